This is an optimization exercise on Yosys and OpenROAD, whose aim is small area, not a production implementation.
Where RTL was checked, it was by simulation tests only, not by an equivalence proof against the original.
The runs stand in the order in which they began. Some may have run side by side, so a run need not build on the results above it, and the first need not be the original design.
Not every run is shown, and edits may drop behaviour that the tests do not exercise.
For runs 5 to 8, only the layout was checked, not whether the RTL still works.
No driver is modelled on the clock port, so clocking that relies on it looks cheaper here than on a real chip.

[design/flow/run.sh]
#!/bin/bash
# synth_recipe.tcl (not shown) runs the flow's synth.tcl, then flattens the netlist and writes it again
# the make line also repeats each setting of config.mk as NAME=value (left out here)
make -C /OpenROAD-flow-scripts/flow DESIGN_CONFIG=/design/flow/config.mk WORK_HOME=/design/flow/orfs CLKGATE_MAP_FILE= SYNTH_SCRIPT=/design/flow/synth_recipe.tcl finish
[design/flow/config.mk]
export PLATFORM = sky130hd
export DESIGN_NAME = RhythmGame_Top
export DESIGN_NICKNAME = RhythmGame_Top
export VERILOG_FILES = /design/flow/design.v
export SDC_FILE = /design/flow/constraint.sdc
export NUM_CORES = 4
export LEC_CHECK = 0
export CAP_MARGIN = 20
export CORE_MARGIN = 2
export CORE_UTILIZATION = 40
export SLEW_MARGIN = 20
[design/flow/constraint.sdc]
create_clock -name core_clock -period 25.0 [get_ports {CLOCK_50}]
set_input_delay 5.0000 -clock core_clock [delete_from_list [all_inputs] [get_ports {CLOCK_50}]]
set_output_delay 5.0000 -clock core_clock [all_outputs]
set_load 0.01 [all_outputs]
[design/flow/design.v]
module LFSR(i_Clk, i_Rst, o_Rand);
    input  wire       i_Clk;   
    input  wire       i_Rst;    
    output wire [7:0] o_Rand; 
    reg  [15:0] r_LFSR;      
    wire        w_Feedback;
    assign w_Feedback = r_LFSR[15] ^ r_LFSR[13] ^ r_LFSR[12] ^ r_LFSR[10];
    always@(posedge i_Clk, negedge i_Rst)
    begin
        if (!i_Rst) begin
            r_LFSR <= 16'h1234; 
        end
        else begin
            r_LFSR <= {r_LFSR[14:0], w_Feedback};
        end
    end
    assign o_Rand = r_LFSR[7:0];
endmodule
module OnePushControl(
    input  wire i_Clk,
    input  wire i_Rst,       
    input  wire i_Push,      
    output reg  o_fPush      
);
    wire w_PushActiveHigh = ~i_Push; 
    parameter DEBOUNCE_MAX = 30;  
    reg r_PushSync0;
    reg r_PushSync1;
    always @(posedge i_Clk or negedge i_Rst) begin
        if (!i_Rst) begin
            r_PushSync0 <= 1'b0;
            r_PushSync1 <= 1'b0;
        end else begin
            r_PushSync0 <= w_PushActiveHigh;  
            r_PushSync1 <= r_PushSync0;
        end
    end
    wire w_Push = r_PushSync1;  
    localparam S_IDLE  = 2'd0;
    localparam S_PULSE = 2'd1;
    localparam S_WAIT  = 2'd2;
    reg [1:0]  r_State, r_NextState;
    reg [18:0] r_Cnt;  
    always @(posedge i_Clk or negedge i_Rst) begin
        if (!i_Rst) begin
            r_State <= S_IDLE;
            r_Cnt   <= 19'd0;
        end else begin
            r_State <= r_NextState;
            if (r_State == S_WAIT) begin
                if (r_Cnt < DEBOUNCE_MAX)
                    r_Cnt <= r_Cnt + 1'b1;
            end else begin
                r_Cnt <= 19'd0;  
            end
        end
    end
    always @(*) begin
        r_NextState = r_State;
        o_fPush     = 1'b0;
        case (r_State)
            S_IDLE: begin
                if (w_Push == 1'b1) 
                    r_NextState = S_PULSE;
            end
            S_PULSE: begin
                o_fPush     = 1'b1;
                r_NextState = S_WAIT;
            end
            S_WAIT: begin
                if (r_Cnt >= DEBOUNCE_MAX) begin
                    if (w_Push == 1'b0)
                        r_NextState = S_IDLE;
                end
            end
            default: r_NextState = S_IDLE;
        endcase
    end
endmodule
module PushControl (
    input  wire       i_Clk,
    input  wire       i_Rst,
    input  wire [3:0] i_Push,     
    output wire [3:0] o_fPush     
);
    OnePushControl u_Btn0 (
        .i_Clk(i_Clk), .i_Rst(i_Rst),
        .i_Push(i_Push[0]), .o_fPush(o_fPush[0])
    );
    OnePushControl u_Btn1 (
        .i_Clk(i_Clk), .i_Rst(i_Rst),
        .i_Push(i_Push[1]), .o_fPush(o_fPush[1])
    );
    OnePushControl u_Btn2 (
        .i_Clk(i_Clk), .i_Rst(i_Rst),
        .i_Push(i_Push[2]), .o_fPush(o_fPush[2])
    );
    OnePushControl u_Btn3 (
        .i_Clk(i_Clk), .i_Rst(i_Rst),
        .i_Push(i_Push[3]), .o_fPush(o_fPush[3])
    );
endmodule
module GameLogic (
    input  wire        i_Clk,         
    input  wire        i_Rst,         
    input  wire [3:0]  i_Pulse,       
    input  wire [7:0]  i_Rand_Val,    
    input  wire [1:0]  i_Speed_Opt,   
    input  wire        i_View_Mode,   
    input  wire        i_Start_Btn,   
    output reg  [63:0] o_Map_Data,    
    output reg  [15:0] o_Score,
    output reg  [7:0]  o_Combo,
    output reg  [9:0]  o_HP,
    output reg  [1:0]  o_Sound_Cmd    
);
    localparam S_IDLE     = 2'd0;
    localparam S_PLAY     = 2'd1;
    localparam S_GAMEOVER = 2'd2;
    localparam SPEED_BASE_1X = 32'd1000;   
    localparam SPEED_LIMIT   = 32'd200;    
    localparam SPEED_STEP    = 32'd2;      
    reg [1:0]  r_State;
    reg [31:0] r_Wait_Cnt;
    reg [15:0] r_Score, r_HighScore; 
    reg [7:0]  r_Combo, r_HighCombo;
    reg [9:0]  r_HP;
    reg [63:0] r_Map;        
    reg [31:0] r_Speed_Cnt;
    reg [31:0] r_Speed_Max;
    reg [63:0] v_Map_Temp; 
    reg [7:0]  v_New_Row;
    always @(posedge i_Clk or negedge i_Rst) begin
        if (!i_Rst) begin
            r_State     <= S_IDLE;
            r_Score     <= 0;
            r_Combo     <= 0;
            r_HP        <= 10'b11_1111_1111;  
            r_Map       <= 64'd0;
            r_Speed_Cnt <= 0;
            r_Speed_Max <= SPEED_BASE_1X;
            o_Sound_Cmd <= 2'd0;
            r_HighScore <= 0;   
            r_HighCombo <= 0;
        end
        else begin
            o_Sound_Cmd <= 2'd0; 
            case (r_State)
                S_IDLE: begin
                    case (i_Speed_Opt)
                        2'b00: r_Speed_Max <= SPEED_BASE_1X;
                        2'b01: r_Speed_Max <= SPEED_BASE_1X >> 1;  
                        2'b10: r_Speed_Max <= SPEED_BASE_1X >> 2;  
                        default: r_Speed_Max <= SPEED_BASE_1X;
                    endcase
                    if (i_Start_Btn) begin
                        r_Score <= 0;
                        r_Combo <= 0;
                        r_HP    <= 10'b11_1111_1111;
                        r_Map   <= 64'd0;
                        r_State <= S_PLAY;
                    end
                end
                S_PLAY: begin
                    v_Map_Temp = r_Map;
                    if (r_HP == 10'd0) begin
                        r_State    <= S_GAMEOVER;
                        r_Wait_Cnt <= 0;
                        if (r_Score > r_HighScore) r_HighScore <= r_Score;
                    end
                    else begin
                        if (i_Pulse[3]) begin
                            if (v_Map_Temp[1:0] != 2'b00) begin  
                                if (r_Speed_Cnt > (r_Speed_Max >> 3) && r_Speed_Cnt < (r_Speed_Max >> 1)) begin
                                    r_Score <= r_Score + 10; o_Sound_Cmd <= 2'd1;  
                                end else begin
                                    r_Score <= r_Score + 5;  o_Sound_Cmd <= 2'd2;  
                                end
                                if (r_Combo < 8'd99) begin
                                    r_Combo <= r_Combo + 1;
                                end
                                v_Map_Temp[1:0] = 2'b00;  
                                if (r_Speed_Max > SPEED_LIMIT) r_Speed_Max <= r_Speed_Max - SPEED_STEP;
                            end else begin
                                r_HP <= {r_HP[8:0], 1'b0}; r_Combo <= 0; o_Sound_Cmd <= 2'd3;
                            end
                        end
                        if (i_Pulse[2]) begin
                            if (v_Map_Temp[3:2] != 2'b00) begin
                                if (r_Speed_Cnt > (r_Speed_Max >> 3) && r_Speed_Cnt < (r_Speed_Max >> 1)) begin
                                    r_Score <= r_Score + 10; o_Sound_Cmd <= 2'd1;
                                end else begin
                                    r_Score <= r_Score + 5;  o_Sound_Cmd <= 2'd2;
                                end
                                if (r_Combo < 8'd99) begin
                                    r_Combo <= r_Combo + 1;
                                end
                                v_Map_Temp[3:2] = 2'b00;
                                if (r_Speed_Max > SPEED_LIMIT) r_Speed_Max <= r_Speed_Max - SPEED_STEP;
                            end else begin
                                r_HP <= {r_HP[8:0], 1'b0}; r_Combo <= 0; o_Sound_Cmd <= 2'd3;
                            end
                        end
                        if (i_Pulse[1]) begin
                            if (v_Map_Temp[5:4] != 2'b00) begin
                                if (r_Speed_Cnt > (r_Speed_Max >> 3) && r_Speed_Cnt < (r_Speed_Max >> 1)) begin
                                    r_Score <= r_Score + 10; o_Sound_Cmd <= 2'd1;
                                end else begin
                                    r_Score <= r_Score + 5;  o_Sound_Cmd <= 2'd2;
                                end
                                if (r_Combo < 8'd99) begin
                                    r_Combo <= r_Combo + 1;
                                end
                                v_Map_Temp[5:4] = 2'b00;
                                if (r_Speed_Max > SPEED_LIMIT) r_Speed_Max <= r_Speed_Max - SPEED_STEP;
                            end else begin
                                r_HP <= {r_HP[8:0], 1'b0}; r_Combo <= 0; o_Sound_Cmd <= 2'd3;
                            end
                        end
                        if (i_Pulse[0]) begin
                            if (v_Map_Temp[7:6] != 2'b00) begin
                                if (r_Speed_Cnt > (r_Speed_Max >> 3) && r_Speed_Cnt < (r_Speed_Max >> 1)) begin
                                    r_Score <= r_Score + 10; o_Sound_Cmd <= 2'd1;
                                end else begin
                                    r_Score <= r_Score + 5;  o_Sound_Cmd <= 2'd2;
                                end
                                if (r_Combo < 8'd99) begin
                                    r_Combo <= r_Combo + 1;
                                end
                                v_Map_Temp[7:6] = 2'b00;
                                if (r_Speed_Max > SPEED_LIMIT) r_Speed_Max <= r_Speed_Max - SPEED_STEP;
                            end else begin
                                r_HP <= {r_HP[8:0], 1'b0}; r_Combo <= 0; o_Sound_Cmd <= 2'd3;
                            end
                        end
                        if (r_Speed_Cnt < r_Speed_Max) begin
                            r_Speed_Cnt <= r_Speed_Cnt + 1;
                            r_Map       <= v_Map_Temp;  
                        end
                        else begin
                            r_Speed_Cnt <= 0;
                            if (v_Map_Temp[7:0] != 8'd0) begin
                                r_HP    <= {r_HP[8:0], 1'b0}; 
                                r_Combo <= 0;
                                o_Sound_Cmd <= 2'd3;
                            end
                            v_New_Row = 8'd0;  
                            if (i_Rand_Val[3:0] > 4'd7) begin  
                                v_New_Row[7:6] = i_Rand_Val[7] ? 2'b11 : 2'b00;
                                v_New_Row[5:4] = i_Rand_Val[6] ? 2'b11 : 2'b00;
                                v_New_Row[3:2] = i_Rand_Val[5] ? 2'b11 : 2'b00;
                                v_New_Row[1:0] = i_Rand_Val[4] ? 2'b11 : 2'b00;
                            end
                            r_Map <= {v_New_Row, v_Map_Temp[63:8]};
                        end
                    end
                    if (r_Combo > r_HighCombo) begin
                        r_HighCombo <= r_Combo;
                    end
                end
                S_GAMEOVER: begin
                    if (r_Wait_Cnt < 32'd1500)  
                        r_Wait_Cnt <= r_Wait_Cnt + 1;
                    else 
                        r_State <= S_IDLE;
                end
            endcase
        end
    end
    always @(*) begin
        o_Map_Data = r_Map;
        o_HP       = r_HP;
        if (i_View_Mode) begin
            o_Score = r_HighScore;   
            o_Combo = r_HighCombo;   
        end else begin
            o_Score = r_Score;       
            o_Combo = r_Combo;       
        end
    end
endmodule
module DotMatrix(i_Clk, i_Rst, i_Data, o_DM_Col, o_DM_Row, o_fDone);
 input i_Clk;
 input i_Rst;
 input [63:0] i_Data;
 output wire [7:0] o_DM_Col, o_DM_Row;
 output wire o_fDone;
 reg [7:0] c_Row, n_Row;
 reg [16:0] c_Cnt, n_Cnt;
 wire f2ms;
 assign o_fDone = c_Row[7] && f2ms;
 assign o_DM_Row = ~c_Row;
wire [7:0] w_Col_Data;
assign w_Col_Data =
    (c_Row[7] ? i_Data[8*7+:8] : 0) |
    (c_Row[6] ? i_Data[8*6+:8] : 0) |
    (c_Row[5] ? i_Data[8*5+:8] : 0) |
    (c_Row[4] ? i_Data[8*4+:8] : 0) |
    (c_Row[3] ? i_Data[8*3+:8] : 0) |
    (c_Row[2] ? i_Data[8*2+:8] : 0) |
    (c_Row[1] ? i_Data[8*1+:8] : 0) |
    (c_Row[0] ? i_Data[8*0+:8] : 0);
assign o_DM_Col = w_Col_Data; 
 assign f2ms = c_Cnt== 12 -1;  
 always@(posedge i_Clk, negedge i_Rst)
 if(!i_Rst) begin
    c_Row <= 1;
    c_Cnt <= 0;
    end
    else begin
        c_Row <= n_Row;
        c_Cnt <= n_Cnt;
    end
 always@*
    begin
        n_Cnt = f2ms ? 0 : c_Cnt+ 1;
        n_Row = f2ms ? {c_Row[6:0], c_Row[7]} : c_Row;
    end
 endmodule
module FND(sel, o_FND);
input wire [3:0] sel;
output reg [6:0] o_FND;
always@*
    case(sel)
        4'h0 : o_FND = 7'b1000000;
        4'h1 : o_FND = 7'b1111001;
        4'h2 : o_FND = 7'b0100100;
        4'h3 : o_FND = 7'b0110000;
        4'h4 : o_FND = 7'b0011001;
        4'h5 : o_FND = 7'b0010010;
        4'h6 : o_FND = 7'b0000010;
        4'h7 : o_FND = 7'b1011000;
        4'h8 : o_FND = 7'b0000000;
        4'h9 : o_FND = 7'b0011000;
        4'hA : o_FND = 7'b0001000;
        4'hB : o_FND = 7'b0000011;
        4'hC : o_FND = 7'b0100110;
        4'hD : o_FND = 7'b0010001;
        4'hE : o_FND = 7'b0000110;
        4'hF : o_FND = 7'b0001110;
    endcase
endmodule
module Sound (
    input  wire       i_Clk,         
    input  wire       i_Rst_n,
    input  wire [1:0] i_Sound_Cmd,   
    output reg        o_Piezo
);
    localparam [17:0] TONE_DIV_PERF_1 = 18'd24;    
    localparam [17:0] TONE_DIV_PERF_2 = 18'd16;    
    localparam [17:0] TONE_DIV_GOOD   = 18'd48;    
    localparam [17:0] TONE_DIV_MISS   = 18'd62;    
    localparam [23:0] DUR_PERF = 24'd150;   
    localparam [23:0] DUR_GOOD = 24'd112;   
    localparam [23:0] DUR_MISS = 24'd200;   
    reg        r_active;        
    reg [1:0]  r_current_cmd;   
    reg [17:0] r_tone_max;     
    reg [17:0] r_tone_cnt;
    reg [23:0] r_dur_max;
    reg [23:0] r_dur_cnt;
    always @(posedge i_Clk or negedge i_Rst_n) begin
        if (!i_Rst_n) begin
            r_active      <= 1'b0;
            r_current_cmd <= 2'd0;
            r_tone_max    <= 18'd0;
            r_tone_cnt    <= 18'd0;
            r_dur_max     <= 24'd0;
            r_dur_cnt     <= 24'd0;
            o_Piezo       <= 1'b0;
        end else begin
            if (i_Sound_Cmd != 2'd0) begin
                r_active      <= 1'b1;
                r_current_cmd <= i_Sound_Cmd;  
                r_tone_cnt    <= 18'd0;
                r_dur_cnt     <= 24'd0;
                o_Piezo       <= 1'b0;
                case (i_Sound_Cmd)
                    2'd1: r_dur_max <= DUR_PERF;  
                    2'd2: r_dur_max <= DUR_GOOD;  
                    2'd3: r_dur_max <= DUR_MISS;  
                    default: r_dur_max <= 24'd0;
                endcase
            end 
            else if (r_active) begin
                if (r_dur_cnt >= r_dur_max) begin
                    r_active <= 1'b0;
                    o_Piezo  <= 1'b0;
                end else begin
                    r_dur_cnt <= r_dur_cnt + 1'b1;
                    if (r_current_cmd == 2'd1) begin
                        if (r_dur_cnt < (DUR_PERF / 2)) 
                            r_tone_max <= TONE_DIV_PERF_1;  
                        else 
                            r_tone_max <= TONE_DIV_PERF_2;  
                    end
                    else if (r_current_cmd == 2'd2) begin
                        r_tone_max <= TONE_DIV_GOOD;
                    end
                    else if (r_current_cmd == 2'd3) begin
                        r_tone_max <= TONE_DIV_MISS;
                    end
                    if (r_tone_max != 18'd0) begin
                        if (r_tone_cnt >= r_tone_max) begin
                            r_tone_cnt <= 18'd0;
                            o_Piezo    <= ~o_Piezo;  
                        end else begin
                            r_tone_cnt <= r_tone_cnt + 1'b1;
                        end
                    end
                end
            end 
            else begin
                o_Piezo <= 1'b0;
            end
        end
    end
endmodule
module UI (
    input  wire        i_Clk,
    input  wire        i_Rst_n,
    input  wire [15:0] i_Score,       
    input  wire [7:0]  i_Combo,       
    input  wire [1:0]  i_Sound_Cmd,   
    output wire [6:0]  o_HEX0, o_HEX1, o_HEX2, o_HEX3,  
    output wire [6:0]  o_HEX4, o_HEX5,                  
    output wire        o_Piezo                          
);
    wire [3:0] score_1    = i_Score % 10;
    wire [3:0] score_10   = (i_Score / 10) % 10;
    wire [3:0] score_100  = (i_Score / 100) % 10;
    wire [3:0] score_1000 = (i_Score / 1000) % 10;
    wire [3:0] combo_1    = i_Combo % 10;
    wire [3:0] combo_10   = (i_Combo / 10) % 10;
    FND u_Score_0 (.sel(score_1),    .o_FND(o_HEX0));
    FND u_Score_1 (.sel(score_10),   .o_FND(o_HEX1));
    FND u_Score_2 (.sel(score_100),  .o_FND(o_HEX2));
    FND u_Score_3 (.sel(score_1000), .o_FND(o_HEX3));
    FND u_Combo_0 (.sel(combo_1),    .o_FND(o_HEX4));
    FND u_Combo_1 (.sel(combo_10),   .o_FND(o_HEX5));
    Sound u_Sound (
        .i_Clk      (i_Clk),
        .i_Rst_n    (i_Rst_n),
        .i_Sound_Cmd(i_Sound_Cmd),
        .o_Piezo    (o_Piezo)
    );
endmodule
module RhythmGame_Top (
    input  wire        CLOCK_50,     
    input  wire [3:0]  KEY,          
    input  wire [9:0]  SW,           
    output wire [6:0]  HEX0, HEX1, HEX2, HEX3, HEX4, HEX5,  
    output wire [9:0]  LEDR,         
    output wire [7:0]  o_DM_Row, 
    output wire [7:0]  o_DM_Col,
    output wire        o_Piezo       
);
    wire        w_Rst_n;       
    wire [3:0]  w_Push_Pulse;  
    wire [7:0]  w_Rand_Val;    
    wire [63:0] w_Map_Data;    
    wire [15:0] w_Score;
    wire [7:0]  w_Combo;
    wire [1:0]  w_Sound_Cmd;
    wire [9:0]  w_HP;
    assign w_Rst_n = SW[9];
    LFSR u_LFSR (
        .i_Clk   (CLOCK_50),
        .i_Rst   (w_Rst_n),
        .o_Rand  (w_Rand_Val)
    );
    PushControl u_Input (
        .i_Clk   (CLOCK_50),
        .i_Rst   (w_Rst_n),
        .i_Push  (KEY),          
        .o_fPush (w_Push_Pulse)
    );
    GameLogic u_GameCore (
        .i_Clk       (CLOCK_50),
        .i_Rst       (w_Rst_n),
        .i_Pulse     (w_Push_Pulse),
        .i_Rand_Val  (w_Rand_Val),
        .i_Speed_Opt (SW[1:0]),      
        .i_View_Mode (SW[2]),        
        .i_Start_Btn (SW[8]),        
        .o_Map_Data  (w_Map_Data),
        .o_Score     (w_Score),
        .o_Combo     (w_Combo),
        .o_HP        (w_HP),
        .o_Sound_Cmd (w_Sound_Cmd)
    );
    DotMatrix u_Display (
        .i_Clk      (CLOCK_50),
        .i_Rst      (w_Rst_n),
        .i_Data     (w_Map_Data),
        .o_DM_Col   (o_DM_Col),      
        .o_DM_Row   (o_DM_Row),      
        .o_fDone    ()               
    );
    UI u_UI (
        .i_Clk       (CLOCK_50),
        .i_Rst_n     (w_Rst_n),
        .i_Score     (w_Score),
        .i_Combo     (w_Combo),
        .i_Sound_Cmd (w_Sound_Cmd),
        .o_HEX0(HEX0), .o_HEX1(HEX1), .o_HEX2(HEX2), .o_HEX3(HEX3),
        .o_HEX4(HEX4), .o_HEX5(HEX5),
        .o_Piezo(o_Piezo)
    );
    assign LEDR = w_HP;
endmodule
==> run notes, run 1 <==
status: timing/DRC/antenna clean
Design Area, Final: 36500 sq um
largest net degree at the start of global routing: 164
IO Pins: 84
vias: 30305
drt pass-1 iters: 6
post-CTS resize count: 0
instance count on the critical path: 41
Worst setup EP type: output pin
Crit path arrival time: 18.75 ns
Netlist cell types: 130
Max Clock Skew: 0.0656 ns
slowest stage cell, crit path: nor4b_4
syn_nets: 4296
initial antenna violation count: 1
crit-path leading delay family: simple AND/OR/NAND/NOR gates
WS Path Type: in2out
initial core utilization: 40.4%
most frequent cells in the layout: 381 x nor2_1, 368 x nand2_1, 328 x dfrtp_1, 269 x o21ai_0, 255 x a21oi_1
total congestion overflow: 0
global-route wire length before repair: 146000 um
layout cells sized above 1: 7.56%
Clock Tree Buf Depth: 3
internal reg-to-reg setup slack: 19.47 ns
post-layout min period: 23.75 ns
sequential element share of the synthesized area: 29.3%
Worst-Margin Slew: 1.13 ns
CP Launch Type: input port
Die ar.: 85400 sq um
cell area after synthesis: 33200 sq um
die height: 292 um
Final #Nets: 4285
Worst Path Buf+Inv: 6
critical path endpoint: HEX1[3]
Post-CTS Setup Repair Bufs: 0
critical path required time: 20.00 ns
filler cell count: 8200
Final ANT Viol Nets: 0
CP Launch Point: SW[2]
Worst-path clk slew: 0.06 ns
Clock Sinks: 382
vias in the first global route: 28576
DR top layer: met4
max_slew headroom: 24.4%
Avg Synthesized Cell Area: 8.18 sq um
most common cell after layout, fill and taps aside: nor2_1
HP Class: reg2reg
clk latency of the worst-skew pair: 0.59 ns
Starting DRT DRC Count: 2063
CTS Buf Count: 44
Syn Inst Count: 4063
fmax: 42.1 MHz
DP Wirelength: 62900 um
Synth async-reset ratio: 91.6%
final setup vio count: 0
Setup TNS: 0 ns
Root Driver: clkbuf_16
DRC viols: 0
htree depth: 2
gpl congestion: 0.903
worst reg2reg startpoint: u_GameCore.r_Speed_Max[3]
WHS: 0.344 ns
Routed WL per cell: 16.8 um
M1 wire length: 42400 um
DIE WIDTH: 292 um
met2 wire length: 39300 um
RSZ-0062 raised after global routing: false
Post-synth EDFFs: 32
RR Endpoint: u_GameCore.r_Score[14]
Tcrit/Tclk final: 95.0%
warnings from Yosys: 6
area post-placement: 35000 sq um
GR Util All Layers: 19.9%
met3 WL post-DR: 3750 um
Post-Route WL: 86900 um
Max Cap Viol: 0
Via density: 5.88
CTS tree: done
CP peak stage delay: 0.69 ns
final hold violation count: 0
area added between synthesis and finish: 9.83%
hold_buf cts: 0
Ant. Diodes: 0
site row count: 105
I/O Buffers: 78
critical path peak fanout: 25
Synth Register Bits: 382
cell count of the worst reg-to-reg path: 33
Main synth FF type: dfrtp_1
Max Slew Vio Count: 0
area of the core: 82200 sq um
-- layer usage --
metal / track usage [%] / up-vias
li1: - / 15044
met1: 28.7 / 14460
met2: 32.3 / 710
met3: 1.95 / 91
met4: 4.53 / 0
met5: 0 / -
-- registers in the layout (all words and copies together) (netlist names), 4 cells and up --
name,count
u_Display.c_Cnt,17
u_Display.c_Row,8
u_GameCore.r_Combo,8
u_GameCore.r_HP,10
u_GameCore.r_HighCombo,8
u_GameCore.r_HighScore,16
u_GameCore.r_Map,36
u_GameCore.r_Score,16
u_GameCore.r_Speed_Cnt,32
u_GameCore.r_Speed_Max,31
u_GameCore.r_Wait_Cnt,32
u_Input.u_Btn0.r_Cnt,19
u_Input.u_Btn1.r_Cnt,19
u_Input.u_Btn2.r_Cnt,19
u_Input.u_Btn3.r_Cnt,19
u_LFSR.r_LFSR,16
u_UI.u_Sound.r_dur_cnt,24
u_UI.u_Sound.r_dur_max,6
u_UI.u_Sound.r_tone_cnt,18
u_UI.u_Sound.r_tone_max,4
-- worst min-delay path by stage --
stage                                           from                         end  slack (ns)  cells past startpoint
after floorplan           u_Input.u_Btn0.r_PushSync0  u_Input.u_Btn0.r_PushSync1        0.33                      0
after global placement              u_LFSR.r_LFSR[0]            u_LFSR.r_LFSR[1]        0.33                      0
after detailed placement  u_Input.u_Btn2.r_PushSync0  u_Input.u_Btn2.r_PushSync1        0.33                      0
after CTS                 u_Input.u_Btn3.r_PushSync0  u_Input.u_Btn3.r_PushSync1        0.35                      0
after global routing               u_LFSR.r_LFSR[14]           u_LFSR.r_LFSR[15]        0.36                      0
final                     u_Input.u_Btn3.r_PushSync0  u_Input.u_Btn3.r_PushSync1        0.34                      0
-- cell usage after synthesis, drive strengths merged (15+ instances only) --
| library cell | count | area share (%) |
|---|---|---|
| a211o | 15 | 0.40 |
| a211oi | 56 | 1.3 |
| a21o | 50 | 1.1 |
| a21oi | 259 | 4.0 |
| a22o | 45 | 1.2 |
| a22oi | 31 | 0.72 |
| a311oi | 19 | 0.52 |
| a31oi | 44 | 0.87 |
| and2 | 115 | 2.2 |
| and3 | 44 | 0.83 |
| and4 | 19 | 0.50 |
| buf | 51 | 0.88 |
| clkbuf | 139 | 1.6 |
| dfrtp | 328 | 25 |
| dfstp | 22 | 1.7 |
| edfxtp | 32 | 2.9 |
| ha | 218 | 8.2 |
| inv | 181 | 2.0 |
| mux2 | 40 | 1.4 |
| mux2i | 75 | 2.3 |
| nand2 | 369 | 4.2 |
| nand2b | 65 | 1.2 |
| nand3 | 130 | 2.0 |
| nand4 | 92 | 1.8 |
| nor2 | 385 | 4.4 |
| nor2b | 60 | 1.1 |
| nor3 | 99 | 1.5 |
| nor4 | 61 | 1.3 |
| o211ai | 46 | 1.1 |
| o21a | 22 | 0.50 |
| o21ai | 296 | 4.5 |
| o22ai | 35 | 0.68 |
| o31ai | 36 | 0.85 |
| or2 | 30 | 0.56 |
| or3 | 29 | 0.55 |
| or4 | 16 | 0.36 |
| xnor2 | 131 | 3.5 |
| xor2 | 84 | 2.2 |
-- per-stage QoR --
stage	util, %	setup WS (ns)	cells
floorplan	-	3.99	4063
global placement	42.6	1.46	5074
detailed placement	42.6	1.31	5074
CTS	44.4	1.33	5155
global route	44.4	0.0248	5157
finish	44.4	1.25	5157
-- cells by family after synthesis --
group / Yosys count / synth area share, %
buffers and inverters: 372 / 4.52
multiplexers: 115 / 3.72
AO/OA/AOI/OAI: 1193 / 24.4
adder cells (fa/ha/maj): 230 / 8.57
flip-flops: 382 / 29.3
XOR/XNOR: 215 / 5.76
AND/OR/NAND/NOR: 1556 / 23.7
-- area by class of cell --
type | count | area, sq um | area share [%]
multi-input combinational | 3309 | 22000 | 60.4
timing repair buffer | 133 | 1210 | 3.30
clock inverter | 22 | 254 | 0.696
tap | 1070 | 1340 | 3.67
sequential | 382 | 9750 | 26.7
clock buffer | 59 | 1230 | 3.37
inverter | 182 | 683 | 1.87
Power of run 1 is not shown: the default activity estimate is doubtful for this run.
==> run 2: changes to the inputs <==
==> design/flow/design.v (replaced) <==
module LFSR(i_Clk, i_Rst, o_Rand);
    input  wire       i_Clk;   
    input  wire       i_Rst;    
    output wire [7:0] o_Rand; 
    reg  [15:0] r_LFSR;      
    wire        w_Feedback;
    assign w_Feedback = r_LFSR[15] ^ r_LFSR[13] ^ r_LFSR[12] ^ r_LFSR[10];
    always@(posedge i_Clk, negedge i_Rst)
    begin
        if (!i_Rst) begin
            r_LFSR <= 16'h1234; 
        end
        else begin
            r_LFSR <= {r_LFSR[14:0], w_Feedback};
        end
    end
    assign o_Rand = r_LFSR[7:0];
endmodule
module OnePushControl(
    input  wire i_Clk,
    input  wire i_Rst,
    input  wire i_Push,
    output wire o_fPush
);
    reg       r_PushSync0, r_PushSync1;
    reg       r_Wait;
    reg [4:0] r_Cnt;
    wire w_Fb = (r_Cnt[4] ^ r_Cnt[2]) & (|r_Cnt[3:0]);
    always @(posedge i_Clk or negedge i_Rst) begin
        if (!i_Rst) begin
            r_PushSync0 <= 1'b0;
            r_PushSync1 <= 1'b0;
            r_Wait      <= 1'b0;
            r_Cnt       <= 5'd0;
        end else begin
            r_PushSync0 <= ~i_Push;
            r_PushSync1 <= r_PushSync0;
            r_Wait      <= r_PushSync1 | (r_Wait & (|r_Cnt));
            r_Cnt       <= {r_Cnt[3:0], w_Fb | (~r_Wait & r_PushSync1)};
        end
    end
    assign o_fPush = (r_Cnt == 5'b00001);
endmodule
module PushControl (
    input  wire       i_Clk,
    input  wire       i_Rst,
    input  wire [3:0] i_Push,
    output wire [3:0] o_fPush
);
    OnePushControl u_Btn0 (.i_Clk(i_Clk), .i_Rst(i_Rst), .i_Push(i_Push[0]), .o_fPush(o_fPush[0]));
    OnePushControl u_Btn1 (.i_Clk(i_Clk), .i_Rst(i_Rst), .i_Push(i_Push[1]), .o_fPush(o_fPush[1]));
    OnePushControl u_Btn2 (.i_Clk(i_Clk), .i_Rst(i_Rst), .i_Push(i_Push[2]), .o_fPush(o_fPush[2]));
    OnePushControl u_Btn3 (.i_Clk(i_Clk), .i_Rst(i_Rst), .i_Push(i_Push[3]), .o_fPush(o_fPush[3]));
endmodule
module GameLogic (
    input  wire        i_Clk,
    input  wire        i_Rst,
    input  wire [3:0]  i_Pulse,
    input  wire [7:0]  i_Rand_Val,
    input  wire [1:0]  i_Speed_Opt,
    input  wire        i_View_Mode,
    input  wire        i_Start_Btn,
    output wire [31:0] o_Map,
    output wire        o_Map_Valid,
    output wire [15:0] o_Score,       
    output wire [7:0]  o_Combo,       
    output wire [9:0]  o_HP,
    output reg  [1:0]  o_Sound_Cmd
);
    reg [1:0]  r_State;
    reg [10:0] r_Half;
    reg [9:0]  r_Speed_Cnt;
    reg [18:0] r_Score, r_HighScore;    
    reg [7:0]  r_Combo, r_HighCombo;
    reg [3:0]  r_Miss;
    reg [31:0] r_Map;
    wire w_Idle = ~(r_State[1] ^ r_State[0]);
    wire w_Play = ~r_State[1] & r_State[0];
    wire w_Over = r_State[1] & ~r_State[0];
    wire w_Hp0  = r_Miss[3] & r_Miss[1];             
    wire w_Act  = w_Play & ~w_Hp0;
    wire [3:0] w_P    = {i_Pulse[0], i_Pulse[1], i_Pulse[2], i_Pulse[3]};
    wire [3:0] w_Row0 = r_Map[3:0];
    wire [3:0] w_Hit  = w_P & w_Row0;
    wire [3:0] w_Mis  = w_P & ~w_Row0;
    wire w_AnyHit  = |w_Hit;
    wire w_AnyMis  = |w_Mis;
    wire w_AnyP    = |w_P;
    wire w_LastHit = w_P[3] ? w_Row0[3] : w_P[2] ? w_Row0[2] : w_P[1] ? w_Row0[1] : w_Row0[0];
    wire [8:0] w_H = r_Half[8:0];
    wire w_Tick    = (r_Speed_Cnt[9:1] >= w_H);      
    wire w_Perfect = (r_Speed_Cnt > {3'b0, w_H[8:2]}) && (r_Speed_Cnt < {1'b0, w_H});
    wire w_BotMiss = w_Tick & (|(w_Row0 & ~w_Hit));
    wire w_Lose    = w_AnyMis | w_BotMiss;
    wire w_ComboUp = ~w_BotMiss & w_AnyP & w_LastHit;
    wire w_ComboClr = w_BotMiss | (w_AnyP & ~w_LastHit);
    wire [2:0] s4 = r_Score[18:16];
    wire [3:0] s3 = r_Score[15:12], s2 = r_Score[11:8], s1 = r_Score[7:4], s0 = r_Score[3:0];
    wire w_Add10 = w_AnyHit & w_Perfect;
    wire       c1   = w_Add10 | (s0 >= 4'd5);
    wire [3:0] n0   = w_Add10 ? s0 : ((s0 >= 4'd5) ? s0 - 4'd5 : s0 + 4'd5);
    wire       c2   = c1 & (s1 == 4'd9);
    wire [3:0] n1   = c1 ? ((s1 == 4'd9) ? 4'd0 : s1 + 4'd1) : s1;
    wire       c3   = c2 & (s2 == 4'd9);
    wire [3:0] n2   = c2 ? ((s2 == 4'd9) ? 4'd0 : s2 + 4'd1) : s2;
    wire       c4   = c3 & (s3 == 4'd9);
    wire [3:0] n3   = c3 ? ((s3 == 4'd9) ? 4'd0 : s3 + 4'd1) : s3;
    wire [2:0] n4   = c4 ? s4 + 3'd1 : s4;
    wire w_Top  = (s4 == 3'd6) & (s3 == 4'd5) & (s2 == 4'd5);
    wire w_Wrap = w_Top & (w_Add10 ? ((s1 == 4'd3) | ((s1 == 4'd2) & (s0 >= 4'd6)))
                                   : ((s1 == 4'd3) & (s0 != 4'd0)));
    wire [3:0] w_WrapOnes = w_Add10 ? ((s1 == 4'd3) ? s0 + 4'd4 : s0 - 4'd6) : s0 - 4'd1;
    wire [18:0] w_ScoreAdd = w_Wrap ? {15'd0, w_WrapOnes} : {n4, n3, n2, n1, n0};
    wire [3:0] k1 = r_Combo[7:4], k0 = r_Combo[3:0];
    wire w_C99 = (k1 == 4'd9) & (k0 == 4'd9);
    wire [7:0] w_ComboInc = w_C99 ? r_Combo :
                            (k0 == 4'd9) ? {k1 + 4'd1, 4'd0} : {k1, k0 + 4'd1};
    reg [8:0] w_OptHalf;
    always @(*) begin
        case (i_Speed_Opt)
            2'b01:   w_OptHalf = 9'd250;
            2'b10:   w_OptHalf = 9'd125;
            default: w_OptHalf = 9'd500;
        endcase
    end
    always @(posedge i_Clk or negedge i_Rst) begin
        if (!i_Rst) begin
            r_State     <= 2'b00;
            r_Score     <= 19'd0;
            r_Combo     <= 8'd0;
            r_Miss      <= 4'd0;
            r_Speed_Cnt <= 10'd0;
            o_Sound_Cmd <= 2'd0;
            r_HighScore <= 19'd0;
            r_HighCombo <= 8'd0;
        end else begin
            o_Sound_Cmd <= 2'd0;
            if (w_Idle) begin
                if (i_Start_Btn) begin
                    r_Score <= 19'd0;
                    r_Combo <= 8'd0;
                    r_Miss  <= 4'd0;
                    r_State <= 2'b01;
                end
            end
            if (w_Play) begin
                if (w_Hp0) begin
                    r_State <= 2'b10;
                    if (r_Score > r_HighScore) r_HighScore <= r_Score;
                end else begin
                    if (w_AnyHit) r_Score <= w_ScoreAdd;
                    if (w_ComboClr) r_Combo <= 8'd0;
                    else if (w_ComboUp) r_Combo <= w_ComboInc;
                    if (w_Lose) r_Miss <= r_Miss + 4'd1;
                    r_Speed_Cnt <= w_Tick ? 10'd0 : r_Speed_Cnt + 10'd1;
                    if (w_BotMiss | (w_AnyP & ~w_LastHit)) o_Sound_Cmd <= 2'd3;
                    else if (w_AnyP) o_Sound_Cmd <= w_Perfect ? 2'd1 : 2'd2;
                end
                if (r_Combo > r_HighCombo) r_HighCombo <= r_Combo;
            end
            if (w_Over && r_Half == 11'd0) r_State <= 2'b11;
        end
    end
    always @(posedge i_Clk) begin
        if (w_Idle)
            r_Half <= {2'b00, w_OptHalf};
        else if (w_Play & w_Hp0)
            r_Half <= 11'd1500;
        else if (w_Over | (w_Act & w_AnyHit & (w_H != 9'd100)))
            r_Half <= r_Half - 11'd1;
        if (w_Idle & i_Start_Btn)
            r_Map <= 32'd0;
        else if (w_Act) begin
            if (w_Tick)
                r_Map <= {i_Rand_Val[7:4] & {4{i_Rand_Val[3]}}, r_Map[31:4]};
            else
                r_Map[3:0] <= w_Row0 & ~w_Hit;
        end
    end
    assign o_Map       = r_Map;
    assign o_Map_Valid = r_State[1] | r_State[0];
    assign o_HP        = 10'h3ff << r_Miss;
    assign o_Score     = i_View_Mode ? r_HighScore[15:0] : r_Score[15:0];
    assign o_Combo     = i_View_Mode ? r_HighCombo : r_Combo;
endmodule
module DotMatrix(
    input  wire        i_Clk,
    input  wire        i_Rst,
    input  wire [31:0] i_Map,
    input  wire        i_Valid,
    output wire [7:0]  o_DM_Col,
    output wire [7:0]  o_DM_Row
);
    reg [3:0] r_Cnt;
    reg [2:0] r_Row;
    wire w_Wrap = r_Cnt[3] & r_Cnt[1] & r_Cnt[0];    
    always @(posedge i_Clk or negedge i_Rst) begin
        if (!i_Rst) begin
            r_Cnt <= 4'd0;
            r_Row <= 3'd0;
        end else begin
            r_Cnt <= w_Wrap ? 4'd0 : r_Cnt + 4'd1;
            if (w_Wrap) r_Row <= r_Row + 3'd1;
        end
    end
    genvar i;
    generate
        for (i = 0; i < 8; i = i + 1) begin : g_row
            assign o_DM_Row[i] = ~(r_Row == i);
        end
        for (i = 0; i < 4; i = i + 1) begin : g_col
            wire w_Bit = i_Valid & i_Map[{r_Row, 2'b00} + i];
            assign o_DM_Col[2*i]   = w_Bit;
            assign o_DM_Col[2*i+1] = w_Bit;
        end
    endgenerate
endmodule
module FND(sel, o_FND);
input  wire [3:0] sel;
output wire [6:0] o_FND;
wire [3:0] s = sel;
assign o_FND[0] = ~(s[3] | s[1] | ~(s[2] ^ s[0]));
assign o_FND[1] = ~(~s[2] | ~(s[1] ^ s[0]));
assign o_FND[2] = ~s[2] & s[1] & ~s[0];
assign o_FND[3] = (~s[2] & ~s[1] & s[0]) | (s[2] & ~s[1] & ~s[0]) | (s[2] & s[1] & s[0]);
assign o_FND[4] = (s[2] & ~s[1]) | s[0];
assign o_FND[5] = ~s[3] & ~s[2] & (s[1] | s[0]);
assign o_FND[6] = (~s[3] & ~s[2] & ~s[1]) | (s[2] & s[1] & s[0]);
endmodule
module Sound (
    input  wire       i_Clk,
    input  wire       i_Rst_n,
    input  wire [1:0] i_Sound_Cmd,
    output reg        o_Piezo
);
    reg [1:0] r_Cur;
    reg       r_Played;
    reg [7:0] r_Dur;
    reg [5:0] r_Tone;
    wire w_End = (r_Cur == 2'd1 & r_Dur[7] & r_Dur[4] & r_Dur[2] & r_Dur[1])    
               | (r_Cur == 2'd2 & r_Dur[6] & r_Dur[5] & r_Dur[4])               
               | (r_Cur == 2'd3 & r_Dur[7] & r_Dur[6] & r_Dur[3]);              
    wire w_Top = (r_Cur == 2'd1) ? ((r_Dur < 8'd76) ? (r_Tone[4] & r_Tone[3])      
                                                    : (r_Tone[5] | r_Tone[4]))     
               : (r_Cur == 2'd2) ? (r_Tone[5] & r_Tone[4])                         
               :                   (&r_Tone[5:1]);                                 
    always @(posedge i_Clk or negedge i_Rst_n) begin
        if (!i_Rst_n) begin
            r_Cur    <= 2'd0;
            r_Played <= 1'b0;
            o_Piezo  <= 1'b0;
        end else if (i_Sound_Cmd != 2'd0) begin
            r_Cur   <= i_Sound_Cmd;
            o_Piezo <= 1'b0;
        end else if (r_Cur != 2'd0) begin
            if (w_End) begin
                r_Cur   <= 2'd0;
                o_Piezo <= 1'b0;
            end else begin
                r_Played <= 1'b1;
                if (r_Played & w_Top) o_Piezo <= ~o_Piezo;
            end
        end
    end
    always @(posedge i_Clk) begin
        if (i_Sound_Cmd != 2'd0) begin
            r_Dur  <= 8'd0;
            r_Tone <= 6'd0;
        end else if (r_Cur != 2'd0 && !w_End) begin
            r_Dur <= r_Dur + 8'd1;
            if (r_Played) r_Tone <= w_Top ? 6'd0 : r_Tone + 6'd1;
        end
    end
endmodule
module UI (
    input  wire        i_Clk,
    input  wire        i_Rst_n,
    input  wire [15:0] i_Score,       
    input  wire [7:0]  i_Combo,       
    input  wire [1:0]  i_Sound_Cmd,
    output wire [6:0]  o_HEX0, o_HEX1, o_HEX2, o_HEX3,
    output wire [6:0]  o_HEX4, o_HEX5,
    output wire        o_Piezo
);
    FND u_Score_0 (.sel(i_Score[3:0]),   .o_FND(o_HEX0));
    FND u_Score_1 (.sel(i_Score[7:4]),   .o_FND(o_HEX1));
    FND u_Score_2 (.sel(i_Score[11:8]),  .o_FND(o_HEX2));
    FND u_Score_3 (.sel(i_Score[15:12]), .o_FND(o_HEX3));
    FND u_Combo_0 (.sel(i_Combo[3:0]),   .o_FND(o_HEX4));
    FND u_Combo_1 (.sel(i_Combo[7:4]),   .o_FND(o_HEX5));
    Sound u_Sound (
        .i_Clk      (i_Clk),
        .i_Rst_n    (i_Rst_n),
        .i_Sound_Cmd(i_Sound_Cmd),
        .o_Piezo    (o_Piezo)
    );
endmodule
module RhythmGame_Top (
    input  wire        CLOCK_50,
    input  wire [3:0]  KEY,
    input  wire [9:0]  SW,
    output wire [6:0]  HEX0, HEX1, HEX2, HEX3, HEX4, HEX5,
    output wire [9:0]  LEDR,
    output wire [7:0]  o_DM_Row,
    output wire [7:0]  o_DM_Col,
    output wire        o_Piezo
);
    wire        w_Rst_n = SW[9];
    wire [3:0]  w_Push_Pulse;
    wire [7:0]  w_Rand_Val;
    wire [31:0] w_Map;
    wire        w_Map_Valid;
    wire [15:0] w_Score;
    wire [7:0]  w_Combo;
    wire [1:0]  w_Sound_Cmd;
    wire [9:0]  w_HP;
    LFSR u_LFSR (
        .i_Clk   (CLOCK_50),
        .i_Rst   (w_Rst_n),
        .o_Rand  (w_Rand_Val)
    );
    PushControl u_Input (
        .i_Clk   (CLOCK_50),
        .i_Rst   (w_Rst_n),
        .i_Push  (KEY),
        .o_fPush (w_Push_Pulse)
    );
    GameLogic u_GameCore (
        .i_Clk       (CLOCK_50),
        .i_Rst       (w_Rst_n),
        .i_Pulse     (w_Push_Pulse),
        .i_Rand_Val  (w_Rand_Val),
        .i_Speed_Opt (SW[1:0]),
        .i_View_Mode (SW[2]),
        .i_Start_Btn (SW[8]),
        .o_Map       (w_Map),
        .o_Map_Valid (w_Map_Valid),
        .o_Score     (w_Score),
        .o_Combo     (w_Combo),
        .o_HP        (w_HP),
        .o_Sound_Cmd (w_Sound_Cmd)
    );
    DotMatrix u_Display (
        .i_Clk    (CLOCK_50),
        .i_Rst    (w_Rst_n),
        .i_Map    (w_Map),
        .i_Valid  (w_Map_Valid),
        .o_DM_Col (o_DM_Col),
        .o_DM_Row (o_DM_Row)
    );
    UI u_UI (
        .i_Clk       (CLOCK_50),
        .i_Rst_n     (w_Rst_n),
        .i_Score     (w_Score),
        .i_Combo     (w_Combo),
        .i_Sound_Cmd (w_Sound_Cmd),
        .o_HEX0(HEX0), .o_HEX1(HEX1), .o_HEX2(HEX2), .o_HEX3(HEX3),
        .o_HEX4(HEX4), .o_HEX5(HEX5),
        .o_Piezo(o_Piezo)
    );
    assign LEDR = w_HP;
endmodule
==> run 2 against run 1 <==
Still clean. Non-clock buffer count decreased by 49. Via count decreased by 72%. Area after synthesis decreased by 67%. Utilization increased by 2.5 points. Worst setup slack improved by 11 ns. Maximum frequency increased by 91%. Clock-buffer cell count decreased by 42. Cell area decreased by 65%. Clock skew decreased by 0.056 ns. Critical endpoint is now HEX2[1].
==> run notes, run 2 <==
Worst setup EP type: output pin
area of the core: 27000 sq um (-67%)
DRC viols: 0 (unchanged)
global-route wire length before repair: 40300 um (-72%)
area added between synthesis and finish: 14.9%
slowest stage cell, crit path: mux2i_1
largest net degree at the start of global routing: 85 (-48%)
sequential element share of the synthesized area: 41.0% (+12 points)
Starting DRT DRC Count: 501 (-76%)
Worst-path clk slew: 0.08 ns (+0.02 ns)
Reg with most FFs: u_GameCore.r_Map
Netlist cell types: 75 (-42%)
cell area after synthesis: 11000 sq um (-67%)
worst reg2reg startpoint: u_GameCore.r_Score[4]
CP most frequent cell: clkdlybuf4s50_1
WS Path Type: in2out
Synth area leaders: dfrtp_1 29%, ha_1 11%, dfxtp_1 8.7%
Max Cap Viol: 0 (unchanged)
RR Endpoint: u_GameCore.r_HighScore[18]
DP Wirelength: 16600 um (-74%)
fin util: 46.9% (+2.5 points)
Ant. Diodes: 0 (unchanged)
HP Class: reg2reg
hold depth: 0 (unchanged)
syn_nets: 1309 (-70%)
cell count of the worst reg-to-reg path: 10 (-70%)
most frequent cells after synthesis: 160 x nand2_1, 126 x dfrtp_1, 99 x ha_1
critical path required time: 20.00 ns (about the same)
CTS tree: done
HP Start: u_Input.u_Btn3.r_PushSync0
Die ar.: 28900 sq um (-66%)
initial antenna violation count: 0 (-1)
warnings from Yosys: 5 (-1)
largest registers: u_GameCore.r_Map: 32 flops, u_GameCore.r_HighScore: 19 flops, u_GameCore.r_Score: 19 flops
drt pass-1 iters: 5 (-1)
vias in the first global route: 8064 (-72%)
gpl congestion: 0.806 (-11%)
final setup vio count: 0 (unchanged)
Crit path arrival time: 7.41 ns (-11.34 ns)
Tcrit/Tclk final: 49.6% (-45 points)
Root Driver: clkbuf_16
die height: 170 um (-42%)
total congestion overflow: 0 (unchanged)
post-CTS resize count: 0 (unchanged)
site row count: 60 (-43%)
Final #Nets: 1368 (-68%)
CP peak stage delay: 0.58 ns (-0.11 ns)
post-layout min period: 12.41 ns (-11.34 ns)
layout cells sized above 1: 6.55% (-1.0 points)
internal reg-to-reg setup slack: 21.66 ns (+2.19 ns)
Via density: 5.28 (-10%)
most frequent cells in the layout: 160 x nand2_1, 126 x dfrtp_1, 99 x ha_1, 87 x inv_1, 87 x a21oi_1
Synth Register Bits: 188 (-51%)
Synth area leader: dfrtp_1
Max Clock Skew: 0.0101 ns (-0.0555 ns)
Post-Route WL: 23400 um (-73%)
Post-synth EDFFs: 9 (-72%)
max_slew headroom: 29.4% (+5.0 points)
IO Pins: 84 (unchanged)
initial core utilization: 40.8% (+0.36 points)
Hold Path Sink: u_Input.u_Btn3.r_PushSync1
critical-path cell list: clkdlybuf4s50_1, buf_4, mux2i_1, ha_1, nor2b_1, clkdlybuf4s50_1
Max Slew Vio Count: 0 (unchanged)
I/O Buffers: 78 (unchanged)
hold_buf cts: 0 (unchanged)
Clock Sinks: 188 (-51%)
count leader, synth: nand2_1
DIE WIDTH: 170 um (-42%)
Synth async-reset ratio: 69.7% (-22 points)
Synth top area share: 28.6% (+3.9 points)
Main synth FF type: dfrtp_1
area post-placement: 12100 sq um (-66%)
htree depth: 4 (+2)
Routed WL per cell: 14.6 um (-14%)
Syn Inst Count: 1195 (-71%)
GR Util All Layers: 17.0% (-2.9 points)
Worst-Margin Slew: 1.06 ns (-0.0750 ns)
Avg Synthesized Cell Area: 9.22 sq um (+13%)
status: timing/DRC/antenna clean
critical path peak fanout: 26 (+4.0%)
Setup TNS: 0 ns (unchanged)
Design Area, Final: 12700 sq um (-65%)
RSZ-0062 raised after global routing: false
CP Launch Type: input port
clk latency of the worst-skew pair: 0.44 ns (-0.15 ns)
fmax: 80.6 MHz (+91%)
vias: 8493 (-72%)
final hold violation count: 0 (unchanged)
Final ANT Viol Nets: 0 (unchanged)
max reg flops: 32 (-11%)
Clock Tree Buf Depth: 2 (-1)
most common cell after layout, fill and taps aside: nand2_1
CTS Buf Count: 17 (-61%)
Post-CTS Setup Repair Bufs: 0 (unchanged)
## run 2: cell types whose count changed after synthesis, moves of 69 or more
| cell | previous run | this run |
|---|---|---|
| nand3_1 | 128 | 52 |
| nand2_1 | 368 | 160 |
| a21oi_1 | 255 | 87 |
| o21ai_0 | 269 | 60 |
| nor3_1 | 98 | 17 |
| xnor2_1 | 128 | 19 |
| nand4_1 | 90 | 21 |
| clkbuf_1 | 137 | 26 |
| inv_1 | 176 | 87 |
| ha_1 | 218 | 99 |
| dfrtp_1 | 328 | 126 |
| nor2_1 | 381 | 82 |
| and2_1 | 114 | 7 |
## run 2: worst max path at each step
stage	start	endpoint	slack (ns)	cells past startpoint
final	SW[2]	HEX2[1]	12.59	6
after global routing	SW[2]	HEX1[3]	12.46	7
after CTS	SW[2]	HEX2[1]	12.57	6
after detailed placement	SW[2]	HEX2[1]	12.57	6
after global placement	SW[2]	HEX2[1]	12.60	6
after floorplan	SW[2]	HEX0[1]	13.37	5
## run 2: metal layers
layer	wire length, um	GRT usage [%]	share of wire [%]
met1	11200	23.1	48
met2	11000	28.4	47
met3	973	2.98	4.2
met4	242	4.09	1.0
met5	0	0	0
## run 2: critical path, delay by kind of cell
family                   cells  cell delay [ns]
adder cells (fa/ha/maj)      1             0.34
buffers and inverters        3             1.35
multiplexers                 1             0.58
AND/OR/NAND/NOR              1             0.13
## run 2: kinds of logic after synthesis
kind of cell    share of synthesized area [%]
xor+xnor                                 2.94
simple gates                             18.1
buf+inv                                  5.06
compound gates                           14.2
fa+ha+maj                                11.3
mux                                      7.41
flops                                    41.0
## run 2: cell type report
type / instances / area (sq um)
Inverter: 90 / 338
Clock buffer: 17 / 425
Tap cell: 341 / 427
Fill cell: 2623 / 14400
Clock inverter: 15 / 174
Sequential cell: 188 / 4520
Multi-Input combinational cell: 873 / 5950
Timing Repair Buffer: 84 / 831
## run 2: per-stage QoR
step / setup WS, ns / hold slack [ns] / std cells
2_1_floorplan: 13.37 / 0.331 / 1195
3_3_place_gp: 12.60 / 0.336 / 1576
3_5_place_dp: 12.57 / 0.337 / 1576
4_1_cts: 12.57 / 0.349 / 1608
5_1_grt: 12.46 / 0.366 / 1608
6_report: 12.59 / 0.347 / 1608
Power of run 2 is not shown: the default activity estimate is doubtful for this run.
==> run 3: changes to the inputs <==
==> design/flow/flow/run.sh (new file) <==
#!/bin/bash
# Standard synthesis, then the combinational logic is re-mapped for area with
# ABC (flip-flops untouched), then the standard layout steps. Ports are
# buffered with the smallest buffer.
set -euo pipefail
HERE=$(pwd)
RES=$HERE/orfs/results/$FLOW_PLATFORM/RhythmGame_Top/base
bash standard.sh $RES/1_2_yosys.v > synth.log 2>&1
cp $RES/1_2_yosys.v $HERE/1_2_yosys_standard.v
export REOPT_LIB=$FLOW_HOME/platforms/$FLOW_PLATFORM/lib/sky130_fd_sc_hd__tt_025C_1v80.lib
export REOPT_IN=$HERE/1_2_yosys_standard.v
export REOPT_OUT=$RES/1_2_yosys.v
export REOPT_ABC=$HERE/flow/reopt.abc
export REOPT_DONT_USE="$(make -s -C $FLOW_HOME DESIGN_CONFIG=$FLOW_CONFIG print-DONT_USE_CELLS 2>/dev/null | sed "s/^DONT_USE_CELLS: //")"
echo "dont use: $REOPT_DONT_USE" > reopt.log
yosys -c flow/reopt.tcl >> reopt.log 2>&1
touch $RES/1_2_yosys.v
bash standard.sh "BUFFER_PORTS_ARGS=-buffer_cell sky130_fd_sc_hd__buf_1" finish > layout.log 2>&1
==> design/flow/flow/reopt.abc (new file) <==
strash; &get -n; &deepsyn -T 30; &put; dch -f; amap
==> design/flow/flow/reopt.tcl (new file) <==
# Re-optimise the combinational logic of the standard synthesis netlist.
# Flip-flops and tie cells stay as they are (same instances, names and types);
# every other cell is read as its liberty function, flattened and re-mapped.
yosys -import
set lib $::env(REOPT_LIB)
set in  $::env(REOPT_IN)
set out $::env(REOPT_OUT)
read_liberty -ignore_miss_func $lib
read_verilog $in
hierarchy -top $::env(FLOW_TOP)
blackbox sky130_fd_sc_hd__df* sky130_fd_sc_hd__edf* sky130_fd_sc_hd__sdf* sky130_fd_sc_hd__conb_1
flatten
hierarchy -top $::env(FLOW_TOP)
opt -purge
set du {}
foreach c $::env(REOPT_DONT_USE) { lappend du -dont_use $c }
abc -liberty $lib {*}$du -script $::env(REOPT_ABC)
opt_clean -purge
hierarchy -top $::env(FLOW_TOP)
stat -liberty $lib
write_verilog -noattr -nohex -nodec $out
==> design/flow/standard.sh (new file) <==
#!/bin/bash
# synth_recipe.tcl (not shown) runs the flow's synth.tcl, then flattens the netlist and writes it again
# the make line also repeats each setting of config.mk as NAME=value (left out here)
make -C /OpenROAD-flow-scripts/flow DESIGN_CONFIG=/design/flow/config.mk WORK_HOME=/design/flow/orfs CLKGATE_MAP_FILE= SYNTH_SCRIPT=/design/flow/synth_recipe.tcl "${@:-finish}"
--- a/design/flow/config.mk
+++ b/design/flow/config.mk
@@ -8,4 +8,5 @@
 export CAP_MARGIN = 20
 export CORE_MARGIN = 2
-export CORE_UTILIZATION = 40
+export CORE_UTILIZATION = 65
+export CTS_BUF_LIST = sky130_fd_sc_hd__clkbuf_8
 export SLEW_MARGIN = 20
removed: design/flow/run.sh
==> run 3 against run 2 <==
Still clean. Sequential share of layout area rose by 12 points. Register-to-register slack got worse by 1.6 ns. Non-clock buffer count down 3. Cell area down 25%. First-iteration DRC count did not move. Clock skew up 0.0064 ns. Final cell count shrank 19%. Critical path depth increased by 3. Die area shrank 51%. Area after synthesis fell by 22%.
==> run notes, run 3 <==
status: timing/DRC/antenna clean
htree depth: 4 (unchanged)
post-CTS resize count: 0 (unchanged)
HP Class: reg2reg
die height: 119 um (-30%)
RSZ-0062 raised after global routing: false
largest net degree at the start of global routing: 81 (-4.7%)
initial antenna violation count: 0 (unchanged)
drt pass-1 iters: 5 (unchanged)
Max Clock Skew: 0.0166 ns (+0.00644 ns)
area added between synthesis and finish: 11.4%
max reg flops: 32 (unchanged)
cell area after synthesis: 8570 sq um (-22%)
largest registers: u_GameCore.r_Map: 32 flops, u_GameCore.r_HighScore: 19 flops, u_GameCore.r_Score: 19 flops
most frequent cells in the layout: 195 x nor2_1, 163 x clkinv_1, 126 x dfrtp_1, 81 x nand2_1, 77 x buf_1
final setup vio count: 0 (unchanged)
gpl congestion: 0.879 (+9.1%)
Starting DRT DRC Count: 501 (unchanged)
Worst-path clk slew: 0.10 ns (+0.02 ns)
Routed WL per cell: 13.9 um (-4.6%)
Ant. Diodes: 0 (unchanged)
Final ANT Viol Nets: 0 (unchanged)
Max Cap Viol: 0 (unchanged)
Via density: 5.79 (+9.6%)
Post-CTS Setup Repair Bufs: 0 (unchanged)
CP peak stage delay: 0.68 ns (+0.10 ns)
WS Path Type: in2out
Crit path arrival time: 7.48 ns (+0.07 ns)
hold_buf cts: 0 (unchanged)
Worst setup EP type: output pin
Worst-Margin Slew: 0.986 ns (-0.0725 ns)
syn_nets: 1031 (-21%)
Root Driver: clkbuf_8
Post-Route WL: 18100 um (-23%)
vias in the first global route: 6765 (-16%)
fin util: 74.8% (+28 points)
max_slew headroom: 34.1% (+4.7 points)
initial core utilization: 67.1% (+26 points)
CTS tree: done
most common cell after layout, fill and taps aside: nor2_1
I/O Buffers: 78 (unchanged)
critical path required time: 20.00 ns (about the same)
clk latency of the worst-skew pair: 0.49 ns (+0.05 ns)
site row count: 41 (-32%)
Setup TNS: 0 ns (unchanged)
Max Slew Vio Count: 0 (unchanged)
Final #Nets: 1131 (-17%)
critical path peak fanout: 26 (unchanged)
Reg with most FFs: u_GameCore.r_Map
final hold violation count: 0 (unchanged)
layout cells sized above 1: 3.72% (-2.8 points)
DRC viols: 0 (unchanged)
WHS: 0.355 ns (+0.00792 ns)
warnings from Yosys: 5 (unchanged)
CP Launch Type: input port
Clock Sinks: 188 (unchanged)
crit-path leading delay family: buffers and inverters
area of the core: 12800 sq um (-53%)
Clock Tree Buf Depth: 2 (unchanged)
IO Pins: 84 (unchanged)
post-layout min period: 12.48 ns (+0.0736 ns)
DIE WIDTH: 119 um (-30%)
Syn Inst Count: 1016 (-15%)
Worst Path Buf+Inv: 5 (+2)
vias: 7533 (-11%)
slowest stage cell, crit path: clkinv_1
CTS Buf Count: 17 (unchanged)
total congestion overflow: 0 (unchanged)
fmax: 80.1 MHz (-0.59%)
Avg Synthesized Cell Area: 8.44 sq um (-8.5%)
global-route wire length before repair: 30900 um (-23%)
Tcrit/Tclk final: 49.9% (+0.29 points)
critical-path cell list: buf_1, buf_4, clkinv_1, o22ai_1, clkinv_1, o21ai_0, nand2_1, nor2_1, buf_1
DP Wirelength: 12800 um (-23%)
Die ar.: 14100 sq um (-51%)
GR Util All Layers: 26.8% (+9.8 points)
run 3: worst paths after layout:
check	start	end	slack (ns)	cells past startpoint
max in group asynchronous	SW[9]	u_LFSR.r_LFSR[10]	19.26	2
min in group asynchronous	SW[9]	u_UI.u_Sound.r_Played	4.56	1
worst max register to register	u_GameCore.r_Speed_Cnt[2]	u_GameCore.r_Map[3]	20.05	14
worst max-delay path	SW[2]	HEX0[1]	12.52	9
worst min register to register	u_LFSR.r_LFSR[14]	u_LFSR.r_LFSR[15]	0.35	0
worst min-delay path	u_LFSR.r_LFSR[14]	u_LFSR.r_LFSR[15]	0.35	0
run 3: metal layers:
layer | part of all wire, % | GRT usage (%) | vias to the layer above
met5 | 0 | 0 | -
met4 | 1.1 | 6.70 | 0
met3 | 4.6 | 6.70 | 22
met2 | 47 | 42.5 | 179
met1 | 47 | 37.3 | 3521
li1 | - | - | 3811
run 3: per-stage QoR:
stage,setup slack (ns),area [sq um],cells
final,12.52,9550,1301
after global routing,12.25,9550,1301
after CTS,12.54,9550,1301
after detailed placement,12.55,9120,1269
after global placement,12.53,9120,1269
after floorplan,13.51,8570,1016
run 3: area by class of cell:
type	count	area [sq um]
tap	172	215
fill	954	3220
timing repair buffer	81	323
multi-input combinational	665	3460
sequential	188	4520
inverter	163	612
clock inverter	15	191
clock buffer	17	234
Power of run 3 is not shown: the default activity estimate is doubtful for this run.
==> run 4: changes to the inputs <==
--- a/design/flow/flow/run.sh
+++ b/design/flow/flow/run.sh
@@ -2,5 +2,5 @@
 # Standard synthesis, then the combinational logic is re-mapped for area with
 # ABC (flip-flops untouched), then the standard layout steps. Ports are
-# buffered with the smallest buffer.
+# buffered with the smallest buffer; CTS takes the arguments in cts_args.txt.
 set -euo pipefail
 HERE=$(pwd)
@@ -16,3 +16,4 @@
 yosys -c flow/reopt.tcl >> reopt.log 2>&1
 touch $RES/1_2_yosys.v
-bash standard.sh "BUFFER_PORTS_ARGS=-buffer_cell sky130_fd_sc_hd__buf_1" finish > layout.log 2>&1
+bash standard.sh "BUFFER_PORTS_ARGS=-buffer_cell sky130_fd_sc_hd__buf_1" \
+  "CTS_ARGS=$(cat flow/cts_args.txt)" finish > layout.log 2>&1
==> design/flow/flow/cts_args.txt (new file) <==
-sink_clustering_enable -repair_clock_nets -buf_list sky130_fd_sc_hd__clkbuf_8 -dont_use_dummy_load
--- a/design/flow/config.mk
+++ b/design/flow/config.mk
@@ -9,4 +9,3 @@
 export CORE_MARGIN = 2
 export CORE_UTILIZATION = 65
-export CTS_BUF_LIST = sky130_fd_sc_hd__clkbuf_8
 export SLEW_MARGIN = 20
==> run 4 against run 3 <==
Routed wire length fell by 0.64%. Clock skew rose by 0.024 ns. Final cell count fell by 1.2%. Critical path type unchanged.
==> run notes, run 4 <==
status: timing/DRC/antenna clean
CP Launch Type: input port
final worst slack: 12.50 ns (-0.0158 ns)
fmax: 80.0 MHz (-0.13%)
drt pass-1 iters: 5 (unchanged)
worst reg2reg startpoint: u_GameCore.r_Speed_Cnt[2]
area of the core: 12800 sq um (unchanged)
Post-CTS Setup Repair Bufs: 0 (unchanged)
Ant. Diodes: 0 (unchanged)
initial antenna violation count: 0 (unchanged)
RR Endpoint: u_GameCore.r_Map[3]
hold depth: 0 (unchanged)
htree depth: 4 (unchanged)
die height: 119 um (unchanged)
Final ANT Viol Nets: 0 (unchanged)
HP Start: u_Input.u_Btn0.r_PushSync0
area added between synthesis and finish: 9.15%
internal reg-to-reg setup slack: 20.12 ns (+0.07 ns)
total congestion overflow: 0 (unchanged)
global-route wire length before repair: 30500 um (-1.5%)
Placed Instances: 1269 (unchanged)
post-CTS resize count: 0 (unchanged)
Die ar.: 14100 sq um (unchanged)
DRC viols: 0 (unchanged)
CTS Buf Count: 17 (unchanged)
most common cell after layout, fill and taps aside: nor2_1
largest net degree at the start of global routing: 81 (unchanged)
Worst-path clk slew: 0.08 ns (-0.02 ns)
Starting DRT DRC Count: 513 (+2.4%)
Routed WL per cell: 14.0 um (+0.52%)
Max Cap Viol: 0 (unchanged)
warnings from Yosys: 5 (unchanged)
HP Class: reg2reg
DP Wirelength: 12800 um (unchanged)
critical path peak fanout: 26 (unchanged)
post-layout min period: 12.50 ns (+0.0158 ns)
I/O Buffers: 78 (unchanged)
cell area after synthesis: 8570 sq um (unchanged)
Avg Synthesized Cell Area: 8.44 sq um (unchanged)
RSZ-0062 raised after global routing: false
final hold violation count: 0 (unchanged)
Post-Route WL: 18000 um (-0.64%)
layout cells sized above 1: 2.42% (-1.3 points)
critical-path cell list: buf_1, buf_4, clkinv_1, o22ai_1, clkinv_1, o21ai_0, nand2_1, nor2_1, buf_1
Final #Nets: 1131 (unchanged)
syn_nets: 1031 (unchanged)
filler cell count: 990 (+3.8%)
critical path required time: 20.00 ns (about the same)
Max Clock Skew: 0.0407 ns (+0.0242 ns)
Syn Inst Count: 1016 (unchanged)
Root Driver: clkbuf_8
vias in the first global route: 6701 (-0.95%)
site row count: 41 (unchanged)
Worst setup EP type: output pin
vias: 7520 (-0.17%)
largest registers: u_GameCore.r_Map: 32 flops, u_GameCore.r_HighScore: 19 flops, u_GameCore.r_Score: 19 flops
Crit path arrival time: 7.50 ns (+0.02 ns)
most frequent cells in the layout: 195 x nor2_1, 163 x clkinv_1, 126 x dfrtp_1, 81 x nand2_1, 77 x buf_1
WS Path Type: in2out
Max Slew Vio Count: 0 (unchanged)
GR Util All Layers: 26.3% (-0.52 points)
Hold Path Sink: u_Input.u_Btn0.r_PushSync1
IO Pins: 84 (unchanged)
DIE WIDTH: 119 um (unchanged)
Setup TNS: 0 ns (unchanged)
gpl congestion: 0.879 (unchanged)
initial core utilization: 67.1% (unchanged)
CTS tree: done
final setup vio count: 0 (unchanged)
Via density: 5.85 (+0.99%)
Clock Tree Buf Depth: 2 (unchanged)
hold_buf cts: 0 (unchanged)
slowest stage cell, crit path: clkinv_1
max reg flops: 32 (unchanged)
clk latency of the worst-skew pair: 0.48 ns (about the same)
Setup WS pre-CTS: 12.55 ns (unchanged)
Tcrit/Tclk final: 50.0% (+0.063 points)
Clock Sinks: 188 (unchanged)
Reg with most FFs: u_GameCore.r_Map
max_slew headroom: 35.7% (+1.6 points)
cell count of the worst reg-to-reg path: 14 (unchanged)
CP peak stage delay: 0.70 ns (+0.02 ns)
Worst-Margin Slew: 0.962 ns (-0.0243 ns)
Layout Cells excl Fill: 1286 (-1.2%)
[run 4: worst max path at each step]
stage	from	end	depth (start not counted)
finish	SW[2]	HEX0[1]	9
global route	SW[2]	HEX2[1]	9
CTS	SW[2]	HEX0[1]	9
detailed placement	SW[2]	HEX0[1]	9
global placement	SW[2]	HEX0[1]	9
floorplan	SW[2]	HEX0[1]	6
[run 4: worst max-delay path: cells and delay by family]
family | cells | cell delay, ns
AO/OA/AOI/OAI | 2 | 0.87
buffers and inverters | 5 | 1.40
AND/OR/NAND/NOR | 2 | 0.21
[run 4: final cells by class]
type	count	area [sq um]	area share [%]
well taps	172	215	2.30
clock buffers	17	234	2.50
repair buffers	81	323	3.45
inverters	163	612	6.54
multi-input cells	665	3460	37.0
flip-flops and latches	188	4520	48.3
[run 4: stage by stage]
step           hold slack, ns  util [%]  area (sq um)
6_report                0.352      73.3          9360
5_1_grt                 0.364      73.3          9360
4_1_cts                 0.353      73.2          9350
3_5_place_dp            0.336      71.4          9120
3_3_place_gp            0.332      71.4          9120
2_1_floorplan           0.331         -          8570
[run 4: layer usage]
metal	global-route usage, %	share of wire (%)	vias up	wire, um
li1	-	-	3778	-
met1	37.0	47	3536	8430
met2	41.6	47	186	8430
met3	5.27	4.8	20	868
met4	7.74	1.3	0	235
met5	0	0	-	0
Power of run 4 is not shown: the default activity estimate is doubtful for this run.
==> run 5: changes to the inputs <==
--- a/design/flow/design.v
+++ b/design/flow/design.v
@@ -71,5 +71,5 @@
     reg [10:0] r_Half;
     reg [9:0]  r_Speed_Cnt;
-    reg [18:0] r_Score, r_HighScore;    
+    reg [18:0] r_Score, r_HighScore;
     reg [7:0]  r_Combo, r_HighCombo;
     reg [3:0]  r_Miss;
@@ -96,24 +96,37 @@
     wire w_ComboClr = w_BotMiss | (w_AnyP & ~w_LastHit);
     wire [2:0] s4 = r_Score[18:16];
-    wire [3:0] s3 = r_Score[15:12], s2 = r_Score[11:8], s1 = r_Score[7:4], s0 = r_Score[3:0];
-    wire w_Add10 = w_AnyHit & w_Perfect;
-    wire       c1   = w_Add10 | (s0 >= 4'd5);
-    wire [3:0] n0   = w_Add10 ? s0 : ((s0 >= 4'd5) ? s0 - 4'd5 : s0 + 4'd5);
-    wire       c2   = c1 & (s1 == 4'd9);
-    wire [3:0] n1   = c1 ? ((s1 == 4'd9) ? 4'd0 : s1 + 4'd1) : s1;
-    wire       c3   = c2 & (s2 == 4'd9);
-    wire [3:0] n2   = c2 ? ((s2 == 4'd9) ? 4'd0 : s2 + 4'd1) : s2;
-    wire       c4   = c3 & (s3 == 4'd9);
-    wire [3:0] n3   = c3 ? ((s3 == 4'd9) ? 4'd0 : s3 + 4'd1) : s3;
-    wire [2:0] n4   = c4 ? s4 + 3'd1 : s4;
-    wire w_Top  = (s4 == 3'd6) & (s3 == 4'd5) & (s2 == 4'd5);
-    wire w_Wrap = w_Top & (w_Add10 ? ((s1 == 4'd3) | ((s1 == 4'd2) & (s0 >= 4'd6)))
-                                   : ((s1 == 4'd3) & (s0 != 4'd0)));
-    wire [3:0] w_WrapOnes = w_Add10 ? ((s1 == 4'd3) ? s0 + 4'd4 : s0 - 4'd6) : s0 - 4'd1;
-    wire [18:0] w_ScoreAdd = w_Wrap ? {15'd0, w_WrapOnes} : {n4, n3, n2, n1, n0};
+    wire [3:0] s3 = r_Score[15:12], s2 = r_Score[11:8], s1 = r_Score[7:4];
+    wire       sb = r_Score[3];
+    wire [2:0] sa = r_Score[2:0];
+    wire w_Add10 = w_Perfect;                          
+    wire       c1 = w_Add10 | sb;
+    wire       c2 = c1 & s1[3] & s1[0];                
+    wire       c3 = c2 & s2[3] & s2[0];
+    wire       c4 = c3 & s3[3] & s3[0];
+    wire [3:0] n1 = c1 ? bcd_inc(s1) : s1;
+    wire [3:0] n2 = c2 ? bcd_inc(s2) : s2;
+    wire [3:0] n3 = c3 ? bcd_inc(s3) : s3;
+    wire [2:0] n4 = c4 ? s4 + 3'd1 : s4;
+    wire w_Top   = s4[2] & s4[1] & s3[2] & s3[0] & s2[2] & s2[0] & s1[1];
+    wire w_ANz   = |sa;
+    wire w_Wrap  = w_Top & (w_Add10 ? (s1[0] | (sb & w_ANz)) : (s1[0] & (sb | w_ANz)));
+    wire       w_WrapB = w_Add10 & s1[0] & (sb | w_ANz);
+    wire [2:0] w_WrapA = {~w_ANz, sa[2] | (sa[1] & sa[0]), sa[2] | (sa[1] & ~sa[0])};   
+    wire [18:0] w_ScoreAdd = w_Wrap ? {15'd0, w_WrapB, w_WrapA}
+                                    : {n4, n3, n2, n1, sb ^ ~w_Add10, sa};
     wire [3:0] k1 = r_Combo[7:4], k0 = r_Combo[3:0];
-    wire w_C99 = (k1 == 4'd9) & (k0 == 4'd9);
+    wire w_K0Nine = k0[3] & k0[0];
+    wire w_C99 = w_K0Nine & k1[3] & k1[0];
     wire [7:0] w_ComboInc = w_C99 ? r_Combo :
-                            (k0 == 4'd9) ? {k1 + 4'd1, 4'd0} : {k1, k0 + 4'd1};
+                            w_K0Nine ? {bcd_inc(k1), 4'd0} : {k1, bcd_inc(k0)};
+    function [3:0] bcd_inc;      
+        input [3:0] d;
+        begin
+            bcd_inc[0] = ~d[0];
+            bcd_inc[1] = (~d[3] & ~d[1] & d[0]) | (d[1] & ~d[0]);
+            bcd_inc[2] = d[2] ^ (d[1] & d[0]);
+            bcd_inc[3] = (d[3] & ~d[0]) | (d[2] & d[1] & d[0]);
+        end
+    endfunction
     reg [8:0] w_OptHalf;
     always @(*) begin
@@ -228,4 +241,16 @@
 assign o_FND[6] = (~s[3] & ~s[2] & ~s[1]) | (s[2] & s[1] & s[0]);
 endmodule
+module FND5(sel, o_FND);
+input  wire [3:0] sel;
+output wire [6:0] o_FND;
+wire [3:0] s = sel;
+assign o_FND[0] = (~s[3] & s[2]) | (~s[3] & ~s[1] & s[0]);
+assign o_FND[1] = s[3] & ~s[2] & ~s[1];
+assign o_FND[2] = ~s[3] & s[1] & ~s[0];
+assign o_FND[3] = (~s[3] & ~s[1] & s[0]) | (s[3] & s[1] & ~s[0]) | s[2];
+assign o_FND[4] = ~((~s[3] & ~s[2] & ~s[0]) | (s[3] & s[0]));
+assign o_FND[5] = ~(s[3] | (~s[1] & ~s[0]));
+assign o_FND[6] = (~s[3] & ~s[2] & ~s[1]) | (s[3] & s[1] & ~s[0]);
+endmodule
 module Sound (
     input  wire       i_Clk,
@@ -283,5 +308,5 @@
     output wire        o_Piezo
 );
-    FND u_Score_0 (.sel(i_Score[3:0]),   .o_FND(o_HEX0));
+    FND5 u_Score_0 (.sel(i_Score[3:0]),   .o_FND(o_HEX0));
     FND u_Score_1 (.sel(i_Score[7:4]),   .o_FND(o_HEX1));
     FND u_Score_2 (.sel(i_Score[11:8]),  .o_FND(o_HEX2));
==> design/flow/flow/cts_args.txt (replaced) <==
-sink_clustering_enable -repair_clock_nets -buf_list sky130_fd_sc_hd__clkbuf_2 sky130_fd_sc_hd__clkbuf_4 sky130_fd_sc_hd__clkbuf_8 -dont_use_dummy_load -balance_levels
==> run 5 against run 4 <==
The flow now stops in clock tree synthesis. Area after synthesis is 1.6% lower. Synthesized cell count down 3.9%.
==> run notes, run 5 <==
site row count: 41 (unchanged)
I/O Buffers: 78 (unchanged)
die height: 118 um (-0.77%)
initial core utilization: 66.6% (-0.53 points)
failing step: clock tree synthesis
syn_nets: 991 (-3.9%)
DP Wirelength: 12100 um (-5.5%)
DIE WIDTH: 118 um (-0.77%)
Syn Inst Count: 976 (-3.9%)
warnings from Yosys: 5 (unchanged)
Avg Synthesized Cell Area: 8.64 sq um (+2.4%)
status: did not finish
gpl congestion: 0.880 (about the same)
cell area after synthesis: 8440 sq um (-1.6%)
IO Pins: 84 (unchanged)
error msg: [ERROR STA-0564] clock_tree_synthesis positional arguments not supported.
Setup WS pre-CTS: 13.07 ns (+0.516 ns)
-- run 5: worst max-delay path by stage --
stage / to / slack, ns
after detailed placement: HEX4[1] / 13.07
after global placement: HEX4[1] / 13.10
after floorplan: HEX0[0] / 13.44
-- run 5: metrics by stage --
step / cells / cell area (sq um) / hold WS [ns]
3_5_place_dp: 1231 / 8990 / 0.338
3_3_place_gp: 1231 / 8990 / 0.332
2_1_floorplan: 976 / 8440 / 0.331
==> run 6: changes to the inputs <==
==> design/flow/flow/cts_args.txt (replaced) <==
-sink_clustering_enable -repair_clock_nets -buf_list sky130_fd_sc_hd__clkbuf_4 sky130_fd_sc_hd__clkbuf_8 -dont_use_dummy_load
==> run 6 against run 5 <==
The flow again stops in clock tree synthesis. Area after synthesis stayed put. Synthesized cell count stayed put.
==> run notes, run 6 <==
status: did not finish
failing step: clock tree synthesis
error msg: [ERROR STA-0564] clock_tree_synthesis positional arguments not supported.
initial core utilization: 66.6% (unchanged)
Setup WS pre-CTS: 13.07 ns (unchanged)
cell area after synthesis: 8440 sq um (unchanged)
die height: 118 um (unchanged)
Avg Synthesized Cell Area: 8.64 sq um (unchanged)
IO Pins: 84 (unchanged)
I/O Buffers: 78 (unchanged)
site row count: 41 (unchanged)
Syn Inst Count: 976 (unchanged)
Placed Instances: 1231 (unchanged)
syn_nets: 991 (unchanged)
DIE WIDTH: 118 um (unchanged)
warnings from Yosys: 5 (unchanged)
DP Wirelength: 12100 um (unchanged)
gpl congestion: 0.880 (unchanged)
## run 6: worst min path at each step
stage	depth (start not counted)	end	start	slack [ns]
2_1_floorplan	0	u_Input.u_Btn0.r_PushSync1	u_Input.u_Btn0.r_PushSync0	0.33
3_3_place_gp	0	u_Input.u_Btn3.r_PushSync1	u_Input.u_Btn3.r_PushSync0	0.33
3_5_place_dp	0	u_LFSR.r_LFSR[1]	u_LFSR.r_LFSR[0]	0.34
## run 6: through the flow
step                hold WS [ns]  instance area (sq um)
detailed placement         0.338                   8990
global placement           0.332                   8990
floorplan                  0.331                   8440
==> run 7: changes to the inputs <==
==> design/flow/flow/cts_args.txt (replaced) <==
-sink_clustering_enable -repair_clock_nets -buf_list {sky130_fd_sc_hd__clkbuf_2 sky130_fd_sc_hd__clkbuf_4 sky130_fd_sc_hd__clkbuf_8} -dont_use_dummy_load -balance_levels
==> run 7 against run 6 <==
The run now finishes clean. Area after synthesis is the same. Synthesized cell count unchanged.
==> run notes, run 7 <==
cell count of the worst reg-to-reg path: 15
fmax: 83.7 MHz
final hold violation count: 0
Worst-Margin Slew: 1.03 ns
post-layout min period: 11.95 ns
IO Pins: 84 (unchanged)
Tcrit/Tclk final: 47.8%
Clock Tree Buf Depth: 2
gpl congestion: 0.880 (unchanged)
Final ANT Viol Nets: 0
Die ar.: 13900 sq um
DP Wirelength: 12100 um (unchanged)
initial antenna violation count: 0
Reg with most FFs: u_GameCore.r_Map
post-CTS resize count: 0
hold_buf cts: 0
max_slew headroom: 31.4%
filler cell count: 1011
Storage cell area: 4520 sq um
max reg flops: 32
vias in the first global route: 6543
most common cell after layout, fill and taps aside: clkinv_1
Multi-input gate area: 3280 sq um
CP peak stage delay: 0.39 ns
Syn Inst Count: 976 (unchanged)
status: timing/DRC/antenna clean
critical path peak fanout: 25
syn_nets: 991 (unchanged)
Max Cap Viol: 0
largest registers: u_GameCore.r_Map: 32 flops, u_GameCore.r_HighScore: 19 flops, u_GameCore.r_Score: 19 flops
Via density: 5.75
site row count: 41 (unchanged)
DIE WIDTH: 118 um (unchanged)
Worst setup EP type: output pin
HP Class: reg2reg
warnings from Yosys: 5 (unchanged)
layout cells sized above 1: 2.60%
final setup vio count: 0
critical path required time: 20.00 ns
Crit path arrival time: 6.95 ns
Clock Sinks: 188
Setup TNS: 0 ns
I/O Buffers: 78 (unchanged)
area added between synthesis and finish: 9.28%
Max Clock Skew: 0.0355 ns
Ant. Diodes: 0
CTS tree: done
Post-Route WL: 17200 um
Root Driver: clkbuf_8
htree depth: 4
drt pass-1 iters: 5
CTS Buf Count: 17
largest net degree at the start of global routing: 69
Placed Instances: 1231 (unchanged)
Avg Synthesized Cell Area: 8.64 sq um (unchanged)
WS Path Type: in2out
Max Slew Vio Count: 0
total congestion overflow: 0
Routed WL per cell: 13.8 um
clk latency of the worst-skew pair: 0.46 ns
area of the core: 12700 sq um
Worst-path clk slew: 0.10 ns
RSZ-0062 raised after global routing: false
GR Util All Layers: 25.5%
initial core utilization: 66.6% (unchanged)
CP Launch Type: input port
most frequent cells in the layout: 171 x clkinv_1, 164 x nor2_1, 126 x dfrtp_1, 95 x o22ai_1, 77 x buf_1
Starting DRT DRC Count: 470
hold depth: 0
global-route wire length before repair: 29500 um
critical-path cell list: buf_1, buf_4, clkinv_1, buf_4, o22ai_1, clkinv_1, nor2_1, nor2_1, o21ai_0, nand2_1, nor2_1, buf_1
CP most frequent cell: nor2_1
die height: 118 um (unchanged)
DRC viols: 0
vias: 7174
Post-CTS Setup Repair Bufs: 0
Final #Nets: 1093
cell area after synthesis: 8440 sq um (unchanged)
Layout Cells excl Fill: 1248
slowest stage cell, crit path: o22ai_1
run 7: metal layers:
layer	up-vias	track usage, %	wire length [um]
met5	-	0	0
met4	0	6.25	162
met3	16	4.75	587
met2	125	42.5	8260
met1	3401	35.0	8240
li1	3632	-	-
run 7: worst max-delay path, delay by kind of cell:
| family | cells | cell delay (ns) |
|---|---|---|
| buffers and inverters | 6 | 1.00 |
| AND/OR/NAND/NOR | 4 | 0.40 |
| AO/OA/AOI/OAI | 2 | 0.52 |
run 7: metrics by stage:
stage / hold WS, ns / utilization [%] / setup WS (ns) / instance area, sq um
after floorplan: 0.331 / - / 13.44 / 8440
after global placement: 0.332 / 70.9 / 13.10 / 8990
after detailed placement: 0.338 / 70.9 / 13.07 / 8990
after CTS: 0.362 / 72.8 / 13.05 / 9220
after global routing: 0.365 / 72.8 / 12.77 / 9220
final: 0.358 / 72.8 / 13.05 / 9220
run 7: cell type report:
| type | count | share of cell area (%) |
|---|---|---|
| Clock buffer | 17 | 2.54 |
| Sequential cell | 188 | 49.0 |
| Timing Repair Buffer | 83 | 3.62 |
| Inverter | 171 | 6.96 |
| Tap cell | 172 | 2.33 |
| Multi-Input combinational cell | 617 | 35.6 |
run 7: worst paths after layout:
check / from / end / slack [ns]
worst max register to register: u_GameCore.r_Speed_Cnt[2] / u_GameCore.r_Map[2] / 19.80
max in group asynchronous: SW[9] / u_GameCore.r_HighCombo[5] / 18.95
min in group asynchronous: SW[9] / u_Input.u_Btn1.r_Cnt[3] / 4.69
worst min-delay path: u_LFSR.r_LFSR[0] / u_LFSR.r_LFSR[1] / 0.36
worst min register to register: u_LFSR.r_LFSR[0] / u_LFSR.r_LFSR[1] / 0.36
worst max-delay path: SW[2] / HEX4[1] / 13.05
Power of run 7 is not shown: the default activity estimate is doubtful for this run.
==> run 8: changes to the inputs <==
==> design/flow/flow/cts_args.txt (replaced) <==
-sink_clustering_enable -repair_clock_nets -buf_list {sky130_fd_sc_hd__clkbuf_4 sky130_fd_sc_hd__clkbuf_8} -dont_use_dummy_load
==> run 8 against run 7 <==
Cell area stayed put. Worst hold slack stayed put. Non-clock buffer count stayed put. Critical path type unchanged. Maximum frequency stayed put. Via count stayed put. Clock-buffer cell count stayed put. Die area stayed put. Area after synthesis stayed put. Synthesized cell count stayed put. Global-route usage stayed put. Critical path depth stayed put. Clock skew stayed put. Highest routed layer unchanged.
==> run notes, run 8 <==
critical path required time: 20.00 ns (about the same)
Worst-path clk slew: 0.10 ns (about the same)
total congestion overflow: 0 (unchanged)
WS Path Type: in2out
CTS tree: done
largest registers: u_GameCore.r_Map: 32 flops, u_GameCore.r_HighScore: 19 flops, u_GameCore.r_Score: 19 flops
Avg Synthesized Cell Area: 8.64 sq um (unchanged)
Starting DRT DRC Count: 470 (unchanged)
CP peak stage delay: 0.39 ns (about the same)
fmax: 83.7 MHz (unchanged)
CP most frequent cell: nor2_1
CTS Buf Count: 17 (unchanged)
GR Util All Layers: 25.5% (unchanged)
vias in the first global route: 6543 (unchanged)
initial core utilization: 66.6% (unchanged)
post-CTS resize count: 0 (unchanged)
drt pass-1 iters: 5 (unchanged)
IO Pins: 84 (unchanged)
critical path peak fanout: 25 (unchanged)
Reg with most FFs: u_GameCore.r_Map
final setup vio count: 0 (unchanged)
Post-Route WL: 17200 um (unchanged)
site row count: 41 (unchanged)
htree depth: 4 (unchanged)
hold_buf cts: 0 (unchanged)
critical-path cell list: buf_1, buf_4, clkinv_1, buf_4, o22ai_1, clkinv_1, nor2_1, nor2_1, o21ai_0, nand2_1, nor2_1, buf_1
Ant. Diodes: 0 (unchanged)
area of the core: 12700 sq um (unchanged)
Final ANT Viol Nets: 0 (unchanged)
Crit path arrival time: 6.95 ns (about the same)
Worst Path Buf+Inv: 6 (unchanged)
Final #Nets: 1093 (unchanged)
Post-CTS Setup Repair Bufs: 0 (unchanged)
largest net degree at the start of global routing: 69 (unchanged)
Setup TNS: 0 ns (unchanged)
fin util: 72.8% (unchanged)
DIE WIDTH: 118 um (unchanged)
final hold violation count: 0 (unchanged)
clk latency of the worst-skew pair: 0.46 ns (about the same)
Clock Tree Buf Depth: 2 (unchanged)
Worst-Margin Slew: 1.03 ns (unchanged)
max reg flops: 32 (unchanged)
cell area after synthesis: 8440 sq um (unchanged)
Tcrit/Tclk final: 47.8% (unchanged)
DP Wirelength: 12100 um (unchanged)
CP Launch Type: input port
syn_nets: 991 (unchanged)
Worst setup EP type: output pin
status: timing/DRC/antenna clean
max_slew headroom: 31.4% (unchanged)
Root Driver: clkbuf_8
warnings from Yosys: 5 (unchanged)
initial antenna violation count: 0 (unchanged)
DRC viols: 0 (unchanged)
Routed WL per cell: 13.8 um (unchanged)
post-layout min period: 11.95 ns (unchanged)
most common cell after layout, fill and taps aside: clkinv_1
Max Clock Skew: 0.0355 ns (unchanged)
RSZ-0062 raised after global routing: false
I/O Buffers: 78 (unchanged)
crit-path leading delay family: buffers and inverters
vias: 7174 (unchanged)
die height: 118 um (unchanged)
layout cells sized above 1: 2.60% (unchanged)
Via density: 5.75 (unchanged)
Clock Sinks: 188 (unchanged)
HP Class: reg2reg
slowest stage cell, crit path: o22ai_1
Max Cap Viol: 0 (unchanged)
gpl congestion: 0.880 (unchanged)
Die ar.: 13900 sq um (unchanged)
global-route wire length before repair: 29500 um (unchanged)
Max Slew Vio Count: 0 (unchanged)
most frequent cells in the layout: 171 x clkinv_1, 164 x nor2_1, 126 x dfrtp_1, 95 x o22ai_1, 77 x buf_1
Syn Inst Count: 976 (unchanged)
area added between synthesis and finish: 9.28% (unchanged)
[run 8: cell type report]
cell class | instances | area [sq um]
clock buffer | 17 | 234
sequential | 188 | 4520
tap | 172 | 215
fill | 1011 | 3450
multi-input combinational | 617 | 3280
inverter | 171 | 642
timing repair buffer | 83 | 334
[run 8: worst register-to-register path, cell delays in order, from the launching register on]
cell      delay [ns]
dfrtp_1         0.38
clkinv_1        0.19
a22oi_1         0.20
nor2_1          0.08
a221oi_1        0.22
a21oi_1         0.08
a222oi_1        0.26
a221oi_1        0.09
o22ai_1         0.19
o221a_1         0.21
a21oi_1         0.06
nor2_1          0.77
clkinv_1        0.94
nand2_1         1.08
o32a_1          0.25
o21ai_0         0.07
[run 8: stage by stage]
stage	area, sq um	std cells	setup slack [ns]	hold slack, ns
floorplan	8440	976	13.44	0.331
global placement	8990	1231	13.10	0.332
detailed placement	8990	1231	13.07	0.338
CTS	9220	1248	13.05	0.362
global route	9220	1248	12.77	0.365
finish	9220	1248	13.05	0.358
[run 8: path summary, 6_finish.rpt]
path | from | endpoint | slack, ns | cells past startpoint
max | SW[2] | HEX4[1] | 13.05 | 12
max in group asynchronous | SW[9] | u_GameCore.r_HighCombo[5] | 18.95 | 2
min in group asynchronous | SW[9] | u_Input.u_Btn1.r_Cnt[3] | 4.69 | 1
min reg2reg | u_LFSR.r_LFSR[0] | u_LFSR.r_LFSR[1] | 0.36 | 0
min | u_LFSR.r_LFSR[0] | u_LFSR.r_LFSR[1] | 0.36 | 0
max reg2reg | u_GameCore.r_Speed_Cnt[2] | u_GameCore.r_Map[2] | 19.80 | 15
[run 8: metal layers]
| layer | wire [um] | track usage, % | vias to the layer above | part of all wire [%] |
|---|---|---|---|---|
| met1 | 8240 | 35.0 | 3401 | 48 |
| met3 | 587 | 4.75 | 16 | 3.4 |
| met5 | 0 | 0 | - | 0 |
| li1 | - | - | 3632 | - |
| met2 | 8260 | 42.5 | 125 | 48 |
| met4 | 162 | 6.25 | 0 | 0.94 |
Power of run 8 is not shown: the default activity estimate is doubtful for this run.
==> run 9: changes to the inputs <==
--- a/design/flow/design.v
+++ b/design/flow/design.v
@@ -270,4 +270,6 @@
                : (r_Cur == 2'd2) ? (r_Tone[5] & r_Tone[4])                         
                :                   (&r_Tone[5:1]);                                 
+    wire w_Start = (i_Sound_Cmd != 2'd0);
+    wire w_Act   = (r_Cur != 2'd0);
     always @(posedge i_Clk or negedge i_Rst_n) begin
         if (!i_Rst_n) begin
@@ -275,25 +277,22 @@
             r_Played <= 1'b0;
             o_Piezo  <= 1'b0;
-        end else if (i_Sound_Cmd != 2'd0) begin
-            r_Cur   <= i_Sound_Cmd;
-            o_Piezo <= 1'b0;
-        end else if (r_Cur != 2'd0) begin
-            if (w_End) begin
-                r_Cur   <= 2'd0;
+        end else begin
+            if (w_Act & ~w_Start) r_Played <= 1'b1;
+            if (w_Start) begin
+                r_Cur   <= i_Sound_Cmd;
                 o_Piezo <= 1'b0;
-            end else begin
-                r_Played <= 1'b1;
-                if (r_Played & w_Top) o_Piezo <= ~o_Piezo;
+            end else if (w_Act) begin
+                if (w_End) begin
+                    r_Cur   <= 2'd0;
+                    o_Piezo <= 1'b0;
+                end else if (r_Played & w_Top) begin
+                    o_Piezo <= ~o_Piezo;
+                end
             end
         end
     end
     always @(posedge i_Clk) begin
-        if (i_Sound_Cmd != 2'd0) begin
-            r_Dur  <= 8'd0;
-            r_Tone <= 6'd0;
-        end else if (r_Cur != 2'd0 && !w_End) begin
-            r_Dur <= r_Dur + 8'd1;
-            if (r_Played) r_Tone <= w_Top ? 6'd0 : r_Tone + 6'd1;
-        end
+        r_Dur  <= w_Start ? 8'd0 : r_Dur + 8'd1;
+        r_Tone <= (w_Start | ~r_Played | w_Top) ? 6'd0 : r_Tone + 6'd1;
     end
 endmodule
==> design/flow/flow/cts_args.txt (replaced) <==
-sink_clustering_enable -repair_clock_nets -buf_list sky130_fd_sc_hd__clkbuf_4 -dont_use_dummy_load
--- a/design/flow/config.mk
+++ b/design/flow/config.mk
@@ -8,4 +8,5 @@
 export CAP_MARGIN = 20
 export CORE_MARGIN = 2
-export CORE_UTILIZATION = 65
+export CORE_UTILIZATION = 85
+export PLACE_DENSITY = 0.9
 export SLEW_MARGIN = 20
==> run 9 against run 8 <==
The flow now stops in global placement. Area after synthesis down 0.47%. Synthesized cell count is 0.41% lower.
==> run notes, run 9 <==
status: did not finish
failing step: global placement
error msg: [ERROR GPL-0301] Utilization 101.015 % exceeds 100%.
initial core utilization: 86.7% (+20 points)
Syn Inst Count: 972 (-0.41%)
die height: 103 um (-12%)
Avg Synthesized Cell Area: 8.64 sq um (about the same)
IO Pins: 84 (unchanged)
cell area after synthesis: 8400 sq um (-0.47%)
I/O Buffers: 78 (unchanged)
warnings from Yosys: 5 (unchanged)
site row count: 36 (-12%)
syn_nets: 987 (-0.40%)
DIE WIDTH: 103 um (-12%)
==> run 10: changes to the inputs <==
==> design/flow/flow/cts_args.txt (replaced) <==
-sink_clustering_enable -repair_clock_nets -buf_list sky130_fd_sc_hd__clkbuf_8 -dont_use_dummy_load
--- a/design/flow/config.mk
+++ b/design/flow/config.mk
@@ -8,5 +8,4 @@
 export CAP_MARGIN = 20
 export CORE_MARGIN = 2
-export CORE_UTILIZATION = 85
-export PLACE_DENSITY = 0.9
+export CORE_UTILIZATION = 65
 export SLEW_MARGIN = 20
==> run 10 against run 9 <==
The run now finishes clean. Area after synthesis unchanged. Synthesized cell count did not move.
==> run notes, run 10 <==
status: timing/DRC/antenna clean
DRC viols: 0
total congestion overflow: 0
Root Driver: clkbuf_8
Post-Route WL: 17100 um
Max Clock Skew: 0.0377 ns
HP Class: reg2reg
gpl congestion: 0.878
area post-placement: 8940 sq um
Routed WL per cell: 13.7 um
max reg flops: 32
largest registers: u_GameCore.r_Map: 32 flops, u_GameCore.r_HighScore: 19 flops, u_GameCore.r_Score: 19 flops
Tcrit/Tclk final: 50.2%
post-CTS resize count: 0
hold depth: 0
most common cell after layout, fill and taps aside: nor2_1
Starting DRT DRC Count: 479
Worst-Margin Slew: 0.999 ns
layout cells sized above 1: 2.52%
hold_buf cts: 0
Reg with most FFs: u_GameCore.r_Map
I/O Buffers: 78 (unchanged)
initial core utilization: 66.5% (-20 points)
CP Launch Type: input port
Final ANT Viol Nets: 0
WHS: 0.337 ns
critical path required time: 20.00 ns
die height: 118 um (+14%)
cell count of the worst reg-to-reg path: 26
final setup vio count: 0
Design Area, Final: 9170 sq um
Post-CTS Setup Repair Bufs: 0
drt pass-1 iters: 5
global-route wire length before repair: 29900 um
Via density: 5.74
Setup TNS: 0 ns
Avg Synthesized Cell Area: 8.64 sq um (unchanged)
warnings from Yosys: 5 (unchanged)
largest net degree at the start of global routing: 77
DP Wirelength: 12200 um
fmax: 79.7 MHz
Syn Inst Count: 972 (unchanged)
max_slew headroom: 33.1%
final hold violation count: 0
Max Cap Viol: 0
filler cell count: 1007
htree depth: 4
CTS Buf Count: 17
syn_nets: 987 (unchanged)
RSZ-0062 raised after global routing: false
Final #Nets: 1088
GR Util All Layers: 25.9%
area added between synthesis and finish: 9.24%
vias in the first global route: 6573
vias: 7134
initial antenna violation count: 0
IO Pins: 84 (unchanged)
Die ar.: 13800 sq um
CTS tree: done
critical path peak fanout: 27
most frequent cells in the layout: 172 x nor2_1, 166 x clkinv_1, 126 x dfrtp_1, 77 x o22ai_1, 77 x buf_1
Clock Sinks: 188
Ant. Diodes: 0
Max Slew Vio Count: 0
Crit path arrival time: 7.54 ns
Worst-path clk slew: 0.10 ns
area of the core: 12600 sq um
cell area after synthesis: 8400 sq um (unchanged)
WS Path Type: in2out
site row count: 41 (+14%)
Clock Tree Buf Depth: 2
clk latency of the worst-skew pair: 0.47 ns
Worst setup EP type: output pin
DIE WIDTH: 118 um (+14%)
post-layout min period: 12.54 ns
==> run 10: worst max-delay path: stages <==
cell and delay (ns):
buf_1 0.07, buf_4 0.27, clkinv_1 0.73, o22ai_1 0.62, clkinv_1 0.16, o21ai_0 0.29
nand2_1 0.12, nor2_1 0.10, buf_1 0.16
==> run 10: metal layers <==
metal | vias to the layer above | track usage [%] | share of wire [%]
met5 | - | 0 | 0
met4 | 0 | 7.83 | 1.0
met3 | 14 | 5.67 | 5.7
met2 | 190 | 40.4 | 46
met1 | 3315 | 36.7 | 47
li1 | 3615 | - | -
==> run 10: path summary, 6_finish.rpt <==
path                                        endpoint  slack [ns]                   from
setup / recovery                             HEX3[1]       12.46                  SW[2]
hold / removal                     u_LFSR.r_LFSR[15]        0.34      u_LFSR.r_LFSR[14]
setup reg to reg           u_GameCore.r_HighScore[0]       20.44  u_GameCore.r_Score[2]
hold reg to reg                    u_LFSR.r_LFSR[15]        0.34      u_LFSR.r_LFSR[14]
max in group asynchronous      u_GameCore.r_Score[3]       18.96                  SW[9]
min in group asynchronous    u_Input.u_Btn1.r_Cnt[0]        4.61                  SW[9]
==> run 10: through the flow <==
step                      cells  util (%)  setup WS, ns
after floorplan             972         -         13.33
after global placement     1226      70.8         12.56
after detailed placement   1226      70.8         12.51
after CTS                  1243      72.7         12.51
after global routing       1243      72.7         12.05
final                      1243      72.7         12.46
==> run 10: area by class of cell <==
type,count,area (sq um),area share [%]
Clock buffer,17,234,2.55
Sequential cell,188,4520,49.2
Multi-Input combinational cell,618,3260,35.5
Tap cell,172,215,2.35
Timing Repair Buffer,82,327,3.56
Inverter,166,623,6.79
Power of run 10 is not shown: the default activity estimate is doubtful for this run.
==> run 11: changes to the inputs <==
--- a/design/flow/design.v
+++ b/design/flow/design.v
@@ -23,19 +23,20 @@
     output wire o_fPush
 );
-    reg       r_PushSync0, r_PushSync1;
+    reg       r_KeySync0, r_KeySync1;      
     reg       r_Wait;
     reg [4:0] r_Cnt;
+    wire w_Pressed = ~r_KeySync1;
     wire w_Fb = (r_Cnt[4] ^ r_Cnt[2]) & (|r_Cnt[3:0]);
     always @(posedge i_Clk or negedge i_Rst) begin
         if (!i_Rst) begin
-            r_PushSync0 <= 1'b0;
-            r_PushSync1 <= 1'b0;
+            r_KeySync0  <= 1'b1;
+            r_KeySync1  <= 1'b1;
             r_Wait      <= 1'b0;
             r_Cnt       <= 5'd0;
         end else begin
-            r_PushSync0 <= ~i_Push;
-            r_PushSync1 <= r_PushSync0;
-            r_Wait      <= r_PushSync1 | (r_Wait & (|r_Cnt));
-            r_Cnt       <= {r_Cnt[3:0], w_Fb | (~r_Wait & r_PushSync1)};
+            r_KeySync0  <= i_Push;
+            r_KeySync1  <= r_KeySync0;
+            r_Wait      <= w_Pressed | (r_Wait & (|r_Cnt));
+            r_Cnt       <= {r_Cnt[3:0], w_Fb | (~r_Wait & w_Pressed)};
         end
     end
@@ -69,10 +70,11 @@
 );
     reg [1:0]  r_State;
-    reg [10:0] r_Half;
+    reg [10:0] r_NHalf;
+    wire [10:0] r_Half = ~r_NHalf;
     reg [9:0]  r_Speed_Cnt;
     reg [18:0] r_Score, r_HighScore;
     reg [7:0]  r_Combo, r_HighCombo;
     reg [3:0]  r_Miss;
-    reg [31:0] r_Map;
+    reg [31:0] r_NoNote;     
     wire w_Idle = ~(r_State[1] ^ r_State[0]);
     wire w_Play = ~r_State[1] & r_State[0];
@@ -81,4 +83,5 @@
     wire w_Act  = w_Play & ~w_Hp0;
     wire [3:0] w_P    = {i_Pulse[0], i_Pulse[1], i_Pulse[2], i_Pulse[3]};
+    wire [31:0] r_Map = ~r_NoNote;
     wire [3:0] w_Row0 = r_Map[3:0];
     wire [3:0] w_Hit  = w_P & w_Row0;
@@ -89,4 +92,5 @@
     wire w_LastHit = w_P[3] ? w_Row0[3] : w_P[2] ? w_Row0[2] : w_P[1] ? w_Row0[1] : w_Row0[0];
     wire [8:0] w_H = r_Half[8:0];
+    wire w_HAbove100 = w_H[8] | w_H[7] | w_H[4] | w_H[3] | w_H[1] | w_H[0];
     wire w_Tick    = (r_Speed_Cnt[9:1] >= w_H);      
     wire w_Perfect = (r_Speed_Cnt > {3'b0, w_H[8:2]}) && (r_Speed_Cnt < {1'b0, w_H});
@@ -177,16 +181,16 @@
     always @(posedge i_Clk) begin
         if (w_Idle)
-            r_Half <= {2'b00, w_OptHalf};
+            r_NHalf <= ~{2'b00, w_OptHalf};
         else if (w_Play & w_Hp0)
-            r_Half <= 11'd1500;
-        else if (w_Over | (w_Act & w_AnyHit & (w_H != 9'd100)))
-            r_Half <= r_Half - 11'd1;
+            r_NHalf <= ~11'd1500;
+        else if (w_Over | (w_Act & w_AnyHit & w_HAbove100))
+            r_NHalf <= ~(r_Half - 11'd1);
         if (w_Idle & i_Start_Btn)
-            r_Map <= 32'd0;
+            r_NoNote <= 32'hffffffff;
         else if (w_Act) begin
             if (w_Tick)
-                r_Map <= {i_Rand_Val[7:4] & {4{i_Rand_Val[3]}}, r_Map[31:4]};
+                r_NoNote <= {~(i_Rand_Val[7:4] & {4{i_Rand_Val[3]}}), r_NoNote[31:4]};
             else
-                r_Map[3:0] <= w_Row0 & ~w_Hit;
+                r_NoNote[3:0] <= r_NoNote[3:0] | w_Hit;
         end
     end
--- a/design/flow/flow/run.sh
+++ b/design/flow/flow/run.sh
@@ -2,5 +2,6 @@
 # Standard synthesis, then the combinational logic is re-mapped for area with
 # ABC (flip-flops untouched), then the standard layout steps. Ports are
-# buffered with the smallest buffer; CTS takes the arguments in cts_args.txt.
+# buffered with the smallest buffer; CTS takes the arguments in cts_args.txt
+# and cts_post.tcl then shrinks clock buffers where the clock slew allows.
 set -euo pipefail
 HERE=$(pwd)
@@ -17,3 +18,4 @@
 touch $RES/1_2_yosys.v
 bash standard.sh "BUFFER_PORTS_ARGS=-buffer_cell sky130_fd_sc_hd__buf_1" \
-  "CTS_ARGS=$(cat flow/cts_args.txt)" finish > layout.log 2>&1
+  "CTS_ARGS=$(cat flow/cts_args.txt)" "POST_CTS_TCL=$HERE/flow/cts_post.tcl" \
+  finish > layout.log 2>&1
==> design/flow/flow/cts_post.tcl (new file) <==
set slew_limit 0.110
set sizes {sky130_fd_sc_hd__clkbuf_2 sky130_fd_sc_hd__clkbuf_4}
proc max_clk_slew {} {
  estimate_parasitics -placement
  set mx 0
  foreach p [get_pins -hierarchical */CLK] {
    set s [get_property $p slew_max]
    if { $s > $mx } { set mx $s }
  }
  return $mx
}
puts "cts_post: max clock pin slew before: [max_clk_slew]"
set bufs {}
foreach i [[ord::get_db_block] getInsts] {
  set m [[$i getMaster] getName]
  if { [string match clkbuf_* [$i getName]] && $m eq "sky130_fd_sc_hd__clkbuf_8" } {
    lappend bufs [$i getName]
  }
}
foreach b $bufs {
  set orig [[[[ord::get_db_block] findInst $b] getMaster] getName]
  set done 0
  foreach c $sizes {
    replace_cell $b $c
    set s [max_clk_slew]
    if { $s <= $slew_limit } {
      puts "cts_post: $b $orig -> $c (max slew $s)"
      set done 1
      break
    }
  }
  if { !$done } {
    replace_cell $b $orig
    puts "cts_post: $b stays $orig"
  }
}
puts "cts_post: max clock pin slew after: [max_clk_slew]"
detailed_placement
check_placement -verbose
==> run 11 against run 10 <==
Register-to-register slack improved by 0.30 ns. Via count decreased by 1.3%. Sequential cell count stayed put. Final cell count fell by 3.5%. Global-route usage increased by 0.69 points. Routed wire length grew 1.7%. Die area fell by 1.3%.
==> run notes, run 11 <==
status: timing/DRC/antenna clean
worst reg2reg startpoint: u_GameCore.r_Score[2]
Max Cap Viol: 0 (unchanged)
critical path peak fanout: 29 (+7.4%)
WS Path Type: in2out
vias: 7038 (-1.3%)
area added between synthesis and finish: 9.45%
CP Launch Type: input port
max reg flops: 32 (unchanged)
crit-path leading delay family: buffers and inverters
warnings from Yosys: 5 (unchanged)
largest registers: u_GameCore.r_NoNote: 32 flops, u_GameCore.r_HighScore: 19 flops, u_GameCore.r_Score: 19 flops
Tcrit/Tclk final: 49.4% (-0.72 points)
vias in the first global route: 6200 (-5.7%)
critical-path cell list: buf_1, buf_4, clkinv_1, o22ai_1, clkinv_1, nor2_1, nor2_1, o21ai_0, nand2_1, nor2_1, buf_1
drt pass-1 iters: 5 (unchanged)
I/O Buffers: 78 (unchanged)
Clock Sinks: 188 (unchanged)
internal reg-to-reg setup slack: 20.74 ns (+0.30 ns)
CTS tree: done
WHS: 0.361 ns (+0.0241 ns)
Final ANT Viol Nets: 0 (unchanged)
Starting DRT DRC Count: 496 (+3.5%)
initial core utilization: 66.2% (-0.34 points)
Hold Path Sink: u_Input.u_Btn2.r_KeySync1
most common cell after layout, fill and taps aside: nor2_1
met2 wire length: 8150 um (+3.8%)
initial antenna violation count: 0 (unchanged)
final setup vio count: 0 (unchanged)
RR Endpoint: u_GameCore.r_HighScore[6]
Final #Nets: 1045 (-4.0%)
DRC viols: 0 (unchanged)
Routed WL per cell: 14.5 um (+5.4%)
Syn Inst Count: 927 (-4.6%)
most frequent cells in the layout: 169 x nor2_1, 118 x dfrtp_1, 116 x clkinv_1, 90 x nand2_1, 77 x buf_1
CP peak stage delay: 0.58 ns (-0.15 ns)
Reg with most FFs: u_GameCore.r_NoNote
global-route wire length before repair: 28800 um (-3.6%)
cell count of the worst reg-to-reg path: 22 (-15%)
Die ar.: 13700 sq um (-1.3%)
final hold violation count: 0 (unchanged)
Via density: 5.87 (+2.2%)
Worst Path Buf+Inv: 5 (unchanged)
CP most frequent cell: nor2_1
hold depth: 0 (unchanged)
cell area after synthesis: 8290 sq um (-1.3%)
Design Area, Final: 9070 sq um (-1.1%)
max_slew headroom: 35.2% (+2.1 points)
HP Class: reg2reg
Worst setup EP type: output pin
Max Slew Vio Count: 0 (unchanged)
syn_nets: 942 (-4.6%)
DP Wirelength: 12400 um (+1.0%)
site row count: 41 (unchanged)
Crit path arrival time: 7.36 ns (-0.18 ns)
Worst-path clk slew: 0.09 ns (about the same)
Max Clock Skew: 0.0358 ns (-0.00184 ns)
Ant. Diodes: 0 (unchanged)
slowest stage cell, crit path: clkinv_1
area post-placement: 8830 sq um (-1.2%)
total congestion overflow: 0 (unchanged)
GR Util All Layers: 26.6% (+0.69 points)
Post-Route WL: 17400 um (+1.7%)
layout cells sized above 1: 3.60% (+1.1 points)
M1 wire length: 8250 um (+2.4%)
HP Start: u_Input.u_Btn2.r_KeySync0
Setup TNS: 0 ns (unchanged)
IO Pins: 84 (unchanged)
Worst-Margin Slew: 0.972 ns (-0.0274 ns)
post-layout min period: 12.36 ns (-0.180 ns)
RSZ-0062 raised after global routing: false
gpl congestion: 0.891 (+1.4%)
clk latency of the worst-skew pair: 0.81 ns (+0.34 ns)
Avg Synthesized Cell Area: 8.94 sq um (+3.5%)
met3 WL post-DR: 696 um (-28%)
fmax: 80.9 MHz (+1.5%)
area of the core: 12500 sq um (-0.81%)
critical path required time: 20.00 ns (about the same)
instance count on the critical path: 11 (+2)
DR top layer: met4
largest net degree at the start of global routing: 79 (+2.6%)
DIE WIDTH: 117 um (-0.65%)
die height: 117 um (-0.65%)
[run 11: cell count changes in the layout (fill, tap and decap cells not counted), sizes merged, moves of 4 or more]
cell / delta
dfrtp: -8
o22ai: -34
a21oi: -7
a211oi: +8
dfstp: +8
a2111oi: +4
nand2: +25
or3: -7
o21ai: +6
o21a: -9
o22a: +16
clkinv: -50
[run 11: how the worst max path moves through the flow]
stage	startpoint	end	slack, ns
3_3_place_gp	SW[2]	HEX1[1]	12.68
3_5_place_dp	SW[2]	HEX1[1]	12.64
5_1_grt	SW[2]	HEX1[1]	12.39
6_report	SW[2]	HEX1[1]	12.64
2_1_floorplan	SW[2]	HEX1[1]	13.53
[run 11: cell type report]
cell class	count	area, sq um
well taps	172	215
multi-input cells	623	3300
inverters	116	435
clock buffers	17	219
flip-flops and latches	188	4550
repair buffers	84	349
fillers	1012	3450
[run 11: layer usage]
metal,GRT usage (%),vias to the layer above
li1,-,3523
met1,37.7,3346
met2,42.4,147
met3,5.05,22
met4,7.61,0
met5,0,-
[run 11: through the flow]
stage	cells	worst slack (ns)	util (%)
floorplan	927	13.53	-
finish	1200	12.64	72.5
global route	1200	12.39	72.5
detailed placement	1182	12.64	70.6
global placement	1182	12.68	70.6
Power of run 11 is not shown: the default activity estimate is doubtful for this run.
==> run 12: changes to the inputs <==
--- a/design/flow/flow/cts_post.tcl
+++ b/design/flow/flow/cts_post.tcl
@@ -1,3 +1,3 @@
-set slew_limit 0.110
+set slew_limit 0.122
 set sizes {sky130_fd_sc_hd__clkbuf_2 sky130_fd_sc_hd__clkbuf_4}
 proc max_clk_slew {} {
@@ -18,4 +18,7 @@
   }
 }
+# leaf buffers first, the root (clkbuf_0_*) last
+set bufs [lsort -command {apply {{a b} {
+  expr {[string match clkbuf_0_* $a] - [string match clkbuf_0_* $b]}}}} $bufs]
 foreach b $bufs {
   set orig [[[[ord::get_db_block] findInst $b] getMaster] getName]
==> run 12 against run 11 <==
Routed wire length shrank 1.3%. Maximum frequency fell by 0.88%. Sequential share of layout area barely moved. Worst setup slack worse by 0.11 ns. Critical path type unchanged. Clock skew up 0.0024 ns. Cell area is essentially flat.
==> run notes, run 12 <==
Max Cap Viol: 0 (unchanged)
Syn Inst Count: 936 (+0.97%)
Routed WL per cell: 14.2 um (-2.1%)
Final ANT Viol Nets: 0 (unchanged)
global-route wire length before repair: 28100 um (-2.5%)
fmax: 80.2 MHz (-0.88%)
GR Util All Layers: 26.0% (-0.62 points)
DIE WIDTH: 117 um (+0.23%)
final hold violation count: 0 (unchanged)
RR Endpoint: u_GameCore.r_HighScore[6]
Ant. Diodes: 0 (unchanged)
slowest stage cell, crit path: clkinv_1
max_slew headroom: 29.4% (-5.8 points)
filler cell count: 1000 (-1.2%)
die height: 117 um (+0.23%)
initial antenna violation count: 0 (unchanged)
layout cells sized above 1: 3.57% (-0.031 points)
Avg Synthesized Cell Area: 8.89 sq um (-0.50%)
Reg with most FFs: u_GameCore.r_NoNote
I/O Buffers: 78 (unchanged)
largest registers: u_GameCore.r_NoNote: 32 flops, u_GameCore.r_HighScore: 19 flops, u_GameCore.r_Score: 19 flops
internal reg-to-reg setup slack: 21.00 ns (+0.26 ns)
area added between synthesis and finish: 8.88%
max reg flops: 32 (unchanged)
clk latency of the worst-skew pair: 0.77 ns (-0.04 ns)
IO Pins: 84 (unchanged)
Worst-path clk slew: 0.10 ns (about the same)
Final #Nets: 1054 (+0.86%)
Hold Path Sink: u_Input.u_Btn0.r_KeySync1
largest net degree at the start of global routing: 77 (-2.5%)
worst reg2reg startpoint: u_GameCore.r_Score[2]
RSZ-0062 raised after global routing: false
Storage cell area: 4550 sq um (unchanged)
Starting DRT DRC Count: 539 (+8.7%)
cell count of the worst reg-to-reg path: 22 (unchanged)
syn_nets: 951 (+0.96%)
CP Launch Type: input port
crit-path leading delay family: buffers and inverters
Crit path arrival time: 7.47 ns (+0.11 ns)
status: timing/DRC/antenna clean
Worst Path Buf+Inv: 5 (unchanged)
Tcrit/Tclk final: 49.9% (+0.44 points)
critical path required time: 20.00 ns (about the same)
DRC viols: 0 (unchanged)
warnings from Yosys: 5 (unchanged)
total congestion overflow: 0 (unchanged)
HP Class: reg2reg
post-layout min period: 12.47 ns (+0.110 ns)
gpl congestion: 0.879 (-1.3%)
vias in the first global route: 6021 (-2.9%)
final setup vio count: 0 (unchanged)
Max Slew Vio Count: 0 (unchanged)
drt pass-1 iters: 5 (unchanged)
initial core utilization: 66.2% (about the same)
most frequent cells in the layout: 176 x nor2_1, 122 x clkinv_1, 118 x dfrtp_1, 86 x nand2_1, 77 x buf_1
Die ar.: 13700 sq um (+0.45%)
WS Path Type: in2out
Multi-input gate area: 3320 sq um (+0.49%)
site row count: 41 (unchanged)
Setup TNS: 0 ns (unchanged)
most common cell after layout, fill and taps aside: nor2_1
area of the core: 12600 sq um (+0.41%)
Clock Sinks: 188 (unchanged)
DP Wirelength: 12300 um (-0.58%)
Worst setup EP type: output pin
critical-path cell list: buf_1, buf_4, clkinv_1, o22ai_1, clkinv_1, o21ai_0, nand2_1, nor2_1, buf_1
Post-Route WL: 17100 um (-1.3%)
hold depth: 0 (unchanged)
HP Start: u_Input.u_Btn0.r_KeySync0
CP peak stage delay: 0.70 ns (+0.12 ns)
cell area after synthesis: 8320 sq um (+0.47%)
Via density: 5.83 (-0.67%)
Worst-Margin Slew: 1.05 ns (+0.0822 ns)
vias: 7043 (+0.071%)
critical path peak fanout: 26 (-10%)
Max Clock Skew: 0.0383 ns (+0.00242 ns)
CTS tree: done
## run 12: changes by cell type in the layout (fill, tap and decap cells not counted), sizes merged, moves of 3 or more
cell | previous run | this run
a21oi | 56 | 65
a221oi | 4 | 10
and3 | 5 | 12
clkinv | 116 | 122
nand2 | 90 | 86
nand3 | 12 | 9
nor2 | 169 | 176
nor3 | 27 | 24
o21ai | 68 | 61
o221ai | 14 | 7
## run 12: metal layers
layer | share of wire [%] | vias up | wire [um] | GRT usage (%)
li1 | - | 3549 | - | -
met1 | 47 | 3328 | 8130 | 36.8
met3 | 3.4 | 17 | 590 | 5.30
met5 | 0 | - | 0 | 0
met2 | 48 | 149 | 8260 | 41.7
met4 | 0.88 | 0 | 150 | 6.43
## run 12: cell type report
class,instances,area share [%]
flip-flops and latches,188,50.2
multi-input cells,626,36.6
inverters,122,5.05
repair buffers,84,3.85
well taps,172,2.37
clock buffers,17,1.93
## run 12: how the worst max path moves through the flow
stage / start / to / depth (start not counted)
finish: SW[2] / HEX5[1] / 9
global route: SW[2] / HEX3[1] / 9
floorplan: SW[2] / HEX4[1] / 6
global placement: SW[2] / HEX4[1] / 9
detailed placement: SW[2] / HEX4[1] / 9
## run 12: worst reg2reg max path, stage by stage, from the launching register on
cell and delay, ns:
dfrtp_1 0.41, clkinv_1 0.12, o22a_1 0.15, a222oi_1 0.07, nor2_1 0.09, a21oi_1 0.04
o21ai_0 0.19, o221ai_1 0.15, a222oi_1 0.28, a211o_1 0.14, o221ai_1 0.10, o221ai_1 0.09
nand2_1 0.08, o211ai_1 0.09, o221ai_1 0.15, o221a_1 0.15, a221oi_1 0.25, nor3_1 0.07
a31oi_1 0.15, buf_4 0.23, clkinv_1 0.53, nor2_1 0.28, a21oi_1 0.06
## run 12: metrics by stage
step / setup WS, ns / instance area (sq um) / std cells / utilization (%) / hold slack (ns)
5_1_grt: 12.22 / 9060 / 1209 / 72.1 / 0.354
3_3_place_gp: 12.61 / 8870 / 1191 / 70.6 / 0.334
3_5_place_dp: 12.58 / 8870 / 1191 / 70.6 / 0.337
2_1_floorplan: 13.51 / 8320 / 936 / - / 0.331
6_report: 12.53 / 9060 / 1209 / 72.1 / 0.350
Power of run 12 is not shown: the default activity estimate is doubtful for this run.
==> run 13: changes to the inputs <==
--- a/design/flow/flow/run.sh
+++ b/design/flow/flow/run.sh
@@ -11,9 +11,22 @@
 export REOPT_LIB=$FLOW_HOME/platforms/$FLOW_PLATFORM/lib/sky130_fd_sc_hd__tt_025C_1v80.lib
 export REOPT_IN=$HERE/1_2_yosys_standard.v
-export REOPT_OUT=$RES/1_2_yosys.v
-export REOPT_ABC=$HERE/flow/reopt.abc
 export REOPT_DONT_USE="$(make -s -C $FLOW_HOME DESIGN_CONFIG=$FLOW_CONFIG print-DONT_USE_CELLS 2>/dev/null | sed "s/^DONT_USE_CELLS: //")"
-echo "dont use: $REOPT_DONT_USE" > reopt.log
-yosys -c flow/reopt.tcl >> reopt.log 2>&1
+# several ABC runs with different seeds; keep the smallest netlist
+for S in 1 2 3 4; do
+  sed "s/@SEED@/$S/" flow/reopt.abc > reopt_$S.abc
+  REOPT_ABC=$HERE/reopt_$S.abc REOPT_OUT=$HERE/reopt_$S.v \
+    yosys -c flow/reopt.tcl > reopt_$S.log 2>&1 &
+done
+wait
+BEST=""; BESTA=""
+for S in 1 2 3 4; do
+  A=$(grep "Chip area for module" reopt_$S.log | tail -1 | awk '{print $NF}')
+  echo "seed $S: area $A" >> reopt.log
+  if [[ -n "$A" && -s reopt_$S.v ]] && { [[ -z "$BESTA" ]] || python3 -c "import sys; sys.exit(0 if $A < $BESTA else 1)"; }; then
+    BEST=$S; BESTA=$A
+  fi
+done
+echo "best seed $BEST: area $BESTA" >> reopt.log
+cp reopt_$BEST.v $RES/1_2_yosys.v
 touch $RES/1_2_yosys.v
 bash standard.sh "BUFFER_PORTS_ARGS=-buffer_cell sky130_fd_sc_hd__buf_1" \
--- a/design/flow/flow/cts_post.tcl
+++ b/design/flow/flow/cts_post.tcl
@@ -1,3 +1,3 @@
-set slew_limit 0.122
+set slew_limit 0.116
 set sizes {sky130_fd_sc_hd__clkbuf_2 sky130_fd_sc_hd__clkbuf_4}
 proc max_clk_slew {} {
==> design/flow/flow/reopt.abc (replaced) <==
strash; &get -n; &deepsyn -T 60 -S @SEED@; &put; dch -f; amap
--- a/design/flow/config.mk
+++ b/design/flow/config.mk
@@ -8,4 +8,5 @@
 export CAP_MARGIN = 20
 export CORE_MARGIN = 2
-export CORE_UTILIZATION = 65
+export CORE_UTILIZATION = 75
+export PLACE_DENSITY = 0.85
 export SLEW_MARGIN = 20
==> run 13 against run 12 <==
Routed wire length grew 4.3%. Global-route usage grew 5.9 points. Area after synthesis fell by 0.54%. Via count grew 1.9%. Still clean. Non-clock buffer count decreased by 1. First-iteration DRC count down 0.19%. Cell area is 1.0% lower. Final cell count fell by 3.2%. Critical path type unchanged. Critical path depth is the same. Worst setup slack got worse by 0.12 ns. Utilization rose by 11 points.
==> run notes, run 13 <==
status: timing/DRC/antenna clean
CP Launch Point: SW[2]
area added between synthesis and finish: 8.37%
Clock Sinks: 188 (unchanged)
slowest stage cell, crit path: clkinv_1
most frequent cells in the layout: 195 x nor2_1, 118 x dfrtp_1, 115 x clkinv_1, 83 x nand2_1, 77 x buf_1
Final ANT Viol Nets: 0 (unchanged)
most common cell after layout, fill and taps aside: nor2_1
Max Slew Vio Count: 0 (unchanged)
vias: 7175 (+1.9%)
Ant. Diodes: 0 (unchanged)
gpl congestion: 0.860 (-2.1%)
cell count of the worst reg-to-reg path: 22 (unchanged)
Avg Synthesized Cell Area: 8.90 sq um (+0.10%)
RSZ-0062 raised after global routing: false
Setup TNS: 0 ns (unchanged)
Storage cell area: 4550 sq um (unchanged)
WHS: 0.353 ns (+0.00341 ns)
Worst Path Buf+Inv: 5 (unchanged)
site row count: 38 (-7.3%)
Syn Inst Count: 930 (-0.64%)
HP Class: reg2reg
vias in the first global route: 6455 (+7.2%)
crit-path leading delay family: buffers and inverters
IO Pins: 84 (unchanged)
Placed Instances: 1153 (-3.2%)
final setup vio count: 0 (unchanged)
cell area after synthesis: 8280 sq um (-0.54%)
Worst setup EP type: output pin
DRC viols: 0 (unchanged)
area of the core: 10800 sq um (-14%)
Layout Cells excl Fill: 1170 (-3.2%)
drt pass-1 iters: 5 (unchanged)
Final #Nets: 1047 (-0.66%)
warnings from Yosys: 5 (unchanged)
instance count on the critical path: 9 (unchanged)
Starting DRT DRC Count: 538 (-0.19%)
global-route wire length before repair: 29300 um (+4.3%)
Crit path arrival time: 7.59 ns (+0.12 ns)
largest registers: u_GameCore.r_NoNote: 32 flops, u_GameCore.r_HighScore: 19 flops, u_GameCore.r_Score: 19 flops
clk latency of the worst-skew pair: 0.60 ns (-0.17 ns)
Die ar.: 11900 sq um (-13%)
critical path peak fanout: 31 (+19%)
largest net degree at the start of global routing: 77 (unchanged)
I/O Buffers: 78 (unchanged)
RR Endpoint: u_GameCore.r_HighScore[6]
final hold violation count: 0 (unchanged)
Routed WL per cell: 15.3 um (+7.8%)
critical-path cell list: buf_1, buf_4, clkinv_1, o22ai_1, clkinv_1, o21ai_0, nand2_1, nor2_1, buf_1
post-layout min period: 12.59 ns (+0.124 ns)
layout cells sized above 1: 3.59% (+0.024 points)
DIE WIDTH: 109 um (-6.9%)
CP Launch Type: input port
worst reg2reg startpoint: u_GameCore.r_Score[2]
critical path required time: 20.00 ns (about the same)
WS Path Type: in2out
CP peak stage delay: 0.76 ns (+0.06 ns)
Tcrit/Tclk final: 50.4% (+0.50 points)
GR Util All Layers: 31.9% (+5.9 points)
internal reg-to-reg setup slack: 20.69 ns (-0.31 ns)
Worst-Margin Slew: 1.06 ns (+0.00782 ns)
DP Wirelength: 12500 um (+1.5%)
initial core utilization: 76.7% (+10 points)
critical path endpoint: HEX2[1]
initial antenna violation count: 0 (unchanged)
syn_nets: 945 (-0.63%)
CTS tree: done
Via density: 6.13 (+5.3%)
Max Clock Skew: 0.0410 ns (+0.00275 ns)
fmax: 79.4 MHz (-0.98%)
max_slew headroom: 29.0% (-0.37 points)
Multi-input gate area: 3310 sq um (-0.19%)
Reg with most FFs: u_GameCore.r_NoNote
total congestion overflow: 0 (unchanged)
die height: 109 um (-6.9%)
max reg flops: 32 (unchanged)
Worst-path clk slew: 0.10 ns (about the same)
Max Cap Viol: 0 (unchanged)
filler cell count: 668 (-33%)
Post-Route WL: 17900 um (+4.3%)
[run 13: changes by cell type in the layout (fill, tap and decap cells not counted), moves of 3 or more]
| cell | change |
|---|---|
| nor2_1 | +19 |
| clkinv_1 | -7 |
| o22ai_1 | -7 |
| and3_1 | -6 |
| o21ai_0 | -6 |
| o221ai_1 | +6 |
| a221oi_1 | -3 |
| a222oi_1 | +3 |
| nand2_1 | -3 |
| nor2b_1 | +3 |
| o22a_1 | +3 |
| o32ai_1 | -3 |
| or2_0 | -3 |
[run 13: worst min-delay path by stage]
stage | from | to | cells past startpoint
after floorplan | u_LFSR.r_LFSR[14] | u_LFSR.r_LFSR[15] | 0
after global placement | u_LFSR.r_LFSR[8] | u_LFSR.r_LFSR[9] | 0
after detailed placement | u_LFSR.r_LFSR[14] | u_LFSR.r_LFSR[15] | 0
after global routing | u_Input.u_Btn0.r_KeySync0 | u_Input.u_Btn0.r_KeySync1 | 0
final | u_Input.u_Btn0.r_KeySync0 | u_Input.u_Btn0.r_KeySync1 | 0
[run 13: worst register-to-register path, cell delays in order (launching register included)]
cell and delay (ns):
dfrtp_1 0.39, clkinv_1 0.17, o22ai_1 0.20, a21oi_1 0.06
a221oi_1 0.25, nor3_1 0.12, a221o_1 0.27, a222oi_1 0.23
nor3_1 0.08, a221o_1 0.28, o221ai_1 0.09, nand2_1 0.09
o221ai_1 0.08, nand2_1 0.08, o221ai_1 0.08, nand2_1 0.09
o221a_1 0.13, a221oi_1 0.30, nor2_1 0.14, a211oi_4 0.55
buf_4 0.36, nor2_1 0.06, a21oi_1 0.13
[run 13: layer usage]
metal / routed length [um] / share of wire, % / GRT usage (%)
met5: 0 / 0 / 0
met4: 334 / 1.9 / 12.5
met3: 1030 / 5.8 / 7.11
met2: 9040 / 51 / 53.0
met1: 7460 / 42 / 41.0
[run 13: cell type report]
type                    instances  share of cell area (%)
clock buffers                  17                    1.91
inverters                     115                    4.81
multi-input cells             627                    36.9
flip-flops and latches        188                    50.7
well taps                     140                    1.95
repair buffers                 83                    3.72
[run 13: per-stage QoR]
step / util (%) / setup slack [ns] / cell area (sq um)
2_1_floorplan: - / 13.40 / 8280
3_3_place_gp: 81.5 / 12.52 / 8800
3_5_place_dp: 81.5 / 12.45 / 8800
5_1_grt: 83.1 / 12.08 / 8970
6_report: 83.1 / 12.41 / 8970
Power of run 13 is not shown: the default activity estimate is doubtful for this run.
==> run 14: changes to the inputs <==
--- a/design/flow/config.mk
+++ b/design/flow/config.mk
@@ -8,5 +8,4 @@
 export CAP_MARGIN = 20
 export CORE_MARGIN = 2
-export CORE_UTILIZATION = 75
-export PLACE_DENSITY = 0.85
+export CORE_UTILIZATION = 65
 export SLEW_MARGIN = 20
==> run 14 against run 13 <==
Highest routed layer unchanged. Worst hold slack improved by 0.0041 ns. Area after synthesis increased by 0.26%. Critical endpoint is now HEX0[0]. Synthesized cell count decreased by 1.1%.
==> run notes, run 14 <==
Die ar.: 13700 sq um (+15%)
cell area after synthesis: 8300 sq um (+0.26%)
RR Endpoint: u_GameCore.r_HighScore[1]
RSZ-0062 raised after global routing: false
GR Util All Layers: 26.0% (-5.9 points)
final setup vio count: 0 (unchanged)
most frequent cells in the layout: 153 x nor2_1, 125 x clkinv_1, 118 x dfrtp_1, 84 x nand2_1, 77 x buf_1
syn_nets: 935 (-1.1%)
critical path peak fanout: 26 (-16%)
area added between synthesis and finish: 9.21%
max reg flops: 32 (unchanged)
area post-placement: 8860 sq um (+0.63%)
Avg Synthesized Cell Area: 9.02 sq um (+1.3%)
post-layout min period: 12.46 ns (-0.139 ns)
largest registers: u_GameCore.r_NoNote: 32 flops, u_GameCore.r_HighScore: 19 flops, u_GameCore.r_Score: 19 flops
Setup TNS: 0 ns (unchanged)
Design Area, Final: 9060 sq um (+1.0%)
Max Cap Viol: 0 (unchanged)
CP Launch Type: input port
vias: 7031 (-2.0%)
IO Pins: 84 (unchanged)
total congestion overflow: 0 (unchanged)
Starting DRT DRC Count: 434 (-19%)
Storage cell area: 4550 sq um (unchanged)
initial antenna violation count: 0 (unchanged)
Crit path arrival time: 7.46 ns (-0.13 ns)
Max Clock Skew: 0.0365 ns (-0.00448 ns)
largest net degree at the start of global routing: 73 (-5.2%)
Max Slew Vio Count: 0 (unchanged)
cell count of the worst reg-to-reg path: 23 (+4.5%)
I/O Buffers: 78 (unchanged)
Clock Sinks: 188 (unchanged)
filler cell count: 997 (+49%)
most common cell after layout, fill and taps aside: nor2_1
final worst slack: 12.54 ns (+0.139 ns)
Routed WL per cell: 14.2 um (-6.8%)
Layout Cells excl Fill: 1193 (+2.0%)
final hold violation count: 0 (unchanged)
Syn Inst Count: 920 (-1.1%)
DIE WIDTH: 117 um (+7.3%)
Worst-path clk slew: 0.10 ns (about the same)
Worst-Margin Slew: 0.802 ns (-0.260 ns)
Hold Path Sink: u_LFSR.r_LFSR[1]
Final ANT Viol Nets: 0 (unchanged)
layout cells sized above 1: 3.82% (+0.23 points)
WS Path Type: in2out
hold depth: 0 (unchanged)
Tcrit/Tclk final: 49.8% (-0.56 points)
drt pass-1 iters: 5 (unchanged)
Final #Nets: 1038 (-0.86%)
status: timing/DRC/antenna clean
HP Class: reg2reg
Reg with most FFs: u_GameCore.r_NoNote
DP Wirelength: 11900 um (-4.6%)
max_slew headroom: 46.2% (+17 points)
worst reg2reg startpoint: u_GameCore.r_HighScore[1]
initial core utilization: 66.0% (-11 points)
Via density: 5.89 (-3.9%)
Multi-input gate area: 3300 sq um (-0.34%)
Placed Instances: 1175 (+1.9%)
die height: 117 um (+7.3%)
HP Start: u_LFSR.r_LFSR[0]
fmax: 80.3 MHz (+1.1%)
Worst setup EP type: output pin
Post-Route WL: 17000 um (-5.0%)
internal reg-to-reg setup slack: 20.53 ns (-0.16 ns)
gpl congestion: 0.870 (+1.1%)
warnings from Yosys: 5 (unchanged)
Ant. Diodes: 0 (unchanged)
area of the core: 12600 sq um (+16%)
critical path required time: 20.00 ns (about the same)
site row count: 41 (+7.9%)
clk latency of the worst-skew pair: 0.46 ns (-0.14 ns)
Setup WS pre-CTS: 12.61 ns (+0.155 ns)
CTS tree: done
vias in the first global route: 6079 (-5.8%)
DRC viols: 0 (unchanged)
global-route wire length before repair: 27800 um (-5.0%)
==> run 14: critical path, stage by stage <==
cell	delay [ns]
buf_1	0.07
buf_4	0.30
clkinv_1	0.72
o22ai_1	0.54
clkinv_1	0.17
nand2_1	0.14
o21a_1	0.16
a21oi_1	0.08
nor2_1	0.09
buf_1	0.15
==> run 14: final cells by class <==
type / instances / area share [%]
sequential: 188 / 50.1
multi-input combinational: 607 / 36.4
inverter: 125 / 5.18
timing repair buffer: 84 / 3.91
tap: 172 / 2.37
clock buffer: 17 / 1.96
==> run 14: worst max path at each step <==
| stage | cells after the start | startpoint | slack (ns) | to |
|---|---|---|---|---|
| 6_report | 10 | SW[2] | 12.54 | HEX0[0] |
| 5_1_grt | 10 | SW[2] | 12.29 | HEX0[3] |
| 3_5_place_dp | 10 | SW[2] | 12.61 | HEX0[3] |
| 3_3_place_gp | 10 | SW[2] | 12.60 | HEX0[3] |
| 2_1_floorplan | 6 | SW[2] | 13.52 | HEX0[0] |
==> run 14: routing by layer <==
metal / up-vias / share of wire (%) / GRT usage [%]
met1: 3289 / 47 / 36.0
met3: 16 / 4.9 / 6.69
met2: 219 / 47 / 41.5
met5: - / 0 / 0
met4: 0 / 0.77 / 6.90
li1: 3507 / - / -
==> run 14: metrics by stage <==
stage / utilization (%) / hold slack [ns]
global placement: 70.5 / 0.333
detailed placement: 70.5 / 0.336
finish: 72.1 / 0.357
floorplan: - / 0.331
global route: 72.1 / 0.366
Power of run 14 is not shown: the default activity estimate is doubtful for this run.
==> run 15: changes to the inputs <==
--- a/design/flow/flow/cts_post.tcl
+++ b/design/flow/flow/cts_post.tcl
@@ -1,3 +1,3 @@
-set slew_limit 0.116
+set slew_limit 0.112
 set sizes {sky130_fd_sc_hd__clkbuf_2 sky130_fd_sc_hd__clkbuf_4}
 proc max_clk_slew {} {
--- a/design/flow/config.mk
+++ b/design/flow/config.mk
@@ -6,6 +6,7 @@
 export NUM_CORES = 4
 export LEC_CHECK = 0
-export CAP_MARGIN = 20
+export CAP_MARGIN = 0
 export CORE_MARGIN = 2
 export CORE_UTILIZATION = 65
-export SLEW_MARGIN = 20
+export GPL_TIMING_DRIVEN = 0
+export SLEW_MARGIN = 0
==> run 15 against run 14 <==
Sequential share of layout area shrank 0.083 points. First-iteration DRC count is 10% lower. Synthesized cell count is 0.11% higher. Maximum frequency shrank 5.2%. Routed wire length shrank 0.69%. Highest routed layer unchanged. Worst hold slack better by 0.0042 ns. Area after synthesis is 0.23% lower. Via count down 1.3%. Worst setup slack lost 0.69 ns. Cell area increased by 0.17%.
==> run notes, run 15 <==
clk latency of the worst-skew pair: 0.61 ns (+0.15 ns)
RSZ-0062 raised after global routing: false
Max Clock Skew: 0.0398 ns (+0.00330 ns)
Starting DRT DRC Count: 389 (-10%)
I/O Buffers: 78 (unchanged)
IO Pins: 84 (unchanged)
final setup vio count: 0 (unchanged)
Design Area, Final: 9080 sq um (+0.17%)
most common cell after layout, fill and taps aside: nor2_1
Clock Sinks: 188 (unchanged)
syn_nets: 936 (+0.11%)
Placed Instances: 1176 (+0.085%)
Ant. Diodes: 0 (unchanged)
vias: 6939 (-1.3%)
critical path required time: 20.00 ns (about the same)
site row count: 41 (unchanged)
Layout Cells excl Fill: 1193 (unchanged)
status: timing/DRC/antenna clean
HP Class: reg2reg
Die ar.: 13700 sq um (-0.22%)
Crit path arrival time: 8.14 ns (+0.68 ns)
GR Util All Layers: 25.7% (-0.31 points)
area added between synthesis and finish: 9.64%
Worst-path clk slew: 0.08 ns (-0.02 ns)
Setup TNS: 0 ns (unchanged)
largest net degree at the start of global routing: 43 (-41%)
WS Path Type: in2out
Max Cap Viol: 0 (unchanged)
gpl congestion: 0.873 (+0.34%)
CP Launch Type: input port
layout cells sized above 1: 3.62% (-0.20 points)
DP Wirelength: 12200 um (+2.8%)
Worst-Margin Slew: 1.30 ns (+0.499 ns)
warnings from Yosys: 5 (unchanged)
worst reg2reg startpoint: u_GameCore.r_Score[1]
largest registers: u_GameCore.r_NoNote: 32 flops, u_GameCore.r_HighScore: 19 flops, u_GameCore.r_Score: 19 flops
Reg with most FFs: u_GameCore.r_NoNote
most frequent cells in the layout: 163 x nor2_1, 120 x clkinv_1, 118 x dfrtp_1, 87 x nand2_1, 77 x buf_1
Syn Inst Count: 921 (+0.11%)
Multi-input gate area: 3300 sq um (-0.15%)
cell count of the worst reg-to-reg path: 25 (+8.7%)
critical path endpoint: HEX3[1]
RR Endpoint: u_GameCore.r_HighScore[9]
Routed WL per cell: 14.1 um (-0.69%)
cell area after synthesis: 8280 sq um (-0.23%)
area post-placement: 8900 sq um (+0.52%)
global-route wire length before repair: 27900 um (+0.13%)
die height: 117 um (-0.11%)
Storage cell area: 4550 sq um (unchanged)
WHS: 0.362 ns (+0.00424 ns)
DIE WIDTH: 117 um (-0.11%)
Via density: 5.82 (-1.3%)
CTS tree: done
Final ANT Viol Nets: 0 (unchanged)
initial core utilization: 66.2% (+0.12 points)
drt pass-1 iters: 5 (unchanged)
initial antenna violation count: 0 (unchanged)
filler cell count: 999 (+0.20%)
Final #Nets: 1038 (unchanged)
area of the core: 12500 sq um (-0.41%)
Avg Synthesized Cell Area: 8.99 sq um (-0.33%)
DRC viols: 0 (unchanged)
CP Launch Point: SW[2]
Worst setup EP type: output pin
Tcrit/Tclk final: 52.6% (+2.8 points)
critical path peak fanout: 25 (-3.8%)
internal reg-to-reg setup slack: 20.55 ns (+0.02 ns)
max_slew headroom: 12.9% (-33 points)
Max Slew Vio Count: 0 (unchanged)
fmax: 76.1 MHz (-5.2%)
post-layout min period: 13.14 ns (+0.690 ns)
vias in the first global route: 6128 (+0.81%)
max reg flops: 32 (unchanged)
total congestion overflow: 0 (unchanged)
final hold violation count: 0 (unchanged)
Post-Route WL: 16900 um (-0.69%)
## run 15: cell types whose count changed in the layout (fill, tap and decap cells not counted), moves of 4 or more
| cell | delta |
|---|---|
| a211oi_1 | +4 |
| o22ai_1 | -4 |
| o21ai_0 | +9 |
| nor2_1 | +10 |
| a22oi_1 | +7 |
| buf_4 | -5 |
| nor3_1 | -10 |
| nor2b_1 | -4 |
| clkinv_1 | -5 |
| or2_0 | -7 |
| o221ai_1 | -7 |
## run 15: worst max-delay path, cell delays in order
cell and delay [ns]:
buf_1 0.82, clkinv_1 0.96, o22ai_1 0.55, clkinv_1 0.15
o21ai_0 0.29, nand2_1 0.11, nor2_1 0.09, buf_1 0.15
## run 15: worst min-delay path by stage
stage                                    from                   endpoint  slack, ns  cells after the start
floorplan                   u_LFSR.r_LFSR[14]          u_LFSR.r_LFSR[15]       0.33                      0
global placement            u_LFSR.r_LFSR[14]          u_LFSR.r_LFSR[15]       0.34                      0
detailed placement           u_LFSR.r_LFSR[0]           u_LFSR.r_LFSR[1]       0.34                      0
global route        u_Input.u_Btn3.r_KeySync0  u_Input.u_Btn3.r_KeySync1       0.37                      0
finish              u_Input.u_Btn2.r_KeySync0  u_Input.u_Btn2.r_KeySync1       0.36                      0
## run 15: through the flow
stage                     worst slack (ns)  utilization [%]
after global placement               11.99             70.2
after detailed placement             11.95             71.1
after floorplan                      13.48                -
after global routing                 11.50             72.5
final                                11.86             72.5
## run 15: layout make-up
cell class,count,area share [%]
clock buffer,17,1.96
inverter,120,4.96
multi-input combinational,613,36.3
sequential,188,50.1
tap,172,2.37
timing repair buffer,83,4.33
## run 15: metal layers
metal  part of all wire (%)  global-route usage (%)  vias up
met4                    1.2                    7.53        0
li1                       -                       -     3501
met1                     47                    35.1     3275
met2                     48                    41.7      141
met5                      0                       0        -
met3                    4.1                    5.72       22
Power of run 15 is not shown: the default activity estimate is doubtful for this run.
==> run 16: changes to the inputs <==
--- a/design/flow/design.v
+++ b/design/flow/design.v
@@ -103,6 +103,7 @@
     wire       sb = r_Score[3];
     wire [2:0] sa = r_Score[2:0];
+    wire w_Add   = w_Act & w_AnyHit;                  
     wire w_Add10 = w_Perfect;                          
-    wire       c1 = w_Add10 | sb;
+    wire       c1 = w_Add & (w_Add10 | sb);
     wire       c2 = c1 & s1[3] & s1[0];                
     wire       c3 = c2 & s2[3] & s2[0];
@@ -114,14 +115,15 @@
     wire w_Top   = s4[2] & s4[1] & s3[2] & s3[0] & s2[2] & s2[0] & s1[1];
     wire w_ANz   = |sa;
-    wire w_Wrap  = w_Top & (w_Add10 ? (s1[0] | (sb & w_ANz)) : (s1[0] & (sb | w_ANz)));
+    wire w_Wrap  = w_Add & w_Top & (w_Add10 ? (s1[0] | (sb & w_ANz)) : (s1[0] & (sb | w_ANz)));
     wire       w_WrapB = w_Add10 & s1[0] & (sb | w_ANz);
     wire [2:0] w_WrapA = {~w_ANz, sa[2] | (sa[1] & sa[0]), sa[2] | (sa[1] & ~sa[0])};   
     wire [18:0] w_ScoreAdd = w_Wrap ? {15'd0, w_WrapB, w_WrapA}
-                                    : {n4, n3, n2, n1, sb ^ ~w_Add10, sa};
+                                    : {n4, n3, n2, n1, sb ^ (w_Add & ~w_Add10), sa};
     wire [3:0] k1 = r_Combo[7:4], k0 = r_Combo[3:0];
     wire w_K0Nine = k0[3] & k0[0];
     wire w_C99 = w_K0Nine & k1[3] & k1[0];
-    wire [7:0] w_ComboInc = w_C99 ? r_Combo :
-                            w_K0Nine ? {bcd_inc(k1), 4'd0} : {k1, bcd_inc(k0)};
+    wire w_U0 = w_Act & w_ComboUp & ~w_C99;            
+    wire w_U1 = w_U0 & w_K0Nine;                       
+    wire [7:0] w_ComboNext = {k1 + {3'd0, w_U1}, w_U1 ? 4'd0 : k0 + {3'd0, w_U0}};
     function [3:0] bcd_inc;      
         input [3:0] d;
@@ -141,4 +143,5 @@
         endcase
     end
+    wire w_Begin = w_Idle & i_Start_Btn;               
     always @(posedge i_Clk or negedge i_Rst) begin
         if (!i_Rst) begin
@@ -152,28 +155,19 @@
             r_HighCombo <= 8'd0;
         end else begin
+            r_Score     <= w_Begin ? 19'd0 : w_ScoreAdd;
+            r_Combo     <= (w_Begin | (w_Act & w_ComboClr)) ? 8'd0 : w_ComboNext;
+            r_Miss      <= w_Begin ? 4'd0 : r_Miss + {3'd0, w_Act & w_Lose};
+            r_Speed_Cnt <= (w_Act & w_Tick) ? 10'd0 : r_Speed_Cnt + {9'd0, w_Act};
             o_Sound_Cmd <= 2'd0;
-            if (w_Idle) begin
-                if (i_Start_Btn) begin
-                    r_Score <= 19'd0;
-                    r_Combo <= 8'd0;
-                    r_Miss  <= 4'd0;
-                    r_State <= 2'b01;
-                end
+            if (w_Act) begin
+                if (w_BotMiss | (w_AnyP & ~w_LastHit)) o_Sound_Cmd <= 2'd3;
+                else if (w_AnyP) o_Sound_Cmd <= w_Perfect ? 2'd1 : 2'd2;
             end
-            if (w_Play) begin
-                if (w_Hp0) begin
-                    r_State <= 2'b10;
-                    if (r_Score > r_HighScore) r_HighScore <= r_Score;
-                end else begin
-                    if (w_AnyHit) r_Score <= w_ScoreAdd;
-                    if (w_ComboClr) r_Combo <= 8'd0;
-                    else if (w_ComboUp) r_Combo <= w_ComboInc;
-                    if (w_Lose) r_Miss <= r_Miss + 4'd1;
-                    r_Speed_Cnt <= w_Tick ? 10'd0 : r_Speed_Cnt + 10'd1;
-                    if (w_BotMiss | (w_AnyP & ~w_LastHit)) o_Sound_Cmd <= 2'd3;
-                    else if (w_AnyP) o_Sound_Cmd <= w_Perfect ? 2'd1 : 2'd2;
-                end
-                if (r_Combo > r_HighCombo) r_HighCombo <= r_Combo;
+            if (w_Begin) r_State <= 2'b01;
+            if (w_Play & w_Hp0) begin
+                r_State <= 2'b10;
+                if (r_Score > r_HighScore) r_HighScore <= r_Score;
             end
+            if (w_Play && r_Combo > r_HighCombo) r_HighCombo <= r_Combo;
             if (w_Over && r_Half == 11'd0) r_State <= 2'b11;
         end
@@ -184,6 +178,6 @@
         else if (w_Play & w_Hp0)
             r_NHalf <= ~11'd1500;
-        else if (w_Over | (w_Act & w_AnyHit & w_HAbove100))
-            r_NHalf <= ~(r_Half - 11'd1);
+        else
+            r_NHalf <= ~(r_Half - {10'd0, w_Over | (w_Act & w_AnyHit & w_HAbove100)});
         if (w_Idle & i_Start_Btn)
             r_NoNote <= 32'hffffffff;
@@ -218,5 +212,5 @@
         end else begin
             r_Cnt <= w_Wrap ? 4'd0 : r_Cnt + 4'd1;
-            if (w_Wrap) r_Row <= r_Row + 3'd1;
+            r_Row <= r_Row + {2'd0, w_Wrap};
         end
     end
--- a/design/flow/flow/cts_post.tcl
+++ b/design/flow/flow/cts_post.tcl
@@ -1,3 +1,3 @@
-set slew_limit 0.112
+set slew_limit 0.114
 set sizes {sky130_fd_sc_hd__clkbuf_2 sky130_fd_sc_hd__clkbuf_4}
 proc max_clk_slew {} {
--- a/design/flow/config.mk
+++ b/design/flow/config.mk
@@ -6,7 +6,6 @@
 export NUM_CORES = 4
 export LEC_CHECK = 0
-export CAP_MARGIN = 0
+export CAP_MARGIN = 20
 export CORE_MARGIN = 2
 export CORE_UTILIZATION = 65
-export GPL_TIMING_DRIVEN = 0
-export SLEW_MARGIN = 0
+export SLEW_MARGIN = 20
==> run 16 against run 15 <==
Via count grew 1.3%. Sequential cell count stayed put. Global-route usage grew 0.27 points.
==> run notes, run 16 <==
status: timing/DRC/antenna clean
largest net degree at the start of global routing: 74 (+72%)
vias: 7031 (+1.3%)
cell area after synthesis: 8140 sq um (-1.7%)
fmax: 80.7 MHz (+6.0%)
Max Cap Viol: 0 (unchanged)
DP Wirelength: 12300 um (+0.86%)
Max Slew Vio Count: 0 (unchanged)
DRC viols: 0 (unchanged)
area added between synthesis and finish: 9.05%
Syn Inst Count: 923 (+0.22%)
gpl congestion: 0.828 (-5.2%)
WHS: 0.338 ns (-0.0234 ns)
initial antenna violation count: 0 (unchanged)
post-layout min period: 12.40 ns (-0.749 ns)
Worst Path Buf+Inv: 5 (+1)
most common cell after layout, fill and taps aside: nor2_1
max reg flops: 32 (unchanged)
Avg Synthesized Cell Area: 8.82 sq um (-1.9%)
total congestion overflow: 0 (unchanged)
layout cells sized above 1: 3.72% (+0.094 points)
warnings from Yosys: 5 (unchanged)
Via density: 5.91 (+1.6%)
global-route wire length before repair: 27700 um (-0.60%)
critical path required time: 20.00 ns (about the same)
largest registers: u_GameCore.r_NoNote: 32 flops, u_GameCore.r_HighScore: 19 flops, u_GameCore.r_Score: 19 flops
Worst-path clk slew: 0.12 ns (+0.04 ns)
IO Pins: 84 (unchanged)
syn_nets: 938 (+0.21%)
crit-path leading delay family: buffers and inverters
initial core utilization: 67.2% (+1.0 points)
I/O Buffers: 78 (unchanged)
WS Path Type: in2out
DIE WIDTH: 116 um (-0.83%)
Placed Instances: 1173 (-0.26%)
max_slew headroom: 28.2% (+15 points)
Max Clock Skew: 0.0387 ns (-0.00113 ns)
HP Class: reg2reg
Routed WL per cell: 14.3 um (+1.5%)
GR Util All Layers: 26.0% (+0.27 points)
Layout Cells excl Fill: 1190 (-0.25%)
final hold violation count: 0 (unchanged)
critical path peak fanout: 26 (+4.0%)
most frequent cells in the layout: 188 x nor2_1, 119 x clkinv_1, 118 x dfrtp_1, 77 x nand2_1, 77 x buf_1
Die ar.: 13400 sq um (-1.7%)
RSZ-0062 raised after global routing: false
Tcrit/Tclk final: 49.6% (-3.0 points)
Clock Sinks: 188 (unchanged)
Worst-Margin Slew: 1.07 ns (-0.227 ns)
Final ANT Viol Nets: 0 (unchanged)
CTS tree: done
Reg with most FFs: u_GameCore.r_NoNote
Ant. Diodes: 0 (unchanged)
critical-path cell list: buf_1, buf_4, clkinv_1, o22ai_1, clkinv_1, o21ai_0, nand2_1, nor2_1, buf_1
Starting DRT DRC Count: 506 (+30%)
clk latency of the worst-skew pair: 0.58 ns (-0.03 ns)
Crit path arrival time: 7.40 ns (-0.74 ns)
CP Launch Type: input port
Final #Nets: 1039 (+0.096%)
vias in the first global route: 6289 (+2.6%)
Post-Route WL: 17100 um (+1.3%)
die height: 116 um (-0.83%)
final setup vio count: 0 (unchanged)
area of the core: 12100 sq um (-3.2%)
site row count: 40 (-2.4%)
Setup TNS: 0 ns (unchanged)
CP peak stage delay: 0.64 ns (-0.32 ns)
slowest stage cell, crit path: clkinv_1
drt pass-1 iters: 5 (unchanged)
Worst setup EP type: output pin
-- run 16: routing by layer --
metal	vias to the layer above	routed length, um	global-route usage [%]
met5	-	0	0
met4	0	196	7.78
met3	20	950	6.43
met2	213	8250	43.9
met1	3319	7670	33.4
li1	3479	-	-
-- run 16: worst paths after layout --
kind	start	end	slack (ns)	cells past startpoint
worst max-delay path	SW[2]	HEX1[1]	12.60	9
worst min register to register	u_Input.u_Btn0.r_KeySync0	u_Input.u_Btn0.r_KeySync1	0.34	0
min in group asynchronous	SW[9]	u_GameCore.r_HighCombo[1]	4.53	1
worst max register to register	u_GameCore.r_NHalf[4]	u_GameCore.r_Score[18]	20.26	22
worst min-delay path	u_Input.u_Btn0.r_KeySync0	u_Input.u_Btn0.r_KeySync1	0.34	0
max in group asynchronous	SW[9]	u_Display.r_Row[2]	19.05	2
-- run 16: final cells by class --
class                      count  area, sq um
clock buffer                  17          184
fill                         933         3240
sequential                   188         4440
tap                          168          210
timing repair buffer          82          327
multi-input combinational    616         3270
inverter                     119          447
-- run 16: stage by stage --
| step | utilization [%] | setup WS (ns) | cell area (sq um) |
|---|---|---|---|
| 2_1_floorplan | - | 13.48 | 8140 |
| 3_3_place_gp | 71.7 | 12.74 | 8680 |
| 3_5_place_dp | 71.7 | 12.63 | 8680 |
| 5_1_grt | 73.3 | 12.34 | 8880 |
| 6_report | 73.3 | 12.60 | 8880 |
Power of run 16 is not shown: the default activity estimate is doubtful for this run.
==> run 17: changes to the inputs <==
--- a/design/flow/flow/run.sh
+++ b/design/flow/flow/run.sh
@@ -12,20 +12,28 @@
 export REOPT_IN=$HERE/1_2_yosys_standard.v
 export REOPT_DONT_USE="$(make -s -C $FLOW_HOME DESIGN_CONFIG=$FLOW_CONFIG print-DONT_USE_CELLS 2>/dev/null | sed "s/^DONT_USE_CELLS: //")"
-# several ABC runs with different seeds; keep the smallest netlist
-for S in 1 2 3 4; do
-  sed "s/@SEED@/$S/" flow/reopt.abc > reopt_$S.abc
-  REOPT_ABC=$HERE/reopt_$S.abc REOPT_OUT=$HERE/reopt_$S.v \
-    yosys -c flow/reopt.tcl > reopt_$S.log 2>&1 &
+# several ABC runs (scripts reopt*.abc, each with several seeds, 4 at a
+# time); keep the smallest netlist
+JOBS=()
+for F in flow/reopt*.abc; do
+  for S in 1 2 3 4 5 6; do JOBS+=("$F:$S"); done
+done
+N=0
+for J in "${JOBS[@]}"; do
+  F=${J%%:*}; S=${J##*:}; N=$((N+1))
+  sed "s/@SEED@/$S/" $F > reopt_$N.abc
+  REOPT_ABC=$HERE/reopt_$N.abc REOPT_OUT=$HERE/reopt_$N.v \
+    yosys -c flow/reopt.tcl > reopt_$N.log 2>&1 &
+  if (( N % 4 == 0 )); then wait; fi
 done
 wait
 BEST=""; BESTA=""
-for S in 1 2 3 4; do
-  A=$(grep "Chip area for module" reopt_$S.log | tail -1 | awk '{print $NF}')
-  echo "seed $S: area $A" >> reopt.log
-  if [[ -n "$A" && -s reopt_$S.v ]] && { [[ -z "$BESTA" ]] || python3 -c "import sys; sys.exit(0 if $A < $BESTA else 1)"; }; then
-    BEST=$S; BESTA=$A
+for K in $(seq 1 $N); do
+  A=$(grep "Chip area for module" reopt_$K.log | tail -1 | awk '{print $NF}')
+  echo "run $K ($(head -c 200 reopt_$K.abc)): area $A" >> reopt.log
+  if [[ -n "$A" && -s reopt_$K.v ]] && { [[ -z "$BESTA" ]] || python3 -c "import sys; sys.exit(0 if $A < $BESTA else 1)"; }; then
+    BEST=$K; BESTA=$A
   fi
 done
-echo "best seed $BEST: area $BESTA" >> reopt.log
+echo "best run $BEST: area $BESTA" >> reopt.log
 cp reopt_$BEST.v $RES/1_2_yosys.v
 touch $RES/1_2_yosys.v
==> design/flow/flow/reopt.abc (replaced) <==
strash; &get -n; &deepsyn -T 40 -S @SEED@; &put; dch -f; amap
==> design/flow/flow/reopt_mfs.abc (new file) <==
strash; &get -n; &deepsyn -T 40 -S @SEED@; &put; if -K 6; mfs -W 20; strash; dch -f; amap
==> run 17 against run 16 <==
Routed wire length up 1.9%. Cell area hardly changed. Die area barely moved. Area after synthesis about the same. Final cell count rose by 0.42%. Non-clock buffer count is 1 higher. First-iteration DRC count decreased by 11%. Via count fell by 0.46%.
==> run notes, run 17 <==
largest net degree at the start of global routing: 78 (+5.4%)
Avg Synthesized Cell Area: 8.79 sq um (-0.29%)
Hold Path Sink: u_Input.u_Btn0.r_KeySync1
filler cell count: 932 (-0.11%)
Routed WL per cell: 14.6 um (+1.5%)
most frequent cells in the layout: 188 x nor2_1, 121 x clkinv_1, 118 x dfrtp_1, 92 x nand2_1, 77 x buf_1
Crit path arrival time: 7.57 ns (+0.17 ns)
CP Launch Type: input port
DP Wirelength: 12500 um (+1.5%)
RSZ-0062 raised after global routing: false
largest registers: u_GameCore.r_NoNote: 32 flops, u_GameCore.r_HighScore: 19 flops, u_GameCore.r_Score: 19 flops
cell area after synthesis: 8140 sq um (about the same)
HP Class: reg2reg
initial core utilization: 67.2% (about the same)
final setup vio count: 0 (unchanged)
critical path required time: 20.00 ns (about the same)
layout cells sized above 1: 3.61% (-0.11 points)
WS Path Type: in2out
max reg flops: 32 (unchanged)
Syn Inst Count: 926 (+0.33%)
Final #Nets: 1043 (+0.38%)
IO Pins: 84 (unchanged)
gpl congestion: 0.833 (+0.59%)
GR Util All Layers: 26.6% (+0.68 points)
Reg with most FFs: u_GameCore.r_NoNote
Worst-path clk slew: 0.11 ns (about the same)
internal reg-to-reg setup slack: 20.94 ns (+0.68 ns)
Max Clock Skew: 0.0350 ns (-0.00368 ns)
Tcrit/Tclk final: 50.3% (+0.71 points)
Max Cap Viol: 0 (unchanged)
total congestion overflow: 0 (unchanged)
RR Endpoint: u_GameCore.r_Score[18]
Max Slew Vio Count: 0 (unchanged)
vias in the first global route: 6372 (+1.3%)
area added between synthesis and finish: 9.04% (about the same)
global-route wire length before repair: 28400 um (+2.5%)
final hold violation count: 0 (unchanged)
most common cell after layout, fill and taps aside: nor2_1
die height: 116 um (about the same)
warnings from Yosys: 5 (unchanged)
DIE WIDTH: 116 um (about the same)
HP Start: u_Input.u_Btn0.r_KeySync0
Setup TNS: 0 ns (unchanged)
final worst slack: 12.43 ns (-0.177 ns)
status: timing/DRC/antenna clean
I/O Buffers: 78 (unchanged)
Setup WS pre-CTS: 12.53 ns (-0.0942 ns)
DRC viols: 0 (unchanged)
Worst-Margin Slew: 0.965 ns (-0.110 ns)
post-layout min period: 12.57 ns (+0.177 ns)
worst reg2reg startpoint: u_GameCore.r_NHalf[2]
vias: 6999 (-0.46%)
fmax: 79.5 MHz (-1.4%)
critical path peak fanout: 26 (unchanged)
CTS tree: done
Via density: 5.86 (-0.87%)
Starting DRT DRC Count: 449 (-11%)
cell count of the worst reg-to-reg path: 22 (unchanged)
hold depth: 0 (unchanged)
initial antenna violation count: 1 (+1)
Final ANT Viol Nets: 0 (unchanged)
Die ar.: 13400 sq um (about the same)
drt pass-1 iters: 6 (+1)
syn_nets: 941 (+0.32%)
site row count: 40 (unchanged)
Worst setup EP type: output pin
max_slew headroom: 35.7% (+7.5 points)
Post-Route WL: 17400 um (+1.9%)
Clock Sinks: 188 (unchanged)
area of the core: 12100 sq um (unchanged)
clk latency of the worst-skew pair: 0.59 ns (about the same)
==> run 17: area by class of cell <==
| type | count | area (sq um) | share of cell area (%) |
|---|---|---|---|
| flip-flops and latches | 188 | 4440 | 50.0 |
| multi-input cells | 617 | 3260 | 36.7 |
| inverters | 121 | 454 | 5.12 |
| repair buffers | 83 | 342 | 3.85 |
| well taps | 168 | 210 | 2.37 |
| clock buffers | 17 | 178 | 2.00 |
| diodes | 1 | 2.50 | 0.0282 |
==> run 17: metal layers <==
| layer | routed length [um] | up-vias | share of wire [%] | GRT usage (%) |
|---|---|---|---|---|
| met5 | 0 | - | 0 | 0 |
| met4 | 225 | 0 | 1.3 | 8.41 |
| met3 | 812 | 25 | 4.7 | 5.33 |
| met2 | 8360 | 186 | 48 | 44.4 |
| met1 | 7990 | 3311 | 46 | 35.5 |
| li1 | - | 3477 | - | - |
==> run 17: worst max-delay path, cell delays in order <==
cell and delay, ns:
buf_1 0.07, buf_4 0.28, clkinv_1 0.69, o22ai_1 0.58
clkinv_1 0.16, o21ai_0 0.38, nand2_1 0.14, nor2_1 0.10
buf_1 0.16
==> run 17: metrics by stage <==
step,utilization [%],hold WS [ns],cells,area [sq um]
floorplan,-,0.331,926,8140
global placement,71.7,0.336,1176,8680
detailed placement,71.7,0.336,1176,8680
global route,73.3,0.336,1195,8880
finish,73.3,0.336,1195,8880
==> run 17: worst max path at each step <==
stage / cells after the start / to / slack, ns / from
after global routing: 9 / HEX1[1] / 12.28 / SW[2]
after detailed placement: 9 / HEX1[1] / 12.53 / SW[2]
after global placement: 9 / HEX4[1] / 12.65 / SW[2]
after floorplan: 8 / HEX3[1] / 13.49 / SW[2]
final: 9 / HEX1[1] / 12.43 / SW[2]
Power of run 17 is not shown: the default activity estimate is doubtful for this run.
==> run 18: changes to the inputs <==
--- a/design/flow/design.v
+++ b/design/flow/design.v
@@ -170,5 +170,6 @@
             end
             if (w_Play && r_Combo > r_HighCombo) r_HighCombo <= r_Combo;
-            if (w_Over && r_Half == 11'd0) r_State <= 2'b11;
+            if (w_Over & ~(r_Half[10] | r_Half[8] | r_Half[7] | r_Half[6] | r_Half[4] | r_Half[3] | r_Half[2]))
+                r_State <= 2'b11;
         end
     end
@@ -177,5 +178,5 @@
             r_NHalf <= ~{2'b00, w_OptHalf};
         else if (w_Play & w_Hp0)
-            r_NHalf <= ~11'd1500;
+            r_NHalf <= 11'd0;                  
         else
             r_NHalf <= ~(r_Half - {10'd0, w_Over | (w_Act & w_AnyHit & w_HAbove100)});
@@ -191,5 +192,15 @@
     assign o_Map       = r_Map;
     assign o_Map_Valid = r_State[1] | r_State[0];
-    assign o_HP        = 10'h3ff << r_Miss;
+    wire [3:0] m = r_Miss;
+    assign o_HP[0] = ~m[3] & ~m[2] & ~m[1] & ~m[0];
+    assign o_HP[1] = ~m[3] & ~m[2] & ~m[1];
+    assign o_HP[2] = ~(m[3] | m[2] | (m[1] & m[0]));
+    assign o_HP[3] = ~m[3] & ~m[2];
+    assign o_HP[4] = (~m[3] & ~m[2]) | (~m[3] & ~m[1] & ~m[0]);
+    assign o_HP[5] = ~(m[3] | (m[2] & m[1]));
+    assign o_HP[6] = ~(m[3] | (m[2] & m[1] & m[0]));
+    assign o_HP[7] = ~m[3];
+    assign o_HP[8] = ~m[3] | (~m[1] & ~m[0]);
+    assign o_HP[9] = ~(m[3] & m[1]);
     assign o_Score     = i_View_Mode ? r_HighScore[15:0] : r_Score[15:0];
     assign o_Combo     = i_View_Mode ? r_HighCombo : r_Combo;
@@ -215,11 +226,15 @@
         end
     end
+    wire [7:0] w_Sel;            
     genvar i;
     generate
         for (i = 0; i < 8; i = i + 1) begin : g_row
-            assign o_DM_Row[i] = ~(r_Row == i);
+            assign w_Sel[i]    = (r_Row == i);
+            assign o_DM_Row[i] = ~w_Sel[i];
         end
         for (i = 0; i < 4; i = i + 1) begin : g_col
-            wire w_Bit = i_Valid & i_Map[{r_Row, 2'b00} + i];
+            wire [7:0] w_Lane = {i_Map[28+i], i_Map[24+i], i_Map[20+i], i_Map[16+i],
+                                 i_Map[12+i], i_Map[8+i],  i_Map[4+i],  i_Map[i]};
+            wire w_Bit = i_Valid & (|(w_Sel & w_Lane));
             assign o_DM_Col[2*i]   = w_Bit;
             assign o_DM_Col[2*i+1] = w_Bit;
--- a/design/flow/flow/run.sh
+++ b/design/flow/flow/run.sh
@@ -16,5 +16,5 @@
 JOBS=()
 for F in flow/reopt*.abc; do
-  for S in 1 2 3 4 5 6; do JOBS+=("$F:$S"); done
+  for S in 1 2 3 4 5 6 7 8; do JOBS+=("$F:$S"); done
 done
 N=0
removed: design/flow/flow/reopt_mfs.abc
==> run 18 against run 17 <==
Area after synthesis down 0.41%. Clock-buffer cell count unchanged. Synthesized cell count down 1.6%. Critical endpoint is now HEX0[3]. Die area down 0.40%. Maximum frequency up 2.0%. Register-to-register slack worse by 0.27 ns. Sequential cell count unchanged. First-iteration DRC count up 9.6%. Still clean on timing, DRC and antenna.
==> run notes, run 18 <==
Via density: 5.95 (+1.6%)
largest net degree at the start of global routing: 91 (+17%)
final setup vio count: 0 (unchanged)
Worst-path clk slew: 0.11 ns (about the same)
IO Pins: 84 (unchanged)
Final #Nets: 1027 (-1.5%)
post-layout min period: 12.33 ns (-0.245 ns)
DIE WIDTH: 116 um (-0.20%)
DP Wirelength: 12600 um (+0.36%)
status: timing/DRC/antenna clean
fmax: 81.1 MHz (+2.0%)
area of the core: 12100 sq um (unchanged)
max_slew headroom: 34.2% (-1.5 points)
total congestion overflow: 0 (unchanged)
Worst setup EP type: output pin
Crit path arrival time: 7.33 ns (-0.24 ns)
max reg flops: 32 (unchanged)
critical path peak fanout: 25 (-3.8%)
Ant. Diodes: 0 (-1)
area added between synthesis and finish: 9.14% (about the same)
drt pass-1 iters: 5 (-1)
Setup TNS: 0 ns (unchanged)
warnings from Yosys: 5 (unchanged)
most frequent cells in the layout: 169 x nor2_1, 119 x clkinv_1, 118 x dfrtp_1, 77 x buf_1, 76 x nand2_1
final hold violation count: 0 (unchanged)
most common cell after layout, fill and taps aside: nor2_1
largest registers: u_GameCore.r_NoNote: 32 flops, u_GameCore.r_HighScore: 19 flops, u_GameCore.r_Score: 19 flops
Routed WL per cell: 14.7 um (+1.1%)
global-route wire length before repair: 28900 um (+1.7%)
Syn Inst Count: 911 (-1.6%)
slowest stage cell, crit path: clkinv_1
Max Cap Viol: 0 (unchanged)
critical path required time: 20.00 ns (about the same)
WHS: 0.320 ns (-0.0159 ns)
Starting DRT DRC Count: 492 (+9.6%)
Clock Sinks: 188 (unchanged)
Final ANT Viol Nets: 0 (unchanged)
CP peak stage delay: 0.63 ns (-0.06 ns)
layout cells sized above 1: 3.56% (-0.042 points)
Max Slew Vio Count: 0 (unchanged)
critical-path cell list: buf_1, buf_4, clkinv_1, o22ai_1, clkinv_1, nor2_1, o21ai_0, a21oi_1, clkinv_1, buf_1
clk latency of the worst-skew pair: 0.61 ns (+0.02 ns)
I/O Buffers: 78 (unchanged)
Tcrit/Tclk final: 49.3% (-0.98 points)
vias: 7010 (+0.16%)
CTS tree: done
Worst-Margin Slew: 0.985 ns (+0.0198 ns)
Avg Synthesized Cell Area: 8.90 sq um (+1.2%)
Post-Route WL: 17300 um (-0.32%)
WS Path Type: in2out
CP Launch Type: input port
site row count: 40 (unchanged)
GR Util All Layers: 27.2% (+0.59 points)
DRC viols: 0 (unchanged)
cell area after synthesis: 8110 sq um (-0.41%)
CP most frequent cell: clkinv_1
gpl congestion: 0.871 (+4.6%)
RSZ-0062 raised after global routing: false
initial antenna violation count: 0 (-1)
HP Class: reg2reg
Die ar.: 13400 sq um (-0.40%)
final worst slack: 12.67 ns (+0.245 ns)
die height: 116 um (-0.20%)
Setup WS pre-CTS: 12.71 ns (+0.181 ns)
syn_nets: 926 (-1.6%)
fin util: 73.1% (-0.24 points)
Reg with most FFs: u_GameCore.r_NoNote
initial core utilization: 66.9% (-0.28 points)
Max Clock Skew: 0.0426 ns (+0.00758 ns)
vias in the first global route: 6320 (-0.82%)
-- run 18: changes by cell type in the layout (fill, tap and decap cells not counted), moves of 5 or more --
| cell | change |
|---|---|
| o21a_1 | +6 |
| nor2b_1 | +5 |
| a211oi_1 | -6 |
| or2_0 | +5 |
| o22ai_1 | +23 |
| nand2_1 | -16 |
| nand2b_1 | +5 |
| nand3_1 | +9 |
| nor2_1 | -19 |
| a21oi_1 | -15 |
-- run 18: worst paths after layout --
kind,startpoint,to,slack [ns],cells past startpoint
max,SW[2],HEX0[3],12.67,10
min,u_LFSR.r_LFSR[0],u_LFSR.r_LFSR[1],0.32,0
max reg2reg,u_GameCore.r_Speed_Cnt[1],u_GameCore.r_Score[3],20.67,24
min reg2reg,u_LFSR.r_LFSR[0],u_LFSR.r_LFSR[1],0.32,0
max in group asynchronous,SW[9],u_GameCore.r_Score[8],19.40,2
min in group asynchronous,SW[9],u_UI.u_Sound.r_Played,4.39,1
-- run 18: cell type report --
| cell class | instances | area, sq um |
|---|---|---|
| inverter | 119 | 447 |
| sequential | 188 | 4440 |
| clock buffer | 17 | 196 |
| multi-input combinational | 604 | 3230 |
| timing repair buffer | 82 | 330 |
| tap | 168 | 210 |
| fill | 941 | 3260 |
-- run 18: worst max-delay path, delay by kind of cell --
kind | cells | cell delay (ns)
simple gates | 1 | 0.15
buf+inv | 6 | 1.33
compound gates | 3 | 0.84
-- run 18: metal layers --
metal	vias up	share of wire, %	GRT usage [%]
li1	3448	-	-
met1	3337	46	37.5
met2	204	48	43.6
met3	21	4.8	5.49
met4	0	1.5	9.60
met5	-	0	0
-- run 18: per-stage QoR --
step | area, sq um | instances
final | 8850 | 1178
after global routing | 8850 | 1178
after detailed placement | 8640 | 1160
after floorplan | 8110 | 911
after global placement | 8640 | 1160
Power of run 18 is not shown: the default activity estimate is doubtful for this run.
==> run 19: changes to the inputs <==
--- a/design/flow/design.v
+++ b/design/flow/design.v
@@ -270,43 +270,40 @@
     input  wire       i_Rst_n,
     input  wire [1:0] i_Sound_Cmd,
-    output reg        o_Piezo
+    output wire       o_Piezo
 );
     reg [1:0] r_Cur;
     reg       r_Played;
     reg [7:0] r_Dur;
-    reg [5:0] r_Tone;
+    reg       r_Late;
+    reg       r_Delay;
+    wire w_Start = (i_Sound_Cmd != 2'd0);
+    wire w_Act   = (r_Cur != 2'd0);
     wire w_End = (r_Cur == 2'd1 & r_Dur[7] & r_Dur[4] & r_Dur[2] & r_Dur[1])    
                | (r_Cur == 2'd2 & r_Dur[6] & r_Dur[5] & r_Dur[4])               
                | (r_Cur == 2'd3 & r_Dur[7] & r_Dur[6] & r_Dur[3]);              
-    wire w_Top = (r_Cur == 2'd1) ? ((r_Dur < 8'd76) ? (r_Tone[4] & r_Tone[3])      
-                                                    : (r_Tone[5] | r_Tone[4]))     
-               : (r_Cur == 2'd2) ? (r_Tone[5] & r_Tone[4])                         
-               :                   (&r_Tone[5:1]);                                 
-    wire w_Start = (i_Sound_Cmd != 2'd0);
-    wire w_Act   = (r_Cur != 2'd0);
+    wire [7:0] k = r_Dur;
+    wire w_PzPerf = (k > 8'd24) ^ (k > 8'd49) ^ (k > 8'd74) ^ (k > 8'd91)
+                  ^ (k > 8'd108) ^ (k > 8'd125) ^ (k > 8'd142);
+    wire w_PzGood = (k > 8'd48) ^ (k > 8'd97);
+    wire w_PzMiss = (k > 8'd62) ^ (k > 8'd125) ^ (k > 8'd188);
+    wire w_Pz = (r_Cur == 2'd1) ? w_PzPerf : (r_Cur == 2'd2) ? w_PzGood : w_PzMiss;
     always @(posedge i_Clk or negedge i_Rst_n) begin
         if (!i_Rst_n) begin
             r_Cur    <= 2'd0;
             r_Played <= 1'b0;
-            o_Piezo  <= 1'b0;
         end else begin
             if (w_Act & ~w_Start) r_Played <= 1'b1;
-            if (w_Start) begin
-                r_Cur   <= i_Sound_Cmd;
-                o_Piezo <= 1'b0;
-            end else if (w_Act) begin
-                if (w_End) begin
-                    r_Cur   <= 2'd0;
-                    o_Piezo <= 1'b0;
-                end else if (r_Played & w_Top) begin
-                    o_Piezo <= ~o_Piezo;
-                end
-            end
+            if (w_Start)
+                r_Cur <= i_Sound_Cmd;
+            else if (w_Act & w_End)
+                r_Cur <= 2'd0;
         end
     end
     always @(posedge i_Clk) begin
-        r_Dur  <= w_Start ? 8'd0 : r_Dur + 8'd1;
-        r_Tone <= (w_Start | ~r_Played | w_Top) ? 6'd0 : r_Tone + 6'd1;
+        r_Dur   <= w_Start ? 8'd0 : r_Dur + 8'd1;
+        r_Delay <= ~w_Start & w_Pz;
+        if (w_Start) r_Late <= ~r_Played;
     end
+    assign o_Piezo = w_Act & (r_Late ? r_Delay : w_Pz);
 endmodule
 module UI (
==> run 19 against run 18 <==
Still clean on timing, DRC and antenna. First-iteration DRC count increased by 29%. Sequential share of layout area decreased by 0.66 points. Utilization decreased by 0.31 points. Die area decreased by 0.82%. Cell area decreased by 0.83%. Sequential cell count decreased by 5.
==> run notes, run 19 <==
critical path endpoint: HEX3[1]
area added between synthesis and finish: 9.15% (about the same)
final worst slack: 12.42 ns (-0.255 ns)
vias: 7104 (+1.3%)
fmax: 79.5 MHz (-2.0%)
CTS tree: done
DP Wirelength: 12800 um (+2.1%)
Worst-Margin Slew: 0.914 ns (-0.0704 ns)
Die ar.: 13300 sq um (-0.82%)
cell area after synthesis: 8040 sq um (-0.85%)
largest registers: u_GameCore.r_NoNote: 32 flops, u_GameCore.r_HighScore: 19 flops, u_GameCore.r_Score: 19 flops
Max Slew Vio Count: 0 (unchanged)
Tcrit/Tclk final: 50.3% (+1.0 points)
clk latency of the worst-skew pair: 0.80 ns (+0.19 ns)
WS Path Type: in2out
global-route wire length before repair: 30300 um (+4.9%)
RSZ-0062 raised after global routing: false
total congestion overflow: 0 (unchanged)
Routed WL per cell: 15.1 um (+2.5%)
gpl congestion: 0.897 (+3.0%)
Setup TNS: 0 ns (unchanged)
max_slew headroom: 38.9% (+4.7 points)
Crit path arrival time: 7.58 ns (+0.25 ns)
Worst setup EP type: output pin
Avg Synthesized Cell Area: 8.86 sq um (-0.41%)
drt pass-1 iters: 7 (+2)
Post-Route WL: 17700 um (+2.2%)
die height: 115 um (-0.41%)
Max Cap Viol: 0 (unchanged)
Max Clock Skew: 0.0376 ns (-0.00504 ns)
DRC viols: 0 (unchanged)
critical path peak fanout: 26 (+4.0%)
site row count: 40 (unchanged)
WHS: 0.335 ns (+0.0151 ns)
CP Launch Type: input port
largest net degree at the start of global routing: 75 (-18%)
Via density: 6.05 (+1.6%)
Setup WS pre-CTS: 12.55 ns (-0.168 ns)
Worst-path clk slew: 0.11 ns (about the same)
Final ANT Viol Nets: 0 (unchanged)
final setup vio count: 0 (unchanged)
initial antenna violation count: 0 (unchanged)
initial core utilization: 66.6% (-0.29 points)
post-layout min period: 12.58 ns (+0.255 ns)
CP Launch Point: SW[2]
HP Start: u_Input.u_Btn2.r_KeySync0
status: timing/DRC/antenna clean
max reg flops: 32 (unchanged)
fin util: 72.7% (-0.31 points)
Starting DRT DRC Count: 633 (+29%)
Ant. Diodes: 0 (unchanged)
syn_nets: 922 (-0.43%)
cell count of the worst reg-to-reg path: 23 (-4.2%)
I/O Buffers: 78 (unchanged)
Syn Inst Count: 907 (-0.44%)
worst reg2reg startpoint: u_GameCore.r_Score[0]
Clock Sinks: 183 (-2.7%)
GR Util All Layers: 28.4% (+1.1 points)
Reg with most FFs: u_GameCore.r_NoNote
IO Pins: 84 (unchanged)
Final #Nets: 1024 (-0.29%)
vias in the first global route: 6509 (+3.0%)
internal reg-to-reg setup slack: 20.79 ns (+0.12 ns)
HP Class: reg2reg
final hold violation count: 0 (unchanged)
layout cells sized above 1: 3.67% (+0.11 points)
warnings from Yosys: 5 (unchanged)
most frequent cells in the layout: 174 x nor2_1, 130 x clkinv_1, 117 x dfrtp_1, 77 x buf_1, 65 x o22ai_1
most common cell after layout, fill and taps aside: nor2_1
critical path required time: 20.00 ns (about the same)
area of the core: 12100 sq um (-0.41%)
RR Endpoint: u_GameCore.r_HighScore[15]
DIE WIDTH: 115 um (-0.41%)
==> run 19: changes by cell type in the layout (fill, tap and decap cells not counted), moves of 6 or more <==
cell      before  now
nand2_1       76   64
o21ai_0       51   58
o21a_1        12    6
clkinv_1     119  130
==> run 19: stage by stage <==
stage / cell area (sq um) / instances
floorplan: 8040 / 907
global placement: 8590 / 1158
detailed placement: 8590 / 1158
global route: 8770 / 1175
finish: 8770 / 1175
==> run 19: worst min path at each step <==
stage	to	slack, ns	cells past startpoint
after detailed placement	u_LFSR.r_LFSR[15]	0.34	0
after floorplan	u_LFSR.r_LFSR[15]	0.33	0
after global placement	u_LFSR.r_LFSR[1]	0.34	0
after global routing	u_Input.u_Btn2.r_KeySync1	0.33	0
final	u_Input.u_Btn2.r_KeySync1	0.33	0
==> run 19: critical path: stages <==
cell and delay [ns]:
buf_1 0.07, buf_4 0.29, clkinv_1 0.63, o22ai_1 0.55, clkinv_1 0.18, nor2_1 0.20
nor2_1 0.06, o21ai_0 0.15, nand2_1 0.15, nor2_1 0.13, buf_1 0.17
==> run 19: cell type report <==
| type | count | area, sq um |
|---|---|---|
| well taps | 168 | 210 |
| inverters | 130 | 488 |
| multi-input cells | 594 | 3210 |
| fillers | 914 | 3290 |
| flip-flops and latches | 183 | 4340 |
| clock buffers | 17 | 188 |
| repair buffers | 83 | 334 |
==> run 19: routing by layer <==
metal / vias to the layer above / track usage [%] / part of all wire (%)
li1: 3446 / - / -
met3: 32 / 5.96 / 6.2
met4: 0 / 8.76 / 1.7
met2: 265 / 44.0 / 46
met1: 3361 / 40.7 / 46
met5: - / 0 / 0
Power of run 19 is not shown: the default activity estimate is doubtful for this run.
==> run 20: changes to the inputs <==
==> design/flow/design.v: back to that of run 18 <==
--- a/design/flow/flow/run.sh
+++ b/design/flow/flow/run.sh
@@ -16,5 +16,5 @@
 JOBS=()
 for F in flow/reopt*.abc; do
-  for S in 1 2 3 4 5 6 7 8; do JOBS+=("$F:$S"); done
+  for S in 1; do JOBS+=("$F:$S"); done
 done
 N=0
==> design/flow/flow/cts_args.txt (replaced) <==
-sink_clustering_enable -repair_clock_nets -buf_list sky130_fd_sc_hd__clkbuf_8 -dont_use_dummy_load -sink_clustering_size 25 -sink_clustering_max_diameter 100
==> run 20 against run 19 <==
Still clean on timing, DRC and antenna. Clock skew is 0.0047 ns lower. Utilization grew 0.70 points. Non-clock buffer count stayed put. Cell area rose by 1.8%. Register-to-register slack got worse by 0.05 ns. Area after synthesis rose by 1.8%. Clock-buffer cell count is the same. Global-route usage is 1.5 points lower. First-iteration DRC count fell by 19%. Die area up 1.7%. Worst setup slack worse by 0.019 ns. Synthesized cell count is 2.0% higher. Critical endpoint is now HEX0[0].
==> run notes, run 20 <==
status: timing/DRC/antenna clean
initial antenna violation count: 0 (unchanged)
max reg flops: 32 (unchanged)
final setup vio count: 0 (unchanged)
most common cell after layout, fill and taps aside: nor2_1
total congestion overflow: 0 (unchanged)
Crit path arrival time: 7.60 ns (+0.02 ns)
vias in the first global route: 6556 (+0.72%)
critical path required time: 20.00 ns (about the same)
DIE WIDTH: 116 um (+0.85%)
post-layout min period: 12.60 ns (+0.0193 ns)
Max Cap Viol: 0 (unchanged)
die height: 116 um (+0.85%)
fin util: 73.4% (+0.70 points)
RSZ-0062 raised after global routing: false
CP Launch Type: input port
critical path peak fanout: 26 (unchanged)
initial core utilization: 67.3% (+0.61 points)
Post-Route WL: 17400 um (-2.1%)
global-route wire length before repair: 28900 um (-4.5%)
IO Pins: 84 (unchanged)
Setup TNS: 0 ns (unchanged)
HP Class: reg2reg
final hold violation count: 0 (unchanged)
Via density: 5.97 (-1.2%)
Ant. Diodes: 0 (unchanged)
GR Util All Layers: 26.9% (-1.5 points)
area of the core: 12200 sq um (+0.83%)
Worst-path clk slew: 0.08 ns (-0.03 ns)
clk latency of the worst-skew pair: 0.46 ns (-0.34 ns)
syn_nets: 940 (+2.0%)
largest net degree at the start of global routing: 87 (+16%)
DRC viols: 0 (unchanged)
Reg with most FFs: u_GameCore.r_NoNote
Worst setup EP type: output pin
Syn Inst Count: 925 (+2.0%)
largest registers: u_GameCore.r_NoNote: 32 flops, u_GameCore.r_HighScore: 19 flops, u_GameCore.r_Score: 19 flops
Max Slew Vio Count: 0 (unchanged)
site row count: 40 (unchanged)
gpl congestion: 0.917 (+2.3%)
max_slew headroom: 35.1% (-3.8 points)
Max Clock Skew: 0.0329 ns (-0.00471 ns)
Routed WL per cell: 14.5 um (-3.6%)
area added between synthesis and finish: 9.19% (about the same)
drt pass-1 iters: 5 (-2)
Final ANT Viol Nets: 0 (unchanged)
Clock Sinks: 188 (+2.7%)
Starting DRT DRC Count: 515 (-19%)
cell area after synthesis: 8180 sq um (+1.8%)
layout cells sized above 1: 3.51% (-0.16 points)
fmax: 79.4 MHz (-0.15%)
WS Path Type: in2out
Die ar.: 13500 sq um (+1.7%)
vias: 7123 (+0.27%)
CTS tree: done
Tcrit/Tclk final: 50.4% (+0.077 points)
Avg Synthesized Cell Area: 8.84 sq um (-0.22%)
DP Wirelength: 12700 um (-0.85%)
warnings from Yosys: 5 (unchanged)
Worst-Margin Slew: 0.971 ns (+0.0565 ns)
I/O Buffers: 78 (unchanged)
most frequent cells in the layout: 203 x nor2_1, 119 x clkinv_1, 118 x dfrtp_1, 77 x buf_1, 70 x nand2_1
Final #Nets: 1042 (+1.8%)
## run 20: cell type report
cell class,count,area [sq um]
multi-input combinational,618,3300
clock buffer,17,196
timing repair buffer,83,345
sequential,188,4440
inverter,119,447
tap,168,210
fill,974,3230
## run 20: per-stage QoR
| stage | std cells | setup slack [ns] | instance area, sq um | hold slack, ns |
|---|---|---|---|---|
| final | 1193 | 12.40 | 8930 | 0.355 |
| after global routing | 1193 | 12.15 | 8930 | 0.363 |
| after detailed placement | 1175 | 12.47 | 8720 | 0.339 |
| after global placement | 1175 | 12.60 | 8720 | 0.342 |
| after floorplan | 925 | 13.24 | 8180 | 0.331 |
## run 20: worst paths after layout
kind / from / endpoint / slack, ns / cells past startpoint
min in group asynchronous: SW[9] / u_GameCore.r_HighScore[6] / 4.60 / 1
worst max register to register: u_GameCore.r_HighScore[1] / u_GameCore.r_HighScore[7] / 20.74 / 24
worst max-delay path: SW[2] / HEX0[0] / 12.40 / 11
max in group asynchronous: SW[9] / u_Input.u_Btn1.r_Cnt[1] / 19.25 / 2
worst min register to register: u_Input.u_Btn2.r_KeySync0 / u_Input.u_Btn2.r_KeySync1 / 0.35 / 0
worst min-delay path: u_Input.u_Btn2.r_KeySync0 / u_Input.u_Btn2.r_KeySync1 / 0.35 / 0
## run 20: critical path, stage by stage
cell	delay, ns
buf_1	0.07
buf_4	0.27
clkinv_1	0.66
o22ai_1	0.51
clkinv_1	0.20
nor2_1	0.22
o21a_1	0.16
nor2_1	0.04
a21oi_1	0.15
nor2b_1	0.15
buf_1	0.16
## run 20: layer usage
metal / share of wire [%] / track usage (%) / vias up
met4: 2.0 / 11.2 / 0
met3: 4.5 / 4.67 / 34
met5: 0 / 0 / -
li1: - / - / 3501
met1: 46 / 35.5 / 3373
met2: 48 / 44.6 / 215
Power of run 20 is not shown: the default activity estimate is doubtful for this run.
==> run 21: changes to the inputs <==
==> design/flow/flow/cts_args.txt (replaced) <==
-sink_clustering_enable -repair_clock_nets -buf_list sky130_fd_sc_hd__clkbuf_8 -dont_use_dummy_load -sink_clustering_levels 1 -sink_clustering_size 25 -sink_clustering_max_diameter 100
==> run 21 against run 20 <==
Critical path depth unchanged. Routed wire length is the same. Largest cell class unchanged. Clock-buffer cell count stayed put. Utilization unchanged. Worst setup slack stayed put.
==> run notes, run 21 <==
HP Class: reg2reg
area of the core: 12200 sq um (unchanged)
Avg Synthesized Cell Area: 8.84 sq um (unchanged)
Starting DRT DRC Count: 515 (unchanged)
IO Pins: 84 (unchanged)
critical path required time: 20.00 ns (about the same)
max reg flops: 32 (unchanged)
HP Start: u_Input.u_Btn2.r_KeySync0
internal reg-to-reg setup slack: 20.74 ns (about the same)
critical path peak fanout: 26 (unchanged)
Final #Nets: 1042 (unchanged)
die height: 116 um (unchanged)
RSZ-0062 raised after global routing: false
final hold violation count: 0 (unchanged)
worst reg2reg startpoint: u_GameCore.r_HighScore[1]
hold depth: 0 (unchanged)
Max Clock Skew: 0.0329 ns (unchanged)
Clock Sinks: 188 (unchanged)
I/O Buffers: 78 (unchanged)
Worst-path clk slew: 0.08 ns (about the same)
max_slew headroom: 35.1% (unchanged)
Reg with most FFs: u_GameCore.r_NoNote
site row count: 40 (unchanged)
cell area after synthesis: 8180 sq um (unchanged)
warnings from Yosys: 5 (unchanged)
initial antenna violation count: 0 (unchanged)
Final ANT Viol Nets: 0 (unchanged)
drt pass-1 iters: 5 (unchanged)
largest registers: u_GameCore.r_NoNote: 32 flops, u_GameCore.r_HighScore: 19 flops, u_GameCore.r_Score: 19 flops
Max Cap Viol: 0 (unchanged)
CP Launch Type: input port
vias in the first global route: 6556 (unchanged)
gpl congestion: 0.917 (unchanged)
RR Endpoint: u_GameCore.r_HighScore[7]
Crit path arrival time: 7.60 ns (about the same)
WS Path Type: in2out
vias: 7123 (unchanged)
DRC viols: 0 (unchanged)
status: timing/DRC/antenna clean
Hold Path Sink: u_Input.u_Btn2.r_KeySync1
Die ar.: 13500 sq um (unchanged)
initial core utilization: 67.3% (unchanged)
cell count of the worst reg-to-reg path: 24 (unchanged)
largest net degree at the start of global routing: 87 (unchanged)
Setup TNS: 0 ns (unchanged)
Worst setup EP type: output pin
post-layout min period: 12.60 ns (unchanged)
fmax: 79.4 MHz (unchanged)
global-route wire length before repair: 28900 um (unchanged)
total congestion overflow: 0 (unchanged)
final setup vio count: 0 (unchanged)
layout cells sized above 1: 3.51% (unchanged)
Ant. Diodes: 0 (unchanged)
Routed WL per cell: 14.5 um (unchanged)
CTS tree: done
Worst-Margin Slew: 0.971 ns (unchanged)
Tcrit/Tclk final: 50.4% (unchanged)
DIE WIDTH: 116 um (unchanged)
Via density: 5.97 (unchanged)
Post-Route WL: 17400 um (unchanged)
syn_nets: 940 (unchanged)
area added between synthesis and finish: 9.19% (unchanged)
clk latency of the worst-skew pair: 0.46 ns (about the same)
Max Slew Vio Count: 0 (unchanged)
Syn Inst Count: 925 (unchanged)
GR Util All Layers: 26.9% (unchanged)
filler cell count: 974 (unchanged)
most common cell after layout, fill and taps aside: nor2_1
most frequent cells in the layout: 203 x nor2_1, 119 x clkinv_1, 118 x dfrtp_1, 77 x buf_1, 70 x nand2_1
DP Wirelength: 12700 um (unchanged)
-- run 21: cell type report --
| class | count | area (sq um) | area share [%] |
|---|---|---|---|
| flip-flops and latches | 188 | 4440 | 49.7 |
| multi-input cells | 618 | 3300 | 36.9 |
| inverters | 119 | 447 | 5.00 |
| repair buffers | 83 | 345 | 3.87 |
| well taps | 168 | 210 | 2.35 |
| clock buffers | 17 | 196 | 2.20 |
-- run 21: layer usage --
layer	GRT usage, %	vias up	wire length [um]
met2	44.6	215	8260
li1	-	3501	-
met4	11.2	0	354
met5	0	-	0
met1	35.5	3373	7960
met3	4.67	34	778
-- run 21: worst max-delay path by stage --
| stage | from | endpoint | slack, ns |
|---|---|---|---|
| floorplan | SW[2] | HEX0[0] | 13.24 |
| finish | SW[2] | HEX0[0] | 12.40 |
| detailed placement | SW[2] | HEX0[0] | 12.47 |
| global placement | SW[2] | HEX0[0] | 12.60 |
| global route | SW[2] | HEX0[0] | 12.15 |
-- run 21: critical path, stage by stage --
cell and delay [ns]:
buf_1 0.07, buf_4 0.27, clkinv_1 0.66, o22ai_1 0.51, clkinv_1 0.20, nor2_1 0.22
o21a_1 0.16, nor2_1 0.04, a21oi_1 0.15, nor2b_1 0.15, buf_1 0.16
-- run 21: stage by stage --
stage | utilization, % | hold slack [ns] | instances | area [sq um] | worst slack (ns)
floorplan | - | 0.331 | 925 | 8180 | 13.24
global placement | 71.7 | 0.342 | 1175 | 8720 | 12.60
detailed placement | 71.7 | 0.339 | 1175 | 8720 | 12.47
global route | 73.4 | 0.363 | 1193 | 8930 | 12.15
finish | 73.4 | 0.355 | 1193 | 8930 | 12.40
Power of run 21 is not shown: the default activity estimate is doubtful for this run.
==> run 22: changes to the inputs <==
==> design/flow/design.v: back to that of run 19 <==
--- a/design/flow/flow/run.sh
+++ b/design/flow/flow/run.sh
@@ -16,5 +16,5 @@
 JOBS=()
 for F in flow/reopt*.abc; do
-  for S in 1; do JOBS+=("$F:$S"); done
+  for S in 1 2 3 4 5 6 7 8; do JOBS+=("$F:$S"); done
 done
 N=0
==> design/flow/flow/cts_args.txt (replaced) <==
-sink_clustering_enable -repair_clock_nets -buf_list sky130_fd_sc_hd__clkbuf_8 -dont_use_dummy_load
--- a/design/flow/config.mk
+++ b/design/flow/config.mk
@@ -8,4 +8,5 @@
 export CAP_MARGIN = 20
 export CORE_MARGIN = 2
-export CORE_UTILIZATION = 65
+export CORE_UTILIZATION = 75
+export PLACE_DENSITY = 0.85
 export SLEW_MARGIN = 20
==> run 22 against run 21 <==
Clock-buffer cell count stayed put. Area after synthesis fell by 1.7%. Worst hold slack got worse by 0.0029 ns. Critical endpoint unchanged. Critical path type unchanged. Still clean.
==> run notes, run 22 <==
Starting DRT DRC Count: 640 (+24%)
clk latency of the worst-skew pair: 0.61 ns (+0.15 ns)
Max Slew Vio Count: 0 (unchanged)
vias: 7301 (+2.5%)
final hold violation count: 0 (unchanged)
Max Cap Viol: 0 (unchanged)
largest registers: u_GameCore.r_NoNote: 32 flops, u_GameCore.r_HighScore: 19 flops, u_GameCore.r_Score: 19 flops
Ant. Diodes: 0 (unchanged)
Tcrit/Tclk final: 49.9% (-0.53 points)
syn_nets: 922 (-1.9%)
cell area after synthesis: 8040 sq um (-1.7%)
Reg with most FFs: u_GameCore.r_NoNote
die height: 108 um (-7.4%)
area added between synthesis and finish: 8.58%
Final #Nets: 1024 (-1.7%)
CTS tree: done
status: timing/DRC/antenna clean
total congestion overflow: 0 (unchanged)
Final ANT Viol Nets: 0 (unchanged)
Avg Synthesized Cell Area: 8.86 sq um (+0.22%)
GR Util All Layers: 34.2% (+7.3 points)
layout cells sized above 1: 3.67% (+0.16 points)
most frequent cells in the layout: 174 x nor2_1, 130 x clkinv_1, 117 x dfrtp_1, 77 x buf_1, 65 x o22ai_1
Syn Inst Count: 907 (-1.9%)
area of the core: 10400 sq um (-15%)
global-route wire length before repair: 30900 um (+7.0%)
most common cell after layout, fill and taps aside: nor2_1
Via density: 6.39 (+7.0%)
DRC viols: 0 (unchanged)
site row count: 37 (-7.5%)
final setup vio count: 0 (unchanged)
max reg flops: 32 (unchanged)
critical path peak fanout: 26 (unchanged)
RR Endpoint: u_GameCore.r_Score[18]
cell count of the worst reg-to-reg path: 20 (-17%)
Post-Route WL: 19100 um (+9.8%)
HP Start: u_LFSR.r_LFSR[8]
largest net degree at the start of global routing: 83 (-4.6%)
drt pass-1 iters: 7 (+2)
HP Class: reg2reg
initial antenna violation count: 0 (unchanged)
Routed WL per cell: 16.7 um (+15%)
Hold Path Sink: u_LFSR.r_LFSR[9]
CP Launch Type: input port
warnings from Yosys: 5 (unchanged)
Worst setup EP type: output pin
internal reg-to-reg setup slack: 20.79 ns (+0.05 ns)
Crit path arrival time: 7.47 ns (-0.13 ns)
DIE WIDTH: 108 um (-7.4%)
critical path required time: 20.00 ns (about the same)
Setup TNS: 0 ns (unchanged)
Worst-path clk slew: 0.09 ns (about the same)
WS Path Type: in2out
Die ar.: 11600 sq um (-14%)
vias in the first global route: 6621 (+0.99%)
worst reg2reg startpoint: u_GameCore.r_NHalf[3]
DP Wirelength: 13400 um (+5.6%)
I/O Buffers: 78 (unchanged)
Worst-Margin Slew: 0.898 ns (-0.0731 ns)
Max Clock Skew: 0.0415 ns (+0.00869 ns)
IO Pins: 84 (unchanged)
gpl congestion: 0.926 (+0.90%)
post-layout min period: 12.47 ns (-0.134 ns)
hold depth: 0 (unchanged)
Clock Sinks: 183 (-2.7%)
fmax: 80.2 MHz (+1.1%)
RSZ-0062 raised after global routing: false
max_slew headroom: 40.0% (+4.9 points)
initial core utilization: 77.5% (+10 points)
filler cell count: 639 (-34%)
run 22: cell count changes in the layout (fill, tap and decap cells not counted), sizes merged, moves of 7 or more:
cell / previous run / this run
a211oi: 22 / 14
o21ai: 48 / 59
clkinv: 119 / 130
nor2: 203 / 174
o221ai: 13 / 20
run 22: area by class of cell:
class / count / area [sq um] / area share [%]
Sequential cell: 183 / 4340 / 49.7
Multi-Input combinational cell: 594 / 3210 / 36.8
Inverter: 130 / 488 / 5.59
Timing Repair Buffer: 83 / 338 / 3.87
Clock buffer: 17 / 178 / 2.04
Tap cell: 136 / 170 / 1.95
run 22: per-stage QoR:
stage / util (%) / worst slack, ns / area, sq um / hold WS, ns / cells
after floorplan: - / 13.50 / 8040 / 0.331 / 907
after global placement: 82.4 / 12.76 / 8550 / 0.334 / 1126
after detailed placement: 82.4 / 12.64 / 8550 / 0.340 / 1126
after global routing: 84.2 / 12.29 / 8730 / 0.360 / 1143
final: 84.2 / 12.53 / 8730 / 0.352 / 1143
run 22: layer usage:
metal  track usage (%)  wire, um  vias up
li1                  -         -     3431
met1              46.0      7830     3440
met2              56.6      9330      389
met3              6.36      1570       41
met4              11.4       329        0
met5                 0         0        -
run 22: critical path, stage by stage:
cell and delay, ns:
buf_1 0.07, buf_4 0.29, clkinv_1 0.64, o22ai_1 0.69
or2_0 0.24, o21a_1 0.17, a21oi_1 0.09, nor2_1 0.11
buf_1 0.16
run 22: how the worst max path moves through the flow:
| stage | startpoint | to | slack [ns] | depth (start not counted) |
|---|---|---|---|---|
| final | SW[2] | HEX0[0] | 12.53 | 9 |
| after global routing | SW[2] | HEX3[1] | 12.29 | 11 |
| after detailed placement | SW[2] | HEX3[1] | 12.64 | 11 |
| after global placement | SW[2] | HEX3[1] | 12.76 | 11 |
| after floorplan | SW[2] | HEX3[1] | 13.50 | 8 |
Power of run 22 is not shown: the default activity estimate is doubtful for this run.
==> run 23: changes to the inputs <==
--- a/design/flow/flow/run.sh
+++ b/design/flow/flow/run.sh
@@ -16,5 +16,5 @@
 JOBS=()
 for F in flow/reopt*.abc; do
-  for S in 1 2 3 4 5 6 7 8; do JOBS+=("$F:$S"); done
+  for S in 1 2 3 4; do JOBS+=("$F:$S"); done
 done
 N=0
==> design/flow/flow/reopt.abc (replaced) <==
strash; &get -n; &deepsyn -T 40 -S @SEED@; &put; dch; amap
==> design/flow/flow/reopt_f.abc (new file) <==
strash; &get -n; &deepsyn -T 40 -S @SEED@; &put; dch -f; amap
--- a/design/flow/config.mk
+++ b/design/flow/config.mk
@@ -8,5 +8,4 @@
 export CAP_MARGIN = 20
 export CORE_MARGIN = 2
-export CORE_UTILIZATION = 75
-export PLACE_DENSITY = 0.85
+export CORE_UTILIZATION = 65
 export SLEW_MARGIN = 20
==> run 23 against run 22 <==
Still clean. Worst hold slack got worse by 0.023 ns. Final cell count grew 0.70%. Clock-buffer cell count unchanged. Register-to-register slack better by 0.20 ns.
==> run notes, run 23 <==
status: timing/DRC/antenna clean
DP Wirelength: 13000 um (-3.2%)
HP Class: reg2reg
critical path required time: 20.00 ns (about the same)
Starting DRT DRC Count: 601 (-6.1%)
cell area after synthesis: 8030 sq um (about the same)
Setup TNS: 0 ns (unchanged)
Die ar.: 13300 sq um (+15%)
Final #Nets: 1020 (-0.39%)
Routed WL per cell: 15.6 um (-6.3%)
IO Pins: 84 (unchanged)
DRC viols: 0 (unchanged)
vias: 7130 (-2.3%)
WHS: 0.329 ns (-0.0233 ns)
vias in the first global route: 6548 (-1.1%)
RR Endpoint: u_GameCore.r_Score[0]
RSZ-0062 raised after global routing: false
total congestion overflow: 0 (unchanged)
die height: 115 um (+7.1%)
Syn Inst Count: 902 (-0.55%)
Worst-Margin Slew: 0.922 ns (+0.0239 ns)
GR Util All Layers: 28.7% (-5.5 points)
Max Clock Skew: 0.0352 ns (-0.00639 ns)
I/O Buffers: 78 (unchanged)
DIE WIDTH: 115 um (+7.1%)
Worst Path Buf+Inv: 5 (+1)
area of the core: 12000 sq um (+16%)
gpl congestion: 0.886 (-4.3%)
Reg with most FFs: u_GameCore.r_NoNote
Avg Synthesized Cell Area: 8.90 sq um (+0.46%)
Worst-path clk slew: 0.11 ns (+0.02 ns)
warnings from Yosys: 5 (unchanged)
worst reg2reg startpoint: u_GameCore.r_NHalf[3]
Via density: 6.19 (-3.0%)
slowest stage cell, crit path: clkinv_1
max reg flops: 32 (unchanged)
WS Path Type: in2out
area post-placement: 8550 sq um (about the same)
max_slew headroom: 38.4% (-1.6 points)
largest registers: u_GameCore.r_NoNote: 32 flops, u_GameCore.r_HighScore: 19 flops, u_GameCore.r_Score: 19 flops
fmax: 79.1 MHz (-1.4%)
final setup vio count: 0 (unchanged)
crit-path leading delay family: buffers and inverters
most frequent cells in the layout: 159 x nor2_1, 132 x clkinv_1, 117 x dfrtp_1, 77 x buf_1, 73 x nand2_1
most common cell after layout, fill and taps aside: nor2_1
Clock Sinks: 183 (unchanged)
cell count of the worst reg-to-reg path: 16 (-20%)
largest net degree at the start of global routing: 80 (-3.6%)
Post-Route WL: 18000 um (-5.7%)
HP Start: u_Input.u_Btn0.r_KeySync0
Layout Cells excl Fill: 1151 (+0.70%)
drt pass-1 iters: 10 (+3)
post-layout min period: 12.65 ns (+0.176 ns)
site row count: 40 (+8.1%)
Design Area, Final: 8760 sq um (+0.37%)
Tcrit/Tclk final: 50.6% (+0.71 points)
Hold Path Sink: u_Input.u_Btn0.r_KeySync1
Max Slew Vio Count: 0 (unchanged)
CP Launch Type: input port
global-route wire length before repair: 30400 um (-1.9%)
initial core utilization: 66.9% (-11 points)
CP peak stage delay: 0.67 ns (-0.02 ns)
initial antenna violation count: 1 (+1)
syn_nets: 917 (-0.54%)
hold depth: 0 (unchanged)
layout cells sized above 1: 3.79% (+0.11 points)
Worst setup EP type: output pin
internal reg-to-reg setup slack: 20.99 ns (+0.20 ns)
Max Cap Viol: 0 (unchanged)
CTS tree: done
Crit path arrival time: 7.65 ns (+0.18 ns)
critical path peak fanout: 25 (-3.8%)
critical-path cell list: buf_1, buf_4, clkinv_1, o22ai_1, clkinv_1, o21ai_0, nand2_1, nor2_1, buf_1
Placed Instances: 1132 (+0.53%)
final hold violation count: 0 (unchanged)
clk latency of the worst-skew pair: 0.45 ns (-0.16 ns)
area added between synthesis and finish: 9.08%
Final ANT Viol Nets: 0 (unchanged)
-- run 23: cell types whose count changed in the layout (fill, tap and decap cells not counted), moves of 3 or more --
cell | before | now
a211oi_1 | 14 | 19
a21oi_1 | 34 | 27
a31oi_1 | 7 | 10
nand2_1 | 64 | 73
nand2b_1 | 3 | 0
nand3_1 | 15 | 10
nor2_1 | 174 | 159
nor3_1 | 24 | 29
o21ai_0 | 58 | 62
o31ai_1 | 2 | 6
or2_0 | 8 | 5
-- run 23: how the worst max path moves through the flow --
stage / slack, ns / from / to / depth (start not counted)
floorplan: 13.55 / SW[2] / HEX5[1] / 6
detailed placement: 12.43 / SW[2] / HEX3[1] / 9
global placement: 12.73 / SW[2] / HEX5[1] / 9
finish: 12.35 / SW[2] / HEX3[1] / 9
global route: 12.09 / SW[2] / HEX3[1] / 9
-- run 23: layout make-up --
type	count	area [sq um]
tap	147	184
antenna	1	2.50
clock buffer	17	178
multi-input combinational	587	3200
fill	919	3250
sequential	183	4340
timing repair buffer	84	362
inverter	132	495
-- run 23: metrics by stage --
stage	worst slack, ns	utilization (%)
6_report	12.35	72.9
3_5_place_dp	12.43	71.2
5_1_grt	12.09	72.9
2_1_floorplan	13.55	-
3_3_place_gp	12.73	71.2
-- run 23: metal layers --
metal | up-vias | GRT usage [%] | wire length [um]
li1 | 3450 | - | -
met5 | - | 0 | 0
met2 | 248 | 44.1 | 8270
met1 | 3398 | 41.1 | 8390
met4 | 0 | 9.96 | 366
met3 | 34 | 5.96 | 943
Power of run 23 is not shown: the default activity estimate is doubtful for this run.
==> run 24: changes to the inputs <==
--- a/design/flow/design.v
+++ b/design/flow/design.v
@@ -150,5 +150,4 @@
             r_Combo     <= 8'd0;
             r_Miss      <= 4'd0;
-            r_Speed_Cnt <= 10'd0;
             o_Sound_Cmd <= 2'd0;
             r_HighScore <= 19'd0;
@@ -158,5 +157,4 @@
             r_Combo     <= (w_Begin | (w_Act & w_ComboClr)) ? 8'd0 : w_ComboNext;
             r_Miss      <= w_Begin ? 4'd0 : r_Miss + {3'd0, w_Act & w_Lose};
-            r_Speed_Cnt <= (w_Act & w_Tick) ? 10'd0 : r_Speed_Cnt + {9'd0, w_Act};
             o_Sound_Cmd <= 2'd0;
             if (w_Act) begin
@@ -175,4 +173,6 @@
     end
     always @(posedge i_Clk) begin
+        r_Speed_Cnt <= ((w_Act & w_Tick) | (w_Begin & ~r_State[0])) ? 10'd0
+                                                                   : r_Speed_Cnt + {9'd0, w_Act};
         if (w_Idle)
             r_NHalf <= ~{2'b00, w_OptHalf};
==> run 24 against run 23 <==
Routed wire length increased by 1.5%. Final cell count hardly changed. Synthesized cell count rose by 0.22%. Clock skew is 0.0025 ns higher. Worst setup slack got worse by 0.067 ns. Sequential cell count is the same. Register-to-register slack got worse by 0.06 ns. Global-route usage rose by 0.14 points. Largest cell class unchanged.
==> run notes, run 24 <==
DRC viols: 0 (unchanged)
most common cell after layout, fill and taps aside: nor2_1
CP peak stage delay: 0.67 ns (about the same)
HP Class: reg2reg
Final #Nets: 1021 (+0.098%)
RSZ-0062 raised after global routing: false
initial antenna violation count: 1 (unchanged)
Max Clock Skew: 0.0377 ns (+0.00253 ns)
site row count: 40 (unchanged)
crit-path leading delay family: buffers and inverters
I/O Buffers: 78 (unchanged)
area of the core: 12000 sq um (unchanged)
Worst setup EP type: output pin
Post-Route WL: 18200 um (+1.5%)
vias in the first global route: 6808 (+4.0%)
IO Pins: 84 (unchanged)
vias: 7133 (+0.042%)
syn_nets: 919 (+0.22%)
critical-path cell list: buf_1, buf_4, clkinv_1, o22ai_1, clkinv_1, nor3_1, a31oi_1, a21oi_1, nor2b_1, buf_1
max reg flops: 32 (unchanged)
Avg Synthesized Cell Area: 8.84 sq um (-0.72%)
clk latency of the worst-skew pair: 0.60 ns (+0.15 ns)
Syn Inst Count: 904 (+0.22%)
critical path peak fanout: 25 (unchanged)
area added between synthesis and finish: 8.97%
Reg with most FFs: u_GameCore.r_NoNote
critical path required time: 20.00 ns (about the same)
Tcrit/Tclk final: 50.8% (+0.27 points)
Die ar.: 13200 sq um (-0.48%)
max_slew headroom: 36.9% (-1.5 points)
warnings from Yosys: 5 (unchanged)
Routed WL per cell: 15.8 um (+1.4%)
Worst-path clk slew: 0.10 ns (about the same)
Crit path arrival time: 7.71 ns (+0.06 ns)
global-route wire length before repair: 30400 um (+0.29%)
initial core utilization: 66.5% (-0.33 points)
Multi-input gate area: 3220 sq um (+0.78%)
Max Cap Viol: 0 (unchanged)
final setup vio count: 0 (unchanged)
total congestion overflow: 0 (unchanged)
Max Slew Vio Count: 0 (unchanged)
slowest stage cell, crit path: clkinv_1
cell area after synthesis: 7990 sq um (-0.50%)
Clock Sinks: 183 (unchanged)
GR Util All Layers: 28.9% (+0.14 points)
CTS tree: done
WS Path Type: in2out
DP Wirelength: 13000 um (-0.19%)
largest registers: u_GameCore.r_NoNote: 32 flops, u_GameCore.r_HighScore: 19 flops, u_GameCore.r_Score: 19 flops
status: timing/DRC/antenna clean
Storage cell area: 4290 sq um (-1.2%)
gpl congestion: 0.869 (-1.8%)
Worst-Margin Slew: 0.947 ns (+0.0250 ns)
CP Launch Type: input port
largest net degree at the start of global routing: 78 (-2.5%)
Setup TNS: 0 ns (unchanged)
final hold violation count: 0 (unchanged)
filler cell count: 864 (-6.0%)
Via density: 6.19 (about the same)
Final ANT Viol Nets: 0 (unchanged)
post-layout min period: 12.71 ns (+0.0671 ns)
Worst Path Buf+Inv: 5 (unchanged)
die height: 115 um (-0.24%)
drt pass-1 iters: 5 (-5)
fmax: 78.7 MHz (-0.53%)
most frequent cells in the layout: 155 x nor2_1, 130 x clkinv_1, 107 x dfrtp_1, 81 x nand2_1, 77 x buf_1
DIE WIDTH: 115 um (-0.24%)
Starting DRT DRC Count: 551 (-8.3%)
layout cells sized above 1: 3.78% (about the same)
[run 24: cell count changes in the layout (fill, tap and decap cells not counted), moves of 5 or more]
cell,change
nand3_1,+5
o22ai_1,+7
a221oi_1,+6
a211oi_1,+5
o221ai_1,-13
dfxtp_1,+10
dfrtp_1,-10
nand2_1,+8
o21ai_0,-6
[run 24: worst paths after layout]
check | startpoint | to | slack [ns] | depth (start not counted)
worst max-delay path | SW[2] | HEX0[0] | 12.29 | 10
worst min-delay path | u_Input.u_Btn0.r_KeySync0 | u_Input.u_Btn0.r_KeySync1 | 0.36 | 0
worst max register to register | u_GameCore.r_NHalf[4] | u_GameCore.r_Score[18] | 20.93 | 19
worst min register to register | u_Input.u_Btn0.r_KeySync0 | u_Input.u_Btn0.r_KeySync1 | 0.36 | 0
max in group asynchronous | SW[9] | u_Display.r_Row[1] | 19.19 | 2
min in group asynchronous | SW[9] | u_GameCore.r_Miss[3] | 4.42 | 1
[run 24: worst reg2reg max path, delay by kind of cell, from the launching register on]
kind | cells | cell delay [ns]
flip-flops | 1 | 0.46
AND/OR/NAND/NOR | 11 | 2.19
buffers and inverters | 1 | 0.19
AO/OA/AOI/OAI | 7 | 1.16
[run 24: metrics by stage]
| stage | utilization [%] | instance area, sq um | hold WS, ns | setup WS, ns | instances |
|---|---|---|---|---|---|
| 2_1_floorplan | - | 7990 | 0.331 | 13.42 | 904 |
| 3_3_place_gp | 70.8 | 8510 | 0.338 | 12.56 | 1133 |
| 3_5_place_dp | 70.8 | 8510 | 0.338 | 12.38 | 1133 |
| 5_1_grt | 72.5 | 8710 | 0.366 | 12.04 | 1152 |
| 6_report | 72.5 | 8710 | 0.362 | 12.29 | 1152 |
[run 24: cell type report]
cell class | instances | area share (%)
Antenna cell | 1 | 0.0287
Timing Repair Buffer | 83 | 3.92
Clock buffer | 17 | 2.04
Tap cell | 147 | 2.11
Inverter | 130 | 5.60
Sequential cell | 183 | 49.3
Multi-Input combinational cell | 591 | 37.0
[run 24: per-layer routing]
metal  vias up  share of wire [%]  track usage (%)
met5         -                  0                0
met4         0                1.8             10.6
met3        34                5.4             6.22
met2       234                 50             50.0
met1      3406                 43             35.7
li1       3459                  -                -
Power of run 24 is not shown: the default activity estimate is doubtful for this run.
==> run 25: changes to the inputs <==
--- a/design/flow/design.v
+++ b/design/flow/design.v
@@ -147,6 +147,4 @@
         if (!i_Rst) begin
             r_State     <= 2'b00;
-            r_Score     <= 19'd0;
-            r_Combo     <= 8'd0;
             r_Miss      <= 4'd0;
             o_Sound_Cmd <= 2'd0;
@@ -154,6 +152,4 @@
             r_HighCombo <= 8'd0;
         end else begin
-            r_Score     <= w_Begin ? 19'd0 : w_ScoreAdd;
-            r_Combo     <= (w_Begin | (w_Act & w_ComboClr)) ? 8'd0 : w_ComboNext;
             r_Miss      <= w_Begin ? 4'd0 : r_Miss + {3'd0, w_Act & w_Lose};
             o_Sound_Cmd <= 2'd0;
@@ -173,4 +169,6 @@
     end
     always @(posedge i_Clk) begin
+        r_Score <= w_Begin ? 19'd0 : w_ScoreAdd;
+        r_Combo <= (w_Begin | (w_Act & w_ComboClr)) ? 8'd0 : w_ComboNext;
         r_Speed_Cnt <= ((w_Act & w_Tick) | (w_Begin & ~r_State[0])) ? 10'd0
                                                                    : r_Speed_Cnt + {9'd0, w_Act};
@@ -203,6 +201,6 @@
     assign o_HP[8] = ~m[3] | (~m[1] & ~m[0]);
     assign o_HP[9] = ~(m[3] & m[1]);
-    assign o_Score     = i_View_Mode ? r_HighScore[15:0] : r_Score[15:0];
-    assign o_Combo     = i_View_Mode ? r_HighCombo : r_Combo;
+    assign o_Score     = i_View_Mode ? r_HighScore[15:0] : (r_Score[15:0] & {16{o_Map_Valid}});
+    assign o_Combo     = i_View_Mode ? r_HighCombo : (r_Combo & {8{o_Map_Valid}});
 endmodule
 module DotMatrix(
==> run 25 against run 24 <==
Area after synthesis is 1.5% lower. Worst setup slack better by 0.20 ns. Clock-buffer cell count unchanged. Maximum frequency rose by 1.6%. Non-clock buffer count up 2. Sequential cell count did not move. Global-route usage shrank 0.27 points. Critical path type unchanged. Synthesized cell count increased by 0.88%. Die area decreased by 1.4%. Worst hold slack got worse by 0.0028 ns. Sequential share of layout area shrank 0.98 points. Via count fell by 1.1%. Largest cell class unchanged.
==> run notes, run 25 <==
area added between synthesis and finish: 9.28%
RSZ-0062 raised after global routing: false
Max Cap Viol: 0 (unchanged)
critical path required time: 20.00 ns (about the same)
cell area after synthesis: 7880 sq um (-1.5%)
met1 GRT Util: 36.6% (+0.86 points)
met2 Usage GRT: 48.1% (-1.9 points)
area of the core: 11900 sq um (-0.83%)
global-route wire length before repair: 30000 um (-1.5%)
WS Path Type: in2out
Post-Route WL: 17600 um (-3.3%)
Starting DRT DRC Count: 568 (+3.1%)
most common cell after layout, fill and taps aside: nor2_1
Final ANT Viol Nets: 0 (unchanged)
GR Util All Layers: 28.6% (-0.27 points)
Avg Synthesized Cell Area: 8.63 sq um (-2.3%)
CP Launch Type: input port
max_slew headroom: 35.6% (-1.3 points)
crit-path leading delay family: compound AO/OA/AOI/OAI gates
Design Area, Final: 8610 sq um (-1.2%)
initial core utilization: 66.1% (-0.42 points)
final hold violation count: 0 (unchanged)
critical path peak fanout: 25 (unchanged)
vias: 7056 (-1.1%)
layout cells sized above 1: 3.85% (+0.061 points)
Die ar.: 13000 sq um (-1.4%)
CP peak stage delay: 0.69 ns (+0.02 ns)
site row count: 40 (unchanged)
Worst-Margin Slew: 0.963 ns (+0.0165 ns)
status: timing/DRC/antenna clean
final setup vio count: 0 (unchanged)
Clock Sinks: 183 (unchanged)
I/O Buffers: 78 (unchanged)
Via density: 6.08 (-1.8%)
largest net degree at the start of global routing: 76 (-2.6%)
fmax: 79.9 MHz (+1.6%)
Crit path arrival time: 7.52 ns (-0.19 ns)
vias in the first global route: 6666 (-2.1%)
post-layout min period: 12.52 ns (-0.196 ns)
initial antenna violation count: 0 (-1)
CP most frequent cell: a21oi_1
final worst slack: 12.48 ns (+0.196 ns)
Tcrit/Tclk final: 50.1% (-0.78 points)
Worst Path Buf+Inv: 4 (-1)
Max Clock Skew: 0.0402 ns (+0.00253 ns)
critical-path cell list: buf_1, clkinv_1, buf_4, nand2_1, o22ai_1, a21oi_1, a21oi_1, a21oi_1, nor2_1, buf_1
largest registers: u_GameCore.r_NoNote: 32 flops, u_GameCore.r_HighScore: 19 flops, u_LFSR.r_LFSR: 16 flops
Final #Nets: 1031 (+0.98%)
Routed WL per cell: 15.2 um (-4.1%)
GR Layer Usage met3: 4.76% (-1.5 points)
warnings from Yosys: 5 (unchanged)
max reg flops: 32 (unchanged)
most frequent cells in the layout: 156 x nor2_1, 128 x clkinv_1, 89 x dfxtp_1, 80 x o22ai_1, 80 x dfrtp_1
Setup TNS: 0 ns (unchanged)
clk latency of the worst-skew pair: 0.58 ns (-0.02 ns)
CTS tree: done
area post-placement: 8410 sq um (-1.2%)
IO Pins: 84 (unchanged)
DP Wirelength: 12600 um (-2.5%)
Syn Inst Count: 912 (+0.88%)
Setup WS pre-CTS: 12.54 ns (+0.167 ns)
die height: 114 um (-0.71%)
Reg with most FFs: u_GameCore.r_NoNote
HP Class: reg2reg
Worst-path clk slew: 0.08 ns (-0.02 ns)
Ant. Diodes: 0 (-1)
total congestion overflow: 0 (unchanged)
drt pass-1 iters: 5 (unchanged)
slowest stage cell, crit path: o22ai_1
GRT busiest layer: met2
DIE WIDTH: 114 um (-0.71%)
Max Slew Vio Count: 0 (unchanged)
DRC viols: 0 (unchanged)
syn_nets: 927 (+0.87%)
gpl congestion: 0.888 (+2.1%)
Worst setup EP type: output pin
## run 25: path summary, 6_finish.rpt
path | start | slack (ns) | depth (start not counted) | to
min in group asynchronous | SW[9] | 4.31 | 1 | u_UI.u_Sound.r_Played
max in group asynchronous | SW[9] | 19.44 | 2 | u_LFSR.r_LFSR[15]
worst min register to register | u_Input.u_Btn1.r_KeySync0 | 0.36 | 0 | u_Input.u_Btn1.r_KeySync1
worst min-delay path | u_Input.u_Btn1.r_KeySync0 | 0.36 | 0 | u_Input.u_Btn1.r_KeySync1
worst max register to register | u_GameCore.r_NHalf[2] | 20.60 | 24 | u_GameCore.r_Score[18]
worst max-delay path | SW[2] | 12.48 | 10 | HEX0[0]
## run 25: final cells by class
| class | count | area (sq um) |
|---|---|---|
| clock buffers | 17 | 184 |
| fillers | 956 | 3310 |
| inverters | 128 | 480 |
| multi-input cells | 601 | 3250 |
| flip-flops and latches | 183 | 4160 |
| well taps | 147 | 184 |
| repair buffers | 85 | 357 |
## run 25: worst reg2reg max path: stages, from the launching register on
cell and delay [ns]:
dfxtp_1 0.45, clkinv_1 0.13, o21ai_0 0.16, o221ai_1 0.14
nand3_1 0.11, o221ai_1 0.12, o211ai_1 0.10, o221ai_1 0.13
o2111a_1 0.14, a2111oi_0 0.39, buf_4 0.24, nor2_1 0.06
nor2_1 0.15, nand2_1 0.18, nor2_1 0.19, clkinv_1 0.11
nor2_1 0.20, clkinv_1 0.15, nor2_1 0.23, nand2_1 0.16
nor2_1 0.24, nand2_1 0.11, nor2_1 0.17, nor2_1 0.06
a211oi_1 0.20
## run 25: metrics by stage
stage	utilization (%)	std cells	hold WS, ns
after floorplan	-	912	0.331
after global placement	70.6	1143	0.338
after detailed placement	70.6	1143	0.341
after global routing	72.2	1161	0.363
final	72.2	1161	0.359
## run 25: per-layer routing
layer  vias up  share of wire [%]
met5         -                  0
met3        30                5.3
met1      3302                 44
met2       264                 49
li1       3460                  -
met4         0                1.7
Power of run 25 is not shown: the default activity estimate is doubtful for this run.
==> run 26: changes to the inputs <==
--- a/design/flow/design.v
+++ b/design/flow/design.v
@@ -149,6 +149,4 @@
             r_Miss      <= 4'd0;
             o_Sound_Cmd <= 2'd0;
-            r_HighScore <= 19'd0;
-            r_HighCombo <= 8'd0;
         end else begin
             r_Miss      <= w_Begin ? 4'd0 : r_Miss + {3'd0, w_Act & w_Lose};
@@ -159,9 +157,5 @@
             end
             if (w_Begin) r_State <= 2'b01;
-            if (w_Play & w_Hp0) begin
-                r_State <= 2'b10;
-                if (r_Score > r_HighScore) r_HighScore <= r_Score;
-            end
-            if (w_Play && r_Combo > r_HighCombo) r_HighCombo <= r_Combo;
+            if (w_Play & w_Hp0) r_State <= 2'b10;
             if (w_Over & ~(r_Half[10] | r_Half[8] | r_Half[7] | r_Half[6] | r_Half[4] | r_Half[3] | r_Half[2]))
                 r_State <= 2'b11;
@@ -171,4 +165,11 @@
         r_Score <= w_Begin ? 19'd0 : w_ScoreAdd;
         r_Combo <= (w_Begin | (w_Act & w_ComboClr)) ? 8'd0 : w_ComboNext;
+        if (w_Begin & ~r_State[0]) begin
+            r_HighScore <= 19'd0;
+            r_HighCombo <= 8'd0;
+        end else begin
+            if (w_Play & w_Hp0 & (r_Score > r_HighScore)) r_HighScore <= r_Score;
+            if (w_Play & (r_Combo > r_HighCombo)) r_HighCombo <= r_Combo;
+        end
         r_Speed_Cnt <= ((w_Act & w_Tick) | (w_Begin & ~r_State[0])) ? 10'd0
                                                                    : r_Speed_Cnt + {9'd0, w_Act};
@@ -201,6 +202,6 @@
     assign o_HP[8] = ~m[3] | (~m[1] & ~m[0]);
     assign o_HP[9] = ~(m[3] & m[1]);
-    assign o_Score     = i_View_Mode ? r_HighScore[15:0] : (r_Score[15:0] & {16{o_Map_Valid}});
-    assign o_Combo     = i_View_Mode ? r_HighCombo : (r_Combo & {8{o_Map_Valid}});
+    assign o_Score     = (i_View_Mode ? r_HighScore[15:0] : r_Score[15:0]) & {16{o_Map_Valid}};
+    assign o_Combo     = (i_View_Mode ? r_HighCombo : r_Combo) & {8{o_Map_Valid}};
 endmodule
 module DotMatrix(
==> run 26 against run 25 <==
Sequential cell count is the same. Critical path depth grew 1. First-iteration DRC count shrank 0.70%. Still clean on timing, DRC and antenna. Final cell count grew 0.26%. Maximum frequency shrank 4.4%. Utilization shrank 0.59 points. Critical endpoint is now HEX5[6]. Register-to-register slack lost 0.17 ns. Synthesized cell count grew 0.44%. Routed wire length grew 0.70%.
==> run notes, run 26 <==
max reg flops: 32 (unchanged)
area of the core: 11900 sq um (-0.42%)
Worst setup EP type: output pin
Post-Route WL: 17800 um (+0.70%)
Max Clock Skew: 0.0326 ns (-0.00759 ns)
status: timing/DRC/antenna clean
Syn Inst Count: 916 (+0.44%)
final hold violation count: 0 (unchanged)
Starting DRT DRC Count: 564 (-0.70%)
initial core utilization: 65.8% (-0.27 points)
Max Slew Vio Count: 0 (unchanged)
Routed WL per cell: 15.3 um (+0.44%)
CP peak stage delay: 0.60 ns (-0.09 ns)
largest net degree at the start of global routing: 67 (-12%)
clk latency of the worst-skew pair: 0.58 ns (about the same)
Clock Sinks: 183 (unchanged)
drt pass-1 iters: 7 (+2)
total congestion overflow: 0 (unchanged)
warnings from Yosys: 5 (unchanged)
DIE WIDTH: 114 um (-0.40%)
vias: 7115 (+0.84%)
critical path required time: 20.00 ns (about the same)
DRC viols: 0 (unchanged)
post-layout min period: 13.10 ns (+0.579 ns)
vias in the first global route: 6475 (-2.9%)
I/O Buffers: 78 (unchanged)
HP Class: reg2reg
Tcrit/Tclk final: 52.4% (+2.3 points)
GR Util All Layers: 28.4% (-0.14 points)
Max Cap Viol: 0 (unchanged)
critical path peak fanout: 13 (-48%)
WS Path Type: in2out
max_slew headroom: 28.5% (-7.2 points)
Reg with most FFs: u_GameCore.r_NoNote
filler cell count: 986 (+3.1%)
Worst Path Buf+Inv: 3 (-1)
fmax: 76.4 MHz (-4.4%)
gpl congestion: 0.885 (-0.30%)
slowest stage cell, crit path: nand2_1
syn_nets: 931 (+0.43%)
CTS tree: done
area added between synthesis and finish: 8.83%
Via density: 6.11 (+0.58%)
Setup TNS: 0 ns (unchanged)
final setup vio count: 0 (unchanged)
fin util: 71.7% (-0.59 points)
IO Pins: 84 (unchanged)
most frequent cells in the layout: 147 x nor2_1, 140 x clkinv_1, 116 x dfxtp_1, 77 x buf_1
Avg Synthesized Cell Area: 8.53 sq um (-1.3%)
Final #Nets: 1033 (+0.19%)
DP Wirelength: 12800 um (+1.3%)
crit-path leading delay family: buffers and inverters
layout cells sized above 1: 3.54% (-0.30 points)
Final ANT Viol Nets: 0 (unchanged)
CP Launch Type: input port
Crit path arrival time: 8.10 ns (+0.58 ns)
cell area after synthesis: 7810 sq um (-0.83%)
initial antenna violation count: 1 (+1)
most common cell after layout, fill and taps aside: nor2_1
global-route wire length before repair: 29800 um (-0.67%)
critical-path cell list: buf_1, clkinv_1, nand2_1, o22a_1, nand2_1, nor2_1, o21ai_0, o31ai_1, nor2_1, nor3_1, buf_1
largest registers: u_GameCore.r_NoNote: 32 flops, u_GameCore.r_HighScore: 19 flops, u_LFSR.r_LFSR: 16 flops
Worst-Margin Slew: 1.07 ns (+0.107 ns)
die height: 114 um (-0.40%)
site row count: 40 (unchanged)
Worst-path clk slew: 0.10 ns (+0.02 ns)
RSZ-0062 raised after global routing: false
Die ar.: 12900 sq um (-0.80%)
WHS: 0.359 ns (-0.000419 ns)
[run 26: worst paths after layout]
| check | cells after the start | slack [ns] | end | startpoint |
|---|---|---|---|---|
| min | 0 | 0.36 | u_Input.u_Btn2.r_KeySync1 | u_Input.u_Btn2.r_KeySync0 |
| max reg2reg | 14 | 20.43 | u_GameCore.r_NoNote[28] | u_GameCore.r_Speed_Cnt[3] |
| max in group asynchronous | 2 | 19.87 | u_GameCore.r_State[1] | SW[9] |
| max | 11 | 11.90 | HEX5[6] | SW[2] |
| min in group asynchronous | 2 | 4.60 | u_Display.r_Cnt[0] | SW[9] |
| min reg2reg | 0 | 0.36 | u_Input.u_Btn2.r_KeySync1 | u_Input.u_Btn2.r_KeySync0 |
[run 26: metrics by stage]
| stage | instances | worst slack [ns] | area (sq um) |
|---|---|---|---|
| final | 1164 | 11.90 | 8500 |
| after global routing | 1164 | 11.61 | 8500 |
| after floorplan | 916 | 13.22 | 7810 |
| after global placement | 1146 | 12.07 | 8330 |
| after detailed placement | 1146 | 11.94 | 8330 |
[run 26: cell type report]
type / count / area (sq um) / area share [%]
Inverter: 140 / 526 / 6.18
Multi-Input combinational cell: 593 / 3260 / 38.4
Tap cell: 147 / 184 / 2.16
Antenna cell: 1 / 2.50 / 0.0294
Sequential cell: 183 / 4020 / 47.3
Clock buffer: 17 / 171 / 2.02
Timing Repair Buffer: 83 / 332 / 3.90
[run 26: metal layers]
metal | vias up | track usage [%] | routed length (um)
li1 | 3500 | - | -
met1 | 3325 | 38.4 | 7960
met2 | 256 | 46.1 | 8400
met3 | 34 | 6.00 | 1110
met4 | 0 | 9.84 | 298
met5 | - | 0 | 0
Power of run 26 is not shown: the default activity estimate is doubtful for this run.
==> run 27: changes to the inputs <==
--- a/design/flow/design.v
+++ b/design/flow/design.v
@@ -67,5 +67,6 @@
     output wire [7:0]  o_Combo,       
     output wire [9:0]  o_HP,
-    output reg  [1:0]  o_Sound_Cmd
+    output reg  [1:0]  o_Sound_Cmd,
+    output wire        o_First        
 );
     reg [1:0]  r_State;
@@ -147,13 +148,5 @@
         if (!i_Rst) begin
             r_State     <= 2'b00;
-            r_Miss      <= 4'd0;
-            o_Sound_Cmd <= 2'd0;
         end else begin
-            r_Miss      <= w_Begin ? 4'd0 : r_Miss + {3'd0, w_Act & w_Lose};
-            o_Sound_Cmd <= 2'd0;
-            if (w_Act) begin
-                if (w_BotMiss | (w_AnyP & ~w_LastHit)) o_Sound_Cmd <= 2'd3;
-                else if (w_AnyP) o_Sound_Cmd <= w_Perfect ? 2'd1 : 2'd2;
-            end
             if (w_Begin) r_State <= 2'b01;
             if (w_Play & w_Hp0) r_State <= 2'b10;
@@ -165,4 +158,10 @@
         r_Score <= w_Begin ? 19'd0 : w_ScoreAdd;
         r_Combo <= (w_Begin | (w_Act & w_ComboClr)) ? 8'd0 : w_ComboNext;
+        r_Miss  <= w_Begin ? 4'd0 : r_Miss + {3'd0, w_Act & w_Lose};
+        o_Sound_Cmd <= 2'd0;
+        if (w_Act) begin
+            if (w_BotMiss | (w_AnyP & ~w_LastHit)) o_Sound_Cmd <= 2'd3;
+            else if (w_AnyP) o_Sound_Cmd <= w_Perfect ? 2'd1 : 2'd2;
+        end
         if (w_Begin & ~r_State[0]) begin
             r_HighScore <= 19'd0;
@@ -191,15 +190,18 @@
     assign o_Map       = r_Map;
     assign o_Map_Valid = r_State[1] | r_State[0];
+    assign o_First     = w_Begin & ~r_State[0];
+    wire [9:0] w_HP;
     wire [3:0] m = r_Miss;
-    assign o_HP[0] = ~m[3] & ~m[2] & ~m[1] & ~m[0];
-    assign o_HP[1] = ~m[3] & ~m[2] & ~m[1];
-    assign o_HP[2] = ~(m[3] | m[2] | (m[1] & m[0]));
-    assign o_HP[3] = ~m[3] & ~m[2];
-    assign o_HP[4] = (~m[3] & ~m[2]) | (~m[3] & ~m[1] & ~m[0]);
-    assign o_HP[5] = ~(m[3] | (m[2] & m[1]));
-    assign o_HP[6] = ~(m[3] | (m[2] & m[1] & m[0]));
-    assign o_HP[7] = ~m[3];
-    assign o_HP[8] = ~m[3] | (~m[1] & ~m[0]);
-    assign o_HP[9] = ~(m[3] & m[1]);
+    assign w_HP[0] = ~m[3] & ~m[2] & ~m[1] & ~m[0];
+    assign w_HP[1] = ~m[3] & ~m[2] & ~m[1];
+    assign w_HP[2] = ~(m[3] | m[2] | (m[1] & m[0]));
+    assign w_HP[3] = ~m[3] & ~m[2];
+    assign w_HP[4] = (~m[3] & ~m[2]) | (~m[3] & ~m[1] & ~m[0]);
+    assign w_HP[5] = ~(m[3] | (m[2] & m[1]));
+    assign w_HP[6] = ~(m[3] | (m[2] & m[1] & m[0]));
+    assign w_HP[7] = ~m[3];
+    assign w_HP[8] = ~m[3] | (~m[1] & ~m[0]);
+    assign w_HP[9] = ~(m[3] & m[1]);
+    assign o_HP = w_HP | {10{~o_Map_Valid}};
     assign o_Score     = (i_View_Mode ? r_HighScore[15:0] : r_Score[15:0]) & {16{o_Map_Valid}};
     assign o_Combo     = (i_View_Mode ? r_HighCombo : r_Combo) & {8{o_Map_Valid}};
@@ -269,4 +271,6 @@
     input  wire       i_Rst_n,
     input  wire [1:0] i_Sound_Cmd,
+    input  wire       i_Clear,       
+    input  wire       i_Valid,       
     output wire       o_Piezo
 );
@@ -287,6 +291,6 @@
     wire w_PzMiss = (k > 8'd62) ^ (k > 8'd125) ^ (k > 8'd188);
     wire w_Pz = (r_Cur == 2'd1) ? w_PzPerf : (r_Cur == 2'd2) ? w_PzGood : w_PzMiss;
-    always @(posedge i_Clk or negedge i_Rst_n) begin
-        if (!i_Rst_n) begin
+    always @(posedge i_Clk) begin
+        if (i_Clear) begin
             r_Cur    <= 2'd0;
             r_Played <= 1'b0;
@@ -304,5 +308,5 @@
         if (w_Start) r_Late <= ~r_Played;
     end
-    assign o_Piezo = w_Act & (r_Late ? r_Delay : w_Pz);
+    assign o_Piezo = i_Valid & w_Act & (r_Late ? r_Delay : w_Pz);
 endmodule
 module UI (
@@ -312,4 +316,6 @@
     input  wire [7:0]  i_Combo,       
     input  wire [1:0]  i_Sound_Cmd,
+    input  wire        i_First,
+    input  wire        i_Valid,
     output wire [6:0]  o_HEX0, o_HEX1, o_HEX2, o_HEX3,
     output wire [6:0]  o_HEX4, o_HEX5,
@@ -326,4 +332,6 @@
         .i_Rst_n    (i_Rst_n),
         .i_Sound_Cmd(i_Sound_Cmd),
+        .i_Clear    (i_First),
+        .i_Valid    (i_Valid),
         .o_Piezo    (o_Piezo)
     );
@@ -348,4 +356,5 @@
     wire [1:0]  w_Sound_Cmd;
     wire [9:0]  w_HP;
+    wire        w_First;
     LFSR u_LFSR (
         .i_Clk   (CLOCK_50),
@@ -372,5 +381,6 @@
         .o_Combo     (w_Combo),
         .o_HP        (w_HP),
-        .o_Sound_Cmd (w_Sound_Cmd)
+        .o_Sound_Cmd (w_Sound_Cmd),
+        .o_First     (w_First)
     );
     DotMatrix u_Display (
@@ -388,4 +398,6 @@
         .i_Combo     (w_Combo),
         .i_Sound_Cmd (w_Sound_Cmd),
+        .i_First     (w_First),
+        .i_Valid     (w_Map_Valid),
         .o_HEX0(HEX0), .o_HEX1(HEX1), .o_HEX2(HEX2), .o_HEX3(HEX3),
         .o_HEX4(HEX4), .o_HEX5(HEX5),
==> run 27 against run 26 <==
Non-clock buffer count stayed put. First-iteration DRC count shrank 6.4%. Utilization increased by 1.6 points. Highest routed layer unchanged. Worst hold slack barely moved. Worst setup slack better by 0.75 ns. Still clean on timing, DRC and antenna.
==> run notes, run 27 <==
Ant. Diodes: 0 (-1)
vias: 6983 (-1.9%)
Worst-Margin Slew: 1.05 ns (-0.0248 ns)
Routed WL per cell: 14.7 um (-3.5%)
largest registers: u_GameCore.r_NoNote: 32 flops, u_GameCore.r_HighScore: 19 flops, u_LFSR.r_LFSR: 16 flops
DP Wirelength: 12000 um (-6.0%)
crit-path leading delay family: compound AO/OA/AOI/OAI gates
vias in the first global route: 6303 (-2.7%)
IO Pins: 84 (unchanged)
CP peak stage delay: 0.67 ns (+0.07 ns)
most common cell after layout, fill and taps aside: nor2_1
Setup TNS: 0 ns (unchanged)
area post-placement: 8290 sq um (-0.39%)
Worst-path clk slew: 0.09 ns (about the same)
final hold violation count: 0 (unchanged)
instance count on the critical path: 9 (-2)
HP Class: reg2reg
Reg with most FFs: u_GameCore.r_NoNote
Syn Inst Count: 924 (+0.87%)
site row count: 39 (-2.5%)
post-layout min period: 12.35 ns (-0.749 ns)
Design Area, Final: 8470 sq um (-0.34%)
internal reg-to-reg setup slack: 20.82 ns (+0.39 ns)
CP Launch Type: input port
initial antenna violation count: 0 (-1)
critical path peak fanout: 15 (+2)
gpl congestion: 0.861 (-2.6%)
Max Cap Viol: 0 (unchanged)
Clock Sinks: 183 (unchanged)
area of the core: 11600 sq um (-2.5%)
Final #Nets: 1041 (+0.77%)
DIE WIDTH: 113 um (-0.21%)
Avg Synthesized Cell Area: 8.42 sq um (-1.3%)
status: timing/DRC/antenna clean
global-route wire length before repair: 29300 um (-1.7%)
hold depth: 0 (unchanged)
Crit path arrival time: 7.35 ns (-0.75 ns)
Post-Route WL: 17200 um (-3.3%)
layout cells sized above 1: 3.61% (+0.070 points)
critical path required time: 20.00 ns (about the same)
Die ar.: 12900 sq um (-0.42%)
cell count of the worst reg-to-reg path: 23 (+9)
area added between synthesis and finish: 8.93% (about the same)
CTS tree: done
warnings from Yosys: 5 (unchanged)
Max Clock Skew: 0.0359 ns (+0.00330 ns)
most frequent cells in the layout: 162 x nor2_1, 131 x clkinv_1, 125 x dfxtp_1, 80 x o22ai_1, 77 x buf_1
largest net degree at the start of global routing: 58 (-13%)
WS Path Type: in2out
Tcrit/Tclk final: 49.4% (-3.0 points)
Hold Path Sink: u_LFSR.r_LFSR[9]
drt pass-1 iters: 5 (-2)
clk latency of the worst-skew pair: 0.46 ns (-0.12 ns)
max reg flops: 32 (unchanged)
cell area after synthesis: 7780 sq um (-0.43%)
initial core utilization: 67.2% (+1.4 points)
fmax: 81.0 MHz (+6.1%)
I/O Buffers: 78 (unchanged)
DRC viols: 0 (unchanged)
Starting DRT DRC Count: 528 (-6.4%)
worst reg2reg startpoint: u_GameCore.r_NHalf[2]
RSZ-0062 raised after global routing: false
HP Start: u_LFSR.r_LFSR[8]
final setup vio count: 0 (unchanged)
total congestion overflow: 0 (unchanged)
slowest stage cell, crit path: o22ai_1
Worst Path Buf+Inv: 5 (+2)
RR Endpoint: u_GameCore.r_Score[18]
Max Slew Vio Count: 0 (unchanged)
Worst setup EP type: output pin
Via density: 5.98 (-2.1%)
GR Util All Layers: 28.4% (-0.082 points)
max_slew headroom: 30.1% (+1.7 points)
die height: 113 um (-0.21%)
syn_nets: 939 (+0.86%)
Final ANT Viol Nets: 0 (unchanged)
critical-path cell list: buf_1, buf_4, clkinv_1, nand2_1, o22ai_1, clkinv_1, a31oi_1, o21ai_0, buf_1
[run 27: final cells by class]
| cell class | instances | area, sq um |
|---|---|---|
| Inverter | 131 | 492 |
| Tap cell | 143 | 179 |
| Multi-Input combinational cell | 610 | 3320 |
| Clock buffer | 17 | 178 |
| Sequential cell | 183 | 3980 |
| Timing Repair Buffer | 83 | 332 |
| Fill cell | 907 | 3090 |
[run 27: worst max path at each step]
stage | from | endpoint | slack (ns)
after floorplan | SW[2] | HEX1[1] | 13.60
after global placement | SW[2] | HEX2[0] | 12.74
after detailed placement | SW[2] | HEX1[1] | 12.74
after global routing | SW[2] | HEX4[1] | 12.46
final | SW[2] | HEX0[3] | 12.65
[run 27: metal layers]
metal / track usage (%) / vias to the layer above / wire length [um]
met2: 46.0 / 226 / 7730
met3: 6.11 / 23 / 990
met4: 9.11 / 0 / 249
met1: 38.4 / 3196 / 8210
met5: 0 / - / 0
li1: - / 3538 / -
[run 27: worst register-to-register path, delay by kind of cell, from the launching register on]
kind	cells	cell delay (ns)
flops	1	0.49
compound gates	9	1.42
simple gates	9	1.45
buf+inv	5	0.75
[run 27: metrics by stage]
stage | worst slack, ns | util, % | hold WS, ns | cells
after floorplan | 13.60 | - | 0.331 | 924
after global placement | 12.74 | 71.7 | 0.335 | 1150
after detailed placement | 12.74 | 71.7 | 0.341 | 1150
after global routing | 12.46 | 73.2 | 0.365 | 1167
final | 12.65 | 73.2 | 0.358 | 1167
Power of run 27 is not shown: the default activity estimate is doubtful for this run.

re-timing with driven ports:
Ports are ideal in the flow. The routed layouts listed here were re-timed in OpenROAD. Step 1, drivers: a clkbuf_16 drives CLOCK_50 and a buf_2 each remaining input, both assumed. Step 2 times the ports against the registers' clock, not the clock port: input delays grow and output delays shrink by t, the midpoint of the rising clock arrivals with the driver on. Three values: ideal ports, drivers, drivers and shift; two values: the first two.
run	t (ns)	setup WS [ns]	slew at the worst register clock pin (ns)
run 1	0.620	1.250 / 1.159 / 1.159	0.06 / 0.06
run 2	0.478	12.590 / 12.562 / 12.562	0.08 / 0.08
run 3	0.522	12.516 / 12.490 / 12.490	0.11 / 0.11
run 4	0.494	12.500 / 12.474 / 12.474	0.10 / 0.10
run 7	0.480	13.055 / 13.032 / 13.032	0.10 / 0.10
run 8	0.480	13.055 / 13.032 / 13.032	0.10 / 0.10
run 10	0.486	12.459 / 12.435 / 12.435	0.10 / 0.10
run 11	0.828	12.639 / 12.618 / 12.618	0.11 / 0.11
run 12	0.784	12.529 / 12.505 / 12.505	0.12 / 0.12
run 13	0.617	12.406 / 12.384 / 12.384	0.12 / 0.12
run 14	0.476	12.545 / 12.523 / 12.523	0.11 / 0.11
run 15	0.627	11.855 / 11.825 / 11.825	0.11 / 0.11
run 16	0.597	12.604 / 12.582 / 12.582	0.12 / 0.12
run 17	0.609	12.427 / 12.404 / 12.404	0.11 / 0.11
run 18	0.631	12.672 / 12.649 / 12.649	0.12 / 0.12
run 19	0.812	12.417 / 12.394 / 12.394	0.11 / 0.11
run 20	0.477	12.398 / 12.373 / 12.373	0.11 / 0.11
run 21	0.477	12.398 / 12.373 / 12.373	0.11 / 0.11
run 22	0.627	12.531 / 12.509 / 12.509	0.12 / 0.12
run 23	0.472	12.355 / 12.331 / 12.331	0.11 / 0.11
run 24	0.625	12.288 / 12.266 / 12.266	0.11 / 0.11
run 25	0.599	12.484 / 12.458 / 12.458	0.11 / 0.11
run 26	0.596	11.904 / 11.876 / 11.876	0.11 / 0.11
run 27	0.485	12.653 / 12.632 / 12.632	0.11 / 0.11
After both steps every run listed still meets setup and hold. The setup slack of run 1, which loses most, moves by -0.091 ns with the drivers and by -0.091 ns with both steps.
